What follows belongs to an exercise in optimizing a design on an open flow for small area, a short achievable clock period and few clock cycles; a production flow would make more cautious choices.
Function was checked by simulation only, so behaviour that the tests miss may differ from the original.
Order is by start time. A run may have started before the one above it ended, and the first run may already hold edits.
The series may have gaps, and a smaller design here may also do less where the tests do not look.
Power is estimated from default activity; no workload was simulated.

==> design.v <==
module CHIP #(                                                                                  
    parameter BIT_W = 32                                                                        
)(                                                                                              
        input               i_clk,                                                              
        input               i_rst_n,                                                            
        input  [BIT_W-1:0]  i_IMEM_data,                                                        
        output [BIT_W-1:0]  o_IMEM_addr,                                                        
        output              o_IMEM_cen,                                                         
        input               i_DMEM_stall,                                                       
        input  [BIT_W-1:0]  i_DMEM_rdata,                                                       
        output              o_DMEM_cen,                                                         
        output              o_DMEM_wen,                                                         
        output [BIT_W-1:0]  o_DMEM_addr,                                                        
        output [BIT_W-1:0]  o_DMEM_wdata,                                                       
        output              o_finish,                                                           
        input               i_cache_finish,                                                     
        output              o_proc_finish                                                       
);                                                                                              
    parameter           S_TYPE = 7'b0100011;
    parameter           B_TYPE = 7'b1100011;
    parameter           J_TYPE = 7'b1101111;
    parameter           R_TYPE = 7'b0110011;
    parameter           I_TYPE = 7'b0010011;
    parameter           I_TYPE_LOAD = 7'b0000011;
    parameter           I_TYPE_JALR = 7'b1100111;
    parameter           U_TYPE_AUIPC = 7'b0010111;
    parameter           ECALL = 7'b1110011;
        reg [BIT_W-1:0] PC, next_PC;
        wire mem_cen, mem_wen;
        wire [BIT_W-1:0] mem_addr, o_mem_wdata, mem_rdata;
        wire mem_stall;
        wire    [BIT_W-1:0]  instr;
        wire    [6:0]       opcode;
        wire    [BIT_W-1:0]  imm;
        reg     [BIT_W-1:0]  imm_gen_output;
        wire                ctrl_jalr, ctrl_jal, ctrl_branch, ctrl_mem_to_reg, ctrl_mem_write, ctrl_alu_src, ctrl_reg_write, ctrl_shamt;
        wire                ctrl_auipc,ctrl_mem_read, ctrl_ecall;
        wire    [BIT_W-1:0]  write_data, rs1_data, rs2_data;
        wire    [BIT_W-1:0]  alu_in_1, alu_in_2, alu_result;
        wire                br_comp; 
        wire                br_equal, br_less;
        reg     [3:0]       ctrl_alu;
        wire    [BIT_W-1:0]  read_or_alu_result; 
        wire    [BIT_W-1:0]  pc_plus_4, pc_plus_imm;
        wire    [BIT_W-1:0]  jal_addr, jalr_addr;
        wire    [6:0]       funct7;
        wire    [2:0]       funct3;
        wire                alu_ready;
    assign instr = i_IMEM_data;
    assign opcode = instr[6:0];
    assign funct3 = instr[14:12];
    assign funct7 = instr[31:25];
    assign o_IMEM_addr = PC;
    assign imm = imm_gen_output;
    assign ctrl_jalr = (opcode == I_TYPE_JALR) ? 1'b1 : 1'b0;
    assign ctrl_jal = (opcode == J_TYPE) ? 1'b1 : 1'b0;
    assign ctrl_shamt = ((opcode == I_TYPE) && ((funct3 == 3'b001) || (funct3 == 3'b101))) ? 1'b1 : 1'b0;
    assign ctrl_alu_src = ( (opcode == I_TYPE_LOAD)||(opcode == I_TYPE)||(opcode == S_TYPE)||(opcode == U_TYPE_AUIPC) ) ? 1'b1 : 1'b0;
    assign ctrl_auipc = (opcode == U_TYPE_AUIPC) ? 1'b1 : 1'b0;
    assign ctrl_mem_to_reg = ( opcode == I_TYPE_LOAD ) ? 1'b1 : 1'b0;
    assign ctrl_reg_write = (( (opcode == S_TYPE) || (opcode == B_TYPE) ) || i_DMEM_stall) ? 1'b0 : 1'b1;
    assign ctrl_mem_write = ( opcode == S_TYPE) ? 1'b1 : 1'b0;
    assign ctrl_mem_read = ( opcode == I_TYPE_LOAD) ? 1'b1 : 1'b0;
    assign ctrl_branch = ( opcode == B_TYPE) ? 1'b1 : 1'b0;
    assign alu_in_1 = rs1_data;
    assign alu_in_2 = (ctrl_shamt) ? {27'b0, instr[24:20]}
                    :(ctrl_alu_src) ? imm : rs2_data;
    assign read_or_alu_result = (ctrl_mem_to_reg) ? i_DMEM_rdata: alu_result;
    assign write_data = (ctrl_auipc) ? pc_plus_imm
                        : (ctrl_jal ||ctrl_jalr) ? pc_plus_4 : read_or_alu_result;
    assign o_DMEM_cen = (ctrl_mem_write || ctrl_mem_read) ; 
    assign o_DMEM_wen = ctrl_mem_write;
    assign o_DMEM_addr = alu_result;
    assign o_DMEM_wdata = rs2_data;
    assign pc_plus_4 = PC +4;
    assign pc_plus_imm = PC + imm;
    assign br_comp = ( 
        (funct3 == 3'b000 && br_equal) || 
        (funct3 == 3'b001 && ~br_equal) || 
        (funct3 == 3'b100 && br_less) || 
        (funct3 == 3'b101 && ~br_less) 
    );
    assign jal_addr = (ctrl_jal||(ctrl_branch && br_comp)) ? pc_plus_imm : pc_plus_4;
    assign jalr_addr = rs1_data + imm;
    always @(*) begin
        next_PC = (i_DMEM_stall || !alu_ready) ? PC 
                : (ctrl_jalr) ? jalr_addr : jal_addr;
    end
    assign o_IMEM_cen = 1'b1;
    assign ctrl_ecall = ({funct3, opcode}== {3'b000, ECALL}) ? 1'b1 : 1'b0;
    assign o_proc_finish = ctrl_ecall;
    assign o_finish = (ctrl_ecall && i_cache_finish) ? 1'b1 : 1'b0;
    Reg_file reg0(               
        .i_clk  (i_clk),             
        .i_rst_n(i_rst_n),         
        .wen    (ctrl_reg_write),          
        .rs1    (instr[19:15]),                
        .rs2    (instr[24:20]),                
        .rd     (instr[11:7]),                 
        .wdata  (write_data),             
        .rdata1 (rs1_data),           
        .rdata2 (rs2_data)
    );
    alu #(.BIT_W(BIT_W)) alu_U0(
        .ctrl(ctrl_alu),
        .x(alu_in_1),
        .y(alu_in_2),
        .i_clk(i_clk),
        .br_equal(br_equal),
        .br_less(br_less),
        .out(alu_result),
        .o_ready(alu_ready)
    );
    always @(*) begin
        case(opcode)
            I_TYPE, I_TYPE_JALR, I_TYPE_LOAD : begin
                imm_gen_output = {{21{instr[31]}}, instr[30:25], instr[24:21], instr[20]};
            end
            S_TYPE : begin
                imm_gen_output = {{21{instr[31]}}, instr[30:25], instr[11:8], instr[7]};
            end
            B_TYPE : begin
                imm_gen_output = {{20{instr[31]}}, instr[7], instr[30:25], instr[11:8], 1'b0};
            end
            J_TYPE : begin
                imm_gen_output = {{12{instr[31]}}, instr[19:12], instr[20],instr[30:25], instr[24:21], 1'b0};
            end
            U_TYPE_AUIPC : begin
                imm_gen_output = {instr[31:12], 12'b0};
            end
            default : imm_gen_output = 0;  
        endcase
    end
    always @(*) begin
        case(opcode)
            R_TYPE : begin
                case ({funct7, funct3})
                    {7'b0000000, 3'b111} : ctrl_alu = 4'b0000; 
                    {7'b0000000, 3'b110} : ctrl_alu = 4'b0001; 
                    {7'b0000000, 3'b000} : ctrl_alu = 4'b0010; 
                    {7'b0100000, 3'b000} : ctrl_alu = 4'b0110; 
                    {7'b0000000, 3'b100} : ctrl_alu = 4'b0100; 
                    {7'b0000001, 3'b000} : ctrl_alu = 4'b0111; 
                    default : ctrl_alu = 4'b0010; 
                endcase
            end
            B_TYPE : ctrl_alu = 4'b0110; 
            I_TYPE : begin
                case (funct3)
                    {3'b000} : ctrl_alu = 4'b0010; 
                    {3'b001} : ctrl_alu = 4'b0101; 
                    {3'b101} : ctrl_alu = 4'b0011; 
                    {3'b010} : ctrl_alu = 4'b1000; 
                    default : ctrl_alu = 4'b0010; 
                endcase
            end
            S_TYPE, I_TYPE_LOAD : ctrl_alu = 4'b0010; 
            default : ctrl_alu = 4'b0010; 
        endcase
    end
    always @(posedge i_clk or negedge i_rst_n) begin
        if (!i_rst_n) begin
            PC <= 32'h00010000;  
        end
        else begin
            PC <= next_PC;
        end
    end
endmodule
module Reg_file(i_clk, i_rst_n, wen, rs1, rs2, rd, wdata, rdata1, rdata2);
    parameter BITS = 32;
    parameter word_depth = 32;
    parameter addr_width = 5;  
    input i_clk, i_rst_n, wen;  
    input [BITS-1:0] wdata;
    input [addr_width-1:0] rs1, rs2, rd;
    output [BITS-1:0] rdata1, rdata2;
    reg [BITS-1:0] mem [0:word_depth-1];
    reg [BITS-1:0] mem_nxt [0:word_depth-1];
    integer i;
    assign rdata1 = mem[rs1];
    assign rdata2 = mem[rs2];
    always @(*) begin
        for (i=0; i<word_depth; i=i+1)
            mem_nxt[i] = (wen && (rd == i)) ? wdata : mem[i];
    end
    always @(posedge i_clk or negedge i_rst_n) begin
        if (!i_rst_n) begin
            mem[0] <= 0;
            for (i=1; i<word_depth; i=i+1) begin
                case(i)
                    32'd2: mem[i] <= 32'hbffffff0;
                    32'd3: mem[i] <= 32'h10008000;
                    default: mem[i] <= 32'h0;
                endcase
            end
        end
        else begin
            mem[0] <= 0;
            for (i=1; i<word_depth; i=i+1)
                mem[i] <= mem_nxt[i];
        end       
    end
endmodule
module Cache#(
        parameter BIT_W = 32,
        parameter ADDR_W = 32
    )(
        input i_clk,
        input i_rst_n,
            input i_proc_cen,
            input i_proc_wen,
            input [ADDR_W-1:0] i_proc_addr,
            input [BIT_W-1:0]  i_proc_wdata,
            output reg [BIT_W-1:0] o_proc_rdata,
            output reg o_proc_stall,
            input i_proc_finish,
            output reg o_cache_finish,
            output o_mem_cen,
            output o_mem_wen,
            output [ADDR_W-1:0] o_mem_addr,
            output reg [BIT_W*4-1:0]  o_mem_wdata,
            input [BIT_W*4-1:0] i_mem_rdata,
            input i_mem_stall,
            output o_cache_available,
        input  [ADDR_W-1: 0] i_offset
    );
    assign o_cache_available = 1;  
        reg  [  2:0] state_r, state_w;
        reg  [ 31:0] cache_data [0:31], cache_data_w [0:31];
        reg  [ 25:0] cache_tags [0:7 ], cache_tags_w [0:7 ];
        reg          cache_valid[0:7 ], cache_valid_w[0:7 ];
        reg          cache_dirty[0:7 ], cache_dirty_w[0:7 ];
        reg          cache_lru  [0:3 ], cache_lru_w  [0:3 ];
        wire         miss;
        wire [ 25:0] tag;
        wire [  1:0] set_i;
        wire [  1:0] offset;
        wire [  3:0] word_i;
        wire [29:0] proc_addr;
        wire         ele_i, lru_i;
        reg  [ 27:0] mem_addr;
        wire mem_ready;
        assign mem_ready = ~i_mem_stall;
        wire   proc_read, proc_write;
        assign proc_read = (i_proc_cen && (!i_proc_wen));
        assign proc_write = (i_proc_cen && i_proc_wen);
        reg mem_read, mem_write;
        assign o_mem_cen = (mem_read || mem_write);
        assign o_mem_wen = mem_write;
        integer i;
        localparam S_IDLE    = 3'd0;
        localparam S_READ    = 3'd1;
        localparam S_WRITE   = 3'd2;
        localparam S_FLUSH   = 3'd3;
        localparam S_FINISH  = 3'd4;
        wire [31:0] correct_address;
        assign correct_address = i_proc_addr - i_offset;
        assign proc_addr = correct_address[31:2];
        assign {tag, word_i}   = proc_addr;
        assign {set_i, offset} = word_i;
        assign miss            = (!cache_valid[{1'b0, set_i}] || (cache_tags[{1'b0, set_i}] != tag))
                            && (!cache_valid[{1'b1, set_i}] || (cache_tags[{1'b1, set_i}] != tag));
        assign ele_i           = (cache_valid[{1'b1, set_i}] && cache_tags[{1'b1, set_i}] == tag);
        assign lru_i           = cache_lru[{set_i}];
        reg [2:0] flush_index;
        wire flush_done;
        assign flush_done = (flush_index == 3'd7) && mem_ready;
        always @(*) begin
            case (state_r)
                S_IDLE : state_w = (i_proc_cen && miss) ? (cache_dirty[{lru_i, set_i}] ? S_WRITE : S_READ) :
                                   (i_proc_finish ? S_FLUSH : S_IDLE);
                S_READ : state_w = mem_ready ? S_IDLE : S_READ;
                S_WRITE: state_w = mem_ready ? S_READ : S_WRITE;
                S_FLUSH: state_w = (mem_ready && flush_done) ? S_FINISH : (mem_ready ? S_FLUSH : S_FLUSH);
                S_FINISH: state_w = S_IDLE;
                default: state_w = S_IDLE;
            endcase
        end
        always @(*) begin
            for (i = 0; i < 32; i = i + 1)
                cache_data_w[i] = cache_data[i];
            if (state_r == S_IDLE && proc_write && !miss)
                cache_data_w[{ele_i, word_i}] = i_proc_wdata;
            if (state_r == S_READ) begin
                {cache_data_w[{lru_i, set_i, 2'b11}], cache_data_w[{lru_i, set_i, 2'b10}],
                cache_data_w[{lru_i, set_i, 2'b01}], cache_data_w[{lru_i, set_i, 2'b00}]} = i_mem_rdata;
                if (proc_write) cache_data_w[{lru_i, word_i}] = i_proc_wdata;
            end
        end
        always @(*) begin
            for (i = 0; i < 8; i = i + 1) begin
                cache_dirty_w[i] = cache_dirty[i];
                cache_tags_w [i] = cache_tags [i];
            end
            if (state_r == S_IDLE && proc_write) begin
                if (miss) cache_dirty_w[{lru_i, set_i}] = 1'b1;
                else      cache_dirty_w[{ele_i, set_i}] = 1'b1;
            end
            if (state_r == S_READ) begin
                cache_dirty_w[{lru_i, set_i}] = proc_write;
                cache_tags_w [{lru_i, set_i}] = tag;
            end
        end
        always @(*) begin
            for (i = 0; i < 8; i = i + 1)
                cache_valid_w[i] = cache_valid[i] || (state_r == S_READ && i == {lru_i, set_i});
        end
        always @(*) begin
            for (i = 0; i < 4; i = i + 1)
                cache_lru_w[i] = cache_lru[i];
            if (state_r == S_IDLE && i_proc_cen && !miss)
                cache_lru_w[set_i] = !ele_i;
            if (state_r == S_READ && mem_ready)
                cache_lru_w[set_i] = !lru_i;
        end
        always @(*) begin
            case (state_r)
                S_IDLE : o_proc_stall = i_proc_cen && miss;
                S_READ : o_proc_stall = i_mem_stall;
                S_WRITE: o_proc_stall = 1'b1;
                S_FLUSH: o_proc_stall = 1'b1;
                S_FINISH: o_proc_stall = 1'b0;
                default: o_proc_stall = 1'b0;
            endcase
        end
        always @(*) begin
            case (state_r)
                S_IDLE: o_proc_rdata = cache_data[{ele_i, set_i, offset}];
                S_READ: o_proc_rdata = i_mem_rdata[32 * offset +: 32];
                default: o_proc_rdata = cache_data[{ele_i, set_i, offset}];
            endcase
        end
        always @(*) begin
            case (state_r)
                S_IDLE: begin
                    mem_read  = proc_read  && miss;
                    mem_write = proc_write && miss && cache_dirty[{lru_i, set_i}];
                end
                S_READ: begin
                    mem_read  = 1'b1;
                    mem_write = 1'b0;
                end
                S_WRITE: begin
                    mem_read  = 1'b0;
                    mem_write = 1'b1;
                end
                S_FLUSH: begin
                    mem_read  = 1'b0;
                    mem_write = cache_dirty[flush_index];
                end
                S_FINISH: begin
                    mem_read  = 1'b0;
                    mem_write = 1'b0;
                end
                default: begin
                    mem_read  = 1'b0;
                    mem_write = 1'b0;
                end
            endcase
        end
        always @(*) begin
            case (state_r)
                S_IDLE : mem_addr = cache_dirty[{lru_i, set_i}] ? {cache_tags[{lru_i, set_i}], set_i} : {tag, set_i};
                S_READ : mem_addr = {tag, set_i};
                S_WRITE: mem_addr = {cache_tags[{lru_i, set_i}], set_i};
                S_FLUSH: mem_addr = {cache_tags[flush_index], flush_index[1:0]};
                default: mem_addr = {tag, set_i};
            endcase
        end
        assign o_mem_addr = {mem_addr, 4'b0}+ i_offset;
        always @(*) begin
            o_mem_wdata = {cache_data[{lru_i, set_i, 2'b11}], cache_data[{lru_i, set_i, 2'b10}],
                        cache_data[{lru_i, set_i, 2'b01}], cache_data[{lru_i, set_i, 2'b00}]};
            if (state_r == S_FLUSH)
                o_mem_wdata = {cache_data[{flush_index, 2'b11}], cache_data[{flush_index, 2'b10}],
                             cache_data[{flush_index, 2'b01}], cache_data[{flush_index, 2'b00}]};
        end
    always@( posedge i_clk ) begin
        if( !i_rst_n ) begin
            for (i = 0; i < 32; i = i + 1) begin
                cache_data [i] <= 32'b0;
            end
            for (i = 0; i < 8; i = i + 1) begin
                cache_tags [i] <= 26'b0;
                cache_valid[i] <= 1'b0;
                cache_dirty[i] <= 1'b0;
            end
            for (i = 0; i < 4; i = i + 1) begin
                cache_lru  [i] <= 1'b0;
            end
            state_r <= S_IDLE;
            flush_index <= 3'd0;
            o_cache_finish <= 1'b0;
        end
        else begin
            for (i = 0; i < 32; i = i + 1) begin
                cache_data [i] <= cache_data_w [i];
            end
            for (i = 0; i < 8; i = i + 1) begin
                cache_tags [i] <= cache_tags_w [i];
                cache_valid[i] <= cache_valid_w[i];
                cache_dirty[i] <= cache_dirty_w[i];
            end
            for (i = 0; i < 4; i = i + 1) begin
                cache_lru  [i] <= cache_lru_w  [i];
            end
            state_r <= state_w;
            if (state_r == S_FLUSH && mem_ready) begin
                    flush_index <= flush_index + 1;
                end
            if (state_r == S_FINISH) begin
                o_cache_finish <= 1'b1;
            end else if (i_proc_finish) begin
                o_cache_finish <= 1'b0;
            end
        end
    end
endmodule
module alu #(
    parameter BIT_W = 32
)(
    ctrl,
    x,
    y,
    i_clk,
    br_equal,
    br_less,
    out,
    o_ready
);
    input  [3:0] ctrl;
    input  i_clk;
    input  [BIT_W-1:0] x; 
    input  [BIT_W-1:0] y; 
    output reg      br_equal, br_less;
    output [BIT_W-1:0] out;
    output o_ready;
    parameter   BITWISE_AND = 4'b0000, BITWISE_OR = 4'b0001, ADD = 4'b0010, SUB = 4'b0110, SLT = 4'b1000,
                SRA = 4'b0011, XOR = 4'b0100, SLL = 4'b0101, MUL = 4'b0111; 
    reg            carry;
    reg [BIT_W-1:0] out;
    reg start_calc;
    wire o_ready;
    wire [63:0] out_64;
    MUL_unit muldiv_unit(
        .A(x),
        .B(y),
        .i_clk(i_clk),
        .i_start_calc(start_calc),
        .Y(out_64),
        .o_ready(o_ready)
    );
    always@(*)begin
        start_calc = 0;
        case(ctrl)
            ADD: begin
                {carry, out} = {x[BIT_W-1], x} + {y[BIT_W-1],y};
                br_equal = 1'b0;
                br_less = 1'b0;
            end
            SUB: begin
                {carry, out} = {x[BIT_W-1], x} - {y[BIT_W-1],y};
                br_equal = ~(|out); 
                br_less = carry; 
            end
            BITWISE_AND:  begin
                {carry, out} = {1'b0, x & y};
                br_equal = 1'b0;
                br_less = 1'b0;
            end  
            BITWISE_OR:begin
                {carry, out} = {1'b0,  x | y};
                br_equal = 1'b0;
                br_less = 1'b0;
            end     
            SLT:  begin
                carry = 1'b0;
                out = ($signed(x) < $signed(y)) ? {31'b0, 1'b1} : {31'b0, 1'b0};
                br_equal = 1'b0;
                br_less = 1'b0;
            end 
            SRA:  begin
                carry = 1'b0;
                out = $signed(x) >>> y[4:0];
                br_equal = 1'b0;
                br_less = 1'b0;
            end 
            SLL:  begin
                carry = 1'b0;
                out = x << y[4:0];
                br_equal = 1'b0;
                br_less = 1'b0;
            end 
            XOR:  begin
                {carry, out} = {1'b0, x ^ y};
                br_equal = 1'b0;
                br_less = 1'b0;
            end 
            MUL : begin
                {carry, out} = {1'b0, out_64[31:0]};
                br_equal = 1'b0;
                br_less = 1'b0;
                start_calc = 1;
            end
            default:    {start_calc, br_equal, br_less, carry, out} = {1'b0, 1'b0, 1'b0, 1'b0, 32'b0};
        endcase
    end   
endmodule
module MUL_unit(
    input [31:0] A, 
    input [31:0] B, 
    input i_clk,
    input i_start_calc,  
    output o_ready,
    output [63:0] Y
);
    reg  [32:0] adder_out;
    reg  [4: 0] counter, counter_nxt;
    reg  [64:0] shreg, shreg_nxt;
    reg state, state_nxt;
    reg [31:0] a, b, a_nxt, b_nxt;
    reg finished, finished_nxt;
    assign Y = shreg;
    assign o_ready = state_nxt;
    localparam S_IDLE = 1'b1, S_CALC = 1'b0;
    always @(*) begin
        case (state)
            S_IDLE: state_nxt = i_start_calc ? S_CALC : S_IDLE;
            S_CALC: state_nxt = (counter == 5'b11111) ? S_IDLE : S_CALC;
            default: state_nxt = S_IDLE;
        endcase
    end
    always @(*) begin
        case (state)
            S_IDLE: begin
                a_nxt = A;
                b_nxt = B;
            end
            default : begin
                a_nxt = a;
                b_nxt = b;
            end
        endcase
    end
    always @(*) begin
        case (state)
            S_IDLE: counter_nxt = 5'b0;
            S_CALC: counter_nxt = (counter == 5'b11111) ? 5'b0 : counter + 5'b1;
        endcase
    end 
    always @(*) begin
        case (counter)
            5'b11111: finished_nxt = 1'b1;
            default: finished_nxt = 1'b0;
        endcase
    end
    always @(*) begin
        adder_out = shreg[63:32] + b;
    end
    always @(*) begin
        case (state)
            S_IDLE: 
                case (state_nxt)
                    S_IDLE: shreg_nxt = 0;
                    S_CALC: 
                        if (A[0]) shreg_nxt = {B, A[31:1]};
                        else shreg_nxt = {33'b0, A[31:1]};
                endcase
            S_CALC:    
                if (shreg[0]) shreg_nxt = {adder_out, shreg[31:1]};
                else shreg_nxt = {1'b0, shreg[64:1]};
        endcase
    end
    always @(posedge i_clk) begin
        begin
            state <= state_nxt;
            counter <= counter_nxt;
            shreg <= shreg_nxt;
            a <= a_nxt;
            b <= b_nxt;
            finished <= finished_nxt;
        end
    end
endmodule
module riscv_sys (
    input          i_clk,
    input          i_rst_n,
    input  [31:0]  i_IMEM_data,
    output [31:0]  o_IMEM_addr,
    output         o_mem_cen,
    output         o_mem_wen,
    output [31:0]  o_mem_addr,
    output [127:0] o_mem_wdata,
    input  [127:0] i_mem_rdata,
    input          i_mem_stall,
    output         o_finish
);
    wire        imem_cen;
    wire        dmem_cen, dmem_wen, dmem_stall;
    wire [31:0] dmem_addr, dmem_wdata, dmem_rdata;
    wire        proc_finish, cache_finish, cache_available;
    CHIP #(.BIT_W(32)) u_chip (
        .i_clk          (i_clk),
        .i_rst_n        (i_rst_n),
        .i_IMEM_data    (i_IMEM_data),
        .o_IMEM_addr    (o_IMEM_addr),
        .o_IMEM_cen     (imem_cen),
        .i_DMEM_stall   (dmem_stall),
        .i_DMEM_rdata   (dmem_rdata),
        .o_DMEM_cen     (dmem_cen),
        .o_DMEM_wen     (dmem_wen),
        .o_DMEM_addr    (dmem_addr),
        .o_DMEM_wdata   (dmem_wdata),
        .o_finish       (o_finish),
        .i_cache_finish (cache_finish),
        .o_proc_finish  (proc_finish)
    );
    Cache #(.BIT_W(32), .ADDR_W(32)) u_cache (
        .i_clk            (i_clk),
        .i_rst_n          (i_rst_n),
        .i_proc_cen       (dmem_cen),
        .i_proc_wen       (dmem_wen),
        .i_proc_addr      (dmem_addr),
        .i_proc_wdata     (dmem_wdata),
        .o_proc_rdata     (dmem_rdata),
        .o_proc_stall     (dmem_stall),
        .i_proc_finish    (proc_finish),
        .o_cache_finish   (cache_finish),
        .o_mem_cen        (o_mem_cen),
        .o_mem_wen        (o_mem_wen),
        .o_mem_addr       (o_mem_addr),
        .o_mem_wdata      (o_mem_wdata),
        .i_mem_rdata      (i_mem_rdata),
        .i_mem_stall      (i_mem_stall),
        .o_cache_available(cache_available),
        .i_offset         (32'd0)
    );
endmodule
==> run.sh <==
#!/bin/bash
# synth_recipe.tcl (not shown) runs the flow's synth.tcl, then flattens the netlist and writes it again
# the make line also repeats each setting of config.mk as NAME=value (left out here)
make -C /OpenROAD-flow-scripts/flow DESIGN_CONFIG=/design/flow/config.mk WORK_HOME=/design/flow/orfs CLKGATE_MAP_FILE= SYNTH_SCRIPT=/design/flow/synth_recipe.tcl finish
==> config.mk <==
export PLATFORM = sky130hd
export DESIGN_NAME = riscv_sys
export DESIGN_NICKNAME = riscv_sys
export VERILOG_FILES = /design/flow/design.v
export SDC_FILE = /design/flow/constraint.sdc
export NUM_CORES = 8
export LEC_CHECK = 0
export CAP_MARGIN = 20
export CORE_MARGIN = 2
export CORE_UTILIZATION = 28
export PLACE_DENSITY = 0.34
export SLEW_MARGIN = 20
==> constraint.sdc <==
create_clock -name core_clock -period 25.0 [get_ports {i_clk}]
set_input_delay 5.0000 -clock core_clock [delete_from_list [all_inputs] [get_ports {i_clk}]]
set_output_delay 5.0000 -clock core_clock [all_outputs]
set_load 0.01 [all_outputs]
==> out/metrics.csv, run 1 <==
metric,value,unit
Power Density,142,nW/um^2
Simple-Gate Fraction of Synth Area,18.2,%
CTS hold repair buffers,0,
clock buffer depth,4,
Finished Layout Cells,26900,
FMAX,45.2,MHz
Yosys cell types,115,
period utilization,88.5,%
initial antenna violation count,214,
"Worst Setup Slack, final",2870,ps
hold depth,1,
Synth Area in Compound Gates,26.4,%
Async SR Flop Fraction,42.9,%
pre-CTS WS,3020,ps
GP Congestion,0.976,
largest net degree at the start of global routing,125,
first-pass GRT wire length,1740000,um
status,no timing/DRC/antenna violations,
RSZ-0062 raised after global routing,no,
CTS H-tree lvls,5,
post-synthesis mux area share,13.6,%
Worst Path Required,20000,ps
Final #Nets,19300,
CTS sink cnt,2385,
Most Frequent Cell on Critical Path,buf_4,
Clock Latency Late Sink,1080,ps
final core utilization,32.5,%
CP Class,primary input to output pin,
TritonCTS clock tree,built,
worst reg-to-reg path cell count,34,
DRT iter0 DRCs,33300,
crit path capture type,output pin,
Residual DRC,0,
GR Overflow Total,0,
VDD IR-drop max,0.207,mV
area delta synth->final,15.5,%
die area,578000,um^2
hold_ws,461,ps
Seq cells post-synth,2385,
slew margin rel.,5.17,%
slowest CP cell,nor4_2,
Die Ht,760,um
port bufs,353,
Final Max Tran Viols,0,
Post-synth EDFFs,32,
minimum clock period,22130,ps
I/O pin count,358,
flop2flop setup slack,10860,ps
routed vias/inst,7.00,
Root Driver,clkbuf_16,
synthesized cell area,160000,um^2
yosys warns,17,
Mapped Cells,19600,
Post-synth top cells,"nor2_1, nand2_1, clkbuf_1, dfxtp_1, mux2_2",
post-detail-place hpwl,863000,um
GRT Resource Usage Total,44.0,%
post-synthesis sequential area ratio,33.2,%
"area leader, netlist",dfxtp_1,
Leakage,70.0,nW
setup bufs post-CTS,0,
core area,569000,um^2
CP arrival,17130,ps
Starting Density,28.1,%
layout cells sized above 1,16.1,%
max incr delay on CP,860,ps
"top cells by area, synth","dfxtp_1, dfrtp_1, mux2_2, a22oi_1, nor2_1",
Worst Skew,99.8,ps
Die W,760,um
Inst Count DP,26200,
Synth Area in Adders,1.53,%
Final Hold Fails,0,
Yosys top cell area share,16.6,%
startpoint types,primary input,
CP max FO,40,
Post-CTS Resized,0,
Final setup viols,0,
xor and xnor fraction of the mapped netlist area,1.01,%
Mean Syn Cell Area,8.16,um^2
post-route ant nets,0,
max-cap violation count,0,
Num CTS Buffers,327,
drt total wl,1340000,um
Worst Tran Pin Value,1420,ps
row count,277,
cell with the most instances after synthesis,nor2_1,
"Clk pin slew, worst setup/hold paths",60,ps
via count,188000,
wire per inst,49.8,um
dominant synthesized flop cell,dfxtp_1,
number of global-route vias before repair,170000,
Hold Path Class,flip-flop to flip-flop,
largest family of logic cells by synthesized area,compound AO/OA/AOI/OAI gates,
Sum Neg Setup Slack,0,ps
TritonRoute pass-1 iters,11,
[sequential cells by signal, indices dropped and copies added (netlist names)]
register / count
u_cache.cache_data: 1024
u_cache.cache_dirty: 8
u_cache.cache_lru: 4
u_cache.cache_tags: 208
u_cache.cache_valid: 8
u_cache.flush_index: 3
u_cache.o_cache_finish: 1
u_cache.state_r: 3
u_chip.PC: 32
u_chip.alu_U0.muldiv_unit.b: 32
u_chip.alu_U0.muldiv_unit.counter: 5
u_chip.alu_U0.muldiv_unit.shreg: 64
u_chip.alu_U0.muldiv_unit.state: 1
u_chip.reg0.mem: 992
[cells in the final DEF (no fill, tap or decap), types with 56 or more instances in the layout]
cell and instances:
nor2_1 1691, nand2_1 1690, dfxtp_1 1323, mux2_2 1150, nand3_1 1087, a22oi_1 1083
o21ai_0 1053, a21oi_1 1012, dfrtp_1 994, buf_4 840, mux2i_1 681, o22ai_1 577
and3_1 527, a211oi_1 417, clkdlybuf4s50_1 342, a31oi_1 341, clkbuf_16 336, a222oi_1 227
a221oi_1 220, nand4_1 217, nor3_1 205, a2111oi_0 191, inv_1 189, ha_1 184
a22o_1 177, o211ai_1 169, diode_2 138, mux2_1 123, xnor2_1 122, nor2_4 109
nor2b_1 92, clkbuf_1 85, o221ai_1 83, a2bb2oi_1 78, nand2b_1 68, a21o_1 64
clkbuf_8 62, xor2_1 60, nand2_4 56
[power by group]
group	internal, mW	total [mW]	switching [mW]
clock network	2.94	5.12	2.18
logic	3.98	15.4	11.4
registers	4.68	5.75	1.06
[metal layers]
metal	up-vias	wire length, um	share of wire [%]	GRT usage (%)
met3	3942	157000	12	13.7
met4	61	106000	7.9	29.9
met2	15600	536000	40	61.3
met1	96100	540000	40	57.6
met5	-	459	0.034	0
li1	72700	-	-	-
[final timing paths]
path,from,end
worst max-delay path,i_IMEM_data[22],o_mem_cen
worst min-delay path,u_chip.alu_U0.muldiv_unit.counter[0],u_chip.alu_U0.muldiv_unit.counter[0]
worst max register to register,u_chip.reg0.mem[24][0],u_chip.reg0.mem[6][28]
worst min register to register,u_chip.alu_U0.muldiv_unit.counter[0],u_chip.alu_U0.muldiv_unit.counter[0]
max in group asynchronous,i_rst_n,u_chip.PC[13]
min in group asynchronous,i_rst_n,u_chip.reg0.mem[25][24]
[cell type report]
| cell class | count | area [um^2] |
|---|---|---|
| Sequential cell | 2385 | 53200 |
| Clock buffer | 483 | 9580 |
| Multi-Input combinational cell | 14800 | 99800 |
| Tap cell | 7533 | 9430 |
| Inverter | 199 | 757 |
| Clock inverter | 107 | 1510 |
| Timing Repair Buffer | 1219 | 10400 |
| Antenna cell | 138 | 345 |
| Fill cell | 60400 | 384000 |
[critical path, delay by kind of cell]
kind	cells	cell delay, ps
AOI/OAI and AO/OA	12	3320
xor gates and xnor gates	1	180
adders and majority gates	1	280
buffers and inverters	9	3260
muxes	2	610
and+or+nand+nor	10	4290
[cells by family after synthesis]
kind of cell | Yosys count
and+or+nand+nor | 6279
AOI/OAI and AO/OA | 6197
buffers and inverters | 2405
DFF | 2385
muxes | 1989
adders and majority gates | 193
xor gates and xnor gates | 184
other | 1
[stage by stage]
step / power (mW) / instance area, um^2
global placement: 20.4 / 173000
detailed placement: 20.3 / 174000
CTS: 25.4 / 185000
global route: 26.4 / 185000
finish: 26.3 / 185000
floorplan: 11.9 / 160000
Testbench counts, summed over its fixed seeds: cycles 165,265.
==> run 2, diff against run 1 <==
==> design.v (replaced) <==
module CHIP (
    input          i_clk,
    input          i_rst_n,
    input  [31:0]  i_IMEM_data,
    output [31:0]  o_IMEM_addr,
    output         o_mem_cen,
    output         o_mem_wen,
    output [31:0]  o_mem_addr,
    output [127:0] o_mem_wdata,
    input  [127:0] i_mem_rdata,
    input          i_mem_stall,
    output         o_finish
);
    reg  [31:2] fpc;             
    reg  [31:0] ir;              
    reg  [31:2] xpc;             
    reg         xv;              
    reg         mph;             
    reg  [31:0] ms, mc;          
    reg  [27:0] ltag;            
    reg         lval, ldirty;
    reg  [127:0] line;
    reg         mcen, mwen;      
    reg         fin;
    assign o_IMEM_addr = {fpc, 2'b00};
    assign o_mem_cen   = mcen;
    assign o_mem_wen   = mwen;
    assign o_mem_addr  = {ltag, 4'b0000};
    assign o_mem_wdata = line;
    assign o_finish    = fin;
    wire [2:0] f3  = ir[14:12];
    wire [4:0] rs1 = ir[19:15];
    wire [4:0] rs2 = ir[24:20];
    wire [4:0] rd  = ir[11:7];
    wire op_jmp  =  ir[6] &  ir[2];                        
    wire op_jal  =  ir[6] &  ir[3];
    wire op_jalr =  ir[6] & ~ir[3] & ir[2];
    wire op_br   =  ir[6] & ~ir[4] & ~ir[2];
    wire op_sys  =  ir[6] &  ir[4];
    wire op_ld   = ~ir[6] & ~ir[5] & ~ir[4];
    wire op_st   = ~ir[6] &  ir[5] & ~ir[4];
    wire op_mem  = ~ir[6] & ~ir[4];
    wire op_r    = ~ir[6] &  ir[5] &  ir[4];
    wire op_i    = ~ir[6] & ~ir[5] &  ir[4] & ~ir[2];
    wire op_aui  = ~ir[6] &  ir[4] &  ir[2];
    wire op_mul  =  op_r & ir[25];
    wire op_wr   = ~(op_st | op_br | op_sys);
    wire [31:0] rfq [0:31];
    reg  [31:1] rfv;             
    wire [31:0] rfv0 = {rfv, 1'b0};
    wire        rf_we;
    reg  [31:0] wd;
    assign rfq[0] = 32'd0;
    genvar g;
    generate for (g = 1; g < 32; g = g + 1) begin : g_rf
        reg [31:0] r;
        always @(posedge i_clk)
            if (rf_we && rd == g) r <= wd;
        assign rfq[g] = r;
    end endgenerate
    always @(posedge i_clk or negedge i_rst_n)
        if (!i_rst_n) rfv <= 31'd0;
        else if (rf_we) rfv[rd] <= 1'b1;    
    function [31:0] rf_init(input [4:0] r);
        rf_init = (r == 5'd2) ? 32'hbffffff0 : (r == 5'd3) ? 32'h10008000 : 32'd0;
    endfunction
    wire [31:0] r1 = rfv0[rs1] ? rfq[rs1] : rf_init(rs1);
    wire [31:0] r2 = rfv0[rs2] ? rfq[rs2] : rf_init(rs2);
    wire [31:0] imm_i = {{20{ir[31]}}, ir[31:20]};
    wire [31:0] imm_s = {{20{ir[31]}}, ir[31:25], ir[11:7]};
    wire        b_reg = ir[5] & (ir[4] | (ir[6] & ~ir[2]));   
    wire [31:0] bv    = b_reg ? r2 : (op_st ? imm_s : imm_i);
    wire        sub   = (op_r & ir[30]) | op_br | (op_i & f3 == 3'b010);
    wire [32:0] sum_c = {r1, 1'b1} + {bv ^ {32{sub}}, sub};
    wire [31:0] sum   = sum_c[32:1];
    wire        lt    = (r1[31] ^ bv[31]) ? r1[31] : sum[31];
    wire        eq    = ~|sum;
    wire [31:0] sh_in, sh_out;
    wire [31:0] sh_r = $signed({f3[2] & r1[31], sh_in}) >>> rs2;
    generate for (g = 0; g < 32; g = g + 1) begin : g_rev
        assign sh_in[g]  = f3[2] ? r1[g] : r1[31-g];
        assign sh_out[g] = f3[2] ? sh_r[g] : sh_r[31-g];
    end endgenerate
    reg [31:0] alu;
    always @(*)
        case (f3)
            3'b000:         alu = sum;
            3'b001, 3'b101: alu = sh_out;
            3'b010:         alu = {31'd0, lt};
            3'b100:         alu = r1 ^ bv;
            3'b110:         alu = r1 | bv;
            default:        alu = r1 & bv;
        endcase
    wire [31:0] ts, tc;
    mul_csa u_mul (.a(r1), .b(r2), .ts(ts), .tc(tc));
    always @(posedge i_clk) begin
        ms <= ts;
        mc <= tc;
    end
    wire [31:0] mul_res = ms + mc;
    wire [31:2] imm_t = op_br  ? {{19{ir[31]}}, ir[31], ir[7], ir[30:25], ir[11:9]} :
                        op_jal ? {{11{ir[31]}}, ir[31], ir[19:12], ir[20], ir[30:22]} :
                                 {ir[31:12], 10'd0};
    wire [31:2] tgt   = xpc + imm_t;
    wire        taken = op_br & (f3[2] ? (lt ^ f3[0]) : (eq ^ f3[0]));
    wire        hit     = lval & (ltag == sum[31:4]);
    wire        mem_done = mcen & ~i_mem_stall;
    wire        rd_act  = mcen & ~mwen;
    wire        rd_done = mem_done & ~mwen;
    wire        wb_done = mem_done & mwen;
    wire        mem_ok  = hit | rd_done;
    wire        need    = xv & op_mem & ~hit;
    wire        st_go   = xv & op_st & mem_ok;
    wire        start_rd = need & ((~mcen & ~ldirty) | wb_done);
    wire        dirty_n = st_go | (ldirty & ~mem_done);
    reg  [31:0] ld_line, ld_mem;
    always @(*) begin
        case (sum[3:2])
            2'd0: begin ld_line = line[31:0];   ld_mem = i_mem_rdata[31:0];   end
            2'd1: begin ld_line = line[63:32];  ld_mem = i_mem_rdata[63:32];  end
            2'd2: begin ld_line = line[95:64];  ld_mem = i_mem_rdata[95:64];  end
            default: begin ld_line = line[127:96]; ld_mem = i_mem_rdata[127:96]; end
        endcase
    end
    wire [31:0] ld_data = rd_act ? ld_mem : ld_line;
    generate for (g = 0; g < 4; g = g + 1) begin : g_line
        wire st_here = st_go && sum[3:2] == g;
        always @(posedge i_clk)
            if (st_here) line[32*g +: 32] <= r2;
            else if (rd_done) line[32*g +: 32] <= i_mem_rdata[32*g +: 32];
    end endgenerate
    always @(posedge i_clk)
        if (start_rd) ltag <= sum[31:4];
    always @(posedge i_clk or negedge i_rst_n)
        if (!i_rst_n) begin
            lval   <= 1'b0;
            ldirty <= 1'b0;
            mcen   <= 1'b0;
            mwen   <= 1'b0;
            fin    <= 1'b0;
        end else begin
            if (start_rd) lval <= 1'b0;
            else if (rd_done) lval <= 1'b1;
            ldirty <= dirty_n;
            if (~mcen | mem_done) begin
                if (start_rd) begin
                    mcen <= 1'b1;
                    mwen <= 1'b0;
                end else begin
                    mcen <= dirty_n;
                    mwen <= 1'b1;
                end
            end
            fin <= xv & op_sys & ((~mcen & ~ldirty) | wb_done);
        end
    wire stall    = xv & ((op_mul & ~mph) | (op_mem & ~mem_ok) | op_sys);
    wire redirect = xv & (taken | op_jmp);
    assign rf_we  = xv & ~stall & op_wr & (rd != 5'd0);
    always @(*) begin
        if (op_mul)       wd = mul_res;
        else if (op_ld)   wd = ld_data;
        else if (op_jmp)  wd = {fpc, 2'b00};
        else if (op_aui)  wd = {tgt, 2'b00};
        else              wd = alu;
    end
    always @(posedge i_clk or negedge i_rst_n)
        if (!i_rst_n) begin
            fpc <= 30'h00004000;
            xv  <= 1'b0;
            mph <= 1'b0;
        end else begin
            mph <= xv & op_mul & ~mph;
            if (!stall) begin
                if (redirect) begin
                    fpc <= op_jalr ? sum[31:2] : tgt;
                    xv  <= 1'b0;
                end else begin
                    fpc <= fpc + 30'd1;
                    xv  <= 1'b1;
                end
            end
        end
    always @(posedge i_clk)
        if (!stall) begin
            ir  <= i_IMEM_data;
            xpc <= fpc;
        end
endmodule
module mul_csa (
    input  [31:0] a,
    input  [31:0] b,
    output [31:0] ts,
    output [31:0] tc
);
    wire [31:0] pp [0:31];
    genvar gi;
    generate for (gi = 0; gi < 32; gi = gi + 1) begin : g_pp
        assign pp[gi] = b[gi] ? a : 32'd0;
    end endgenerate
    wire t1 = pp[0][28] ^ pp[1][27];
    wire t2 = pp[0][28] & pp[1][27];
    wire t3 = pp[0][29] ^ pp[1][28] ^ pp[2][27];
    wire t4 = (pp[0][29] & pp[1][28]) | (pp[0][29] & pp[2][27]) | (pp[1][28] & pp[2][27]);
    wire t5 = pp[3][26] ^ pp[4][25];
    wire t6 = pp[3][26] & pp[4][25];
    wire t7 = pp[0][30] ^ pp[1][29] ^ pp[2][28];
    wire t8 = (pp[0][30] & pp[1][29]) | (pp[0][30] & pp[2][28]) | (pp[1][29] & pp[2][28]);
    wire t9 = pp[3][27] ^ pp[4][26] ^ pp[5][25];
    wire t10 = (pp[3][27] & pp[4][26]) | (pp[3][27] & pp[5][25]) | (pp[4][26] & pp[5][25]);
    wire t11 = pp[6][24] ^ pp[7][23];
    wire t12 = pp[6][24] & pp[7][23];
    wire t13 = pp[0][31] ^ pp[1][30] ^ pp[2][29];
    wire t15 = pp[3][28] ^ pp[4][27] ^ pp[5][26];
    wire t17 = pp[6][25] ^ pp[7][24] ^ pp[8][23];
    wire t19 = pp[9][22] ^ pp[10][21];
    wire t21 = pp[0][19] ^ pp[1][18];
    wire t22 = pp[0][19] & pp[1][18];
    wire t23 = pp[0][20] ^ pp[1][19] ^ pp[2][18];
    wire t24 = (pp[0][20] & pp[1][19]) | (pp[0][20] & pp[2][18]) | (pp[1][19] & pp[2][18]);
    wire t25 = pp[3][17] ^ pp[4][16];
    wire t26 = pp[3][17] & pp[4][16];
    wire t27 = pp[0][21] ^ pp[1][20] ^ pp[2][19];
    wire t28 = (pp[0][21] & pp[1][20]) | (pp[0][21] & pp[2][19]) | (pp[1][20] & pp[2][19]);
    wire t29 = pp[3][18] ^ pp[4][17] ^ pp[5][16];
    wire t30 = (pp[3][18] & pp[4][17]) | (pp[3][18] & pp[5][16]) | (pp[4][17] & pp[5][16]);
    wire t31 = pp[6][15] ^ pp[7][14];
    wire t32 = pp[6][15] & pp[7][14];
    wire t33 = pp[0][22] ^ pp[1][21] ^ pp[2][20];
    wire t34 = (pp[0][22] & pp[1][21]) | (pp[0][22] & pp[2][20]) | (pp[1][21] & pp[2][20]);
    wire t35 = pp[3][19] ^ pp[4][18] ^ pp[5][17];
    wire t36 = (pp[3][19] & pp[4][18]) | (pp[3][19] & pp[5][17]) | (pp[4][18] & pp[5][17]);
    wire t37 = pp[6][16] ^ pp[7][15] ^ pp[8][14];
    wire t38 = (pp[6][16] & pp[7][15]) | (pp[6][16] & pp[8][14]) | (pp[7][15] & pp[8][14]);
    wire t39 = pp[9][13] ^ pp[10][12];
    wire t40 = pp[9][13] & pp[10][12];
    wire t41 = pp[0][23] ^ pp[1][22] ^ pp[2][21];
    wire t42 = (pp[0][23] & pp[1][22]) | (pp[0][23] & pp[2][21]) | (pp[1][22] & pp[2][21]);
    wire t43 = pp[3][20] ^ pp[4][19] ^ pp[5][18];
    wire t44 = (pp[3][20] & pp[4][19]) | (pp[3][20] & pp[5][18]) | (pp[4][19] & pp[5][18]);
    wire t45 = pp[6][17] ^ pp[7][16] ^ pp[8][15];
    wire t46 = (pp[6][17] & pp[7][16]) | (pp[6][17] & pp[8][15]) | (pp[7][16] & pp[8][15]);
    wire t47 = pp[9][14] ^ pp[10][13] ^ pp[11][12];
    wire t48 = (pp[9][14] & pp[10][13]) | (pp[9][14] & pp[11][12]) | (pp[10][13] & pp[11][12]);
    wire t49 = pp[12][11] ^ pp[13][10];
    wire t50 = pp[12][11] & pp[13][10];
    wire t51 = pp[0][24] ^ pp[1][23] ^ pp[2][22];
    wire t52 = (pp[0][24] & pp[1][23]) | (pp[0][24] & pp[2][22]) | (pp[1][23] & pp[2][22]);
    wire t53 = pp[3][21] ^ pp[4][20] ^ pp[5][19];
    wire t54 = (pp[3][21] & pp[4][20]) | (pp[3][21] & pp[5][19]) | (pp[4][20] & pp[5][19]);
    wire t55 = pp[6][18] ^ pp[7][17] ^ pp[8][16];
    wire t56 = (pp[6][18] & pp[7][17]) | (pp[6][18] & pp[8][16]) | (pp[7][17] & pp[8][16]);
    wire t57 = pp[9][15] ^ pp[10][14] ^ pp[11][13];
    wire t58 = (pp[9][15] & pp[10][14]) | (pp[9][15] & pp[11][13]) | (pp[10][14] & pp[11][13]);
    wire t59 = pp[12][12] ^ pp[13][11] ^ pp[14][10];
    wire t60 = (pp[12][12] & pp[13][11]) | (pp[12][12] & pp[14][10]) | (pp[13][11] & pp[14][10]);
    wire t61 = pp[15][9] ^ pp[16][8];
    wire t62 = pp[15][9] & pp[16][8];
    wire t63 = pp[0][25] ^ pp[1][24] ^ pp[2][23];
    wire t64 = (pp[0][25] & pp[1][24]) | (pp[0][25] & pp[2][23]) | (pp[1][24] & pp[2][23]);
    wire t65 = pp[3][22] ^ pp[4][21] ^ pp[5][20];
    wire t66 = (pp[3][22] & pp[4][21]) | (pp[3][22] & pp[5][20]) | (pp[4][21] & pp[5][20]);
    wire t67 = pp[6][19] ^ pp[7][18] ^ pp[8][17];
    wire t68 = (pp[6][19] & pp[7][18]) | (pp[6][19] & pp[8][17]) | (pp[7][18] & pp[8][17]);
    wire t69 = pp[9][16] ^ pp[10][15] ^ pp[11][14];
    wire t70 = (pp[9][16] & pp[10][15]) | (pp[9][16] & pp[11][14]) | (pp[10][15] & pp[11][14]);
    wire t71 = pp[12][13] ^ pp[13][12] ^ pp[14][11];
    wire t72 = (pp[12][13] & pp[13][12]) | (pp[12][13] & pp[14][11]) | (pp[13][12] & pp[14][11]);
    wire t73 = pp[15][10] ^ pp[16][9] ^ pp[17][8];
    wire t74 = (pp[15][10] & pp[16][9]) | (pp[15][10] & pp[17][8]) | (pp[16][9] & pp[17][8]);
    wire t75 = pp[18][7] ^ pp[19][6];
    wire t76 = pp[18][7] & pp[19][6];
    wire t77 = pp[0][26] ^ pp[1][25] ^ pp[2][24];
    wire t78 = (pp[0][26] & pp[1][25]) | (pp[0][26] & pp[2][24]) | (pp[1][25] & pp[2][24]);
    wire t79 = pp[3][23] ^ pp[4][22] ^ pp[5][21];
    wire t80 = (pp[3][23] & pp[4][22]) | (pp[3][23] & pp[5][21]) | (pp[4][22] & pp[5][21]);
    wire t81 = pp[6][20] ^ pp[7][19] ^ pp[8][18];
    wire t82 = (pp[6][20] & pp[7][19]) | (pp[6][20] & pp[8][18]) | (pp[7][19] & pp[8][18]);
    wire t83 = pp[9][17] ^ pp[10][16] ^ pp[11][15];
    wire t84 = (pp[9][17] & pp[10][16]) | (pp[9][17] & pp[11][15]) | (pp[10][16] & pp[11][15]);
    wire t85 = pp[12][14] ^ pp[13][13] ^ pp[14][12];
    wire t86 = (pp[12][14] & pp[13][13]) | (pp[12][14] & pp[14][12]) | (pp[13][13] & pp[14][12]);
    wire t87 = pp[15][11] ^ pp[16][10] ^ pp[17][9];
    wire t88 = (pp[15][11] & pp[16][10]) | (pp[15][11] & pp[17][9]) | (pp[16][10] & pp[17][9]);
    wire t89 = pp[18][8] ^ pp[19][7] ^ pp[20][6];
    wire t90 = (pp[18][8] & pp[19][7]) | (pp[18][8] & pp[20][6]) | (pp[19][7] & pp[20][6]);
    wire t91 = pp[21][5] ^ pp[22][4];
    wire t92 = pp[21][5] & pp[22][4];
    wire t93 = pp[0][27] ^ pp[1][26] ^ pp[2][25];
    wire t94 = (pp[0][27] & pp[1][26]) | (pp[0][27] & pp[2][25]) | (pp[1][26] & pp[2][25]);
    wire t95 = pp[3][24] ^ pp[4][23] ^ pp[5][22];
    wire t96 = (pp[3][24] & pp[4][23]) | (pp[3][24] & pp[5][22]) | (pp[4][23] & pp[5][22]);
    wire t97 = pp[6][21] ^ pp[7][20] ^ pp[8][19];
    wire t98 = (pp[6][21] & pp[7][20]) | (pp[6][21] & pp[8][19]) | (pp[7][20] & pp[8][19]);
    wire t99 = pp[9][18] ^ pp[10][17] ^ pp[11][16];
    wire t100 = (pp[9][18] & pp[10][17]) | (pp[9][18] & pp[11][16]) | (pp[10][17] & pp[11][16]);
    wire t101 = pp[12][15] ^ pp[13][14] ^ pp[14][13];
    wire t102 = (pp[12][15] & pp[13][14]) | (pp[12][15] & pp[14][13]) | (pp[13][14] & pp[14][13]);
    wire t103 = pp[15][12] ^ pp[16][11] ^ pp[17][10];
    wire t104 = (pp[15][12] & pp[16][11]) | (pp[15][12] & pp[17][10]) | (pp[16][11] & pp[17][10]);
    wire t105 = pp[18][9] ^ pp[19][8] ^ pp[20][7];
    wire t106 = (pp[18][9] & pp[19][8]) | (pp[18][9] & pp[20][7]) | (pp[19][8] & pp[20][7]);
    wire t107 = pp[21][6] ^ pp[22][5] ^ pp[23][4];
    wire t108 = (pp[21][6] & pp[22][5]) | (pp[21][6] & pp[23][4]) | (pp[22][5] & pp[23][4]);
    wire t109 = pp[24][3] ^ pp[25][2];
    wire t110 = pp[24][3] & pp[25][2];
    wire t111 = t1 ^ pp[2][26] ^ pp[3][25];
    wire t112 = (t1 & pp[2][26]) | (t1 & pp[3][25]) | (pp[2][26] & pp[3][25]);
    wire t113 = pp[4][24] ^ pp[5][23] ^ pp[6][22];
    wire t114 = (pp[4][24] & pp[5][23]) | (pp[4][24] & pp[6][22]) | (pp[5][23] & pp[6][22]);
    wire t115 = pp[7][21] ^ pp[8][20] ^ pp[9][19];
    wire t116 = (pp[7][21] & pp[8][20]) | (pp[7][21] & pp[9][19]) | (pp[8][20] & pp[9][19]);
    wire t117 = pp[10][18] ^ pp[11][17] ^ pp[12][16];
    wire t118 = (pp[10][18] & pp[11][17]) | (pp[10][18] & pp[12][16]) | (pp[11][17] & pp[12][16]);
    wire t119 = pp[13][15] ^ pp[14][14] ^ pp[15][13];
    wire t120 = (pp[13][15] & pp[14][14]) | (pp[13][15] & pp[15][13]) | (pp[14][14] & pp[15][13]);
    wire t121 = pp[16][12] ^ pp[17][11] ^ pp[18][10];
    wire t122 = (pp[16][12] & pp[17][11]) | (pp[16][12] & pp[18][10]) | (pp[17][11] & pp[18][10]);
    wire t123 = pp[19][9] ^ pp[20][8] ^ pp[21][7];
    wire t124 = (pp[19][9] & pp[20][8]) | (pp[19][9] & pp[21][7]) | (pp[20][8] & pp[21][7]);
    wire t125 = pp[22][6] ^ pp[23][5] ^ pp[24][4];
    wire t126 = (pp[22][6] & pp[23][5]) | (pp[22][6] & pp[24][4]) | (pp[23][5] & pp[24][4]);
    wire t127 = pp[25][3] ^ pp[26][2] ^ pp[27][1];
    wire t128 = (pp[25][3] & pp[26][2]) | (pp[25][3] & pp[27][1]) | (pp[26][2] & pp[27][1]);
    wire t129 = t2 ^ t3 ^ t5;
    wire t130 = (t2 & t3) | (t2 & t5) | (t3 & t5);
    wire t131 = pp[5][24] ^ pp[6][23] ^ pp[7][22];
    wire t132 = (pp[5][24] & pp[6][23]) | (pp[5][24] & pp[7][22]) | (pp[6][23] & pp[7][22]);
    wire t133 = pp[8][21] ^ pp[9][20] ^ pp[10][19];
    wire t134 = (pp[8][21] & pp[9][20]) | (pp[8][21] & pp[10][19]) | (pp[9][20] & pp[10][19]);
    wire t135 = pp[11][18] ^ pp[12][17] ^ pp[13][16];
    wire t136 = (pp[11][18] & pp[12][17]) | (pp[11][18] & pp[13][16]) | (pp[12][17] & pp[13][16]);
    wire t137 = pp[14][15] ^ pp[15][14] ^ pp[16][13];
    wire t138 = (pp[14][15] & pp[15][14]) | (pp[14][15] & pp[16][13]) | (pp[15][14] & pp[16][13]);
    wire t139 = pp[17][12] ^ pp[18][11] ^ pp[19][10];
    wire t140 = (pp[17][12] & pp[18][11]) | (pp[17][12] & pp[19][10]) | (pp[18][11] & pp[19][10]);
    wire t141 = pp[20][9] ^ pp[21][8] ^ pp[22][7];
    wire t142 = (pp[20][9] & pp[21][8]) | (pp[20][9] & pp[22][7]) | (pp[21][8] & pp[22][7]);
    wire t143 = pp[23][6] ^ pp[24][5] ^ pp[25][4];
    wire t144 = (pp[23][6] & pp[24][5]) | (pp[23][6] & pp[25][4]) | (pp[24][5] & pp[25][4]);
    wire t145 = pp[26][3] ^ pp[27][2] ^ pp[28][1];
    wire t146 = (pp[26][3] & pp[27][2]) | (pp[26][3] & pp[28][1]) | (pp[27][2] & pp[28][1]);
    wire t147 = t4 ^ t6 ^ t7;
    wire t148 = (t4 & t6) | (t4 & t7) | (t6 & t7);
    wire t149 = t9 ^ t11 ^ pp[8][22];
    wire t150 = (t9 & t11) | (t9 & pp[8][22]) | (t11 & pp[8][22]);
    wire t151 = pp[9][21] ^ pp[10][20] ^ pp[11][19];
    wire t152 = (pp[9][21] & pp[10][20]) | (pp[9][21] & pp[11][19]) | (pp[10][20] & pp[11][19]);
    wire t153 = pp[12][18] ^ pp[13][17] ^ pp[14][16];
    wire t154 = (pp[12][18] & pp[13][17]) | (pp[12][18] & pp[14][16]) | (pp[13][17] & pp[14][16]);
    wire t155 = pp[15][15] ^ pp[16][14] ^ pp[17][13];
    wire t156 = (pp[15][15] & pp[16][14]) | (pp[15][15] & pp[17][13]) | (pp[16][14] & pp[17][13]);
    wire t157 = pp[18][12] ^ pp[19][11] ^ pp[20][10];
    wire t158 = (pp[18][12] & pp[19][11]) | (pp[18][12] & pp[20][10]) | (pp[19][11] & pp[20][10]);
    wire t159 = pp[21][9] ^ pp[22][8] ^ pp[23][7];
    wire t160 = (pp[21][9] & pp[22][8]) | (pp[21][9] & pp[23][7]) | (pp[22][8] & pp[23][7]);
    wire t161 = pp[24][6] ^ pp[25][5] ^ pp[26][4];
    wire t162 = (pp[24][6] & pp[25][5]) | (pp[24][6] & pp[26][4]) | (pp[25][5] & pp[26][4]);
    wire t163 = pp[27][3] ^ pp[28][2] ^ pp[29][1];
    wire t164 = (pp[27][3] & pp[28][2]) | (pp[27][3] & pp[29][1]) | (pp[28][2] & pp[29][1]);
    wire t165 = t8 ^ t10 ^ t12;
    wire t167 = t13 ^ t15 ^ t17;
    wire t169 = t19 ^ pp[11][20] ^ pp[12][19];
    wire t171 = pp[13][18] ^ pp[14][17] ^ pp[15][16];
    wire t173 = pp[16][15] ^ pp[17][14] ^ pp[18][13];
    wire t175 = pp[19][12] ^ pp[20][11] ^ pp[21][10];
    wire t177 = pp[22][9] ^ pp[23][8] ^ pp[24][7];
    wire t179 = pp[25][6] ^ pp[26][5] ^ pp[27][4];
    wire t181 = pp[28][3] ^ pp[29][2] ^ pp[30][1];
    wire t183 = pp[0][13] ^ pp[1][12];
    wire t184 = pp[0][13] & pp[1][12];
    wire t185 = pp[0][14] ^ pp[1][13] ^ pp[2][12];
    wire t186 = (pp[0][14] & pp[1][13]) | (pp[0][14] & pp[2][12]) | (pp[1][13] & pp[2][12]);
    wire t187 = pp[3][11] ^ pp[4][10];
    wire t188 = pp[3][11] & pp[4][10];
    wire t189 = pp[0][15] ^ pp[1][14] ^ pp[2][13];
    wire t190 = (pp[0][15] & pp[1][14]) | (pp[0][15] & pp[2][13]) | (pp[1][14] & pp[2][13]);
    wire t191 = pp[3][12] ^ pp[4][11] ^ pp[5][10];
    wire t192 = (pp[3][12] & pp[4][11]) | (pp[3][12] & pp[5][10]) | (pp[4][11] & pp[5][10]);
    wire t193 = pp[6][9] ^ pp[7][8];
    wire t194 = pp[6][9] & pp[7][8];
    wire t195 = pp[0][16] ^ pp[1][15] ^ pp[2][14];
    wire t196 = (pp[0][16] & pp[1][15]) | (pp[0][16] & pp[2][14]) | (pp[1][15] & pp[2][14]);
    wire t197 = pp[3][13] ^ pp[4][12] ^ pp[5][11];
    wire t198 = (pp[3][13] & pp[4][12]) | (pp[3][13] & pp[5][11]) | (pp[4][12] & pp[5][11]);
    wire t199 = pp[6][10] ^ pp[7][9] ^ pp[8][8];
    wire t200 = (pp[6][10] & pp[7][9]) | (pp[6][10] & pp[8][8]) | (pp[7][9] & pp[8][8]);
    wire t201 = pp[9][7] ^ pp[10][6];
    wire t202 = pp[9][7] & pp[10][6];
    wire t203 = pp[0][17] ^ pp[1][16] ^ pp[2][15];
    wire t204 = (pp[0][17] & pp[1][16]) | (pp[0][17] & pp[2][15]) | (pp[1][16] & pp[2][15]);
    wire t205 = pp[3][14] ^ pp[4][13] ^ pp[5][12];
    wire t206 = (pp[3][14] & pp[4][13]) | (pp[3][14] & pp[5][12]) | (pp[4][13] & pp[5][12]);
    wire t207 = pp[6][11] ^ pp[7][10] ^ pp[8][9];
    wire t208 = (pp[6][11] & pp[7][10]) | (pp[6][11] & pp[8][9]) | (pp[7][10] & pp[8][9]);
    wire t209 = pp[9][8] ^ pp[10][7] ^ pp[11][6];
    wire t210 = (pp[9][8] & pp[10][7]) | (pp[9][8] & pp[11][6]) | (pp[10][7] & pp[11][6]);
    wire t211 = pp[12][5] ^ pp[13][4];
    wire t212 = pp[12][5] & pp[13][4];
    wire t213 = pp[0][18] ^ pp[1][17] ^ pp[2][16];
    wire t214 = (pp[0][18] & pp[1][17]) | (pp[0][18] & pp[2][16]) | (pp[1][17] & pp[2][16]);
    wire t215 = pp[3][15] ^ pp[4][14] ^ pp[5][13];
    wire t216 = (pp[3][15] & pp[4][14]) | (pp[3][15] & pp[5][13]) | (pp[4][14] & pp[5][13]);
    wire t217 = pp[6][12] ^ pp[7][11] ^ pp[8][10];
    wire t218 = (pp[6][12] & pp[7][11]) | (pp[6][12] & pp[8][10]) | (pp[7][11] & pp[8][10]);
    wire t219 = pp[9][9] ^ pp[10][8] ^ pp[11][7];
    wire t220 = (pp[9][9] & pp[10][8]) | (pp[9][9] & pp[11][7]) | (pp[10][8] & pp[11][7]);
    wire t221 = pp[12][6] ^ pp[13][5] ^ pp[14][4];
    wire t222 = (pp[12][6] & pp[13][5]) | (pp[12][6] & pp[14][4]) | (pp[13][5] & pp[14][4]);
    wire t223 = pp[15][3] ^ pp[16][2];
    wire t224 = pp[15][3] & pp[16][2];
    wire t225 = t21 ^ pp[2][17] ^ pp[3][16];
    wire t226 = (t21 & pp[2][17]) | (t21 & pp[3][16]) | (pp[2][17] & pp[3][16]);
    wire t227 = pp[4][15] ^ pp[5][14] ^ pp[6][13];
    wire t228 = (pp[4][15] & pp[5][14]) | (pp[4][15] & pp[6][13]) | (pp[5][14] & pp[6][13]);
    wire t229 = pp[7][12] ^ pp[8][11] ^ pp[9][10];
    wire t230 = (pp[7][12] & pp[8][11]) | (pp[7][12] & pp[9][10]) | (pp[8][11] & pp[9][10]);
    wire t231 = pp[10][9] ^ pp[11][8] ^ pp[12][7];
    wire t232 = (pp[10][9] & pp[11][8]) | (pp[10][9] & pp[12][7]) | (pp[11][8] & pp[12][7]);
    wire t233 = pp[13][6] ^ pp[14][5] ^ pp[15][4];
    wire t234 = (pp[13][6] & pp[14][5]) | (pp[13][6] & pp[15][4]) | (pp[14][5] & pp[15][4]);
    wire t235 = pp[16][3] ^ pp[17][2] ^ pp[18][1];
    wire t236 = (pp[16][3] & pp[17][2]) | (pp[16][3] & pp[18][1]) | (pp[17][2] & pp[18][1]);
    wire t237 = t22 ^ t23 ^ t25;
    wire t238 = (t22 & t23) | (t22 & t25) | (t23 & t25);
    wire t239 = pp[5][15] ^ pp[6][14] ^ pp[7][13];
    wire t240 = (pp[5][15] & pp[6][14]) | (pp[5][15] & pp[7][13]) | (pp[6][14] & pp[7][13]);
    wire t241 = pp[8][12] ^ pp[9][11] ^ pp[10][10];
    wire t242 = (pp[8][12] & pp[9][11]) | (pp[8][12] & pp[10][10]) | (pp[9][11] & pp[10][10]);
    wire t243 = pp[11][9] ^ pp[12][8] ^ pp[13][7];
    wire t244 = (pp[11][9] & pp[12][8]) | (pp[11][9] & pp[13][7]) | (pp[12][8] & pp[13][7]);
    wire t245 = pp[14][6] ^ pp[15][5] ^ pp[16][4];
    wire t246 = (pp[14][6] & pp[15][5]) | (pp[14][6] & pp[16][4]) | (pp[15][5] & pp[16][4]);
    wire t247 = pp[17][3] ^ pp[18][2] ^ pp[19][1];
    wire t248 = (pp[17][3] & pp[18][2]) | (pp[17][3] & pp[19][1]) | (pp[18][2] & pp[19][1]);
    wire t249 = t24 ^ t26 ^ t27;
    wire t250 = (t24 & t26) | (t24 & t27) | (t26 & t27);
    wire t251 = t29 ^ t31 ^ pp[8][13];
    wire t252 = (t29 & t31) | (t29 & pp[8][13]) | (t31 & pp[8][13]);
    wire t253 = pp[9][12] ^ pp[10][11] ^ pp[11][10];
    wire t254 = (pp[9][12] & pp[10][11]) | (pp[9][12] & pp[11][10]) | (pp[10][11] & pp[11][10]);
    wire t255 = pp[12][9] ^ pp[13][8] ^ pp[14][7];
    wire t256 = (pp[12][9] & pp[13][8]) | (pp[12][9] & pp[14][7]) | (pp[13][8] & pp[14][7]);
    wire t257 = pp[15][6] ^ pp[16][5] ^ pp[17][4];
    wire t258 = (pp[15][6] & pp[16][5]) | (pp[15][6] & pp[17][4]) | (pp[16][5] & pp[17][4]);
    wire t259 = pp[18][3] ^ pp[19][2] ^ pp[20][1];
    wire t260 = (pp[18][3] & pp[19][2]) | (pp[18][3] & pp[20][1]) | (pp[19][2] & pp[20][1]);
    wire t261 = t28 ^ t30 ^ t32;
    wire t262 = (t28 & t30) | (t28 & t32) | (t30 & t32);
    wire t263 = t33 ^ t35 ^ t37;
    wire t264 = (t33 & t35) | (t33 & t37) | (t35 & t37);
    wire t265 = t39 ^ pp[11][11] ^ pp[12][10];
    wire t266 = (t39 & pp[11][11]) | (t39 & pp[12][10]) | (pp[11][11] & pp[12][10]);
    wire t267 = pp[13][9] ^ pp[14][8] ^ pp[15][7];
    wire t268 = (pp[13][9] & pp[14][8]) | (pp[13][9] & pp[15][7]) | (pp[14][8] & pp[15][7]);
    wire t269 = pp[16][6] ^ pp[17][5] ^ pp[18][4];
    wire t270 = (pp[16][6] & pp[17][5]) | (pp[16][6] & pp[18][4]) | (pp[17][5] & pp[18][4]);
    wire t271 = pp[19][3] ^ pp[20][2] ^ pp[21][1];
    wire t272 = (pp[19][3] & pp[20][2]) | (pp[19][3] & pp[21][1]) | (pp[20][2] & pp[21][1]);
    wire t273 = t34 ^ t36 ^ t38;
    wire t274 = (t34 & t36) | (t34 & t38) | (t36 & t38);
    wire t275 = t40 ^ t41 ^ t43;
    wire t276 = (t40 & t41) | (t40 & t43) | (t41 & t43);
    wire t277 = t45 ^ t47 ^ t49;
    wire t278 = (t45 & t47) | (t45 & t49) | (t47 & t49);
    wire t279 = pp[14][9] ^ pp[15][8] ^ pp[16][7];
    wire t280 = (pp[14][9] & pp[15][8]) | (pp[14][9] & pp[16][7]) | (pp[15][8] & pp[16][7]);
    wire t281 = pp[17][6] ^ pp[18][5] ^ pp[19][4];
    wire t282 = (pp[17][6] & pp[18][5]) | (pp[17][6] & pp[19][4]) | (pp[18][5] & pp[19][4]);
    wire t283 = pp[20][3] ^ pp[21][2] ^ pp[22][1];
    wire t284 = (pp[20][3] & pp[21][2]) | (pp[20][3] & pp[22][1]) | (pp[21][2] & pp[22][1]);
    wire t285 = t42 ^ t44 ^ t46;
    wire t286 = (t42 & t44) | (t42 & t46) | (t44 & t46);
    wire t287 = t48 ^ t50 ^ t51;
    wire t288 = (t48 & t50) | (t48 & t51) | (t50 & t51);
    wire t289 = t53 ^ t55 ^ t57;
    wire t290 = (t53 & t55) | (t53 & t57) | (t55 & t57);
    wire t291 = t59 ^ t61 ^ pp[17][7];
    wire t292 = (t59 & t61) | (t59 & pp[17][7]) | (t61 & pp[17][7]);
    wire t293 = pp[18][6] ^ pp[19][5] ^ pp[20][4];
    wire t294 = (pp[18][6] & pp[19][5]) | (pp[18][6] & pp[20][4]) | (pp[19][5] & pp[20][4]);
    wire t295 = pp[21][3] ^ pp[22][2] ^ pp[23][1];
    wire t296 = (pp[21][3] & pp[22][2]) | (pp[21][3] & pp[23][1]) | (pp[22][2] & pp[23][1]);
    wire t297 = t52 ^ t54 ^ t56;
    wire t298 = (t52 & t54) | (t52 & t56) | (t54 & t56);
    wire t299 = t58 ^ t60 ^ t62;
    wire t300 = (t58 & t60) | (t58 & t62) | (t60 & t62);
    wire t301 = t63 ^ t65 ^ t67;
    wire t302 = (t63 & t65) | (t63 & t67) | (t65 & t67);
    wire t303 = t69 ^ t71 ^ t73;
    wire t304 = (t69 & t71) | (t69 & t73) | (t71 & t73);
    wire t305 = t75 ^ pp[20][5] ^ pp[21][4];
    wire t306 = (t75 & pp[20][5]) | (t75 & pp[21][4]) | (pp[20][5] & pp[21][4]);
    wire t307 = pp[22][3] ^ pp[23][2] ^ pp[24][1];
    wire t308 = (pp[22][3] & pp[23][2]) | (pp[22][3] & pp[24][1]) | (pp[23][2] & pp[24][1]);
    wire t309 = t64 ^ t66 ^ t68;
    wire t310 = (t64 & t66) | (t64 & t68) | (t66 & t68);
    wire t311 = t70 ^ t72 ^ t74;
    wire t312 = (t70 & t72) | (t70 & t74) | (t72 & t74);
    wire t313 = t76 ^ t77 ^ t79;
    wire t314 = (t76 & t77) | (t76 & t79) | (t77 & t79);
    wire t315 = t81 ^ t83 ^ t85;
    wire t316 = (t81 & t83) | (t81 & t85) | (t83 & t85);
    wire t317 = t87 ^ t89 ^ t91;
    wire t318 = (t87 & t89) | (t87 & t91) | (t89 & t91);
    wire t319 = pp[23][3] ^ pp[24][2] ^ pp[25][1];
    wire t320 = (pp[23][3] & pp[24][2]) | (pp[23][3] & pp[25][1]) | (pp[24][2] & pp[25][1]);
    wire t321 = t78 ^ t80 ^ t82;
    wire t322 = (t78 & t80) | (t78 & t82) | (t80 & t82);
    wire t323 = t84 ^ t86 ^ t88;
    wire t324 = (t84 & t86) | (t84 & t88) | (t86 & t88);
    wire t325 = t90 ^ t92 ^ t93;
    wire t326 = (t90 & t92) | (t90 & t93) | (t92 & t93);
    wire t327 = t95 ^ t97 ^ t99;
    wire t328 = (t95 & t97) | (t95 & t99) | (t97 & t99);
    wire t329 = t101 ^ t103 ^ t105;
    wire t330 = (t101 & t103) | (t101 & t105) | (t103 & t105);
    wire t331 = t107 ^ t109 ^ pp[26][1];
    wire t332 = (t107 & t109) | (t107 & pp[26][1]) | (t109 & pp[26][1]);
    wire t333 = t94 ^ t96 ^ t98;
    wire t334 = (t94 & t96) | (t94 & t98) | (t96 & t98);
    wire t335 = t100 ^ t102 ^ t104;
    wire t336 = (t100 & t102) | (t100 & t104) | (t102 & t104);
    wire t337 = t106 ^ t108 ^ t110;
    wire t338 = (t106 & t108) | (t106 & t110) | (t108 & t110);
    wire t339 = t111 ^ t113 ^ t115;
    wire t340 = (t111 & t113) | (t111 & t115) | (t113 & t115);
    wire t341 = t117 ^ t119 ^ t121;
    wire t342 = (t117 & t119) | (t117 & t121) | (t119 & t121);
    wire t343 = t123 ^ t125 ^ t127;
    wire t344 = (t123 & t125) | (t123 & t127) | (t125 & t127);
    wire t345 = t112 ^ t114 ^ t116;
    wire t346 = (t112 & t114) | (t112 & t116) | (t114 & t116);
    wire t347 = t118 ^ t120 ^ t122;
    wire t348 = (t118 & t120) | (t118 & t122) | (t120 & t122);
    wire t349 = t124 ^ t126 ^ t128;
    wire t350 = (t124 & t126) | (t124 & t128) | (t126 & t128);
    wire t351 = t129 ^ t131 ^ t133;
    wire t352 = (t129 & t131) | (t129 & t133) | (t131 & t133);
    wire t353 = t135 ^ t137 ^ t139;
    wire t354 = (t135 & t137) | (t135 & t139) | (t137 & t139);
    wire t355 = t141 ^ t143 ^ t145;
    wire t356 = (t141 & t143) | (t141 & t145) | (t143 & t145);
    wire t357 = t130 ^ t132 ^ t134;
    wire t358 = (t130 & t132) | (t130 & t134) | (t132 & t134);
    wire t359 = t136 ^ t138 ^ t140;
    wire t360 = (t136 & t138) | (t136 & t140) | (t138 & t140);
    wire t361 = t142 ^ t144 ^ t146;
    wire t362 = (t142 & t144) | (t142 & t146) | (t144 & t146);
    wire t363 = t147 ^ t149 ^ t151;
    wire t364 = (t147 & t149) | (t147 & t151) | (t149 & t151);
    wire t365 = t153 ^ t155 ^ t157;
    wire t366 = (t153 & t155) | (t153 & t157) | (t155 & t157);
    wire t367 = t159 ^ t161 ^ t163;
    wire t368 = (t159 & t161) | (t159 & t163) | (t161 & t163);
    wire t369 = t148 ^ t150 ^ t152;
    wire t371 = t154 ^ t156 ^ t158;
    wire t373 = t160 ^ t162 ^ t164;
    wire t375 = t165 ^ t167 ^ t169;
    wire t377 = t171 ^ t173 ^ t175;
    wire t379 = t177 ^ t179 ^ t181;
    wire t381 = pp[0][9] ^ pp[1][8];
    wire t382 = pp[0][9] & pp[1][8];
    wire t383 = pp[0][10] ^ pp[1][9] ^ pp[2][8];
    wire t384 = (pp[0][10] & pp[1][9]) | (pp[0][10] & pp[2][8]) | (pp[1][9] & pp[2][8]);
    wire t385 = pp[3][7] ^ pp[4][6];
    wire t386 = pp[3][7] & pp[4][6];
    wire t387 = pp[0][11] ^ pp[1][10] ^ pp[2][9];
    wire t388 = (pp[0][11] & pp[1][10]) | (pp[0][11] & pp[2][9]) | (pp[1][10] & pp[2][9]);
    wire t389 = pp[3][8] ^ pp[4][7] ^ pp[5][6];
    wire t390 = (pp[3][8] & pp[4][7]) | (pp[3][8] & pp[5][6]) | (pp[4][7] & pp[5][6]);
    wire t391 = pp[6][5] ^ pp[7][4];
    wire t392 = pp[6][5] & pp[7][4];
    wire t393 = pp[0][12] ^ pp[1][11] ^ pp[2][10];
    wire t394 = (pp[0][12] & pp[1][11]) | (pp[0][12] & pp[2][10]) | (pp[1][11] & pp[2][10]);
    wire t395 = pp[3][9] ^ pp[4][8] ^ pp[5][7];
    wire t396 = (pp[3][9] & pp[4][8]) | (pp[3][9] & pp[5][7]) | (pp[4][8] & pp[5][7]);
    wire t397 = pp[6][6] ^ pp[7][5] ^ pp[8][4];
    wire t398 = (pp[6][6] & pp[7][5]) | (pp[6][6] & pp[8][4]) | (pp[7][5] & pp[8][4]);
    wire t399 = pp[9][3] ^ pp[10][2];
    wire t400 = pp[9][3] & pp[10][2];
    wire t401 = t183 ^ pp[2][11] ^ pp[3][10];
    wire t402 = (t183 & pp[2][11]) | (t183 & pp[3][10]) | (pp[2][11] & pp[3][10]);
    wire t403 = pp[4][9] ^ pp[5][8] ^ pp[6][7];
    wire t404 = (pp[4][9] & pp[5][8]) | (pp[4][9] & pp[6][7]) | (pp[5][8] & pp[6][7]);
    wire t405 = pp[7][6] ^ pp[8][5] ^ pp[9][4];
    wire t406 = (pp[7][6] & pp[8][5]) | (pp[7][6] & pp[9][4]) | (pp[8][5] & pp[9][4]);
    wire t407 = pp[10][3] ^ pp[11][2] ^ pp[12][1];
    wire t408 = (pp[10][3] & pp[11][2]) | (pp[10][3] & pp[12][1]) | (pp[11][2] & pp[12][1]);
    wire t409 = t184 ^ t185 ^ t187;
    wire t410 = (t184 & t185) | (t184 & t187) | (t185 & t187);
    wire t411 = pp[5][9] ^ pp[6][8] ^ pp[7][7];
    wire t412 = (pp[5][9] & pp[6][8]) | (pp[5][9] & pp[7][7]) | (pp[6][8] & pp[7][7]);
    wire t413 = pp[8][6] ^ pp[9][5] ^ pp[10][4];
    wire t414 = (pp[8][6] & pp[9][5]) | (pp[8][6] & pp[10][4]) | (pp[9][5] & pp[10][4]);
    wire t415 = pp[11][3] ^ pp[12][2] ^ pp[13][1];
    wire t416 = (pp[11][3] & pp[12][2]) | (pp[11][3] & pp[13][1]) | (pp[12][2] & pp[13][1]);
    wire t417 = t186 ^ t188 ^ t189;
    wire t418 = (t186 & t188) | (t186 & t189) | (t188 & t189);
    wire t419 = t191 ^ t193 ^ pp[8][7];
    wire t420 = (t191 & t193) | (t191 & pp[8][7]) | (t193 & pp[8][7]);
    wire t421 = pp[9][6] ^ pp[10][5] ^ pp[11][4];
    wire t422 = (pp[9][6] & pp[10][5]) | (pp[9][6] & pp[11][4]) | (pp[10][5] & pp[11][4]);
    wire t423 = pp[12][3] ^ pp[13][2] ^ pp[14][1];
    wire t424 = (pp[12][3] & pp[13][2]) | (pp[12][3] & pp[14][1]) | (pp[13][2] & pp[14][1]);
    wire t425 = t190 ^ t192 ^ t194;
    wire t426 = (t190 & t192) | (t190 & t194) | (t192 & t194);
    wire t427 = t195 ^ t197 ^ t199;
    wire t428 = (t195 & t197) | (t195 & t199) | (t197 & t199);
    wire t429 = t201 ^ pp[11][5] ^ pp[12][4];
    wire t430 = (t201 & pp[11][5]) | (t201 & pp[12][4]) | (pp[11][5] & pp[12][4]);
    wire t431 = pp[13][3] ^ pp[14][2] ^ pp[15][1];
    wire t432 = (pp[13][3] & pp[14][2]) | (pp[13][3] & pp[15][1]) | (pp[14][2] & pp[15][1]);
    wire t433 = t196 ^ t198 ^ t200;
    wire t434 = (t196 & t198) | (t196 & t200) | (t198 & t200);
    wire t435 = t202 ^ t203 ^ t205;
    wire t436 = (t202 & t203) | (t202 & t205) | (t203 & t205);
    wire t437 = t207 ^ t209 ^ t211;
    wire t438 = (t207 & t209) | (t207 & t211) | (t209 & t211);
    wire t439 = pp[14][3] ^ pp[15][2] ^ pp[16][1];
    wire t440 = (pp[14][3] & pp[15][2]) | (pp[14][3] & pp[16][1]) | (pp[15][2] & pp[16][1]);
    wire t441 = t204 ^ t206 ^ t208;
    wire t442 = (t204 & t206) | (t204 & t208) | (t206 & t208);
    wire t443 = t210 ^ t212 ^ t213;
    wire t444 = (t210 & t212) | (t210 & t213) | (t212 & t213);
    wire t445 = t215 ^ t217 ^ t219;
    wire t446 = (t215 & t217) | (t215 & t219) | (t217 & t219);
    wire t447 = t221 ^ t223 ^ pp[17][1];
    wire t448 = (t221 & t223) | (t221 & pp[17][1]) | (t223 & pp[17][1]);
    wire t449 = t214 ^ t216 ^ t218;
    wire t450 = (t214 & t216) | (t214 & t218) | (t216 & t218);
    wire t451 = t220 ^ t222 ^ t224;
    wire t452 = (t220 & t222) | (t220 & t224) | (t222 & t224);
    wire t453 = t225 ^ t227 ^ t229;
    wire t454 = (t225 & t227) | (t225 & t229) | (t227 & t229);
    wire t455 = t231 ^ t233 ^ t235;
    wire t456 = (t231 & t233) | (t231 & t235) | (t233 & t235);
    wire t457 = t226 ^ t228 ^ t230;
    wire t458 = (t226 & t228) | (t226 & t230) | (t228 & t230);
    wire t459 = t232 ^ t234 ^ t236;
    wire t460 = (t232 & t234) | (t232 & t236) | (t234 & t236);
    wire t461 = t237 ^ t239 ^ t241;
    wire t462 = (t237 & t239) | (t237 & t241) | (t239 & t241);
    wire t463 = t243 ^ t245 ^ t247;
    wire t464 = (t243 & t245) | (t243 & t247) | (t245 & t247);
    wire t465 = t238 ^ t240 ^ t242;
    wire t466 = (t238 & t240) | (t238 & t242) | (t240 & t242);
    wire t467 = t244 ^ t246 ^ t248;
    wire t468 = (t244 & t246) | (t244 & t248) | (t246 & t248);
    wire t469 = t249 ^ t251 ^ t253;
    wire t470 = (t249 & t251) | (t249 & t253) | (t251 & t253);
    wire t471 = t255 ^ t257 ^ t259;
    wire t472 = (t255 & t257) | (t255 & t259) | (t257 & t259);
    wire t473 = t250 ^ t252 ^ t254;
    wire t474 = (t250 & t252) | (t250 & t254) | (t252 & t254);
    wire t475 = t256 ^ t258 ^ t260;
    wire t476 = (t256 & t258) | (t256 & t260) | (t258 & t260);
    wire t477 = t261 ^ t263 ^ t265;
    wire t478 = (t261 & t263) | (t261 & t265) | (t263 & t265);
    wire t479 = t267 ^ t269 ^ t271;
    wire t480 = (t267 & t269) | (t267 & t271) | (t269 & t271);
    wire t481 = t262 ^ t264 ^ t266;
    wire t482 = (t262 & t264) | (t262 & t266) | (t264 & t266);
    wire t483 = t268 ^ t270 ^ t272;
    wire t484 = (t268 & t270) | (t268 & t272) | (t270 & t272);
    wire t485 = t273 ^ t275 ^ t277;
    wire t486 = (t273 & t275) | (t273 & t277) | (t275 & t277);
    wire t487 = t279 ^ t281 ^ t283;
    wire t488 = (t279 & t281) | (t279 & t283) | (t281 & t283);
    wire t489 = t274 ^ t276 ^ t278;
    wire t490 = (t274 & t276) | (t274 & t278) | (t276 & t278);
    wire t491 = t280 ^ t282 ^ t284;
    wire t492 = (t280 & t282) | (t280 & t284) | (t282 & t284);
    wire t493 = t285 ^ t287 ^ t289;
    wire t494 = (t285 & t287) | (t285 & t289) | (t287 & t289);
    wire t495 = t291 ^ t293 ^ t295;
    wire t496 = (t291 & t293) | (t291 & t295) | (t293 & t295);
    wire t497 = t286 ^ t288 ^ t290;
    wire t498 = (t286 & t288) | (t286 & t290) | (t288 & t290);
    wire t499 = t292 ^ t294 ^ t296;
    wire t500 = (t292 & t294) | (t292 & t296) | (t294 & t296);
    wire t501 = t297 ^ t299 ^ t301;
    wire t502 = (t297 & t299) | (t297 & t301) | (t299 & t301);
    wire t503 = t303 ^ t305 ^ t307;
    wire t504 = (t303 & t305) | (t303 & t307) | (t305 & t307);
    wire t505 = t298 ^ t300 ^ t302;
    wire t506 = (t298 & t300) | (t298 & t302) | (t300 & t302);
    wire t507 = t304 ^ t306 ^ t308;
    wire t508 = (t304 & t306) | (t304 & t308) | (t306 & t308);
    wire t509 = t309 ^ t311 ^ t313;
    wire t510 = (t309 & t311) | (t309 & t313) | (t311 & t313);
    wire t511 = t315 ^ t317 ^ t319;
    wire t512 = (t315 & t317) | (t315 & t319) | (t317 & t319);
    wire t513 = t310 ^ t312 ^ t314;
    wire t514 = (t310 & t312) | (t310 & t314) | (t312 & t314);
    wire t515 = t316 ^ t318 ^ t320;
    wire t516 = (t316 & t318) | (t316 & t320) | (t318 & t320);
    wire t517 = t321 ^ t323 ^ t325;
    wire t518 = (t321 & t323) | (t321 & t325) | (t323 & t325);
    wire t519 = t327 ^ t329 ^ t331;
    wire t520 = (t327 & t329) | (t327 & t331) | (t329 & t331);
    wire t521 = t322 ^ t324 ^ t326;
    wire t522 = (t322 & t324) | (t322 & t326) | (t324 & t326);
    wire t523 = t328 ^ t330 ^ t332;
    wire t524 = (t328 & t330) | (t328 & t332) | (t330 & t332);
    wire t525 = t333 ^ t335 ^ t337;
    wire t526 = (t333 & t335) | (t333 & t337) | (t335 & t337);
    wire t527 = t339 ^ t341 ^ t343;
    wire t528 = (t339 & t341) | (t339 & t343) | (t341 & t343);
    wire t529 = t334 ^ t336 ^ t338;
    wire t530 = (t334 & t336) | (t334 & t338) | (t336 & t338);
    wire t531 = t340 ^ t342 ^ t344;
    wire t532 = (t340 & t342) | (t340 & t344) | (t342 & t344);
    wire t533 = t345 ^ t347 ^ t349;
    wire t534 = (t345 & t347) | (t345 & t349) | (t347 & t349);
    wire t535 = t351 ^ t353 ^ t355;
    wire t536 = (t351 & t353) | (t351 & t355) | (t353 & t355);
    wire t537 = t346 ^ t348 ^ t350;
    wire t538 = (t346 & t348) | (t346 & t350) | (t348 & t350);
    wire t539 = t352 ^ t354 ^ t356;
    wire t540 = (t352 & t354) | (t352 & t356) | (t354 & t356);
    wire t541 = t357 ^ t359 ^ t361;
    wire t542 = (t357 & t359) | (t357 & t361) | (t359 & t361);
    wire t543 = t363 ^ t365 ^ t367;
    wire t544 = (t363 & t365) | (t363 & t367) | (t365 & t367);
    wire t545 = t358 ^ t360 ^ t362;
    wire t547 = t364 ^ t366 ^ t368;
    wire t549 = t369 ^ t371 ^ t373;
    wire t551 = t375 ^ t377 ^ t379;
    wire t553 = pp[0][6] ^ pp[1][5];
    wire t554 = pp[0][6] & pp[1][5];
    wire t555 = pp[0][7] ^ pp[1][6] ^ pp[2][5];
    wire t556 = (pp[0][7] & pp[1][6]) | (pp[0][7] & pp[2][5]) | (pp[1][6] & pp[2][5]);
    wire t557 = pp[3][4] ^ pp[4][3];
    wire t558 = pp[3][4] & pp[4][3];
    wire t559 = pp[0][8] ^ pp[1][7] ^ pp[2][6];
    wire t560 = (pp[0][8] & pp[1][7]) | (pp[0][8] & pp[2][6]) | (pp[1][7] & pp[2][6]);
    wire t561 = pp[3][5] ^ pp[4][4] ^ pp[5][3];
    wire t562 = (pp[3][5] & pp[4][4]) | (pp[3][5] & pp[5][3]) | (pp[4][4] & pp[5][3]);
    wire t563 = pp[6][2] ^ pp[7][1];
    wire t564 = pp[6][2] & pp[7][1];
    wire t565 = t381 ^ pp[2][7] ^ pp[3][6];
    wire t566 = (t381 & pp[2][7]) | (t381 & pp[3][6]) | (pp[2][7] & pp[3][6]);
    wire t567 = pp[4][5] ^ pp[5][4] ^ pp[6][3];
    wire t568 = (pp[4][5] & pp[5][4]) | (pp[4][5] & pp[6][3]) | (pp[5][4] & pp[6][3]);
    wire t569 = pp[7][2] ^ pp[8][1] ^ pp[9][0];
    wire t570 = (pp[7][2] & pp[8][1]) | (pp[7][2] & pp[9][0]) | (pp[8][1] & pp[9][0]);
    wire t571 = t382 ^ t383 ^ t385;
    wire t572 = (t382 & t383) | (t382 & t385) | (t383 & t385);
    wire t573 = pp[5][5] ^ pp[6][4] ^ pp[7][3];
    wire t574 = (pp[5][5] & pp[6][4]) | (pp[5][5] & pp[7][3]) | (pp[6][4] & pp[7][3]);
    wire t575 = pp[8][2] ^ pp[9][1] ^ pp[10][0];
    wire t576 = (pp[8][2] & pp[9][1]) | (pp[8][2] & pp[10][0]) | (pp[9][1] & pp[10][0]);
    wire t577 = t384 ^ t386 ^ t387;
    wire t578 = (t384 & t386) | (t384 & t387) | (t386 & t387);
    wire t579 = t389 ^ t391 ^ pp[8][3];
    wire t580 = (t389 & t391) | (t389 & pp[8][3]) | (t391 & pp[8][3]);
    wire t581 = pp[9][2] ^ pp[10][1] ^ pp[11][0];
    wire t582 = (pp[9][2] & pp[10][1]) | (pp[9][2] & pp[11][0]) | (pp[10][1] & pp[11][0]);
    wire t583 = t388 ^ t390 ^ t392;
    wire t584 = (t388 & t390) | (t388 & t392) | (t390 & t392);
    wire t585 = t393 ^ t395 ^ t397;
    wire t586 = (t393 & t395) | (t393 & t397) | (t395 & t397);
    wire t587 = t399 ^ pp[11][1] ^ pp[12][0];
    wire t588 = (t399 & pp[11][1]) | (t399 & pp[12][0]) | (pp[11][1] & pp[12][0]);
    wire t589 = t394 ^ t396 ^ t398;
    wire t590 = (t394 & t396) | (t394 & t398) | (t396 & t398);
    wire t591 = t400 ^ t401 ^ t403;
    wire t592 = (t400 & t401) | (t400 & t403) | (t401 & t403);
    wire t593 = t405 ^ t407 ^ pp[13][0];
    wire t594 = (t405 & t407) | (t405 & pp[13][0]) | (t407 & pp[13][0]);
    wire t595 = t402 ^ t404 ^ t406;
    wire t596 = (t402 & t404) | (t402 & t406) | (t404 & t406);
    wire t597 = t408 ^ t409 ^ t411;
    wire t598 = (t408 & t409) | (t408 & t411) | (t409 & t411);
    wire t599 = t413 ^ t415 ^ pp[14][0];
    wire t600 = (t413 & t415) | (t413 & pp[14][0]) | (t415 & pp[14][0]);
    wire t601 = t410 ^ t412 ^ t414;
    wire t602 = (t410 & t412) | (t410 & t414) | (t412 & t414);
    wire t603 = t416 ^ t417 ^ t419;
    wire t604 = (t416 & t417) | (t416 & t419) | (t417 & t419);
    wire t605 = t421 ^ t423 ^ pp[15][0];
    wire t606 = (t421 & t423) | (t421 & pp[15][0]) | (t423 & pp[15][0]);
    wire t607 = t418 ^ t420 ^ t422;
    wire t608 = (t418 & t420) | (t418 & t422) | (t420 & t422);
    wire t609 = t424 ^ t425 ^ t427;
    wire t610 = (t424 & t425) | (t424 & t427) | (t425 & t427);
    wire t611 = t429 ^ t431 ^ pp[16][0];
    wire t612 = (t429 & t431) | (t429 & pp[16][0]) | (t431 & pp[16][0]);
    wire t613 = t426 ^ t428 ^ t430;
    wire t614 = (t426 & t428) | (t426 & t430) | (t428 & t430);
    wire t615 = t432 ^ t433 ^ t435;
    wire t616 = (t432 & t433) | (t432 & t435) | (t433 & t435);
    wire t617 = t437 ^ t439 ^ pp[17][0];
    wire t618 = (t437 & t439) | (t437 & pp[17][0]) | (t439 & pp[17][0]);
    wire t619 = t434 ^ t436 ^ t438;
    wire t620 = (t434 & t436) | (t434 & t438) | (t436 & t438);
    wire t621 = t440 ^ t441 ^ t443;
    wire t622 = (t440 & t441) | (t440 & t443) | (t441 & t443);
    wire t623 = t445 ^ t447 ^ pp[18][0];
    wire t624 = (t445 & t447) | (t445 & pp[18][0]) | (t447 & pp[18][0]);
    wire t625 = t442 ^ t444 ^ t446;
    wire t626 = (t442 & t444) | (t442 & t446) | (t444 & t446);
    wire t627 = t448 ^ t449 ^ t451;
    wire t628 = (t448 & t449) | (t448 & t451) | (t449 & t451);
    wire t629 = t453 ^ t455 ^ pp[19][0];
    wire t630 = (t453 & t455) | (t453 & pp[19][0]) | (t455 & pp[19][0]);
    wire t631 = t450 ^ t452 ^ t454;
    wire t632 = (t450 & t452) | (t450 & t454) | (t452 & t454);
    wire t633 = t456 ^ t457 ^ t459;
    wire t634 = (t456 & t457) | (t456 & t459) | (t457 & t459);
    wire t635 = t461 ^ t463 ^ pp[20][0];
    wire t636 = (t461 & t463) | (t461 & pp[20][0]) | (t463 & pp[20][0]);
    wire t637 = t458 ^ t460 ^ t462;
    wire t638 = (t458 & t460) | (t458 & t462) | (t460 & t462);
    wire t639 = t464 ^ t465 ^ t467;
    wire t640 = (t464 & t465) | (t464 & t467) | (t465 & t467);
    wire t641 = t469 ^ t471 ^ pp[21][0];
    wire t642 = (t469 & t471) | (t469 & pp[21][0]) | (t471 & pp[21][0]);
    wire t643 = t466 ^ t468 ^ t470;
    wire t644 = (t466 & t468) | (t466 & t470) | (t468 & t470);
    wire t645 = t472 ^ t473 ^ t475;
    wire t646 = (t472 & t473) | (t472 & t475) | (t473 & t475);
    wire t647 = t477 ^ t479 ^ pp[22][0];
    wire t648 = (t477 & t479) | (t477 & pp[22][0]) | (t479 & pp[22][0]);
    wire t649 = t474 ^ t476 ^ t478;
    wire t650 = (t474 & t476) | (t474 & t478) | (t476 & t478);
    wire t651 = t480 ^ t481 ^ t483;
    wire t652 = (t480 & t481) | (t480 & t483) | (t481 & t483);
    wire t653 = t485 ^ t487 ^ pp[23][0];
    wire t654 = (t485 & t487) | (t485 & pp[23][0]) | (t487 & pp[23][0]);
    wire t655 = t482 ^ t484 ^ t486;
    wire t656 = (t482 & t484) | (t482 & t486) | (t484 & t486);
    wire t657 = t488 ^ t489 ^ t491;
    wire t658 = (t488 & t489) | (t488 & t491) | (t489 & t491);
    wire t659 = t493 ^ t495 ^ pp[24][0];
    wire t660 = (t493 & t495) | (t493 & pp[24][0]) | (t495 & pp[24][0]);
    wire t661 = t490 ^ t492 ^ t494;
    wire t662 = (t490 & t492) | (t490 & t494) | (t492 & t494);
    wire t663 = t496 ^ t497 ^ t499;
    wire t664 = (t496 & t497) | (t496 & t499) | (t497 & t499);
    wire t665 = t501 ^ t503 ^ pp[25][0];
    wire t666 = (t501 & t503) | (t501 & pp[25][0]) | (t503 & pp[25][0]);
    wire t667 = t498 ^ t500 ^ t502;
    wire t668 = (t498 & t500) | (t498 & t502) | (t500 & t502);
    wire t669 = t504 ^ t505 ^ t507;
    wire t670 = (t504 & t505) | (t504 & t507) | (t505 & t507);
    wire t671 = t509 ^ t511 ^ pp[26][0];
    wire t672 = (t509 & t511) | (t509 & pp[26][0]) | (t511 & pp[26][0]);
    wire t673 = t506 ^ t508 ^ t510;
    wire t674 = (t506 & t508) | (t506 & t510) | (t508 & t510);
    wire t675 = t512 ^ t513 ^ t515;
    wire t676 = (t512 & t513) | (t512 & t515) | (t513 & t515);
    wire t677 = t517 ^ t519 ^ pp[27][0];
    wire t678 = (t517 & t519) | (t517 & pp[27][0]) | (t519 & pp[27][0]);
    wire t679 = t514 ^ t516 ^ t518;
    wire t680 = (t514 & t516) | (t514 & t518) | (t516 & t518);
    wire t681 = t520 ^ t521 ^ t523;
    wire t682 = (t520 & t521) | (t520 & t523) | (t521 & t523);
    wire t683 = t525 ^ t527 ^ pp[28][0];
    wire t684 = (t525 & t527) | (t525 & pp[28][0]) | (t527 & pp[28][0]);
    wire t685 = t522 ^ t524 ^ t526;
    wire t686 = (t522 & t524) | (t522 & t526) | (t524 & t526);
    wire t687 = t528 ^ t529 ^ t531;
    wire t688 = (t528 & t529) | (t528 & t531) | (t529 & t531);
    wire t689 = t533 ^ t535 ^ pp[29][0];
    wire t690 = (t533 & t535) | (t533 & pp[29][0]) | (t535 & pp[29][0]);
    wire t691 = t530 ^ t532 ^ t534;
    wire t692 = (t530 & t532) | (t530 & t534) | (t532 & t534);
    wire t693 = t536 ^ t537 ^ t539;
    wire t694 = (t536 & t537) | (t536 & t539) | (t537 & t539);
    wire t695 = t541 ^ t543 ^ pp[30][0];
    wire t696 = (t541 & t543) | (t541 & pp[30][0]) | (t543 & pp[30][0]);
    wire t697 = t538 ^ t540 ^ t542;
    wire t699 = t544 ^ t545 ^ t547;
    wire t701 = t549 ^ t551 ^ pp[31][0];
    wire t703 = pp[0][4] ^ pp[1][3];
    wire t704 = pp[0][4] & pp[1][3];
    wire t705 = pp[0][5] ^ pp[1][4] ^ pp[2][3];
    wire t706 = (pp[0][5] & pp[1][4]) | (pp[0][5] & pp[2][3]) | (pp[1][4] & pp[2][3]);
    wire t707 = pp[3][2] ^ pp[4][1];
    wire t708 = pp[3][2] & pp[4][1];
    wire t709 = t553 ^ pp[2][4] ^ pp[3][3];
    wire t710 = (t553 & pp[2][4]) | (t553 & pp[3][3]) | (pp[2][4] & pp[3][3]);
    wire t711 = pp[4][2] ^ pp[5][1] ^ pp[6][0];
    wire t712 = (pp[4][2] & pp[5][1]) | (pp[4][2] & pp[6][0]) | (pp[5][1] & pp[6][0]);
    wire t713 = t554 ^ t555 ^ t557;
    wire t714 = (t554 & t555) | (t554 & t557) | (t555 & t557);
    wire t715 = pp[5][2] ^ pp[6][1] ^ pp[7][0];
    wire t716 = (pp[5][2] & pp[6][1]) | (pp[5][2] & pp[7][0]) | (pp[6][1] & pp[7][0]);
    wire t717 = t556 ^ t558 ^ t559;
    wire t718 = (t556 & t558) | (t556 & t559) | (t558 & t559);
    wire t719 = t561 ^ t563 ^ pp[8][0];
    wire t720 = (t561 & t563) | (t561 & pp[8][0]) | (t563 & pp[8][0]);
    wire t721 = t560 ^ t562 ^ t564;
    wire t722 = (t560 & t562) | (t560 & t564) | (t562 & t564);
    wire t723 = t565 ^ t567 ^ t569;
    wire t724 = (t565 & t567) | (t565 & t569) | (t567 & t569);
    wire t725 = t566 ^ t568 ^ t570;
    wire t726 = (t566 & t568) | (t566 & t570) | (t568 & t570);
    wire t727 = t571 ^ t573 ^ t575;
    wire t728 = (t571 & t573) | (t571 & t575) | (t573 & t575);
    wire t729 = t572 ^ t574 ^ t576;
    wire t730 = (t572 & t574) | (t572 & t576) | (t574 & t576);
    wire t731 = t577 ^ t579 ^ t581;
    wire t732 = (t577 & t579) | (t577 & t581) | (t579 & t581);
    wire t733 = t578 ^ t580 ^ t582;
    wire t734 = (t578 & t580) | (t578 & t582) | (t580 & t582);
    wire t735 = t583 ^ t585 ^ t587;
    wire t736 = (t583 & t585) | (t583 & t587) | (t585 & t587);
    wire t737 = t584 ^ t586 ^ t588;
    wire t738 = (t584 & t586) | (t584 & t588) | (t586 & t588);
    wire t739 = t589 ^ t591 ^ t593;
    wire t740 = (t589 & t591) | (t589 & t593) | (t591 & t593);
    wire t741 = t590 ^ t592 ^ t594;
    wire t742 = (t590 & t592) | (t590 & t594) | (t592 & t594);
    wire t743 = t595 ^ t597 ^ t599;
    wire t744 = (t595 & t597) | (t595 & t599) | (t597 & t599);
    wire t745 = t596 ^ t598 ^ t600;
    wire t746 = (t596 & t598) | (t596 & t600) | (t598 & t600);
    wire t747 = t601 ^ t603 ^ t605;
    wire t748 = (t601 & t603) | (t601 & t605) | (t603 & t605);
    wire t749 = t602 ^ t604 ^ t606;
    wire t750 = (t602 & t604) | (t602 & t606) | (t604 & t606);
    wire t751 = t607 ^ t609 ^ t611;
    wire t752 = (t607 & t609) | (t607 & t611) | (t609 & t611);
    wire t753 = t608 ^ t610 ^ t612;
    wire t754 = (t608 & t610) | (t608 & t612) | (t610 & t612);
    wire t755 = t613 ^ t615 ^ t617;
    wire t756 = (t613 & t615) | (t613 & t617) | (t615 & t617);
    wire t757 = t614 ^ t616 ^ t618;
    wire t758 = (t614 & t616) | (t614 & t618) | (t616 & t618);
    wire t759 = t619 ^ t621 ^ t623;
    wire t760 = (t619 & t621) | (t619 & t623) | (t621 & t623);
    wire t761 = t620 ^ t622 ^ t624;
    wire t762 = (t620 & t622) | (t620 & t624) | (t622 & t624);
    wire t763 = t625 ^ t627 ^ t629;
    wire t764 = (t625 & t627) | (t625 & t629) | (t627 & t629);
    wire t765 = t626 ^ t628 ^ t630;
    wire t766 = (t626 & t628) | (t626 & t630) | (t628 & t630);
    wire t767 = t631 ^ t633 ^ t635;
    wire t768 = (t631 & t633) | (t631 & t635) | (t633 & t635);
    wire t769 = t632 ^ t634 ^ t636;
    wire t770 = (t632 & t634) | (t632 & t636) | (t634 & t636);
    wire t771 = t637 ^ t639 ^ t641;
    wire t772 = (t637 & t639) | (t637 & t641) | (t639 & t641);
    wire t773 = t638 ^ t640 ^ t642;
    wire t774 = (t638 & t640) | (t638 & t642) | (t640 & t642);
    wire t775 = t643 ^ t645 ^ t647;
    wire t776 = (t643 & t645) | (t643 & t647) | (t645 & t647);
    wire t777 = t644 ^ t646 ^ t648;
    wire t778 = (t644 & t646) | (t644 & t648) | (t646 & t648);
    wire t779 = t649 ^ t651 ^ t653;
    wire t780 = (t649 & t651) | (t649 & t653) | (t651 & t653);
    wire t781 = t650 ^ t652 ^ t654;
    wire t782 = (t650 & t652) | (t650 & t654) | (t652 & t654);
    wire t783 = t655 ^ t657 ^ t659;
    wire t784 = (t655 & t657) | (t655 & t659) | (t657 & t659);
    wire t785 = t656 ^ t658 ^ t660;
    wire t786 = (t656 & t658) | (t656 & t660) | (t658 & t660);
    wire t787 = t661 ^ t663 ^ t665;
    wire t788 = (t661 & t663) | (t661 & t665) | (t663 & t665);
    wire t789 = t662 ^ t664 ^ t666;
    wire t790 = (t662 & t664) | (t662 & t666) | (t664 & t666);
    wire t791 = t667 ^ t669 ^ t671;
    wire t792 = (t667 & t669) | (t667 & t671) | (t669 & t671);
    wire t793 = t668 ^ t670 ^ t672;
    wire t794 = (t668 & t670) | (t668 & t672) | (t670 & t672);
    wire t795 = t673 ^ t675 ^ t677;
    wire t796 = (t673 & t675) | (t673 & t677) | (t675 & t677);
    wire t797 = t674 ^ t676 ^ t678;
    wire t798 = (t674 & t676) | (t674 & t678) | (t676 & t678);
    wire t799 = t679 ^ t681 ^ t683;
    wire t800 = (t679 & t681) | (t679 & t683) | (t681 & t683);
    wire t801 = t680 ^ t682 ^ t684;
    wire t802 = (t680 & t682) | (t680 & t684) | (t682 & t684);
    wire t803 = t685 ^ t687 ^ t689;
    wire t804 = (t685 & t687) | (t685 & t689) | (t687 & t689);
    wire t805 = t686 ^ t688 ^ t690;
    wire t806 = (t686 & t688) | (t686 & t690) | (t688 & t690);
    wire t807 = t691 ^ t693 ^ t695;
    wire t808 = (t691 & t693) | (t691 & t695) | (t693 & t695);
    wire t809 = t692 ^ t694 ^ t696;
    wire t811 = t697 ^ t699 ^ t701;
    wire t813 = pp[0][3] ^ pp[1][2];
    wire t814 = pp[0][3] & pp[1][2];
    wire t815 = t703 ^ pp[2][2] ^ pp[3][1];
    wire t816 = (t703 & pp[2][2]) | (t703 & pp[3][1]) | (pp[2][2] & pp[3][1]);
    wire t817 = t704 ^ t705 ^ t707;
    wire t818 = (t704 & t705) | (t704 & t707) | (t705 & t707);
    wire t819 = t706 ^ t708 ^ t709;
    wire t820 = (t706 & t708) | (t706 & t709) | (t708 & t709);
    wire t821 = t710 ^ t712 ^ t713;
    wire t822 = (t710 & t712) | (t710 & t713) | (t712 & t713);
    wire t823 = t714 ^ t716 ^ t717;
    wire t824 = (t714 & t716) | (t714 & t717) | (t716 & t717);
    wire t825 = t718 ^ t720 ^ t721;
    wire t826 = (t718 & t720) | (t718 & t721) | (t720 & t721);
    wire t827 = t722 ^ t724 ^ t725;
    wire t828 = (t722 & t724) | (t722 & t725) | (t724 & t725);
    wire t829 = t726 ^ t728 ^ t729;
    wire t830 = (t726 & t728) | (t726 & t729) | (t728 & t729);
    wire t831 = t730 ^ t732 ^ t733;
    wire t832 = (t730 & t732) | (t730 & t733) | (t732 & t733);
    wire t833 = t734 ^ t736 ^ t737;
    wire t834 = (t734 & t736) | (t734 & t737) | (t736 & t737);
    wire t835 = t738 ^ t740 ^ t741;
    wire t836 = (t738 & t740) | (t738 & t741) | (t740 & t741);
    wire t837 = t742 ^ t744 ^ t745;
    wire t838 = (t742 & t744) | (t742 & t745) | (t744 & t745);
    wire t839 = t746 ^ t748 ^ t749;
    wire t840 = (t746 & t748) | (t746 & t749) | (t748 & t749);
    wire t841 = t750 ^ t752 ^ t753;
    wire t842 = (t750 & t752) | (t750 & t753) | (t752 & t753);
    wire t843 = t754 ^ t756 ^ t757;
    wire t844 = (t754 & t756) | (t754 & t757) | (t756 & t757);
    wire t845 = t758 ^ t760 ^ t761;
    wire t846 = (t758 & t760) | (t758 & t761) | (t760 & t761);
    wire t847 = t762 ^ t764 ^ t765;
    wire t848 = (t762 & t764) | (t762 & t765) | (t764 & t765);
    wire t849 = t766 ^ t768 ^ t769;
    wire t850 = (t766 & t768) | (t766 & t769) | (t768 & t769);
    wire t851 = t770 ^ t772 ^ t773;
    wire t852 = (t770 & t772) | (t770 & t773) | (t772 & t773);
    wire t853 = t774 ^ t776 ^ t777;
    wire t854 = (t774 & t776) | (t774 & t777) | (t776 & t777);
    wire t855 = t778 ^ t780 ^ t781;
    wire t856 = (t778 & t780) | (t778 & t781) | (t780 & t781);
    wire t857 = t782 ^ t784 ^ t785;
    wire t858 = (t782 & t784) | (t782 & t785) | (t784 & t785);
    wire t859 = t786 ^ t788 ^ t789;
    wire t860 = (t786 & t788) | (t786 & t789) | (t788 & t789);
    wire t861 = t790 ^ t792 ^ t793;
    wire t862 = (t790 & t792) | (t790 & t793) | (t792 & t793);
    wire t863 = t794 ^ t796 ^ t797;
    wire t864 = (t794 & t796) | (t794 & t797) | (t796 & t797);
    wire t865 = t798 ^ t800 ^ t801;
    wire t866 = (t798 & t800) | (t798 & t801) | (t800 & t801);
    wire t867 = t802 ^ t804 ^ t805;
    wire t868 = (t802 & t804) | (t802 & t805) | (t804 & t805);
    wire t869 = t806 ^ t808 ^ t809;
    wire t871 = pp[0][2] ^ pp[1][1];
    wire t872 = pp[0][2] & pp[1][1];
    wire t873 = t813 ^ pp[2][1] ^ pp[3][0];
    wire t874 = (t813 & pp[2][1]) | (t813 & pp[3][0]) | (pp[2][1] & pp[3][0]);
    wire t875 = t814 ^ t815 ^ pp[4][0];
    wire t876 = (t814 & t815) | (t814 & pp[4][0]) | (t815 & pp[4][0]);
    wire t877 = t816 ^ t817 ^ pp[5][0];
    wire t878 = (t816 & t817) | (t816 & pp[5][0]) | (t817 & pp[5][0]);
    wire t879 = t818 ^ t819 ^ t711;
    wire t880 = (t818 & t819) | (t818 & t711) | (t819 & t711);
    wire t881 = t820 ^ t821 ^ t715;
    wire t882 = (t820 & t821) | (t820 & t715) | (t821 & t715);
    wire t883 = t822 ^ t823 ^ t719;
    wire t884 = (t822 & t823) | (t822 & t719) | (t823 & t719);
    wire t885 = t824 ^ t825 ^ t723;
    wire t886 = (t824 & t825) | (t824 & t723) | (t825 & t723);
    wire t887 = t826 ^ t827 ^ t727;
    wire t888 = (t826 & t827) | (t826 & t727) | (t827 & t727);
    wire t889 = t828 ^ t829 ^ t731;
    wire t890 = (t828 & t829) | (t828 & t731) | (t829 & t731);
    wire t891 = t830 ^ t831 ^ t735;
    wire t892 = (t830 & t831) | (t830 & t735) | (t831 & t735);
    wire t893 = t832 ^ t833 ^ t739;
    wire t894 = (t832 & t833) | (t832 & t739) | (t833 & t739);
    wire t895 = t834 ^ t835 ^ t743;
    wire t896 = (t834 & t835) | (t834 & t743) | (t835 & t743);
    wire t897 = t836 ^ t837 ^ t747;
    wire t898 = (t836 & t837) | (t836 & t747) | (t837 & t747);
    wire t899 = t838 ^ t839 ^ t751;
    wire t900 = (t838 & t839) | (t838 & t751) | (t839 & t751);
    wire t901 = t840 ^ t841 ^ t755;
    wire t902 = (t840 & t841) | (t840 & t755) | (t841 & t755);
    wire t903 = t842 ^ t843 ^ t759;
    wire t904 = (t842 & t843) | (t842 & t759) | (t843 & t759);
    wire t905 = t844 ^ t845 ^ t763;
    wire t906 = (t844 & t845) | (t844 & t763) | (t845 & t763);
    wire t907 = t846 ^ t847 ^ t767;
    wire t908 = (t846 & t847) | (t846 & t767) | (t847 & t767);
    wire t909 = t848 ^ t849 ^ t771;
    wire t910 = (t848 & t849) | (t848 & t771) | (t849 & t771);
    wire t911 = t850 ^ t851 ^ t775;
    wire t912 = (t850 & t851) | (t850 & t775) | (t851 & t775);
    wire t913 = t852 ^ t853 ^ t779;
    wire t914 = (t852 & t853) | (t852 & t779) | (t853 & t779);
    wire t915 = t854 ^ t855 ^ t783;
    wire t916 = (t854 & t855) | (t854 & t783) | (t855 & t783);
    wire t917 = t856 ^ t857 ^ t787;
    wire t918 = (t856 & t857) | (t856 & t787) | (t857 & t787);
    wire t919 = t858 ^ t859 ^ t791;
    wire t920 = (t858 & t859) | (t858 & t791) | (t859 & t791);
    wire t921 = t860 ^ t861 ^ t795;
    wire t922 = (t860 & t861) | (t860 & t795) | (t861 & t795);
    wire t923 = t862 ^ t863 ^ t799;
    wire t924 = (t862 & t863) | (t862 & t799) | (t863 & t799);
    wire t925 = t864 ^ t865 ^ t803;
    wire t926 = (t864 & t865) | (t864 & t803) | (t865 & t803);
    wire t927 = t866 ^ t867 ^ t807;
    wire t928 = (t866 & t867) | (t866 & t807) | (t867 & t807);
    wire t929 = t868 ^ t869 ^ t811;
    assign ts[0] = pp[0][0];
    assign tc[0] = 1'b0;
    assign ts[1] = pp[0][1];
    assign tc[1] = pp[1][0];
    assign ts[2] = t871;
    assign tc[2] = pp[2][0];
    assign ts[3] = t872;
    assign tc[3] = t873;
    assign ts[4] = t874;
    assign tc[4] = t875;
    assign ts[5] = t876;
    assign tc[5] = t877;
    assign ts[6] = t878;
    assign tc[6] = t879;
    assign ts[7] = t880;
    assign tc[7] = t881;
    assign ts[8] = t882;
    assign tc[8] = t883;
    assign ts[9] = t884;
    assign tc[9] = t885;
    assign ts[10] = t886;
    assign tc[10] = t887;
    assign ts[11] = t888;
    assign tc[11] = t889;
    assign ts[12] = t890;
    assign tc[12] = t891;
    assign ts[13] = t892;
    assign tc[13] = t893;
    assign ts[14] = t894;
    assign tc[14] = t895;
    assign ts[15] = t896;
    assign tc[15] = t897;
    assign ts[16] = t898;
    assign tc[16] = t899;
    assign ts[17] = t900;
    assign tc[17] = t901;
    assign ts[18] = t902;
    assign tc[18] = t903;
    assign ts[19] = t904;
    assign tc[19] = t905;
    assign ts[20] = t906;
    assign tc[20] = t907;
    assign ts[21] = t908;
    assign tc[21] = t909;
    assign ts[22] = t910;
    assign tc[22] = t911;
    assign ts[23] = t912;
    assign tc[23] = t913;
    assign ts[24] = t914;
    assign tc[24] = t915;
    assign ts[25] = t916;
    assign tc[25] = t917;
    assign ts[26] = t918;
    assign tc[26] = t919;
    assign ts[27] = t920;
    assign tc[27] = t921;
    assign ts[28] = t922;
    assign tc[28] = t923;
    assign ts[29] = t924;
    assign tc[29] = t925;
    assign ts[30] = t926;
    assign tc[30] = t927;
    assign ts[31] = t928;
    assign tc[31] = t929;
endmodule
module riscv_sys (
    input          i_clk,
    input          i_rst_n,
    input  [31:0]  i_IMEM_data,
    output [31:0]  o_IMEM_addr,
    output         o_mem_cen,
    output         o_mem_wen,
    output [31:0]  o_mem_addr,
    output [127:0] o_mem_wdata,
    input  [127:0] i_mem_rdata,
    input          i_mem_stall,
    output         o_finish
);
    CHIP u_chip (
        .i_clk       (i_clk),
        .i_rst_n     (i_rst_n),
        .i_IMEM_data (i_IMEM_data),
        .o_IMEM_addr (o_IMEM_addr),
        .o_mem_cen   (o_mem_cen),
        .o_mem_wen   (o_mem_wen),
        .o_mem_addr  (o_mem_addr),
        .o_mem_wdata (o_mem_wdata),
        .i_mem_rdata (i_mem_rdata),
        .i_mem_stall (i_mem_stall),
        .o_finish    (o_finish)
    );
endmodule
==> run 2 against run 1 <==
  * Non-clock buffer count shrank 473
  * Utilization grew 1.1 points
  * Via count shrank 60%
  * Synthesized area shrank 47%
  * Clock-buffer cell count shrank 275
  * Critical path depth shrank 1
  * Wire length shrank 60%
  * Clock skew shrank 13 ps
  * Design area shrank 45%
  * Flip-flop and latch count shrank 1046
  * Critical path type is now flip-flop to flip-flop
==> out/metrics.csv, run 2 <==
metric,value,unit,change
status,no timing/DRC/antenna violations,,unchanged
hold_ws,431,ps,was 461 ps
max incr delay on CP,1060,ps,was 860 ps
die area,309000,um^2,was 578000 um^2
Yosys top cell area share,42.6,%,was 16.6%
routed vias/inst,6.10,,was 7.00
TritonCTS clock tree,built,,unchanged
period utilization,56.9,%,was 88.5%
minimum clock period,14220,ps,was 22130 ps
area delta synth->final,19.5,%,was 15.5%
number of global-route vias before repair,74100,,was 170k
Worst Path Required,25490,ps,was 20000 ps
Clock Latency Late Sink,920,ps,was 1080 ps
Post-synth EDFFs,1208,,was 32
"top cells by area, synth","edfxtp_1, fa_1, a22oi_1, nand3_1, inv_1",,"was dfxtp_1, dfrtp_1, mux2_2, a22oi_1, nor2_1"
wire per inst,42.9,um,was 49.8 um
cell with the most instances after synthesis,edfxtp_1,,was nor2_1
I/O pin count,358,,unchanged
post-synthesis sequential area ratio,46.1,%,was 33.2%
synthesized cell area,85200,um^2,was 160000 um^2
FMAX,70.3,MHz,was 45.2 MHz
via count,75300,,was 188k
Final #Nets,8975,,was 19.3k
post-detail-place hpwl,351000,um,was 863000 um
Residual DRC,0,,unchanged
Worst Skew,86.9,ps,was 99.8 ps
first-pass GRT wire length,700000,um,was 1740000 um
dominant synthesized flop cell,edfxtp_1,,was dfxtp_1
crit path capture type,flip-flop,,was output pin
CTS hold repair buffers,0,,unchanged
Final Hold Fails,0,,unchanged
slew margin rel.,10.1,%,was 5.17%
Biggest register,u_chip.g_rf.r,,was u_cache.cache_data
largest net degree at the start of global routing,82,,was 125
Num CTS Buffers,171,,was 327
Async SR Flop Fraction,5.08,%,was 42.9%
port bufs,349,,was 353
most frequent cells in the layout,"edfxtp_1, inv_1, nand3_1",,"was nor2_1, nand2_1, dfxtp_1"
Post-synth top cells,"edfxtp_1, inv_1, nand3_1, nor2_1, nand2_1",,"was nor2_1, nand2_1, clkbuf_1, dfxtp_1, mux2_2"
CP Class,flip-flop to flip-flop,,was primary input to output pin
TritonRoute pass-1 iters,7,,was 11
Die Ht,556,um,was 760 um
Post-CTS Resized,0,,unchanged
row count,202,,was 277
Root Driver,clkbuf_16,,unchanged
CP max FO,50,,was 40
"commonest non-fill, non-tap cell in the layout",edfxtp_1,,was nor2_1
Sum Neg Setup Slack,0,ps,unchanged
area of the multi-input gates,42600,um^2,was 99800 um^2
post-route ant nets,0,,unchanged
"area leader, netlist",edfxtp_1,,was dfxtp_1
Seq cells post-synth,1339,,was 2385
GP Congestion,0.928,,was 0.976
DRT iter0 DRCs,10300,,was 33.3k
RSZ-0062 raised after global routing,no,,unchanged
setup bufs post-CTS,0,,unchanged
Yosys cell types,113,,was 115
drt total wl,529000,um,was 1340000 um
yosys warns,2,,was 17
Mean Syn Cell Area,10.9,um^2,was 8.16 um^2
core area,303000,um^2,was 569000 um^2
slowest CP cell,nor2_4,,was nor4_2
max-cap violation count,0,,unchanged
biggest regs,"u_chip.g_rf.r x992, u_chip.line x128, u_chip.ms x32",,"was u_cache.cache_data x1024, u_chip.reg0.mem x992, u_cache.cache_tags x208"
initial antenna violation count,44,,was 214
GRT Resource Usage Total,33.4,%,was 44.0%
clock buffer depth,4,,unchanged
Starting Density,28.1,%,about the same
Die W,556,um,was 760 um
Reg area,39200,um^2,was 53200 um^2
startpoint types,flip-flop,,was primary input
Final setup viols,0,,unchanged
layout cells sized above 1,12.8,%,was 16.1%
critical path's top delay family,simple AND/OR/NAND/NOR gates,,unchanged
filler cell count in the final layout,30500,,was 60.4k
"Clk pin slew, worst setup/hold paths",60,ps,about the same
max reg flops,992,,was 1024
CTS sink cnt,1339,,was 2385
Buf/Inv on CP,6,,was 9
CTS H-tree lvls,4,,was 5
GR Overflow Total,0,,unchanged
CP arrival,14710,ps,was 17130 ps
Worst Tran Pin Value,1350,ps,was 1420 ps
Hold Path Class,flip-flop to flip-flop,,unchanged
Final Max Tran Viols,0,,unchanged
Mapped Cells,7848,,was 19.6k
-- run 2: cell types whose count changed after synthesis, moves of 565 or more --
cell,before,now
a21oi_1,1034,223
clkbuf_1,1640,451
mux2_2,1150,69
nor2_1,1818,525
nand3_1,1096,531
dfxtp_1,1329,63
a22oi_1,1084,386
nand2_1,1755,515
dfrtp_1,994,67
o21ai_0,1085,295
edfxtp_1,32,1208
-- run 2: path summary, 6_finish.rpt --
path / from / endpoint / slack, ps / cells after the start
max in group asynchronous: i_rst_n / u_chip.rfv[13] / 19840 / 2
setup reg to reg: u_chip.ir[21] / u_chip.g_rf[7].r[29] / 10780 / 34
hold / removal: u_chip.mph / u_chip.mph / 430 / 1
min in group asynchronous: i_rst_n / u_chip.fpc[10] / 4020 / 1
setup / recovery: u_chip.ir[21] / u_chip.g_rf[7].r[29] / 10780 / 34
hold reg to reg: u_chip.mph / u_chip.mph / 430 / 1
-- run 2: cell type report --
cell class / count / area share, %
timing repair buffer: 746 / 6.48
antenna: 23 / 0.0565
clock buffer: 208 / 4.43
tap: 3978 / 4.89
inverter: 692 / 2.55
clock inverter: 101 / 1.22
multi-input combinational: 5257 / 41.8
sequential: 1339 / 38.5
-- run 2: logic make-up after synthesis --
| group | count (synthesis) | synth area share, % |
|---|---|---|
| compound gates | 1770 | 15.1 |
| xor+xnor | 198 | 2.17 |
| fa+ha+maj | 605 | 12.5 |
| buf+inv | 1257 | 5.71 |
| flops | 1339 | 46.1 |
| mux | 311 | 4.72 |
| other cells | 1 | 0.00440 |
| simple gates | 2367 | 13.8 |
-- run 2: metal layers --
metal	track usage (%)	wire length [um]
met5	0	149
met3	6.24	44100
met1	42.9	212000
met4	17.8	33700
met2	53.3	239000
-- run 2: worst register-to-register path, delay by kind of cell, from the launching register on --
family | cells | cell delay, ps
and+or+nand+nor | 21 | 7820
buffers and inverters | 6 | 3420
AOI/OAI and AO/OA | 5 | 1590
adders and majority gates | 1 | 460
DFF | 1 | 320
xor gates and xnor gates | 1 | 260
-- run 2: through the flow --
| step | setup WS, ps | util [%] | instances | area (um^2) |
|---|---|---|---|---|
| floorplan | 15140 | - | 7853 | 85200 |
| global placement | 10970 | 31.7 | 12000 | 96000 |
| detailed placement | 11020 | 31.7 | 12000 | 96000 |
| CTS | 11010 | 33.6 | 12300 | 102000 |
| global route | 10550 | 33.6 | 12300 | 102000 |
| finish | 10780 | 33.6 | 12300 | 102000 |
Testbench counts for the RTL of run 2, summed over its fixed seeds: cycles 108,154.
Power of run 2 is left out: the tool's default activity adds up to more than one toggle a clock period on the data nets, which glitch-free logic cannot reach.
==> run 3, diff against run 2 <==
--- a/design.v
+++ b/design.v
@@ -16,5 +16,5 @@
     reg  [31:2] xpc;             
     reg         xv;              
-    reg         mph;             
+    reg  [1:0]  mph;             
     reg  [31:0] ms, mc;          
     reg  [27:0] ltag;            
@@ -50,4 +50,6 @@
     wire [31:0] rfv0 = {rfv, 1'b0};
     wire        rf_we;
+    wire [4:0]  rf_wa;
+    wire [31:0] rf_wd;
     reg  [31:0] wd;
     assign rfq[0] = 32'd0;
@@ -56,10 +58,10 @@
         reg [31:0] r;
         always @(posedge i_clk)
-            if (rf_we && rd == g) r <= wd;
+            if (rf_we && rf_wa == g) r <= rf_wd;
         assign rfq[g] = r;
     end endgenerate
     always @(posedge i_clk or negedge i_rst_n)
         if (!i_rst_n) rfv <= 31'd0;
-        else if (rf_we) rfv[rd] <= 1'b1;    
+        else if (rf_we) rfv[rf_wa] <= 1'b1;    
     function [31:0] rf_init(input [4:0] r);
         rf_init = (r == 5'd2) ? 32'hbffffff0 : (r == 5'd3) ? 32'h10008000 : 32'd0;
@@ -75,5 +77,5 @@
     wire [31:0] sum   = sum_c[32:1];
     wire        lt    = (r1[31] ^ bv[31]) ? r1[31] : sum[31];
-    wire        eq    = ~|sum;
+    wire        eq    = r1 == r2;
     wire [31:0] sh_in, sh_out;
     wire [31:0] sh_r = $signed({f3[2] & r1[31], sh_in}) >>> rs2;
@@ -92,7 +94,10 @@
             default:        alu = r1 & bv;
         endcase
+    reg  [31:0] ma, mb;
     wire [31:0] ts, tc;
-    mul_csa u_mul (.a(r1), .b(r2), .ts(ts), .tc(tc));
+    mul_csa u_mul (.a(ma), .b(mb), .ts(ts), .tc(tc));
     always @(posedge i_clk) begin
+        ma <= r1;
+        mb <= r2;
         ms <= ts;
         mc <= tc;
@@ -104,32 +109,54 @@
     wire [31:2] tgt   = xpc + imm_t;
     wire        taken = op_br & (f3[2] ? (lt ^ f3[0]) : (eq ^ f3[0]));
-    wire        hit     = lval & (ltag == sum[31:4]);
+    reg         pl, ps;          
+    reg  [4:0]  prd;             
+    reg  [1:0]  pwi;             
+    wire [31:0] kt = {ltag, 4'd0};
+    wire [4:0]  lo4 = {1'b0, r1[3:0]} + {1'b0, bv[3:0]};
+    wire [31:4] ec;              
+    assign ec[4] = lo4[4];
+    generate for (g = 5; g < 32; g = g + 1) begin : g_ec
+        assign ec[g] = (r1[g-1] & bv[g-1]) | ((r1[g-1] | bv[g-1]) & ~kt[g-1]);
+    end endgenerate
+    wire        hit      = lval & ((r1[31:4] ^ bv[31:4] ^ kt[31:4]) == ec[31:4]);
     wire        mem_done = mcen & ~i_mem_stall;
-    wire        rd_act  = mcen & ~mwen;
-    wire        rd_done = mem_done & ~mwen;
-    wire        wb_done = mem_done & mwen;
-    wire        mem_ok  = hit | rd_done;
-    wire        need    = xv & op_mem & ~hit;
-    wire        st_go   = xv & op_st & mem_ok;
-    wire        start_rd = need & ((~mcen & ~ldirty) | wb_done);
-    wire        dirty_n = st_go | (ldirty & ~mem_done);
-    reg  [31:0] ld_line, ld_mem;
+    wire        rd_act   = mcen & ~mwen;
+    wire        rd_done  = mem_done & ~mwen;
+    wire        wb_done  = mem_done & mwen;
+    wire        xw_raw   = xv & op_wr & ~op_mem & ~(op_mul & (mph != 2'd2)) & ~pl_hz & (rd != 5'd0);
+    wire        lwb      = pl & lval & ~xw_raw;
+    wire        can_rd   = (~mcen & ~ldirty) | wb_done;
+    wire        mem_go   = xv & op_mem & ~pl_hz & ~(pl & lval & op_ld) & (hit | can_rd);
+    wire        start_rd = mem_go & ~hit;
+    wire        st_go    = mem_go & op_st;
+    wire        dirty_n  = (st_go & hit) | (ldirty & ~wb_done) | (rd_done & ps);
+    reg  [31:0] ld_line, lwb_data;
     always @(*) begin
         case (sum[3:2])
-            2'd0: begin ld_line = line[31:0];   ld_mem = i_mem_rdata[31:0];   end
-            2'd1: begin ld_line = line[63:32];  ld_mem = i_mem_rdata[63:32];  end
-            2'd2: begin ld_line = line[95:64];  ld_mem = i_mem_rdata[95:64];  end
-            default: begin ld_line = line[127:96]; ld_mem = i_mem_rdata[127:96]; end
+            2'd0: ld_line = line[31:0];
+            2'd1: ld_line = line[63:32];
+            2'd2: ld_line = line[95:64];
+            default: ld_line = line[127:96];
+        endcase
+        case (pwi)
+            2'd0: lwb_data = line[31:0];
+            2'd1: lwb_data = line[63:32];
+            2'd2: lwb_data = line[95:64];
+            default: lwb_data = line[127:96];
         endcase
     end
-    wire [31:0] ld_data = rd_act ? ld_mem : ld_line;
     generate for (g = 0; g < 4; g = g + 1) begin : g_line
         wire st_here = st_go && sum[3:2] == g;
+        wire keep    = ps && pwi == g;
         always @(posedge i_clk)
             if (st_here) line[32*g +: 32] <= r2;
-            else if (rd_done) line[32*g +: 32] <= i_mem_rdata[32*g +: 32];
+            else if (rd_done && !keep) line[32*g +: 32] <= i_mem_rdata[32*g +: 32];
     end endgenerate
     always @(posedge i_clk)
-        if (start_rd) ltag <= sum[31:4];
+        if (start_rd) begin
+            ltag <= sum[31:4];
+            pwi  <= sum[3:2];
+            prd  <= rd;
+        end
     always @(posedge i_clk or negedge i_rst_n)
         if (!i_rst_n) begin
@@ -138,4 +165,6 @@
             mcen   <= 1'b0;
             mwen   <= 1'b0;
+            pl     <= 1'b0;
+            ps     <= 1'b0;
             fin    <= 1'b0;
         end else begin
@@ -143,4 +172,8 @@
             else if (rd_done) lval <= 1'b1;
             ldirty <= dirty_n;
+            if (start_rd) ps <= op_st;
+            else if (rd_done) ps <= 1'b0;
+            if (start_rd) pl <= op_ld & (rd != 5'd0);
+            else if (lwb) pl <= 1'b0;
             if (~mcen | mem_done) begin
                 if (start_rd) begin
@@ -152,12 +185,20 @@
                 end
             end
-            fin <= xv & op_sys & ((~mcen & ~ldirty) | wb_done);
+            fin <= xv & op_sys & ~pl & ((~mcen & ~ldirty) | wb_done);
         end
-    wire stall    = xv & ((op_mul & ~mph) | (op_mem & ~mem_ok) | op_sys);
+    wire use1  = ~(op_jal | op_aui | op_sys);
+    wire use2  = b_reg | op_st;
+    wire pl_hz = pl & ((use1 & rs1 == prd) | (use2 & rs2 == prd) | (op_wr & rd == prd));
+    wire hz    = pl_hz | (lwb & op_ld);
+    wire stall = xv & ((op_mul & (mph != 2'd2)) | (op_mem & ~mem_go) | op_sys | hz);
     wire redirect = xv & (taken | op_jmp);
-    assign rf_we  = xv & ~stall & op_wr & (rd != 5'd0);
+    wire x_we  = xv & op_wr & (rd != 5'd0) & ~(op_mul & (mph != 2'd2)) & ~hz &
+                 (op_ld ? hit & ~(pl & lval) & ~pl_hz : ~op_mem);
+    assign rf_we  = x_we | lwb;
+    assign rf_wa  = lwb ? prd : rd;
+    assign rf_wd  = lwb ? lwb_data : wd;
     always @(*) begin
         if (op_mul)       wd = mul_res;
-        else if (op_ld)   wd = ld_data;
+        else if (op_ld)   wd = ld_line;
         else if (op_jmp)  wd = {fpc, 2'b00};
         else if (op_aui)  wd = {tgt, 2'b00};
@@ -168,7 +209,12 @@
             fpc <= 30'h00004000;
             xv  <= 1'b0;
-            mph <= 1'b0;
+            mph <= 2'd0;
         end else begin
-            mph <= xv & op_mul & ~mph;
+            if (!(xv & op_mul) | (mph == 2'd0 & hz))
+                mph <= 2'd0;
+            else if (mph != 2'd2)
+                mph <= mph + 2'd1;
+            else if (!hz)
+                mph <= 2'd0;
             if (!stall) begin
                 if (redirect) begin
==> flow/run.sh (new file) <==
#!/bin/bash
# The standard ORFS layout (standard.sh, unchanged synthesis), with timing
# repair asked to leave 18 ns of setup slack at the 25 ns clock, so that the
# layout is made for the shortest period it can reach. Each step's full
# output goes to make_finish.log here; ORFS's own logs stay under orfs/logs.
set -uo pipefail
bash standard.sh SETUP_SLACK_MARGIN=18 finish > make_finish.log 2>&1
status=$?
tail -n 20 make_finish.log
exit $status
==> standard.sh (new file) <==
#!/bin/bash
# synth_recipe.tcl (not shown) runs the flow's synth.tcl, then flattens the netlist and writes it again
# the make line also repeats each setting of config.mk as NAME=value (left out here)
make -C /OpenROAD-flow-scripts/flow DESIGN_CONFIG=/design/flow/config.mk WORK_HOME=/design/flow/orfs CLKGATE_MAP_FILE= SYNTH_SCRIPT=/design/flow/synth_recipe.tcl "${@:-finish}"
--- a/config.mk
+++ b/config.mk
@@ -8,5 +8,5 @@
 export CAP_MARGIN = 20
 export CORE_MARGIN = 2
-export CORE_UTILIZATION = 28
-export PLACE_DENSITY = 0.34
+export CORE_UTILIZATION = 40
+export PLACE_DENSITY = 0.5
 export SLEW_MARGIN = 20
removed: run.sh
==> run 3 against run 2 <==
  * The layout now fails its checks (max-capacitance violations, max-slew violations)
  * Sequential share of layout area fell by 2.8 points
  * Flip-flop and latch count up 74
  * Worst setup slack better by 6800 ps
  * Die area fell by 26%
  * Maximum frequency is 93% higher
  * Critical path type unchanged
  * Highest routed layer unchanged
==> out/metrics.csv, run 3 <==
metric,value,unit,change
clock buffer depth,3,,was 4
max-cap violation count,1,,was 0
Yosys cell types,116,,was 113
Final Hold Fails,0,,unchanged
Hold Path Class,flip-flop to flip-flop,,unchanged
"commonest non-fill, non-tap cell in the layout",edfxtp_1,,unchanged
startpoint types,flip-flop,,unchanged
slowest CP cell,fa_1,,was nor2_4
FMAX,136,MHz,was 70.3 MHz
RR Startpoint,u_chip.ir[19],,was u_chip.ir[21]
Worst Path Required,25500,ps,was 25490 ps
flop2flop setup slack,17620,ps,was 10780 ps
period utilization,29.5,%,was 56.9%
Biggest register,u_chip.g_rf.r,,unchanged
hold depth,1,,unchanged
post-route ant nets,0,,unchanged
routed vias/inst,7.18,,was 6.10
Yosys top cell area share,40.7,%,was 42.6%
worst hold start,u_chip.mph[0],,was u_chip.mph
RSZ-0062 raised after global routing,yes,,was no
Sum Neg Setup Slack,0,ps,unchanged
post-synthesis sequential area ratio,45.5,%,was 46.1%
CP max FO,32,,was 50
status,finished with violations,,was no timing/DRC/antenna violations
largest net degree at the start of global routing,89,,was 82
minimum clock period,7380,ps,was 14220 ps
Num CTS Buffers,165,,was 171
post-detail-place hpwl,329000,um,was 351000 um
Final Max Tran Viols,12,,was 0
die area,228000,um^2,was 309000 um^2
Worst Hold End,u_chip.mph[0],,was u_chip.mph
biggest regs,"u_chip.g_rf.r x992, u_chip.line x128",,"was u_chip.g_rf.r x992, u_chip.line x128, u_chip.ms x32"
Starting Density,40.3,%,was 28.1%
crit path capture type,flip-flop,,unchanged
Seq cells post-synth,1413,,was 1339
I/O pin count,358,,unchanged
Die W,478,um,was 556 um
first-pass GRT wire length,705000,um,was 700000 um
cell with the most instances after synthesis,edfxtp_1,,unchanged
Post-synth top cells,"edfxtp_1, inv_1, and3_1, nand2_1, fa_1",,"was edfxtp_1, inv_1, nand3_1, nor2_1, nand2_1"
Most Frequent Cell on Critical Path,buf_4,,
GR Overflow Total,0,,unchanged
Async SR Flop Fraction,5.02,%,was 5.08%
max incr delay on CP,560,ps,was 1060 ps
area delta synth->final,27.4,%,was 19.5%
synthesized cell area,89700,um^2,was 85200 um^2
row count,173,,was 202
max reg flops,992,,unchanged
number of global-route vias before repair,78900,,was 74.1k
Root Driver,clkbuf_16,,unchanged
GRT Resource Usage Total,45.4,%,was 33.4%
Residual DRC,0,,unchanged
Mapped Cells,8101,,was 7848
core area,223000,um^2,was 303000 um^2
"top cells by area, synth","edfxtp_1, fa_1, and3_1, a22oi_1, and2_1",,"was edfxtp_1, fa_1, a22oi_1, nand3_1, inv_1"
"Clk pin slew, worst setup/hold paths",60,ps,about the same
initial antenna violation count,81,,was 44
yosys warns,2,,unchanged
filler cell count in the final layout,19800,,was 30.5k
Mean Syn Cell Area,11.1,um^2,was 10.9 um^2
TritonCTS clock tree,built,,unchanged
"area leader, netlist",edfxtp_1,,unchanged
wire per inst,45.8,um,was 42.9 um
Final #Nets,9689,,was 8975
layout cells sized above 1,20.6,%,was 12.8%
drt total wl,553000,um,was 529000 um
CTS H-tree lvls,4,,unchanged
CTS sink cnt,1413,,was 1339
CP Class,flip-flop to flip-flop,,unchanged
Final setup viols,0,,unchanged
port bufs,349,,unchanged
Worst Skew,65.1,ps,was 86.9 ps
TritonRoute pass-1 iters,11,,was 7
most frequent cells in the layout,"edfxtp_1, inv_1, and3_1",,"was edfxtp_1, inv_1, nand3_1"
DRT iter0 DRCs,16500,,was 10.3k
GP Congestion,1.04,,was 0.928
Clock Latency Late Sink,890,ps,was 920 ps
dominant synthesized flop cell,edfxtp_1,,unchanged
Post-synth EDFFs,1215,,was 1208
CP arrival,7880,ps,was 14710 ps
slew margin rel.,-2.85,%,was 10.1%
Die Ht,478,um,was 556 um
R2R Path End,u_chip.g_rf[4].r[13],,was u_chip.g_rf[7].r[29]
worst reg-to-reg path cell count,25,,was 34
Violated Checks,"max-capacitance violations, max-slew violations",,
via count,86800,,was 75.3k
Worst Tran Pin Value,1540,ps,was 1350 ps
==> run 3: cell types whose count changed in the layout (fill, tap and decap cells not counted), moves of 89 or more <==
cell      before  now
a221oi_1     163   58
and2_1        87  408
and3_1       105  487
buf_12        10  137
buf_4        388  484
mux2i_1      175   86
nand3_1      530  343
nor2_1       441  212
o21ai_0      288  193
==> run 3: through the flow <==
step	instance area, um^2	hold slack, ps	setup WS (ps)	cells	util (%)
after detailed placement	98400	454	14180	11200	44.2
after global placement	98400	439	14260	11200	44.2
after global routing	114000	496	17780	12000	51.3
final	114000	463	17620	12100	51.3
after CTS	110000	461	17950	11800	49.5
after floorplan	89800	424	17550	8106	-
==> run 3: routing by layer <==
layer / routed length [um] / part of all wire [%] / track usage [%]
met1: 186000 / 34 / 54.5
met2: 220000 / 40 / 63.9
met3: 86700 / 16 / 19.5
met4: 60000 / 11 / 35.2
met5: 515 / 0.093 / 0.0210
==> run 3: what timing repair did <==
action	in CTS	in global routing
hold buffers	0	0
setup buffers	224	161
gates resized for setup	707	347
hold endpoints to repair	0	0
pin swaps	115	122
cloned	41	46
endpoints found under the setup margin	2480	2080
==> run 3: layout make-up <==
| cell class | count | area [um^2] | area share [%] |
|---|---|---|---|
| inverter | 624 | 2380 | 2.08 |
| timing repair buffer | 1174 | 13900 | 12.1 |
| tap | 2975 | 3720 | 3.26 |
| sequential | 1413 | 40800 | 35.7 |
| clock buffer | 194 | 4340 | 3.80 |
| clock inverter | 117 | 1310 | 1.15 |
| antenna | 75 | 188 | 0.164 |
| multi-input combinational | 5517 | 47600 | 41.7 |
==> run 3: cell families (layout without fill, tap and decap cells) <==
family	count (synthesis)	in the layout	share of synthesized area [%]
XOR/XNOR	246	246	2.40
AO/OA/AOI/OAI	1709	1711	13.9
AND/OR/NAND/NOR	2635	2643	16.0
other	1	81	0.00418
flip-flops	1413	1413	45.5
adder cells (fa/ha/maj)	632	632	12.5
multiplexers	279	279	4.47
buffers and inverters	1186	2109	5.24
==> run 3: worst max-delay path: cells and delay by family, from the launching register on <==
kind / cells / cell delay, ps
buffers and inverters: 8 / 2010
DFF: 1 / 420
adders and majority gates: 1 / 560
xor gates and xnor gates: 1 / 190
AOI/OAI and AO/OA: 5 / 900
and+or+nand+nor: 10 / 2560
==> run 3: worst max path at each step <==
| stage | from | to | slack, ps | cells after the start |
|---|---|---|---|---|
| floorplan | i_mem_stall | u_chip.pl | 17550 | 6 |
| global placement | u_chip.ir[23] | u_chip.g_rf[17].r[22] | 14260 | 26 |
| detailed placement | u_chip.ir[23] | u_chip.g_rf[17].r[22] | 14180 | 26 |
| CTS | u_chip.ir[21] | u_chip.g_rf[6].r[27] | 17950 | 32 |
| global route | u_chip.ir[20] | u_chip.g_rf[24].r[27] | 17780 | 28 |
| finish | u_chip.ir[19] | u_chip.g_rf[4].r[13] | 17620 | 25 |
Testbench counts for the RTL of run 3, summed over its fixed seeds: cycles 94,812.
Power of run 3 is not shown: the default activity estimate is doubtful for this run.
==> run 4, diff against run 3 <==
--- a/design.v
+++ b/design.v
@@ -48,5 +48,4 @@
     wire [31:0] rfq [0:31];
     reg  [31:1] rfv;             
-    wire [31:0] rfv0 = {rfv, 1'b0};
     wire        rf_we;
     wire [4:0]  rf_wa;
@@ -64,9 +63,15 @@
         if (!i_rst_n) rfv <= 31'd0;
         else if (rf_we) rfv[rf_wa] <= 1'b1;    
-    function [31:0] rf_init(input [4:0] r);
-        rf_init = (r == 5'd2) ? 32'hbffffff0 : (r == 5'd3) ? 32'h10008000 : 32'd0;
-    endfunction
-    wire [31:0] r1 = rfv0[rs1] ? rfq[rs1] : rf_init(rs1);
-    wire [31:0] r2 = rfv0[rs2] ? rfq[rs2] : rf_init(rs2);
+    reg  [31:1] oh1, oh2;
+    reg  [31:0] r1, r2;
+    integer k;
+    always @(*) begin
+        r1 = ({32{oh1[2] & ~rfv[2]}} & 32'hbffffff0) | ({32{oh1[3] & ~rfv[3]}} & 32'h10008000);
+        r2 = ({32{oh2[2] & ~rfv[2]}} & 32'hbffffff0) | ({32{oh2[3] & ~rfv[3]}} & 32'h10008000);
+        for (k = 1; k < 32; k = k + 1) begin
+            r1 = r1 | ({32{oh1[k] & rfv[k]}} & rfq[k]);
+            r2 = r2 | ({32{oh2[k] & rfv[k]}} & rfq[k]);
+        end
+    end
     wire [31:0] imm_i = {{20{ir[31]}}, ir[31:20]};
     wire [31:0] imm_s = {{20{ir[31]}}, ir[31:25], ir[11:7]};
@@ -151,5 +156,5 @@
         always @(posedge i_clk)
             if (st_here) line[32*g +: 32] <= r2;
-            else if (rd_done && !keep) line[32*g +: 32] <= i_mem_rdata[32*g +: 32];
+            else if (rd_act && !keep) line[32*g +: 32] <= i_mem_rdata[32*g +: 32];
     end endgenerate
     always @(posedge i_clk)
@@ -201,5 +206,5 @@
         if (op_mul)       wd = mul_res;
         else if (op_ld)   wd = ld_line;
-        else if (op_jmp)  wd = {fpc, 2'b00};
+        else if (op_jmp)  wd = {fpc, 2'b00};      
         else if (op_aui)  wd = {tgt, 2'b00};
         else              wd = alu;
@@ -229,6 +234,8 @@
     always @(posedge i_clk)
         if (!stall) begin
-            ir  <= i_IMEM_data;
-            xpc <= fpc;
+            ir    <= i_IMEM_data;
+            oh1   <= 31'h7fffffff & (32'd1 << i_IMEM_data[19:15]) >> 1;
+            oh2   <= 31'h7fffffff & (32'd1 << i_IMEM_data[24:20]) >> 1;
+            xpc   <= fpc;
         end
 endmodule
--- a/config.mk
+++ b/config.mk
@@ -6,7 +6,7 @@
 export NUM_CORES = 8
 export LEC_CHECK = 0
-export CAP_MARGIN = 20
+export CAP_MARGIN = 40
 export CORE_MARGIN = 2
 export CORE_UTILIZATION = 40
 export PLACE_DENSITY = 0.5
-export SLEW_MARGIN = 20
+export SLEW_MARGIN = 40
==> run 4 against run 3 <==
  * Now clean on timing, DRC and antenna
  * Non-clock buffer count decreased by 330
  * Clock skew increased by 31 ps
  * Flip-flop and latch count is 62 higher
  * Clock-buffer cell count up 2
  * Wire length fell by 6.4%
  * Synthesized cell count decreased by 2.7%
  * Largest cell class unchanged
==> out/metrics.csv, run 4 <==
metric,value,unit,change
largest net degree at the start of global routing,67,,was 89
startpoint types,flip-flop,,unchanged
routed vias/inst,7.18,,about the same
"Clk pin slew, worst setup/hold paths",60,ps,about the same
most frequent cells in the layout,"edfxtp_1, inv_1, nand3_1",,"was edfxtp_1, inv_1, and3_1"
CP max FO,32,,unchanged
pre-CTS WS,16130,ps,was 14180 ps
slowest CP cell,buf_6,,was fa_1
CTS H-tree lvls,4,,unchanged
Die W,478,um,about the same
Mapped Cells,7879,,was 8101
Buf/Inv on CP,5,,was 8
"area leader, netlist",edfxtp_1,,unchanged
"top cells by area, synth","edfxtp_1, fa_1, nand3_1, and2_1, a22oi_1",,"was edfxtp_1, fa_1, and3_1, a22oi_1, and2_1"
max incr delay on CP,590,ps,was 560 ps
GP Congestion,1.01,,was 1.04
initial antenna violation count,83,,was 81
Biggest register,u_chip.g_rf.r,,unchanged
Post-synth top cells,"edfxtp_1, inv_1, nand3_1, clkbuf_1, and2_1",,"was edfxtp_1, inv_1, and3_1, nand2_1, fa_1"
layout cells sized above 1,15.6,%,was 20.6%
Critical Path Start,u_chip.rfv[22],,was u_chip.ir[19]
Die Ht,478,um,about the same
CP arrival,7760,ps,was 7880 ps
Yosys cell types,94,,was 116
post-detail-place hpwl,327000,um,was 329000 um
slew margin rel.,35.4,%,was -2.85%
CTS sink cnt,1475,,was 1413
max reg flops,992,,unchanged
Root Driver,clkbuf_16,,unchanged
TritonCTS clock tree,built,,unchanged
Starting Density,40.3,%,about the same
Final #Nets,9102,,was 9689
worst-path cell chain,buf_4 -> buf_6 -> and2_2 -> buf_4 -> a22oi_1 -> nand3_1 -> or4_1 -> buf_4 -> fa_1 -> xor2_2 -> nand4_1 -> nor4_2 -> nand4_1 -> nor2_4 -> nor2_1 -> o22ai_1 -> a21boi_2 -> nor2_4 -> nand2_2 -> nor2_4 -> buf_6,,
worst hold start,u_chip.mph[1],,was u_chip.mph[0]
TritonRoute pass-1 iters,13,,was 11
Hold Path Class,flip-flop to flip-flop,,unchanged
biggest regs,"u_chip.g_rf.r x992, u_chip.line x128",,unchanged
Final Max Tran Viols,0,,was 12
GR Overflow Total,0,,unchanged
CTS hold repair buffers,0,,unchanged
post-synthesis sequential area ratio,47.5,%,was 45.5%
Worst Tran Pin Value,962,ps,was 1540 ps
Mean Syn Cell Area,11.4,um^2,was 11.1 um^2
CP Class,flip-flop to flip-flop,,unchanged
die area,228000,um^2,about the same
clock buffer depth,3,,unchanged
core area,223000,um^2,about the same
synthesized cell area,89800,um^2,was 89700 um^2
Num CTS Buffers,167,,was 165
crit path capture type,flip-flop,,unchanged
yosys warns,2,,unchanged
via count,83100,,was 86.8k
wire per inst,44.7,um,was 45.8 um
port bufs,349,,unchanged
"commonest non-fill, non-tap cell in the layout",edfxtp_1,,unchanged
Worst Path Required,25440,ps,was 25500 ps
post-route ant nets,0,,unchanged
Final Hold Fails,0,,unchanged
drt total wl,518000,um,was 553000 um
row count,173,,unchanged
Worst Skew,96.0,ps,was 65.1 ps
minimum clock period,7320,ps,was 7380 ps
RSZ-0062 raised after global routing,no,,was yes
first-pass GRT wire length,683000,um,was 705000 um
Yosys top cell area share,42.7,%,was 40.7%
dominant synthesized flop cell,edfxtp_1,,unchanged
Async SR Flop Fraction,4.81,%,was 5.02%
FMAX,137,MHz,was 136 MHz
I/O pin count,358,,unchanged
period utilization,29.3,%,was 29.5%
critical path's top delay family,buffers and inverters,,was simple AND/OR/NAND/NOR gates
number of global-route vias before repair,76400,,was 78.9k
cell with the most instances after synthesis,edfxtp_1,,unchanged
max-cap violation count,0,,was 1
Residual DRC,0,,unchanged
Seq cells post-synth,1475,,was 1413
GRT Resource Usage Total,44.0,%,was 45.4%
status,no timing/DRC/antenna violations,,was finished with violations
Post-synth EDFFs,1277,,was 1215
RR Startpoint,u_chip.rfv[22],,was u_chip.ir[19]
Final setup viols,0,,unchanged
"Worst Setup Slack, final",17680,ps,was 17620 ps
Clock Latency Late Sink,910,ps,was 890 ps
DRT iter0 DRCs,16700,,was 16.5k
Sum Neg Setup Slack,0,ps,unchanged
area delta synth->final,19.3,%,was 27.4%
[run 4: area by class of cell]
cell class                 count  area, um^2
antenna                      152         380
clock buffer                 196        4390
clock inverter               114        1430
fill                       20000      116000
inverter                     618        2350
multi-input combinational   5201       43900
sequential                  1475       42700
tap                         2975        3720
timing repair buffer         844        8240
timing repair inverter         1        16.3
[run 4: what timing repair did]
action,CTS,global route
pin swaps,20,24
setup buffers,43,19
gates resized for setup,220,189
gates cloned,3,4
endpoints found under the setup margin,2420,1981
[run 4: path summary, 6_finish.rpt]
| check | end | slack (ps) | cells past startpoint |
|---|---|---|---|
| min reg2reg | u_chip.mph[0] | 460 | 1 |
| max in group asynchronous | u_chip.rfv[11] | 19770 | 2 |
| max | u_chip.g_rf[30].r[30] | 17680 | 21 |
| min in group asynchronous | u_chip.fin | 4130 | 1 |
| max reg2reg | u_chip.g_rf[30].r[30] | 17680 | 21 |
| min | u_chip.mph[0] | 460 | 1 |
[run 4: worst register-to-register path, stage by stage, from the launching register on]
cell	delay (ps)
dfrtp_2	340
buf_4	480
buf_6	650
and2_2	470
buf_4	480
a22oi_1	200
nand3_1	100
or4_1	190
buf_4	340
fa_1	570
xor2_2	280
nand4_1	260
nor4_2	360
nand4_1	200
nor2_4	250
nor2_1	70
o22ai_1	200
a21boi_2	200
nor2_4	210
nand2_2	180
nor2_4	120
buf_6	590
[run 4: logic make-up (layout without fill, tap and decap cells)]
| family | after synthesis | count (layout) | share of synthesized area, % |
|---|---|---|---|
| mux | 316 | 316 | 5.26 |
| fa+ha+maj | 631 | 631 | 12.4 |
| simple gates | 2584 | 2585 | 15.4 |
| compound gates | 1401 | 1401 | 11.6 |
| flops | 1475 | 1475 | 47.5 |
| buf+inv | 1209 | 1773 | 5.28 |
| xor+xnor | 262 | 262 | 2.56 |
| other cells | 1 | 158 | 0.00418 |
[run 4: through the flow]
stage          util, %  std cells  cell area (um^2)  hold WS, ps
2_1_floorplan        -       7884             89900          424
3_3_place_gp      44.1      11000             98300          438
3_5_place_dp      44.3      11000             98800          454
4_1_cts           47.5      11400            106000          462
5_1_grt           48.0      11500            107000          491
6_report          48.1      11600            107000          461
[run 4: per-layer routing]
| metal | vias to the layer above | global-route usage, % | wire (um) |
|---|---|---|---|
| li1 | 30200 | - | - |
| met1 | 41100 | 53.2 | 179000 |
| met2 | 8925 | 61.8 | 210000 |
| met3 | 2826 | 18.8 | 76800 |
| met4 | 37 | 33.6 | 51700 |
| met5 | - | 1.05 | 603 |
Testbench counts for the RTL of run 4, summed over its fixed seeds: cycles 94,812.
Power of run 4 is left out: the tool's default activity adds up to more than one toggle a clock period on the data nets, which glitch-free logic cannot reach.
==> run 5, diff against run 4 <==
--- a/design.v
+++ b/design.v
@@ -15,6 +15,6 @@
     reg  [31:0] ir;              
     reg  [31:2] xpc;             
+    reg         xpred;           
     reg         xv;              
-    reg  [1:0]  mph;             
     reg  [31:0] ms, mc;          
     reg  [27:0] ltag;            
@@ -47,9 +47,18 @@
     wire op_wr   = ~(op_st | op_br | op_sys);
     wire [31:0] rfq [0:31];
-    reg  [31:1] rfv;             
     wire        rf_we;
     wire [4:0]  rf_wa;
     wire [31:0] rf_wd;
     reg  [31:0] wd;
+    reg         rst_q;           
+    reg  [4:0]  ini;             
+    always @(posedge i_clk) begin
+        rst_q <= i_rst_n;
+        ini   <= ini + 5'd1;
+    end
+    wire        we_all = rf_we | ~rst_q;
+    wire [4:0]  wa_all = rst_q ? rf_wa : ini;
+    wire [31:0] wd_all = rst_q ? rf_wd :
+                         (ini == 5'd2) ? 32'hbffffff0 : (ini == 5'd3) ? 32'h10008000 : 32'd0;
     assign rfq[0] = 32'd0;
     genvar g;
@@ -57,19 +66,16 @@
         reg [31:0] r;
         always @(posedge i_clk)
-            if (rf_we && rf_wa == g) r <= rf_wd;
+            if (we_all && wa_all == g) r <= wd_all;
         assign rfq[g] = r;
     end endgenerate
-    always @(posedge i_clk or negedge i_rst_n)
-        if (!i_rst_n) rfv <= 31'd0;
-        else if (rf_we) rfv[rf_wa] <= 1'b1;    
     reg  [31:1] oh1, oh2;
     reg  [31:0] r1, r2;
     integer k;
     always @(*) begin
-        r1 = ({32{oh1[2] & ~rfv[2]}} & 32'hbffffff0) | ({32{oh1[3] & ~rfv[3]}} & 32'h10008000);
-        r2 = ({32{oh2[2] & ~rfv[2]}} & 32'hbffffff0) | ({32{oh2[3] & ~rfv[3]}} & 32'h10008000);
+        r1 = 32'd0;
+        r2 = 32'd0;
         for (k = 1; k < 32; k = k + 1) begin
-            r1 = r1 | ({32{oh1[k] & rfv[k]}} & rfq[k]);
-            r2 = r2 | ({32{oh2[k] & rfv[k]}} & rfq[k]);
+            r1 = r1 | ({32{oh1[k]}} & rfq[k]);
+            r2 = r2 | ({32{oh2[k]}} & rfq[k]);
         end
     end
@@ -100,9 +106,15 @@
         endcase
     reg  [31:0] ma, mb;
+    reg         pm, pm1;         
+    reg  [4:0]  pmrd;            
     wire [31:0] ts, tc;
+    wire        mul_go;
     mul_csa u_mul (.a(ma), .b(mb), .ts(ts), .tc(tc));
     always @(posedge i_clk) begin
-        ma <= r1;
-        mb <= r2;
+        if (mul_go) begin
+            ma   <= r1;
+            mb   <= r2;
+            pmrd <= rd;
+        end
         ms <= ts;
         mc <= tc;
@@ -113,4 +125,5 @@
                                  {ir[31:12], 10'd0};
     wire [31:2] tgt   = xpc + imm_t;
+    wire [31:2] xpc1  = xpc + 30'd1;
     wire        taken = op_br & (f3[2] ? (lt ^ f3[0]) : (eq ^ f3[0]));
     reg         pl, ps;          
@@ -129,8 +142,9 @@
     wire        rd_done  = mem_done & ~mwen;
     wire        wb_done  = mem_done & mwen;
-    wire        xw_raw   = xv & op_wr & ~op_mem & ~(op_mul & (mph != 2'd2)) & ~pl_hz & (rd != 5'd0);
+    wire        xw_raw   = xv & op_wr & ~op_mem & ~op_mul & ~dep_hz & (rd != 5'd0);
     wire        lwb      = pl & lval & ~xw_raw;
+    wire        mwb      = pm & pm1 & ~xw_raw & ~lwb;
     wire        can_rd   = (~mcen & ~ldirty) | wb_done;
-    wire        mem_go   = xv & op_mem & ~pl_hz & ~(pl & lval & op_ld) & (hit | can_rd);
+    wire        mem_go   = xv & op_mem & ~dep_hz & ~(op_ld & (bwb_want)) & (hit | can_rd);
     wire        start_rd = mem_go & ~hit;
     wire        st_go    = mem_go & op_st;
@@ -190,21 +204,34 @@
                 end
             end
-            fin <= xv & op_sys & ~pl & ((~mcen & ~ldirty) | wb_done);
+            fin <= xv & op_sys & ~pl & ~pm & ((~mcen & ~ldirty) | wb_done);
         end
+    wire [31:0] fi      = i_IMEM_data;
+    wire [31:2] fpc_inc = fpc + 30'd1;
+    wire        f_jal   = fi[6] & fi[3];
+    wire        f_br    = fi[6] & ~fi[4] & ~fi[2];
+    wire [8:0]  f_js    = {1'b0, fpc[9:2]} + {1'b0, fi[29], fi[28:22]};
+    wire [8:0]  f_bs    = {1'b0, fpc[9:2]} + {2'b01, fi[28:25], fi[11:9]};
+    wire        f_jok   = f_jal & (fi[19:12] == {8{fi[29]}}) & (fi[31] == fi[29]) &
+                          (fi[20] == fi[29]) & (fi[30] == fi[29]) & (f_js[8] == fi[29]);
+    wire        f_bok   = f_br & fi[31] & fi[7] & fi[30] & fi[29] & f_bs[8];
+    wire        f_pred  = (f_jok | f_bok) & ~(&fpc[9:2]);
+    wire [9:2]  f_lo    = f_jal ? f_js[7:0] : f_bs[7:0];
     wire use1  = ~(op_jal | op_aui | op_sys);
     wire use2  = b_reg | op_st;
     wire pl_hz = pl & ((use1 & rs1 == prd) | (use2 & rs2 == prd) | (op_wr & rd == prd));
-    wire hz    = pl_hz | (lwb & op_ld);
-    wire stall = xv & ((op_mul & (mph != 2'd2)) | (op_mem & ~mem_go) | op_sys | hz);
-    wire redirect = xv & (taken | op_jmp);
-    wire x_we  = xv & op_wr & (rd != 5'd0) & ~(op_mul & (mph != 2'd2)) & ~hz &
-                 (op_ld ? hit & ~(pl & lval) & ~pl_hz : ~op_mem);
-    assign rf_we  = x_we | lwb;
-    assign rf_wa  = lwb ? prd : rd;
-    assign rf_wd  = lwb ? lwb_data : wd;
+    wire pm_hz = pm & ((use1 & rs1 == pmrd) | (use2 & rs2 == pmrd) | (op_wr & rd == pmrd));
+    wire dep_hz = pl_hz | pm_hz;
+    wire bwb_want = (pl & lval) | (pm & pm1);    
+    wire hz    = dep_hz | (op_ld & bwb_want) | (op_mul & pm);
+    assign mul_go = xv & op_mul & ~hz & (rd != 5'd0);
+    wire stall = xv & ((op_mem & ~mem_go) | op_sys | hz);
+    wire redirect = xv & (op_jalr | (op_jal & ~xpred) | (op_br & (taken ^ xpred)));
+    wire x_we  = xv & op_wr & (rd != 5'd0) & ~op_mul & ~hz & (~op_mem | hit);
+    assign rf_we  = x_we | lwb | mwb;
+    assign rf_wa  = lwb ? prd : mwb ? pmrd : rd;
+    assign rf_wd  = lwb ? lwb_data : mwb ? mul_res : wd;
     always @(*) begin
-        if (op_mul)       wd = mul_res;
-        else if (op_ld)   wd = ld_line;
-        else if (op_jmp)  wd = {fpc, 2'b00};      
+        if (op_ld)        wd = ld_line;
+        else if (op_jmp)  wd = {xpc1, 2'b00};
         else if (op_aui)  wd = {tgt, 2'b00};
         else              wd = alu;
@@ -214,18 +241,16 @@
             fpc <= 30'h00004000;
             xv  <= 1'b0;
-            mph <= 2'd0;
+            pm  <= 1'b0;
+            pm1 <= 1'b0;
         end else begin
-            if (!(xv & op_mul) | (mph == 2'd0 & hz))
-                mph <= 2'd0;
-            else if (mph != 2'd2)
-                mph <= mph + 2'd1;
-            else if (!hz)
-                mph <= 2'd0;
+            if (mul_go) pm <= 1'b1;
+            else if (mwb) pm <= 1'b0;
+            pm1 <= pm & ~mul_go & ~mwb;
             if (!stall) begin
                 if (redirect) begin
-                    fpc <= op_jalr ? sum[31:2] : tgt;
+                    fpc <= op_jalr ? sum[31:2] : (op_br & xpred) ? xpc1 : tgt;
                     xv  <= 1'b0;
                 end else begin
-                    fpc <= fpc + 30'd1;
+                    fpc <= {fpc_inc[31:10], f_pred ? f_lo : fpc_inc[9:2]};
                     xv  <= 1'b1;
                 end
@@ -238,4 +263,5 @@
             oh2   <= 31'h7fffffff & (32'd1 << i_IMEM_data[24:20]) >> 1;
             xpc   <= fpc;
+            xpred <= f_pred;
         end
 endmodule
==> run 5 against run 4 <==
  * Utilization decreased by 0.74 points
  * Global-route usage down 4.4 points
  * Clock-buffer cell count increased by 23
  * Hold slack got worse by 2.6 ps
  * Still clean
  * Clock skew decreased by 33 ps
  * Critical path type unchanged
  * Worst setup slack better by 310 ps
  * Synthesized cell count decreased by 4.1%
  * Wire length shrank 12%
==> out/metrics.csv, run 5 <==
metric,value,unit,change
Hold Path Class,flip-flop to flip-flop,,unchanged
wire per inst,41.1,um,was 44.7 um
row count,172,,was 173
Biggest register,u_chip.g_rf.r,,unchanged
I/O pin count,358,,unchanged
via count,75400,,was 83.1k
Yosys cell types,86,,was 94
synthesized cell area,87900,um^2,was 89800 um^2
core area,219000,um^2,was 223000 um^2
Clock Latency Late Sink,890,ps,was 910 ps
slowest CP cell,edfxtp_1,,was buf_6
Async SR Flop Fraction,2.75,%,was 4.81%
drt total wl,453000,um,was 518000 um
"Clk pin slew, worst setup/hold paths",60,ps,about the same
largest net degree at the start of global routing,64,,was 67
CP arrival,7520,ps,was 7760 ps
"top cells by area, synth","edfxtp_1, fa_1, a22oi_1, and2_1, mux4_2",,"was edfxtp_1, fa_1, nand3_1, and2_1, a22oi_1"
Seq cells post-synth,1456,,was 1475
RSZ-0062 raised after global routing,no,,unchanged
period utilization,28.1,%,was 29.3%
Post-synth EDFFs,1347,,was 1277
port bufs,349,,unchanged
routed vias/inst,6.84,,was 7.18
CP max FO,32,,unchanged
max reg flops,992,,unchanged
dominant synthesized flop cell,edfxtp_1,,unchanged
post-detail-place hpwl,285000,um,was 327000 um
Num CTS Buffers,166,,was 167
TritonRoute pass-1 iters,13,,unchanged
max-cap violation count,0,,unchanged
filler cell count in the final layout,19800,,was 20.0k
Final Hold Fails,0,,unchanged
minimum clock period,7010,ps,was 7320 ps
startpoint types,flip-flop,,unchanged
area of the multi-input gates,41900,um^2,was 43900 um^2
crit path capture type,flip-flop,,unchanged
Starting Density,40.1,%,was 40.3%
Sum Neg Setup Slack,0,ps,unchanged
CTS sink cnt,1456,,was 1475
pre-CTS WS,16150,ps,was 16130 ps
max incr delay on CP,740,ps,was 590 ps
Worst Path Required,25500,ps,was 25440 ps
FMAX,143,MHz,was 137 MHz
GP Congestion,0.990,,was 1.01
cell with the most instances after synthesis,edfxtp_1,,unchanged
Residual DRC,0,,unchanged
Final Max Tran Viols,0,,unchanged
yosys warns,2,,unchanged
die area,224000,um^2,was 228000 um^2
Final setup viols,0,,unchanged
Post-synth top cells,"edfxtp_1, a22oi_1, inv_1, nand2_1, fa_1",,"was edfxtp_1, inv_1, nand3_1, clkbuf_1, and2_1"
CP Class,flip-flop to flip-flop,,unchanged
Root Driver,clkbuf_16,,unchanged
worst-path cell chain,buf_4 -> a22o_1 -> a221oi_1 -> nand3_1 -> or4_1 -> buf_4 -> fa_1 -> xor2_1 -> nand4_1 -> nor4_1 -> nand3_2 -> o21ai_0 -> a21oi_1 -> o31ai_4 -> nor2b_1 -> nand2_1 -> nor2_4 -> buf_6,,was buf_4 -> buf_6 -> and2_2 -> buf_4 -> a22oi_1 -> nand3_1 -> or4_1 -> buf_4 -> fa_1 -> xor2_2 -> nand4_1 -> nor4_2 -> nand4_1 -> nor2_4 -> nor2_1 -> o22ai_1 -> a21boi_2 -> nor2_4 -> nand2_2 -> nor2_4 -> buf_6
Die Ht,473,um,was 478 um
layout cells sized above 1,12.7,%,was 15.6%
area delta synth->final,18.0,%,was 19.3%
post-synthesis sequential area ratio,48.7,%,was 47.5%
"Worst Setup Slack, final",17990,ps,was 17680 ps
initial antenna violation count,29,,was 83
DRT iter0 DRCs,13400,,was 16.7k
CTS H-tree lvls,4,,unchanged
GR Overflow Total,0,,unchanged
Worst Tran Pin Value,1050,ps,was 962 ps
clock buffer depth,3,,unchanged
Yosys top cell area share,46.0,%,was 42.7%
Mean Syn Cell Area,11.6,um^2,was 11.4 um^2
Final #Nets,8794,,was 9102
GRT Resource Usage Total,39.6,%,was 44.0%
slew margin rel.,30.0,%,was 35.4%
TritonCTS clock tree,built,,unchanged
most frequent cells in the layout,"edfxtp_1, a22oi_1, inv_1",,"was edfxtp_1, inv_1, nand3_1"
"area leader, netlist",edfxtp_1,,unchanged
Die W,473,um,was 478 um
Most Frequent Cell on Critical Path,buf_4,,
Mapped Cells,7555,,was 7879
Worst Skew,63.3,ps,was 96.0 ps
"commonest non-fill, non-tap cell in the layout",edfxtp_1,,unchanged
status,no timing/DRC/antenna violations,,unchanged
number of global-route vias before repair,72100,,was 76.4k
biggest regs,"u_chip.g_rf.r x992, u_chip.line x128",,unchanged
post-route ant nets,0,,unchanged
first-pass GRT wire length,610000,um,was 683000 um
Reg area,42800,um^2,was 42700 um^2
==> run 5: critical path, delay by kind of cell (launching register included) <==
family | cells | cell delay (ps)
buffers and inverters | 3 | 1380
AOI/OAI and AO/OA | 5 | 1340
xor gates and xnor gates | 1 | 180
adders and majority gates | 1 | 550
and+or+nand+nor | 8 | 2290
DFF | 1 | 740
==> run 5: kinds of logic (layout without fill, tap and decap cells) <==
group                    after synthesis  in the layout  share of synthesized area (%)
buffers and inverters               1156           1732                           5.11
other                                  1             19                        0.00427
XOR/XNOR                             312            312                           3.11
AO/OA/AOI/OAI                       1924           1924                           15.7
multiplexers                         193            193                           3.83
AND/OR/NAND/NOR                     1878           1880                           10.8
flip-flops                          1456           1456                           48.7
adder cells (fa/ha/maj)              635            635                           12.8
==> run 5: final timing paths <==
kind | endpoint | from | cells past startpoint | slack, ps
worst max-delay path | u_chip.g_rf[16].r[11] | u_chip.oh1[8] | 18 | 17990
min in group asynchronous | u_chip.fpc[18] | i_rst_n | 2 | 4190
max in group asynchronous | u_chip.fpc[3] | i_rst_n | 2 | 20330
worst min-delay path | u_chip.ini[0] | u_chip.ini[0] | 1 | 460
worst min register to register | u_chip.ini[0] | u_chip.ini[0] | 1 | 460
worst max register to register | u_chip.g_rf[16].r[11] | u_chip.oh1[8] | 18 | 17990
==> run 5: per-layer routing <==
layer	share of wire, %	up-vias	GRT usage, %	routed length (um)
li1	-	29100	-	-
met1	36	38000	49.6	162000
met2	42	6452	58.3	192000
met3	13	1844	12.0	58200
met4	9.0	22	28.7	40600
met5	0.040	-	0	182
==> run 5: cell type report <==
class,count,share of cell area [%]
clock buffer,219,4.41
antenna,13,0.0314
sequential,1456,41.3
inverter,664,2.43
clock inverter,91,0.968
tap,2871,3.46
multi-input combinational,4950,40.4
timing repair buffer,757,7.00
timing repair inverter,1,0.00844
==> run 5: per-stage QoR <==
stage	hold WS (ps)	instances	util [%]	cell area (um^2)
final	458	11000	47.4	104000
after CTS	461	11000	47.1	103000
after global routing	487	11000	47.3	104000
after floorplan	405	7560	-	88100
after global placement	431	10600	43.9	96200
after detailed placement	449	10600	44.2	96800
==> run 5: repair_timing <==
action                                  4_1_cts  5_1_grt
hold buffers                                  0        0
gates resized for setup                     121       88
hold endpoints to repair                      0        0
endpoints found under the setup margin     2035     1869
buffers inserted                             36       22
pin swaps                                    16       15
cloned                                        3        1
Testbench counts for the RTL of run 5, summed over its fixed seeds: cycles 89,293.
Power of run 5 is not shown: the default activity estimate is doubtful for this run.
==> run 6, diff against run 5 <==
--- a/design.v
+++ b/design.v
@@ -148,14 +148,9 @@
     wire        mem_go   = xv & op_mem & ~dep_hz & ~(op_ld & (bwb_want)) & (hit | can_rd);
     wire        start_rd = mem_go & ~hit;
+    wire        ld_go    = mem_go & op_ld;
     wire        st_go    = mem_go & op_st;
     wire        dirty_n  = (st_go & hit) | (ldirty & ~wb_done) | (rd_done & ps);
-    reg  [31:0] ld_line, lwb_data;
+    reg  [31:0] lwb_data;
     always @(*) begin
-        case (sum[3:2])
-            2'd0: ld_line = line[31:0];
-            2'd1: ld_line = line[63:32];
-            2'd2: ld_line = line[95:64];
-            default: ld_line = line[127:96];
-        endcase
         case (pwi)
             2'd0: lwb_data = line[31:0];
@@ -172,10 +167,11 @@
             else if (rd_act && !keep) line[32*g +: 32] <= i_mem_rdata[32*g +: 32];
     end endgenerate
-    always @(posedge i_clk)
-        if (start_rd) begin
-            ltag <= sum[31:4];
+    always @(posedge i_clk) begin
+        if (start_rd) ltag <= sum[31:4];
+        if (start_rd | ld_go) begin
             pwi  <= sum[3:2];
             prd  <= rd;
         end
+    end
     always @(posedge i_clk or negedge i_rst_n)
         if (!i_rst_n) begin
@@ -193,5 +189,5 @@
             if (start_rd) ps <= op_st;
             else if (rd_done) ps <= 1'b0;
-            if (start_rd) pl <= op_ld & (rd != 5'd0);
+            if (start_rd | ld_go) pl <= op_ld & (rd != 5'd0);
             else if (lwb) pl <= 1'b0;
             if (~mcen | mem_done) begin
@@ -208,13 +204,8 @@
     wire [31:0] fi      = i_IMEM_data;
     wire [31:2] fpc_inc = fpc + 30'd1;
-    wire        f_jal   = fi[6] & fi[3];
-    wire        f_br    = fi[6] & ~fi[4] & ~fi[2];
-    wire [8:0]  f_js    = {1'b0, fpc[9:2]} + {1'b0, fi[29], fi[28:22]};
     wire [8:0]  f_bs    = {1'b0, fpc[9:2]} + {2'b01, fi[28:25], fi[11:9]};
-    wire        f_jok   = f_jal & (fi[19:12] == {8{fi[29]}}) & (fi[31] == fi[29]) &
-                          (fi[20] == fi[29]) & (fi[30] == fi[29]) & (f_js[8] == fi[29]);
-    wire        f_bok   = f_br & fi[31] & fi[7] & fi[30] & fi[29] & f_bs[8];
-    wire        f_pred  = (f_jok | f_bok) & ~(&fpc[9:2]);
-    wire [9:2]  f_lo    = f_jal ? f_js[7:0] : f_bs[7:0];
+    wire        f_pred  = fi[6] & ~fi[4] & ~fi[2] & fi[31] & fi[7] & fi[30] & fi[29] &
+                          f_bs[8] & ~(&fpc[9:2]);
+    wire [9:2]  f_lo    = f_bs[7:0];
     wire use1  = ~(op_jal | op_aui | op_sys);
     wire use2  = b_reg | op_st;
@@ -226,12 +217,11 @@
     assign mul_go = xv & op_mul & ~hz & (rd != 5'd0);
     wire stall = xv & ((op_mem & ~mem_go) | op_sys | hz);
-    wire redirect = xv & (op_jalr | (op_jal & ~xpred) | (op_br & (taken ^ xpred)));
-    wire x_we  = xv & op_wr & (rd != 5'd0) & ~op_mul & ~hz & (~op_mem | hit);
+    wire redirect = xv & (op_jmp | (op_br & (taken ^ xpred)));
+    wire x_we  = xv & op_wr & (rd != 5'd0) & ~op_mul & ~hz & ~op_mem;
     assign rf_we  = x_we | lwb | mwb;
     assign rf_wa  = lwb ? prd : mwb ? pmrd : rd;
     assign rf_wd  = lwb ? lwb_data : mwb ? mul_res : wd;
     always @(*) begin
-        if (op_ld)        wd = ld_line;
-        else if (op_jmp)  wd = {xpc1, 2'b00};
+        if (op_jmp)  wd = {xpc1, 2'b00};
         else if (op_aui)  wd = {tgt, 2'b00};
         else              wd = alu;
==> flow/run.sh (replaced) <==
#!/bin/bash
# The standard ORFS layout (standard.sh, unchanged synthesis) with two
# changes to how it is made: the port buffers buffer_ports inserts are
# buf_2 cells (every port still gets its buffer), and timing repair is asked
# to leave 18.5 ns of setup slack at the 25 ns clock, so that the layout is
# made for the shortest period it can reach. The full output of the make
# run goes to make_finish.log here; ORFS's own logs stay under orfs/logs.
set -uo pipefail
export BUFFER_PORTS_ARGS="-buffer_cell sky130_fd_sc_hd__buf_2"
bash standard.sh SETUP_SLACK_MARGIN=18.5 finish > make_finish.log 2>&1
status=$?
tail -n 20 make_finish.log
exit $status
==> run 6 against run 5 <==
  * Final cell count down 3.0%
  * Wire length down 6.6%
  * Global-route usage shrank 2.4 points
  * Via count shrank 4.2%
  * Worst setup slack better by 420 ps
  * First-iteration DRC count fell by 5.8%
  * Synthesized cell count fell by 4.0%
  * Critical path depth down 17
  * Die area down 1.1%
  * Hold slack got worse by 2.7 ps
  * Utilization shrank 0.64 points
  * Critical path type is now flip-flop to output pin
  * Highest routed layer unchanged
==> out/metrics.csv, run 6 <==
metric,value,unit,change
Final setup viols,0,,unchanged
"top cells by area, synth","edfxtp_1, fa_1, a22oi_1, and2_1, ha_1",,"was edfxtp_1, fa_1, a22oi_1, and2_1, mux4_2"
GRT Resource Usage Total,37.2,%,was 39.6%
pre-CTS WS,16650,ps,was 16150 ps
CP arrival,1590,ps,was 7520 ps
slowest CP cell,edfxtp_1,,unchanged
TritonRoute pass-1 iters,10,,was 13
Root Driver,clkbuf_16,,unchanged
"Worst Setup Slack, final",18410,ps,was 17990 ps
Worst Path Required,20000,ps,was 25500 ps
filler cell count in the final layout,19800,,about the same
Yosys cell types,92,,was 86
max reg flops,992,,unchanged
Final #Nets,8475,,was 8794
largest net degree at the start of global routing,71,,was 64
Post-synth EDFFs,1347,,unchanged
layout cells sized above 1,18.9,%,was 12.7%
period utilization,26.4,%,was 28.1%
via count,72200,,was 75.4k
Sum Neg Setup Slack,0,ps,unchanged
cell with the most instances after synthesis,edfxtp_1,,unchanged
Hold Path Class,flip-flop to flip-flop,,unchanged
Async SR Flop Fraction,2.75,%,unchanged
Mapped Cells,7254,,was 7555
max incr delay on CP,540,ps,was 740 ps
synthesized cell area,86900,um^2,was 87900 um^2
die area,221000,um^2,was 224000 um^2
area delta synth->final,16.4,%,was 18.0%
Die W,470,um,was 473 um
Biggest register,u_chip.g_rf.r,,unchanged
biggest regs,"u_chip.g_rf.r x992, u_chip.line x128",,unchanged
most frequent cells in the layout,"edfxtp_1, a22oi_1, inv_1",,unchanged
Buf/Inv on CP,1,,was 3
Post-synth top cells,"edfxtp_1, a22oi_1, inv_1, fa_1, and2_1",,"was edfxtp_1, a22oi_1, inv_1, nand2_1, fa_1"
clock buffer depth,3,,unchanged
Reg area,42900,um^2,was 42800 um^2
Worst Skew,61.3,ps,was 63.3 ps
DRT iter0 DRCs,12600,,was 13.4k
Starting Density,40.1,%,about the same
post-route ant nets,0,,unchanged
Residual DRC,0,,unchanged
GP Congestion,1.02,,was 0.990
wire per inst,39.6,um,was 41.1 um
final core utilization,46.7,%,was 47.4%
port bufs,349,,unchanged
post-detail-place hpwl,260000,um,was 285000 um
worst-path cell chain,buf_2,,was buf_4 -> a22o_1 -> a221oi_1 -> nand3_1 -> or4_1 -> buf_4 -> fa_1 -> xor2_1 -> nand4_1 -> nor4_1 -> nand3_2 -> o21ai_0 -> a21oi_1 -> o31ai_4 -> nor2b_1 -> nand2_1 -> nor2_4 -> buf_6
critical path's top delay family,flip-flops,,was simple AND/OR/NAND/NOR gates
Yosys top cell area share,46.5,%,was 46.0%
core area,217000,um^2,was 219000 um^2
"commonest non-fill, non-tap cell in the layout",edfxtp_1,,unchanged
Seq cells post-synth,1456,,unchanged
Clock Latency Late Sink,860,ps,was 890 ps
"Clk pin slew, worst setup/hold paths",60,ps,about the same
CP Class,flip-flop to output pin,,was flip-flop to flip-flop
routed vias/inst,6.75,,was 6.84
Final Max Tran Viols,0,,unchanged
dominant synthesized flop cell,edfxtp_1,,unchanged
Num CTS Buffers,163,,was 166
"area leader, netlist",edfxtp_1,,unchanged
max-cap violation count,0,,unchanged
Final Hold Fails,0,,unchanged
initial antenna violation count,36,,was 29
first-pass GRT wire length,573000,um,was 610000 um
Die Ht,470,um,was 473 um
post-synthesis sequential area ratio,49.3,%,was 48.7%
Worst Tran Pin Value,1060,ps,was 1050 ps
number of global-route vias before repair,69200,,was 72.1k
row count,171,,was 172
status,no timing/DRC/antenna violations,,unchanged
CP max FO,2,,was 32
TritonCTS clock tree,built,,unchanged
I/O pin count,358,,unchanged
RSZ-0062 raised after global routing,yes,,was no
minimum clock period,6590,ps,was 7010 ps
slew margin rel.,29.2,%,was 30.0%
crit path capture type,output pin,,was flip-flop
CTS H-tree lvls,4,,unchanged
yosys warns,2,,unchanged
GR Overflow Total,0,,unchanged
CTS sink cnt,1456,,unchanged
startpoint types,flip-flop,,unchanged
Mean Syn Cell Area,12.0,um^2,was 11.6 um^2
area of the multi-input gates,41100,um^2,was 41900 um^2
drt total wl,423000,um,was 453000 um
FMAX,152,MHz,was 143 MHz
-- run 6: what timing repair did --
| item | in CTS | in global routing |
|---|---|---|
| gates resized for setup | 131 | 106 |
| setup buffers | 53 | 27 |
| pin swaps | 20 | 34 |
| hold buffers | 0 | 0 |
| endpoints found under the setup margin | 1079 | 883 |
| gates cloned | 9 | 2 |
| hold endpoints to repair | 0 | 0 |
-- run 6: cell families (layout without fill, tap and decap cells) --
kind of cell | after synthesis | after routing | synth area share (%)
mux | 283 | 283 | 4.69
buf+inv | 1122 | 1684 | 5.15
simple gates | 1723 | 1724 | 10.3
flops | 1456 | 1456 | 49.3
compound gates | 1739 | 1739 | 14.7
xor+xnor | 300 | 300 | 3.02
other cells | 1 | 21 | 0.00431
fa+ha+maj | 630 | 630 | 12.8
-- run 6: layer usage --
layer | part of all wire, % | GRT usage [%]
met4 | 7.9 | 23.3
met2 | 43 | 55.9
met3 | 13 | 12.2
met1 | 36 | 46.4
met5 | 0.068 | 0
-- run 6: layout make-up --
cell class              count  area share (%)
multi-input cells        4682            40.6
well taps                2854            3.53
repair inverters            2          0.0173
clock buffers             204            4.27
clock inverters           101            1.09
diodes                     15          0.0371
repair buffers            755            5.71
inverters                 622            2.33
flip-flops and latches   1456            42.4
-- run 6: path summary, 6_finish.rpt --
check | slack (ps) | from | depth (start not counted) | endpoint
worst max-delay path | 18410 | u_chip.ltag[4] | 1 | o_mem_addr[8]
worst min-delay path | 460 | u_chip.ini[0] | 1 | u_chip.ini[0]
worst max register to register | 18490 | u_chip.oh2[20] | 25 | u_chip.g_rf[31].r[27]
worst min register to register | 460 | u_chip.ini[0] | 1 | u_chip.ini[0]
max in group asynchronous | 20290 | i_rst_n | 1 | u_chip.fpc[5]
min in group asynchronous | 4210 | i_rst_n | 1 | u_chip.fpc[23]
-- run 6: metrics by stage --
step | hold slack, ps | cells | instance area (um^2)
after floorplan | 405 | 7259 | 87600
after global placement | 437 | 10300 | 93200
after detailed placement | 449 | 10300 | 93700
after CTS | 462 | 10600 | 100000
after global routing | 478 | 10700 | 101000
final | 455 | 10700 | 101000
Testbench counts for the RTL of run 6, summed over its fixed seeds: cycles 89,926.
Power of run 6 is not shown: the default activity estimate is doubtful for this run.
==> run 7, diff against run 6 <==
--- a/design.v
+++ b/design.v
@@ -121,9 +121,8 @@
     end
     wire [31:0] mul_res = ms + mc;
-    wire [31:2] imm_t = op_br  ? {{19{ir[31]}}, ir[31], ir[7], ir[30:25], ir[11:9]} :
+    wire [31:2] imm_t = op_br  ? (xpred ? 30'd1 : {{19{ir[31]}}, ir[31], ir[7], ir[30:25], ir[11:9]}) :
                         op_jal ? {{11{ir[31]}}, ir[31], ir[19:12], ir[20], ir[30:22]} :
                                  {ir[31:12], 10'd0};
     wire [31:2] tgt   = xpc + imm_t;
-    wire [31:2] xpc1  = xpc + 30'd1;
     wire        taken = op_br & (f3[2] ? (lt ^ f3[0]) : (eq ^ f3[0]));
     reg         pl, ps;          
@@ -146,5 +145,5 @@
     wire        mwb      = pm & pm1 & ~xw_raw & ~lwb;
     wire        can_rd   = (~mcen & ~ldirty) | wb_done;
-    wire        mem_go   = xv & op_mem & ~dep_hz & ~(op_ld & (bwb_want)) & (hit | can_rd);
+    wire        mem_go   = xv & op_mem & ~dep_hz & (hit | can_rd);
     wire        start_rd = mem_go & ~hit;
     wire        ld_go    = mem_go & op_ld;
@@ -213,6 +212,5 @@
     wire pm_hz = pm & ((use1 & rs1 == pmrd) | (use2 & rs2 == pmrd) | (op_wr & rd == pmrd));
     wire dep_hz = pl_hz | pm_hz;
-    wire bwb_want = (pl & lval) | (pm & pm1);    
-    wire hz    = dep_hz | (op_ld & bwb_want) | (op_mul & pm);
+    wire hz    = dep_hz | (op_mul & pm);
     assign mul_go = xv & op_mul & ~hz & (rd != 5'd0);
     wire stall = xv & ((op_mem & ~mem_go) | op_sys | hz);
@@ -223,5 +221,5 @@
     assign rf_wd  = lwb ? lwb_data : mwb ? mul_res : wd;
     always @(*) begin
-        if (op_jmp)  wd = {xpc1, 2'b00};
+        if (op_jmp)       wd = {fpc, 2'b00};      
         else if (op_aui)  wd = {tgt, 2'b00};
         else              wd = alu;
@@ -239,5 +237,5 @@
             if (!stall) begin
                 if (redirect) begin
-                    fpc <= op_jalr ? sum[31:2] : (op_br & xpred) ? xpc1 : tgt;
+                    fpc <= op_jalr ? sum[31:2] : tgt;
                     xv  <= 1'b0;
                 end else begin
--- a/config.mk
+++ b/config.mk
@@ -9,4 +9,6 @@
 export CORE_MARGIN = 2
 export CORE_UTILIZATION = 40
-export PLACE_DENSITY = 0.5
+export CTS_CLUSTER_DIAMETER = 80
+export CTS_CLUSTER_SIZE = 24
+export PLACE_DENSITY = 0.6
 export SLEW_MARGIN = 40
==> run 7 against run 6 <==
  * Still clean on timing, DRC and antenna
  * Hold slack better by 8.0 ps
  * Clock-buffer cell count shrank 110
  * Global-route usage is 0.55 points lower
  * Synthesized area down 0.80%
  * Critical path depth did not move
  * Register-to-register slack improved by 20 ps
  * Flip-flop and latch count did not move
  * First-iteration DRC count up 9.7%
  * Wire length decreased by 2.3%
  * Synthesized cell count fell by 1.4%
  * Highest routed layer unchanged
==> out/metrics.csv, run 7 <==
metric,value,unit,change
wire per inst,39.7,um,was 39.6 um
clock buffer depth,3,,unchanged
period utilization,26.3,%,was 26.4%
Final Hold Fails,0,,unchanged
crit path capture type,output pin,,unchanged
CP Class,flip-flop to output pin,,unchanged
Async SR Flop Fraction,2.75,%,unchanged
biggest regs,"u_chip.g_rf.r x992, u_chip.line x128",,unchanged
Worst Path Required,20000,ps,about the same
yosys warns,2,,unchanged
"Clk pin slew, worst setup/hold paths",90,ps,was 60 ps
Final setup viols,0,,unchanged
flop2flop setup slack,18510,ps,was 18490 ps
max reg flops,992,,unchanged
minimum clock period,6580,ps,was 6590 ps
GR Overflow Total,0,,unchanged
Worst Skew,84.8,ps,was 61.3 ps
DRT iter0 DRCs,13900,,was 12.6k
Mapped Cells,7149,,was 7254
port bufs,349,,unchanged
CTS sink cnt,1456,,unchanged
post-route ant nets,0,,unchanged
critical path's top delay family,flip-flops,,unchanged
Seq cells post-synth,1456,,unchanged
Root Driver,clkbuf_16,,unchanged
slowest CP cell,edfxtp_1,,unchanged
"Worst Setup Slack, final",18420,ps,was 18410 ps
Post-synth top cells,"edfxtp_1, a22oi_1, inv_1, fa_1, and2_1",,unchanged
GP Congestion,0.986,,was 1.02
worst-path cell chain,buf_6,,was buf_2
drt total wl,413000,um,was 423000 um
via count,72100,,was 72.2k
area delta synth->final,12.9,%,was 16.4%
CP max FO,2,,unchanged
Residual DRC,0,,unchanged
I/O pin count,358,,unchanged
Biggest register,u_chip.g_rf.r,,unchanged
"area leader, netlist",edfxtp_1,,unchanged
layout cells sized above 1,18.0,%,was 18.9%
routed vias/inst,6.92,,was 6.75
synthesized cell area,86200,um^2,was 86900 um^2
hold_ws,463,ps,was 455 ps
slew margin rel.,29.3,%,was 29.2%
startpoint types,flip-flop,,unchanged
Buf/Inv on CP,1,,unchanged
initial antenna violation count,39,,was 36
filler cell count in the final layout,19500,,was 19.8k
post-synthesis sequential area ratio,49.7,%,was 49.3%
Yosys top cell area share,46.9,%,was 46.5%
Sum Neg Setup Slack,0,ps,unchanged
Clock Latency Late Sink,820,ps,was 860 ps
FMAX,152,MHz,about the same
Die W,468,um,was 470 um
largest net degree at the start of global routing,84,,was 71
Final Max Tran Viols,0,,unchanged
Yosys cell types,90,,was 92
TritonCTS clock tree,built,,unchanged
Final #Nets,8294,,was 8475
Num CTS Buffers,90,,was 163
core area,214000,um^2,was 217000 um^2
dominant synthesized flop cell,edfxtp_1,,unchanged
number of global-route vias before repair,68400,,was 69.2k
die area,219000,um^2,was 221000 um^2
Mean Syn Cell Area,12.1,um^2,was 12.0 um^2
Post-synth EDFFs,1347,,unchanged
most frequent cells in the layout,"edfxtp_1, a22oi_1, inv_1",,unchanged
pre-CTS WS,17180,ps,was 16650 ps
GRT Resource Usage Total,36.7,%,was 37.2%
Starting Density,40.2,%,was 40.1%
post-detail-place hpwl,254000,um,was 260000 um
Die Ht,468,um,was 470 um
first-pass GRT wire length,558000,um,was 573000 um
TritonRoute pass-1 iters,7,,was 10
CTS H-tree lvls,3,,was 4
Hold Path Class,flip-flop to flip-flop,,unchanged
CTS hold repair buffers,0,,unchanged
CP arrival,1580,ps,was 1590 ps
max-cap violation count,0,,unchanged
RSZ-0062 raised after global routing,yes,,unchanged
status,no timing/DRC/antenna violations,,unchanged
max incr delay on CP,590,ps,was 540 ps
row count,170,,was 171
cell with the most instances after synthesis,edfxtp_1,,unchanged
Worst Tran Pin Value,1060,ps,about the same
"top cells by area, synth","edfxtp_1, fa_1, a22oi_1, and2_1, ha_1",,unchanged
"commonest non-fill, non-tap cell in the layout",edfxtp_1,,unchanged
run 7: cell count changes in the layout (fill, tap and decap cells not counted), sizes merged, moves of 11 or more:
cell / previous run / this run
clkbuf: 208 / 96
xor2: 143 / 118
a21oi: 172 / 185
nand4: 161 / 144
inv: 630 / 647
clkinv: 68 / 13
o21a: 42 / 14
o211ai: 36 / 25
o22ai: 11 / 23
nor3: 48 / 37
xnor2: 157 / 175
a22o: 76 / 96
diode: 15 / 27
a22oi: 768 / 738
run 7: what timing repair did:
action                     in CTS  in global routing
buffers inserted               66                 22
setup endpoints to repair    1348               1025
gates cloned                    2                  3
gates resized for setup       124                 82
pin swaps                      20                 28
run 7: metal layers:
layer	up-vias	wire length, um	GRT usage (%)
met2	7009	169000	52.5
met5	-	96	0
met4	12	36900	25.3
li1	27300	-	-
met3	1976	64700	14.6
met1	35800	142000	45.2
run 7: stage by stage:
step | area, um^2 | std cells | utilization (%)
floorplan | 86600 | 7154 | -
CTS | 96600 | 10400 | 45.0
global route | 97300 | 10400 | 45.4
detailed placement | 92500 | 10100 | 43.1
global placement | 92100 | 10100 | 42.9
finish | 97300 | 10400 | 45.4
run 7: final cells by class:
cell class / instances / area [um^2] / share of cell area (%)
flip-flops and latches: 1456 / 42900 / 44.0
multi-input cells: 4590 / 40000 / 41.1
repair buffers: 747 / 5440 / 5.59
well taps: 2838 / 3550 / 3.65
inverters: 617 / 2330 / 2.40
clock buffers: 94 / 2290 / 2.35
clock inverters: 53 / 803 / 0.825
diodes: 27 / 67.6 / 0.0694
run 7: worst paths after layout:
check                            startpoint                   end  depth (start not counted)
min                           u_chip.ini[0]         u_chip.ini[0]                          1
max                        u_chip.line[110]      o_mem_wdata[110]                          1
min in group asynchronous           i_rst_n        u_chip.fpc[24]                          2
max in group asynchronous           i_rst_n        u_chip.fpc[12]                          2
max reg2reg                  u_chip.oh2[12]  u_chip.g_rf[3].r[30]                         23
min reg2reg                   u_chip.ini[0]         u_chip.ini[0]                          1
run 7: cells by family (layout without fill, tap and decap cells):
logic type	after synthesis	count (layout)	synth area share [%]
flops	1456	1456	49.7
other cells	1	33	0.00435
xor+xnor	293	293	2.98
fa+ha+maj	629	629	12.9
buf+inv	1111	1511	5.23
compound gates	1676	1679	14.2
simple gates	1689	1689	10.1
mux	294	294	4.82
Testbench counts for the RTL of run 7, summed over its fixed seeds: cycles 88,284.
Power of run 7 is not shown: the default activity estimate is doubtful for this run.
==> run 8, diff against run 7 <==
--- a/design.v
+++ b/design.v
@@ -52,19 +52,15 @@
     reg  [31:0] wd;
     reg         rst_q;           
-    reg  [4:0]  ini;             
-    always @(posedge i_clk) begin
+    always @(posedge i_clk)
         rst_q <= i_rst_n;
-        ini   <= ini + 5'd1;
-    end
-    wire        we_all = rf_we | ~rst_q;
-    wire [4:0]  wa_all = rst_q ? rf_wa : ini;
-    wire [31:0] wd_all = rst_q ? rf_wd :
-                         (ini == 5'd2) ? 32'hbffffff0 : (ini == 5'd3) ? 32'h10008000 : 32'd0;
+    wire [31:0] wd_all = rf_wd & {32{rst_q}};
     assign rfq[0] = 32'd0;
     genvar g;
     generate for (g = 1; g < 32; g = g + 1) begin : g_rf
         reg [31:0] r;
+        wire [31:0] d = (g == 2) ? (rst_q ? rf_wd : 32'hbffffff0) :
+                        (g == 3) ? (rst_q ? rf_wd : 32'h10008000) : wd_all;
         always @(posedge i_clk)
-            if (we_all && wa_all == g) r <= wd_all;
+            if ((rf_we && rf_wa == g) || !rst_q) r <= d;
         assign rfq[g] = r;
     end endgenerate
==> run 8 against run 7 <==
  * Critical path depth increased by 19
  * Worst setup slack worse by 50 ps
  * Wire length increased by 2.8%
  * Synthesized cell count up 0.48%
  * Utilization up 0.48 points
==> out/metrics.csv, run 8 <==
metric,value,unit,change
post-synthesis sequential area ratio,49.6,%,was 49.7%
initial antenna violation count,37,,was 39
Biggest register,u_chip.g_rf.r,,unchanged
Final #Nets,8350,,was 8294
startpoint types,flip-flop,,unchanged
dominant synthesized flop cell,edfxtp_1,,unchanged
CTS sink cnt,1451,,was 1456
area delta synth->final,14.1,%,was 12.9%
core area,214000,um^2,unchanged
layout cells sized above 1,18.4,%,was 18.0%
max reg flops,992,,unchanged
CP Class,flip-flop to flip-flop,,was flip-flop to output pin
filler cell count in the final layout,19400,,was 19.5k
Worst Path Required,25540,ps,was 20000 ps
Yosys cell types,90,,unchanged
RR Startpoint,u_chip.oh1[24],,was u_chip.oh2[12]
most frequent cells in the layout,"edfxtp_1, a22oi_1, inv_1",,unchanged
TritonCTS clock tree,built,,unchanged
hold_ws,560,ps,was 463 ps
slew margin rel.,28.5,%,was 29.3%
"top cells by area, synth","edfxtp_1, fa_1, a22oi_1, and2_1, ha_1",,unchanged
worst hold start,u_chip.fpc[13],,was u_chip.ini[0]
hold depth,0,,was 1
I/O pin count,358,,unchanged
post-route ant nets,0,,unchanged
Simple-Gate Fraction of Synth Area,10.2,%,was 10.1%
CP arrival,7180,ps,was 1580 ps
post-synthesis mux area share,4.64,%,was 4.82%
row count,170,,unchanged
minimum clock period,6630,ps,was 6580 ps
"Clk pin slew, worst setup/hold paths",90,ps,about the same
RSZ-0062 raised after global routing,yes,,unchanged
Final setup viols,0,,unchanged
Worst Tran Pin Value,1070,ps,was 1060 ps
FMAX,151,MHz,was 152 MHz
CTS H-tree lvls,3,,unchanged
period utilization,26.5,%,was 26.3%
xor and xnor fraction of the mapped netlist area,2.81,%,was 2.98%
Die Ht,468,um,about the same
Yosys top cell area share,46.9,%,about the same
clock buffer depth,3,,unchanged
drt total wl,425000,um,was 413000 um
DRT iter0 DRCs,14600,,was 13.9k
Die W,468,um,about the same
cell with the most instances after synthesis,edfxtp_1,,unchanged
GR Overflow Total,0,,unchanged
Clock Latency Late Sink,830,ps,was 820 ps
Seq cells post-synth,1451,,was 1456
Worst Skew,69.2,ps,was 84.8 ps
Mean Syn Cell Area,12.0,um^2,was 12.1 um^2
Root Driver,clkbuf_16,,unchanged
CTS hold repair buffers,0,,unchanged
Synth Area in Adders,12.9,%,about the same
"commonest non-fill, non-tap cell in the layout",edfxtp_1,,unchanged
flop2flop setup slack,18370,ps,was 18510 ps
crit path capture type,flip-flop,,was output pin
port bufs,349,,unchanged
number of global-route vias before repair,68700,,was 68.4k
via count,73100,,was 72.1k
GRT Resource Usage Total,37.5,%,was 36.7%
Residual DRC,0,,unchanged
"area leader, netlist",edfxtp_1,,unchanged
routed vias/inst,6.97,,was 6.92
wire per inst,40.5,um,was 39.7 um
worst reg-to-reg path cell count,20,,was 23
max-cap violation count,0,,unchanged
Hold Path Class,flip-flop to flip-flop,,unchanged
Post-synth top cells,"edfxtp_1, a22oi_1, inv_1, fa_1, and2_1",,unchanged
GP Congestion,1.02,,was 0.986
status,no timing/DRC/antenna violations,,unchanged
post-detail-place hpwl,267000,um,was 254000 um
R2R Path End,u_chip.g_rf[19].r[28],,was u_chip.g_rf[3].r[30]
TritonRoute pass-1 iters,12,,was 7
yosys warns,2,,unchanged
first-pass GRT wire length,566000,um,was 558000 um
Num CTS Buffers,91,,was 90
biggest regs,"u_chip.g_rf.r x992, u_chip.line x128",,unchanged
Final Max Tran Viols,0,,unchanged
largest net degree at the start of global routing,73,,was 84
CP max FO,29,,was 2
Mapped Cells,7183,,was 7149
die area,219000,um^2,about the same
Worst Hold End,u_chip.xpc[13],,was u_chip.ini[0]
Final Hold Fails,0,,unchanged
synthesized cell area,86200,um^2,about the same
Sum Neg Setup Slack,0,ps,unchanged
Post-synth EDFFs,1347,,unchanged
Starting Density,40.2,%,about the same
largest family of logic cells by synthesized area,compound AO/OA/AOI/OAI gates,,unchanged
Synth Area in Compound Gates,14.7,%,was 14.2%
Async SR Flop Fraction,2.76,%,was 2.75%
## run 8: cell types whose count changed in the layout (fill, tap and decap cells not counted), sizes merged, moves of 22 or more
cell / change
a21oi: -22
a221oi: +46
a22o: +32
a22oi: -72
nand2: +26
o21ai: +36
## run 8: worst max-delay path, cell delays in order, from the launching register on
cell and delay (ps):
edfxtp_1 820, buf_4 530, a22o_1 300, a221oi_1 220, nand4_1 150, or3_1 410, buf_4 250, ha_2 460
and3_1 220, nand4_1 180, or2_2 380, a311oi_4 250, buf_4 210, o21ai_2 100, a21oi_2 310, o41ai_4 130
xnor2_2 250, a221oi_4 420, o221a_4 410, nor2_1 70, buf_4 250
## run 8: kinds of logic (layout without fill, tap and decap cells)
family,count (synthesis),in the layout
buffers and inverters,1127,1555
flip-flops,1451,1451
AND/OR/NAND/NOR,1714,1719
XOR/XNOR,275,275
adder cells (fa/ha/maj),627,627
multiplexers,274,274
other,1,38
AO/OA/AOI/OAI,1714,1716
## run 8: area by class of cell
cell class	count	area, um^2	share of cell area, %
clock buffer	101	2390	2.43
timing repair buffer	774	5830	5.93
sequential	1451	42800	43.5
tap	2838	3550	3.61
multi-input combinational	4617	40700	41.3
inverter	623	2370	2.41
timing repair inverter	2	22.5	0.0229
antenna	32	80.1	0.0814
clock inverter	55	692	0.703
## run 8: how the worst max path moves through the flow
stage / start / endpoint / slack [ps] / depth (start not counted)
finish: u_chip.oh1[24] / u_chip.g_rf[19].r[28] / 18370 / 20
global route: i_IMEM_data[9] / u_chip.fpc[2] / 18440 / 16
CTS: i_mem_stall / u_chip.fpc[13] / 18440 / 14
detailed placement: i_mem_stall / u_chip.fpc[13] / 16380 / 13
global placement: u_chip.oh2[25] / u_chip.g_rf[23].r[30] / 15770 / 22
floorplan: i_IMEM_data[9] / u_chip.fpc[9] / 17970 / 15
## run 8: per-layer routing
metal	track usage, %	share of wire (%)
met1	45.0	33
met2	52.8	41
met3	17.1	16
met4	27.1	9.7
met5	0	0.064
## run 8: timing repair
action                                 4_1_cts  5_1_grt
endpoints found under the hold margin        0        0
gates cloned                                 8        8
setup endpoints to repair                 1311     1094
pin swaps                                   28       31
resized for setup                          170      121
setup buffers                               52       33
## run 8: stage by stage
stage | utilization [%] | cells | setup slack, ps | cell area [um^2]
6_report | 45.9 | 10500 | 18370 | 98400
3_3_place_gp | 43.2 | 10200 | 15770 | 92600
2_1_floorplan | - | 7188 | 17970 | 86800
5_1_grt | 45.8 | 10500 | 18440 | 98300
4_1_cts | 45.4 | 10400 | 18440 | 97300
3_5_place_dp | 43.3 | 10200 | 16380 | 92900
Testbench counts for the RTL of run 8, summed over its fixed seeds: cycles 88,284.
Power of run 8 is left out: the tool's default activity adds up to more than one toggle a clock period on the data nets, which glitch-free logic cannot reach.
==> run 9, diff against run 8 <==
==> design.v (replaced) <==
module CHIP (
    input          i_clk,
    input          i_rst_n,
    input  [31:0]  i_IMEM_data,
    output [31:0]  o_IMEM_addr,
    output         o_mem_cen,
    output         o_mem_wen,
    output [31:0]  o_mem_addr,
    output [127:0] o_mem_wdata,
    input  [127:0] i_mem_rdata,
    input          i_mem_stall,
    output         o_finish
);
    reg  [31:2] fpc;             
    reg  [31:0] ir;              
    reg  [31:2] xpc;             
    reg         xpred;           
    reg         xv;              
    reg  [31:0] ms, mc;          
    reg  [27:0] ltag;            
    reg         lval, ldirty;
    reg  [127:0] line;
    reg         mcen, mwen;      
    reg         fin;
    assign o_IMEM_addr = {fpc, 2'b00};
    assign o_mem_cen   = mcen;
    assign o_mem_wen   = mwen;
    assign o_mem_addr  = {ltag, 4'b0000};
    assign o_mem_wdata = line;
    assign o_finish    = fin;
    wire [2:0] f3  = ir[14:12];
    wire [4:0] rs1 = ir[19:15];
    wire [4:0] rs2 = ir[24:20];
    wire [4:0] rd  = ir[11:7];
    wire op_jmp  =  ir[6] &  ir[2];                        
    wire op_jal  =  ir[6] &  ir[3];
    wire op_jalr =  ir[6] & ~ir[3] & ir[2];
    wire op_br   =  ir[6] & ~ir[4] & ~ir[2];
    wire op_sys  =  ir[6] &  ir[4];
    wire op_ld   = ~ir[6] & ~ir[5] & ~ir[4];
    wire op_st   = ~ir[6] &  ir[5] & ~ir[4];
    wire op_mem  = ~ir[6] & ~ir[4];
    wire op_r    = ~ir[6] &  ir[5] &  ir[4];
    wire op_i    = ~ir[6] & ~ir[5] &  ir[4] & ~ir[2];
    wire op_aui  = ~ir[6] &  ir[4] &  ir[2];
    wire op_mul  =  op_r & ir[25];
    wire op_wr   = ~(op_st | op_br | op_sys);
    wire [31:0] rfq [0:31];
    wire        rf_we;
    wire [4:0]  rf_wa;
    wire [31:0] rf_wd;
    reg  [31:0] wd;
    reg         rst_q;           
    always @(posedge i_clk)
        rst_q <= i_rst_n;
    wire [31:0] wd_all = rf_wd & {32{rst_q}};
    assign rfq[0] = 32'd0;
    genvar g;
    generate for (g = 1; g < 32; g = g + 1) begin : g_rf
        reg [31:0] r;
        wire [31:0] d = (g == 2) ? (rst_q ? rf_wd : 32'hbffffff0) :
                        (g == 3) ? (rst_q ? rf_wd : 32'h10008000) : wd_all;
        always @(posedge i_clk)
            if ((rf_we && rf_wa == g) || !rst_q) r <= d;
        assign rfq[g] = r;
    end endgenerate
    reg  [31:1] oh1, oh2;
    reg  [31:0] r1, r2;
    integer k;
    always @(*) begin
        r1 = 32'd0;
        r2 = 32'd0;
        for (k = 1; k < 32; k = k + 1) begin
            r1 = r1 | ({32{oh1[k]}} & rfq[k]);
            r2 = r2 | ({32{oh2[k]}} & rfq[k]);
        end
    end
    wire [31:0] imm_i = {{20{ir[31]}}, ir[31:20]};
    wire [31:0] imm_s = {{20{ir[31]}}, ir[31:25], ir[11:7]};
    wire        b_reg = ir[5] & (ir[4] | (ir[6] & ~ir[2]));   
    wire [31:0] bv    = b_reg ? r2 : (op_st ? imm_s : imm_i);
    wire        sub   = (op_r & ir[30]) | op_br | (op_i & f3 == 3'b010);
    wire [32:0] sum_c = {r1, 1'b1} + {bv ^ {32{sub}}, sub};
    wire [31:0] sum   = sum_c[32:1];
    wire        lt    = (r1[31] ^ bv[31]) ? r1[31] : sum[31];
    wire        eq    = r1 == r2;
    wire [31:0] sh_in, sh_out;
    wire [31:0] sh_r = $signed({f3[2] & r1[31], sh_in}) >>> rs2;
    generate for (g = 0; g < 32; g = g + 1) begin : g_rev
        assign sh_in[g]  = f3[2] ? r1[g] : r1[31-g];
        assign sh_out[g] = f3[2] ? sh_r[g] : sh_r[31-g];
    end endgenerate
    reg [31:0] alu;
    always @(*)
        case (f3)
            3'b000:         alu = sum;
            3'b001, 3'b101: alu = sh_out;
            3'b010:         alu = {31'd0, lt};
            3'b100:         alu = r1 ^ bv;
            3'b110:         alu = r1 | bv;
            default:        alu = r1 & bv;
        endcase
    localparam MK = 8;
    reg  [31:0] ma, mb;
    reg         pm;              
    reg  [3:0]  mcnt;            
    reg  [4:0]  pmrd;            
    wire [31:0] ts, tc;
    wire        mul_go;
    wire        pm1 = pm & (mcnt == 4'd0);     
    mul_step u_mul (.a(ma), .b(mb[MK-1:0]), .s(ms), .c(mc), .ts(ts), .tc(tc));
    always @(posedge i_clk) begin
        if (mul_go) begin
            ma   <= r1;
            mb   <= r2;
            ms   <= 32'd0;
            mc   <= 32'd0;
            pmrd <= rd;
        end else if (mcnt != 4'd0) begin
            ma   <= ma << MK;
            mb   <= mb >> MK;
            ms   <= ts;
            mc   <= tc;
        end
    end
    wire [31:0] mul_res = ms + mc;
    wire [31:2] imm_t = op_br  ? (xpred ? 30'd1 : {{19{ir[31]}}, ir[31], ir[7], ir[30:25], ir[11:9]}) :
                        op_jal ? {{11{ir[31]}}, ir[31], ir[19:12], ir[20], ir[30:22]} :
                                 {ir[31:12], 10'd0};
    wire [31:2] tgt   = xpc + imm_t;
    wire        taken = op_br & (f3[2] ? (lt ^ f3[0]) : (eq ^ f3[0]));
    reg         pl, ps;          
    reg  [4:0]  prd;             
    reg  [1:0]  pwi;             
    wire [31:0] kt = {ltag, 4'd0};
    wire [4:0]  lo4 = {1'b0, r1[3:0]} + {1'b0, bv[3:0]};
    wire [31:4] ec;              
    assign ec[4] = lo4[4];
    generate for (g = 5; g < 32; g = g + 1) begin : g_ec
        assign ec[g] = (r1[g-1] & bv[g-1]) | ((r1[g-1] | bv[g-1]) & ~kt[g-1]);
    end endgenerate
    wire        hit      = lval & ((r1[31:4] ^ bv[31:4] ^ kt[31:4]) == ec[31:4]);
    wire        mem_done = mcen & ~i_mem_stall;
    wire        rd_act   = mcen & ~mwen;
    wire        rd_done  = mem_done & ~mwen;
    wire        wb_done  = mem_done & mwen;
    wire        xw_raw   = xv & op_wr & ~op_mem & ~op_mul & ~dep_hz & (rd != 5'd0);
    wire        lwb      = pl & lval & ~xw_raw;
    wire        mwb      = pm & pm1 & ~xw_raw & ~lwb;
    wire        can_rd   = (~mcen & ~ldirty) | wb_done;
    wire        mem_go   = xv & op_mem & ~dep_hz & (hit | can_rd);
    wire        start_rd = mem_go & ~hit;
    wire        ld_go    = mem_go & op_ld;
    wire        st_go    = mem_go & op_st;
    wire        dirty_n  = (st_go & hit) | (ldirty & ~wb_done) | (rd_done & ps);
    reg  [31:0] lwb_data;
    always @(*) begin
        case (pwi)
            2'd0: lwb_data = line[31:0];
            2'd1: lwb_data = line[63:32];
            2'd2: lwb_data = line[95:64];
            default: lwb_data = line[127:96];
        endcase
    end
    generate for (g = 0; g < 4; g = g + 1) begin : g_line
        wire st_here = st_go && sum[3:2] == g;
        wire keep    = ps && pwi == g;
        always @(posedge i_clk)
            if (st_here) line[32*g +: 32] <= r2;
            else if (rd_act && !keep) line[32*g +: 32] <= i_mem_rdata[32*g +: 32];
    end endgenerate
    always @(posedge i_clk) begin
        if (start_rd) ltag <= sum[31:4];
        if (start_rd | ld_go) begin
            pwi  <= sum[3:2];
            prd  <= rd;
        end
    end
    always @(posedge i_clk or negedge i_rst_n)
        if (!i_rst_n) begin
            lval   <= 1'b0;
            ldirty <= 1'b0;
            mcen   <= 1'b0;
            mwen   <= 1'b0;
            pl     <= 1'b0;
            ps     <= 1'b0;
            fin    <= 1'b0;
        end else begin
            if (start_rd) lval <= 1'b0;
            else if (rd_done) lval <= 1'b1;
            ldirty <= dirty_n;
            if (start_rd) ps <= op_st;
            else if (rd_done) ps <= 1'b0;
            if (start_rd | ld_go) pl <= op_ld & (rd != 5'd0);
            else if (lwb) pl <= 1'b0;
            if (~mcen | mem_done) begin
                if (start_rd) begin
                    mcen <= 1'b1;
                    mwen <= 1'b0;
                end else begin
                    mcen <= dirty_n;
                    mwen <= 1'b1;
                end
            end
            fin <= xv & op_sys & ~pl & ~pm & ((~mcen & ~ldirty) | wb_done);
        end
    wire [31:0] fi      = i_IMEM_data;
    wire [31:2] fpc_inc = fpc + 30'd1;
    wire [8:0]  f_bs    = {1'b0, fpc[9:2]} + {2'b01, fi[28:25], fi[11:9]};
    wire        f_pred  = fi[6] & ~fi[4] & ~fi[2] & fi[31] & fi[7] & fi[30] & fi[29] &
                          f_bs[8] & ~(&fpc[9:2]);
    wire [9:2]  f_lo    = f_bs[7:0];
    wire use1  = ~(op_jal | op_aui | op_sys);
    wire use2  = b_reg | op_st;
    wire pl_hz = pl & ((use1 & rs1 == prd) | (use2 & rs2 == prd) | (op_wr & rd == prd));
    wire pm_hz = pm & ((use1 & rs1 == pmrd) | (use2 & rs2 == pmrd) | (op_wr & rd == pmrd));
    wire dep_hz = pl_hz | pm_hz;
    wire hz    = dep_hz | (op_mul & pm);
    assign mul_go = xv & op_mul & ~hz & (rd != 5'd0);
    wire stall = xv & ((op_mem & ~mem_go) | op_sys | hz);
    wire redirect = xv & (op_jmp | (op_br & (taken ^ xpred)));
    wire x_we  = xv & op_wr & (rd != 5'd0) & ~op_mul & ~hz & ~op_mem;
    assign rf_we  = x_we | lwb | mwb;
    assign rf_wa  = lwb ? prd : mwb ? pmrd : rd;
    assign rf_wd  = lwb ? lwb_data : mwb ? mul_res : wd;
    always @(*) begin
        if (op_jmp)       wd = {fpc, 2'b00};      
        else if (op_aui)  wd = {tgt, 2'b00};
        else              wd = alu;
    end
    always @(posedge i_clk or negedge i_rst_n)
        if (!i_rst_n) begin
            fpc <= 30'h00004000;
            xv  <= 1'b0;
            pm   <= 1'b0;
            mcnt <= 4'd0;
        end else begin
            if (mul_go) pm <= 1'b1;
            else if (mwb) pm <= 1'b0;
            if (mul_go) mcnt <= 32 / MK;
            else if (mcnt != 4'd0) mcnt <= mcnt - 4'd1;
            if (!stall) begin
                if (redirect) begin
                    fpc <= op_jalr ? sum[31:2] : tgt;
                    xv  <= 1'b0;
                end else begin
                    fpc <= {fpc_inc[31:10], f_pred ? f_lo : fpc_inc[9:2]};
                    xv  <= 1'b1;
                end
            end
        end
    always @(posedge i_clk)
        if (!stall) begin
            ir    <= i_IMEM_data;
            oh1   <= 31'h7fffffff & (32'd1 << i_IMEM_data[19:15]) >> 1;
            oh2   <= 31'h7fffffff & (32'd1 << i_IMEM_data[24:20]) >> 1;
            xpc   <= fpc;
            xpred <= f_pred;
        end
endmodule
module mul_step (
    input  [31:0] a,
    input  [7:0]  b,
    input  [31:0] s,
    input  [31:0] c,
    output [31:0] ts,
    output [31:0] tc
);
    wire [31:0] pp0 = b[0] ? a[31:0] : 32'd0;
    wire [30:0] pp1 = b[1] ? a[30:0] : 31'd0;
    wire [29:0] pp2 = b[2] ? a[29:0] : 30'd0;
    wire [28:0] pp3 = b[3] ? a[28:0] : 29'd0;
    wire [27:0] pp4 = b[4] ? a[27:0] : 28'd0;
    wire [26:0] pp5 = b[5] ? a[26:0] : 27'd0;
    wire [25:0] pp6 = b[6] ? a[25:0] : 26'd0;
    wire [24:0] pp7 = b[7] ? a[24:0] : 25'd0;
    wire t1 = s[7] ^ c[7];
    wire t2 = s[7] & c[7];
    wire t3 = s[8] ^ c[8] ^ pp0[8];
    wire t4 = (s[8] & c[8]) | (s[8] & pp0[8]) | (c[8] & pp0[8]);
    wire t5 = s[9] ^ c[9] ^ pp0[9];
    wire t6 = (s[9] & c[9]) | (s[9] & pp0[9]) | (c[9] & pp0[9]);
    wire t7 = s[10] ^ c[10] ^ pp0[10];
    wire t8 = (s[10] & c[10]) | (s[10] & pp0[10]) | (c[10] & pp0[10]);
    wire t9 = s[11] ^ c[11] ^ pp0[11];
    wire t10 = (s[11] & c[11]) | (s[11] & pp0[11]) | (c[11] & pp0[11]);
    wire t11 = s[12] ^ c[12] ^ pp0[12];
    wire t12 = (s[12] & c[12]) | (s[12] & pp0[12]) | (c[12] & pp0[12]);
    wire t13 = s[13] ^ c[13] ^ pp0[13];
    wire t14 = (s[13] & c[13]) | (s[13] & pp0[13]) | (c[13] & pp0[13]);
    wire t15 = s[14] ^ c[14] ^ pp0[14];
    wire t16 = (s[14] & c[14]) | (s[14] & pp0[14]) | (c[14] & pp0[14]);
    wire t17 = s[15] ^ c[15] ^ pp0[15];
    wire t18 = (s[15] & c[15]) | (s[15] & pp0[15]) | (c[15] & pp0[15]);
    wire t19 = s[16] ^ c[16] ^ pp0[16];
    wire t20 = (s[16] & c[16]) | (s[16] & pp0[16]) | (c[16] & pp0[16]);
    wire t21 = s[17] ^ c[17] ^ pp0[17];
    wire t22 = (s[17] & c[17]) | (s[17] & pp0[17]) | (c[17] & pp0[17]);
    wire t23 = s[18] ^ c[18] ^ pp0[18];
    wire t24 = (s[18] & c[18]) | (s[18] & pp0[18]) | (c[18] & pp0[18]);
    wire t25 = s[19] ^ c[19] ^ pp0[19];
    wire t26 = (s[19] & c[19]) | (s[19] & pp0[19]) | (c[19] & pp0[19]);
    wire t27 = s[20] ^ c[20] ^ pp0[20];
    wire t28 = (s[20] & c[20]) | (s[20] & pp0[20]) | (c[20] & pp0[20]);
    wire t29 = s[21] ^ c[21] ^ pp0[21];
    wire t30 = (s[21] & c[21]) | (s[21] & pp0[21]) | (c[21] & pp0[21]);
    wire t31 = s[22] ^ c[22] ^ pp0[22];
    wire t32 = (s[22] & c[22]) | (s[22] & pp0[22]) | (c[22] & pp0[22]);
    wire t33 = s[23] ^ c[23] ^ pp0[23];
    wire t34 = (s[23] & c[23]) | (s[23] & pp0[23]) | (c[23] & pp0[23]);
    wire t35 = s[24] ^ c[24] ^ pp0[24];
    wire t36 = (s[24] & c[24]) | (s[24] & pp0[24]) | (c[24] & pp0[24]);
    wire t37 = s[25] ^ c[25] ^ pp0[25];
    wire t38 = (s[25] & c[25]) | (s[25] & pp0[25]) | (c[25] & pp0[25]);
    wire t39 = s[26] ^ c[26] ^ pp0[26];
    wire t40 = (s[26] & c[26]) | (s[26] & pp0[26]) | (c[26] & pp0[26]);
    wire t41 = s[27] ^ c[27] ^ pp0[27];
    wire t42 = (s[27] & c[27]) | (s[27] & pp0[27]) | (c[27] & pp0[27]);
    wire t43 = s[28] ^ c[28] ^ pp0[28];
    wire t44 = (s[28] & c[28]) | (s[28] & pp0[28]) | (c[28] & pp0[28]);
    wire t45 = s[29] ^ c[29] ^ pp0[29];
    wire t46 = (s[29] & c[29]) | (s[29] & pp0[29]) | (c[29] & pp0[29]);
    wire t47 = s[30] ^ c[30] ^ pp0[30];
    wire t48 = (s[30] & c[30]) | (s[30] & pp0[30]) | (c[30] & pp0[30]);
    wire t49 = s[31] ^ c[31] ^ pp0[31];
    wire t51 = s[4] ^ c[4];
    wire t52 = s[4] & c[4];
    wire t53 = s[5] ^ c[5] ^ pp0[5];
    wire t54 = (s[5] & c[5]) | (s[5] & pp0[5]) | (c[5] & pp0[5]);
    wire t55 = pp1[4] ^ pp2[3];
    wire t56 = pp1[4] & pp2[3];
    wire t57 = s[6] ^ c[6] ^ pp0[6];
    wire t58 = (s[6] & c[6]) | (s[6] & pp0[6]) | (c[6] & pp0[6]);
    wire t59 = pp1[5] ^ pp2[4] ^ pp3[3];
    wire t60 = (pp1[5] & pp2[4]) | (pp1[5] & pp3[3]) | (pp2[4] & pp3[3]);
    wire t61 = pp4[2] ^ pp5[1];
    wire t62 = pp4[2] & pp5[1];
    wire t63 = t1 ^ pp0[7] ^ pp1[6];
    wire t64 = (t1 & pp0[7]) | (t1 & pp1[6]) | (pp0[7] & pp1[6]);
    wire t65 = pp2[5] ^ pp3[4] ^ pp4[3];
    wire t66 = (pp2[5] & pp3[4]) | (pp2[5] & pp4[3]) | (pp3[4] & pp4[3]);
    wire t67 = pp5[2] ^ pp6[1] ^ pp7[0];
    wire t68 = (pp5[2] & pp6[1]) | (pp5[2] & pp7[0]) | (pp6[1] & pp7[0]);
    wire t69 = t2 ^ t3 ^ pp1[7];
    wire t70 = (t2 & t3) | (t2 & pp1[7]) | (t3 & pp1[7]);
    wire t71 = pp2[6] ^ pp3[5] ^ pp4[4];
    wire t72 = (pp2[6] & pp3[5]) | (pp2[6] & pp4[4]) | (pp3[5] & pp4[4]);
    wire t73 = pp5[3] ^ pp6[2] ^ pp7[1];
    wire t74 = (pp5[3] & pp6[2]) | (pp5[3] & pp7[1]) | (pp6[2] & pp7[1]);
    wire t75 = t4 ^ t5 ^ pp1[8];
    wire t76 = (t4 & t5) | (t4 & pp1[8]) | (t5 & pp1[8]);
    wire t77 = pp2[7] ^ pp3[6] ^ pp4[5];
    wire t78 = (pp2[7] & pp3[6]) | (pp2[7] & pp4[5]) | (pp3[6] & pp4[5]);
    wire t79 = pp5[4] ^ pp6[3] ^ pp7[2];
    wire t80 = (pp5[4] & pp6[3]) | (pp5[4] & pp7[2]) | (pp6[3] & pp7[2]);
    wire t81 = t6 ^ t7 ^ pp1[9];
    wire t82 = (t6 & t7) | (t6 & pp1[9]) | (t7 & pp1[9]);
    wire t83 = pp2[8] ^ pp3[7] ^ pp4[6];
    wire t84 = (pp2[8] & pp3[7]) | (pp2[8] & pp4[6]) | (pp3[7] & pp4[6]);
    wire t85 = pp5[5] ^ pp6[4] ^ pp7[3];
    wire t86 = (pp5[5] & pp6[4]) | (pp5[5] & pp7[3]) | (pp6[4] & pp7[3]);
    wire t87 = t8 ^ t9 ^ pp1[10];
    wire t88 = (t8 & t9) | (t8 & pp1[10]) | (t9 & pp1[10]);
    wire t89 = pp2[9] ^ pp3[8] ^ pp4[7];
    wire t90 = (pp2[9] & pp3[8]) | (pp2[9] & pp4[7]) | (pp3[8] & pp4[7]);
    wire t91 = pp5[6] ^ pp6[5] ^ pp7[4];
    wire t92 = (pp5[6] & pp6[5]) | (pp5[6] & pp7[4]) | (pp6[5] & pp7[4]);
    wire t93 = t10 ^ t11 ^ pp1[11];
    wire t94 = (t10 & t11) | (t10 & pp1[11]) | (t11 & pp1[11]);
    wire t95 = pp2[10] ^ pp3[9] ^ pp4[8];
    wire t96 = (pp2[10] & pp3[9]) | (pp2[10] & pp4[8]) | (pp3[9] & pp4[8]);
    wire t97 = pp5[7] ^ pp6[6] ^ pp7[5];
    wire t98 = (pp5[7] & pp6[6]) | (pp5[7] & pp7[5]) | (pp6[6] & pp7[5]);
    wire t99 = t12 ^ t13 ^ pp1[12];
    wire t100 = (t12 & t13) | (t12 & pp1[12]) | (t13 & pp1[12]);
    wire t101 = pp2[11] ^ pp3[10] ^ pp4[9];
    wire t102 = (pp2[11] & pp3[10]) | (pp2[11] & pp4[9]) | (pp3[10] & pp4[9]);
    wire t103 = pp5[8] ^ pp6[7] ^ pp7[6];
    wire t104 = (pp5[8] & pp6[7]) | (pp5[8] & pp7[6]) | (pp6[7] & pp7[6]);
    wire t105 = t14 ^ t15 ^ pp1[13];
    wire t106 = (t14 & t15) | (t14 & pp1[13]) | (t15 & pp1[13]);
    wire t107 = pp2[12] ^ pp3[11] ^ pp4[10];
    wire t108 = (pp2[12] & pp3[11]) | (pp2[12] & pp4[10]) | (pp3[11] & pp4[10]);
    wire t109 = pp5[9] ^ pp6[8] ^ pp7[7];
    wire t110 = (pp5[9] & pp6[8]) | (pp5[9] & pp7[7]) | (pp6[8] & pp7[7]);
    wire t111 = t16 ^ t17 ^ pp1[14];
    wire t112 = (t16 & t17) | (t16 & pp1[14]) | (t17 & pp1[14]);
    wire t113 = pp2[13] ^ pp3[12] ^ pp4[11];
    wire t114 = (pp2[13] & pp3[12]) | (pp2[13] & pp4[11]) | (pp3[12] & pp4[11]);
    wire t115 = pp5[10] ^ pp6[9] ^ pp7[8];
    wire t116 = (pp5[10] & pp6[9]) | (pp5[10] & pp7[8]) | (pp6[9] & pp7[8]);
    wire t117 = t18 ^ t19 ^ pp1[15];
    wire t118 = (t18 & t19) | (t18 & pp1[15]) | (t19 & pp1[15]);
    wire t119 = pp2[14] ^ pp3[13] ^ pp4[12];
    wire t120 = (pp2[14] & pp3[13]) | (pp2[14] & pp4[12]) | (pp3[13] & pp4[12]);
    wire t121 = pp5[11] ^ pp6[10] ^ pp7[9];
    wire t122 = (pp5[11] & pp6[10]) | (pp5[11] & pp7[9]) | (pp6[10] & pp7[9]);
    wire t123 = t20 ^ t21 ^ pp1[16];
    wire t124 = (t20 & t21) | (t20 & pp1[16]) | (t21 & pp1[16]);
    wire t125 = pp2[15] ^ pp3[14] ^ pp4[13];
    wire t126 = (pp2[15] & pp3[14]) | (pp2[15] & pp4[13]) | (pp3[14] & pp4[13]);
    wire t127 = pp5[12] ^ pp6[11] ^ pp7[10];
    wire t128 = (pp5[12] & pp6[11]) | (pp5[12] & pp7[10]) | (pp6[11] & pp7[10]);
    wire t129 = t22 ^ t23 ^ pp1[17];
    wire t130 = (t22 & t23) | (t22 & pp1[17]) | (t23 & pp1[17]);
    wire t131 = pp2[16] ^ pp3[15] ^ pp4[14];
    wire t132 = (pp2[16] & pp3[15]) | (pp2[16] & pp4[14]) | (pp3[15] & pp4[14]);
    wire t133 = pp5[13] ^ pp6[12] ^ pp7[11];
    wire t134 = (pp5[13] & pp6[12]) | (pp5[13] & pp7[11]) | (pp6[12] & pp7[11]);
    wire t135 = t24 ^ t25 ^ pp1[18];
    wire t136 = (t24 & t25) | (t24 & pp1[18]) | (t25 & pp1[18]);
    wire t137 = pp2[17] ^ pp3[16] ^ pp4[15];
    wire t138 = (pp2[17] & pp3[16]) | (pp2[17] & pp4[15]) | (pp3[16] & pp4[15]);
    wire t139 = pp5[14] ^ pp6[13] ^ pp7[12];
    wire t140 = (pp5[14] & pp6[13]) | (pp5[14] & pp7[12]) | (pp6[13] & pp7[12]);
    wire t141 = t26 ^ t27 ^ pp1[19];
    wire t142 = (t26 & t27) | (t26 & pp1[19]) | (t27 & pp1[19]);
    wire t143 = pp2[18] ^ pp3[17] ^ pp4[16];
    wire t144 = (pp2[18] & pp3[17]) | (pp2[18] & pp4[16]) | (pp3[17] & pp4[16]);
    wire t145 = pp5[15] ^ pp6[14] ^ pp7[13];
    wire t146 = (pp5[15] & pp6[14]) | (pp5[15] & pp7[13]) | (pp6[14] & pp7[13]);
    wire t147 = t28 ^ t29 ^ pp1[20];
    wire t148 = (t28 & t29) | (t28 & pp1[20]) | (t29 & pp1[20]);
    wire t149 = pp2[19] ^ pp3[18] ^ pp4[17];
    wire t150 = (pp2[19] & pp3[18]) | (pp2[19] & pp4[17]) | (pp3[18] & pp4[17]);
    wire t151 = pp5[16] ^ pp6[15] ^ pp7[14];
    wire t152 = (pp5[16] & pp6[15]) | (pp5[16] & pp7[14]) | (pp6[15] & pp7[14]);
    wire t153 = t30 ^ t31 ^ pp1[21];
    wire t154 = (t30 & t31) | (t30 & pp1[21]) | (t31 & pp1[21]);
    wire t155 = pp2[20] ^ pp3[19] ^ pp4[18];
    wire t156 = (pp2[20] & pp3[19]) | (pp2[20] & pp4[18]) | (pp3[19] & pp4[18]);
    wire t157 = pp5[17] ^ pp6[16] ^ pp7[15];
    wire t158 = (pp5[17] & pp6[16]) | (pp5[17] & pp7[15]) | (pp6[16] & pp7[15]);
    wire t159 = t32 ^ t33 ^ pp1[22];
    wire t160 = (t32 & t33) | (t32 & pp1[22]) | (t33 & pp1[22]);
    wire t161 = pp2[21] ^ pp3[20] ^ pp4[19];
    wire t162 = (pp2[21] & pp3[20]) | (pp2[21] & pp4[19]) | (pp3[20] & pp4[19]);
    wire t163 = pp5[18] ^ pp6[17] ^ pp7[16];
    wire t164 = (pp5[18] & pp6[17]) | (pp5[18] & pp7[16]) | (pp6[17] & pp7[16]);
    wire t165 = t34 ^ t35 ^ pp1[23];
    wire t166 = (t34 & t35) | (t34 & pp1[23]) | (t35 & pp1[23]);
    wire t167 = pp2[22] ^ pp3[21] ^ pp4[20];
    wire t168 = (pp2[22] & pp3[21]) | (pp2[22] & pp4[20]) | (pp3[21] & pp4[20]);
    wire t169 = pp5[19] ^ pp6[18] ^ pp7[17];
    wire t170 = (pp5[19] & pp6[18]) | (pp5[19] & pp7[17]) | (pp6[18] & pp7[17]);
    wire t171 = t36 ^ t37 ^ pp1[24];
    wire t172 = (t36 & t37) | (t36 & pp1[24]) | (t37 & pp1[24]);
    wire t173 = pp2[23] ^ pp3[22] ^ pp4[21];
    wire t174 = (pp2[23] & pp3[22]) | (pp2[23] & pp4[21]) | (pp3[22] & pp4[21]);
    wire t175 = pp5[20] ^ pp6[19] ^ pp7[18];
    wire t176 = (pp5[20] & pp6[19]) | (pp5[20] & pp7[18]) | (pp6[19] & pp7[18]);
    wire t177 = t38 ^ t39 ^ pp1[25];
    wire t178 = (t38 & t39) | (t38 & pp1[25]) | (t39 & pp1[25]);
    wire t179 = pp2[24] ^ pp3[23] ^ pp4[22];
    wire t180 = (pp2[24] & pp3[23]) | (pp2[24] & pp4[22]) | (pp3[23] & pp4[22]);
    wire t181 = pp5[21] ^ pp6[20] ^ pp7[19];
    wire t182 = (pp5[21] & pp6[20]) | (pp5[21] & pp7[19]) | (pp6[20] & pp7[19]);
    wire t183 = t40 ^ t41 ^ pp1[26];
    wire t184 = (t40 & t41) | (t40 & pp1[26]) | (t41 & pp1[26]);
    wire t185 = pp2[25] ^ pp3[24] ^ pp4[23];
    wire t186 = (pp2[25] & pp3[24]) | (pp2[25] & pp4[23]) | (pp3[24] & pp4[23]);
    wire t187 = pp5[22] ^ pp6[21] ^ pp7[20];
    wire t188 = (pp5[22] & pp6[21]) | (pp5[22] & pp7[20]) | (pp6[21] & pp7[20]);
    wire t189 = t42 ^ t43 ^ pp1[27];
    wire t190 = (t42 & t43) | (t42 & pp1[27]) | (t43 & pp1[27]);
    wire t191 = pp2[26] ^ pp3[25] ^ pp4[24];
    wire t192 = (pp2[26] & pp3[25]) | (pp2[26] & pp4[24]) | (pp3[25] & pp4[24]);
    wire t193 = pp5[23] ^ pp6[22] ^ pp7[21];
    wire t194 = (pp5[23] & pp6[22]) | (pp5[23] & pp7[21]) | (pp6[22] & pp7[21]);
    wire t195 = t44 ^ t45 ^ pp1[28];
    wire t196 = (t44 & t45) | (t44 & pp1[28]) | (t45 & pp1[28]);
    wire t197 = pp2[27] ^ pp3[26] ^ pp4[25];
    wire t198 = (pp2[27] & pp3[26]) | (pp2[27] & pp4[25]) | (pp3[26] & pp4[25]);
    wire t199 = pp5[24] ^ pp6[23] ^ pp7[22];
    wire t200 = (pp5[24] & pp6[23]) | (pp5[24] & pp7[22]) | (pp6[23] & pp7[22]);
    wire t201 = t46 ^ t47 ^ pp1[29];
    wire t202 = (t46 & t47) | (t46 & pp1[29]) | (t47 & pp1[29]);
    wire t203 = pp2[28] ^ pp3[27] ^ pp4[26];
    wire t204 = (pp2[28] & pp3[27]) | (pp2[28] & pp4[26]) | (pp3[27] & pp4[26]);
    wire t205 = pp5[25] ^ pp6[24] ^ pp7[23];
    wire t206 = (pp5[25] & pp6[24]) | (pp5[25] & pp7[23]) | (pp6[24] & pp7[23]);
    wire t207 = t48 ^ t49 ^ pp1[30];
    wire t209 = pp2[29] ^ pp3[28] ^ pp4[27];
    wire t211 = pp5[26] ^ pp6[25] ^ pp7[24];
    wire t213 = s[2] ^ c[2];
    wire t214 = s[2] & c[2];
    wire t215 = s[3] ^ c[3] ^ pp0[3];
    wire t216 = (s[3] & c[3]) | (s[3] & pp0[3]) | (c[3] & pp0[3]);
    wire t217 = pp1[2] ^ pp2[1];
    wire t218 = pp1[2] & pp2[1];
    wire t219 = t51 ^ pp0[4] ^ pp1[3];
    wire t220 = (t51 & pp0[4]) | (t51 & pp1[3]) | (pp0[4] & pp1[3]);
    wire t221 = pp2[2] ^ pp3[1] ^ pp4[0];
    wire t222 = (pp2[2] & pp3[1]) | (pp2[2] & pp4[0]) | (pp3[1] & pp4[0]);
    wire t223 = t52 ^ t53 ^ t55;
    wire t224 = (t52 & t53) | (t52 & t55) | (t53 & t55);
    wire t225 = pp3[2] ^ pp4[1] ^ pp5[0];
    wire t226 = (pp3[2] & pp4[1]) | (pp3[2] & pp5[0]) | (pp4[1] & pp5[0]);
    wire t227 = t54 ^ t56 ^ t57;
    wire t228 = (t54 & t56) | (t54 & t57) | (t56 & t57);
    wire t229 = t59 ^ t61 ^ pp6[0];
    wire t230 = (t59 & t61) | (t59 & pp6[0]) | (t61 & pp6[0]);
    wire t231 = t58 ^ t60 ^ t62;
    wire t232 = (t58 & t60) | (t58 & t62) | (t60 & t62);
    wire t233 = t63 ^ t65 ^ t67;
    wire t234 = (t63 & t65) | (t63 & t67) | (t65 & t67);
    wire t235 = t64 ^ t66 ^ t68;
    wire t236 = (t64 & t66) | (t64 & t68) | (t66 & t68);
    wire t237 = t69 ^ t71 ^ t73;
    wire t238 = (t69 & t71) | (t69 & t73) | (t71 & t73);
    wire t239 = t70 ^ t72 ^ t74;
    wire t240 = (t70 & t72) | (t70 & t74) | (t72 & t74);
    wire t241 = t75 ^ t77 ^ t79;
    wire t242 = (t75 & t77) | (t75 & t79) | (t77 & t79);
    wire t243 = t76 ^ t78 ^ t80;
    wire t244 = (t76 & t78) | (t76 & t80) | (t78 & t80);
    wire t245 = t81 ^ t83 ^ t85;
    wire t246 = (t81 & t83) | (t81 & t85) | (t83 & t85);
    wire t247 = t82 ^ t84 ^ t86;
    wire t248 = (t82 & t84) | (t82 & t86) | (t84 & t86);
    wire t249 = t87 ^ t89 ^ t91;
    wire t250 = (t87 & t89) | (t87 & t91) | (t89 & t91);
    wire t251 = t88 ^ t90 ^ t92;
    wire t252 = (t88 & t90) | (t88 & t92) | (t90 & t92);
    wire t253 = t93 ^ t95 ^ t97;
    wire t254 = (t93 & t95) | (t93 & t97) | (t95 & t97);
    wire t255 = t94 ^ t96 ^ t98;
    wire t256 = (t94 & t96) | (t94 & t98) | (t96 & t98);
    wire t257 = t99 ^ t101 ^ t103;
    wire t258 = (t99 & t101) | (t99 & t103) | (t101 & t103);
    wire t259 = t100 ^ t102 ^ t104;
    wire t260 = (t100 & t102) | (t100 & t104) | (t102 & t104);
    wire t261 = t105 ^ t107 ^ t109;
    wire t262 = (t105 & t107) | (t105 & t109) | (t107 & t109);
    wire t263 = t106 ^ t108 ^ t110;
    wire t264 = (t106 & t108) | (t106 & t110) | (t108 & t110);
    wire t265 = t111 ^ t113 ^ t115;
    wire t266 = (t111 & t113) | (t111 & t115) | (t113 & t115);
    wire t267 = t112 ^ t114 ^ t116;
    wire t268 = (t112 & t114) | (t112 & t116) | (t114 & t116);
    wire t269 = t117 ^ t119 ^ t121;
    wire t270 = (t117 & t119) | (t117 & t121) | (t119 & t121);
    wire t271 = t118 ^ t120 ^ t122;
    wire t272 = (t118 & t120) | (t118 & t122) | (t120 & t122);
    wire t273 = t123 ^ t125 ^ t127;
    wire t274 = (t123 & t125) | (t123 & t127) | (t125 & t127);
    wire t275 = t124 ^ t126 ^ t128;
    wire t276 = (t124 & t126) | (t124 & t128) | (t126 & t128);
    wire t277 = t129 ^ t131 ^ t133;
    wire t278 = (t129 & t131) | (t129 & t133) | (t131 & t133);
    wire t279 = t130 ^ t132 ^ t134;
    wire t280 = (t130 & t132) | (t130 & t134) | (t132 & t134);
    wire t281 = t135 ^ t137 ^ t139;
    wire t282 = (t135 & t137) | (t135 & t139) | (t137 & t139);
    wire t283 = t136 ^ t138 ^ t140;
    wire t284 = (t136 & t138) | (t136 & t140) | (t138 & t140);
    wire t285 = t141 ^ t143 ^ t145;
    wire t286 = (t141 & t143) | (t141 & t145) | (t143 & t145);
    wire t287 = t142 ^ t144 ^ t146;
    wire t288 = (t142 & t144) | (t142 & t146) | (t144 & t146);
    wire t289 = t147 ^ t149 ^ t151;
    wire t290 = (t147 & t149) | (t147 & t151) | (t149 & t151);
    wire t291 = t148 ^ t150 ^ t152;
    wire t292 = (t148 & t150) | (t148 & t152) | (t150 & t152);
    wire t293 = t153 ^ t155 ^ t157;
    wire t294 = (t153 & t155) | (t153 & t157) | (t155 & t157);
    wire t295 = t154 ^ t156 ^ t158;
    wire t296 = (t154 & t156) | (t154 & t158) | (t156 & t158);
    wire t297 = t159 ^ t161 ^ t163;
    wire t298 = (t159 & t161) | (t159 & t163) | (t161 & t163);
    wire t299 = t160 ^ t162 ^ t164;
    wire t300 = (t160 & t162) | (t160 & t164) | (t162 & t164);
    wire t301 = t165 ^ t167 ^ t169;
    wire t302 = (t165 & t167) | (t165 & t169) | (t167 & t169);
    wire t303 = t166 ^ t168 ^ t170;
    wire t304 = (t166 & t168) | (t166 & t170) | (t168 & t170);
    wire t305 = t171 ^ t173 ^ t175;
    wire t306 = (t171 & t173) | (t171 & t175) | (t173 & t175);
    wire t307 = t172 ^ t174 ^ t176;
    wire t308 = (t172 & t174) | (t172 & t176) | (t174 & t176);
    wire t309 = t177 ^ t179 ^ t181;
    wire t310 = (t177 & t179) | (t177 & t181) | (t179 & t181);
    wire t311 = t178 ^ t180 ^ t182;
    wire t312 = (t178 & t180) | (t178 & t182) | (t180 & t182);
    wire t313 = t183 ^ t185 ^ t187;
    wire t314 = (t183 & t185) | (t183 & t187) | (t185 & t187);
    wire t315 = t184 ^ t186 ^ t188;
    wire t316 = (t184 & t186) | (t184 & t188) | (t186 & t188);
    wire t317 = t189 ^ t191 ^ t193;
    wire t318 = (t189 & t191) | (t189 & t193) | (t191 & t193);
    wire t319 = t190 ^ t192 ^ t194;
    wire t320 = (t190 & t192) | (t190 & t194) | (t192 & t194);
    wire t321 = t195 ^ t197 ^ t199;
    wire t322 = (t195 & t197) | (t195 & t199) | (t197 & t199);
    wire t323 = t196 ^ t198 ^ t200;
    wire t324 = (t196 & t198) | (t196 & t200) | (t198 & t200);
    wire t325 = t201 ^ t203 ^ t205;
    wire t326 = (t201 & t203) | (t201 & t205) | (t203 & t205);
    wire t327 = t202 ^ t204 ^ t206;
    wire t329 = t207 ^ t209 ^ t211;
    wire t331 = s[1] ^ c[1];
    wire t332 = s[1] & c[1];
    wire t333 = t213 ^ pp0[2] ^ pp1[1];
    wire t334 = (t213 & pp0[2]) | (t213 & pp1[1]) | (pp0[2] & pp1[1]);
    wire t335 = t214 ^ t215 ^ t217;
    wire t336 = (t214 & t215) | (t214 & t217) | (t215 & t217);
    wire t337 = t216 ^ t218 ^ t219;
    wire t338 = (t216 & t218) | (t216 & t219) | (t218 & t219);
    wire t339 = t220 ^ t222 ^ t223;
    wire t340 = (t220 & t222) | (t220 & t223) | (t222 & t223);
    wire t341 = t224 ^ t226 ^ t227;
    wire t342 = (t224 & t226) | (t224 & t227) | (t226 & t227);
    wire t343 = t228 ^ t230 ^ t231;
    wire t344 = (t228 & t230) | (t228 & t231) | (t230 & t231);
    wire t345 = t232 ^ t234 ^ t235;
    wire t346 = (t232 & t234) | (t232 & t235) | (t234 & t235);
    wire t347 = t236 ^ t238 ^ t239;
    wire t348 = (t236 & t238) | (t236 & t239) | (t238 & t239);
    wire t349 = t240 ^ t242 ^ t243;
    wire t350 = (t240 & t242) | (t240 & t243) | (t242 & t243);
    wire t351 = t244 ^ t246 ^ t247;
    wire t352 = (t244 & t246) | (t244 & t247) | (t246 & t247);
    wire t353 = t248 ^ t250 ^ t251;
    wire t354 = (t248 & t250) | (t248 & t251) | (t250 & t251);
    wire t355 = t252 ^ t254 ^ t255;
    wire t356 = (t252 & t254) | (t252 & t255) | (t254 & t255);
    wire t357 = t256 ^ t258 ^ t259;
    wire t358 = (t256 & t258) | (t256 & t259) | (t258 & t259);
    wire t359 = t260 ^ t262 ^ t263;
    wire t360 = (t260 & t262) | (t260 & t263) | (t262 & t263);
    wire t361 = t264 ^ t266 ^ t267;
    wire t362 = (t264 & t266) | (t264 & t267) | (t266 & t267);
    wire t363 = t268 ^ t270 ^ t271;
    wire t364 = (t268 & t270) | (t268 & t271) | (t270 & t271);
    wire t365 = t272 ^ t274 ^ t275;
    wire t366 = (t272 & t274) | (t272 & t275) | (t274 & t275);
    wire t367 = t276 ^ t278 ^ t279;
    wire t368 = (t276 & t278) | (t276 & t279) | (t278 & t279);
    wire t369 = t280 ^ t282 ^ t283;
    wire t370 = (t280 & t282) | (t280 & t283) | (t282 & t283);
    wire t371 = t284 ^ t286 ^ t287;
    wire t372 = (t284 & t286) | (t284 & t287) | (t286 & t287);
    wire t373 = t288 ^ t290 ^ t291;
    wire t374 = (t288 & t290) | (t288 & t291) | (t290 & t291);
    wire t375 = t292 ^ t294 ^ t295;
    wire t376 = (t292 & t294) | (t292 & t295) | (t294 & t295);
    wire t377 = t296 ^ t298 ^ t299;
    wire t378 = (t296 & t298) | (t296 & t299) | (t298 & t299);
    wire t379 = t300 ^ t302 ^ t303;
    wire t380 = (t300 & t302) | (t300 & t303) | (t302 & t303);
    wire t381 = t304 ^ t306 ^ t307;
    wire t382 = (t304 & t306) | (t304 & t307) | (t306 & t307);
    wire t383 = t308 ^ t310 ^ t311;
    wire t384 = (t308 & t310) | (t308 & t311) | (t310 & t311);
    wire t385 = t312 ^ t314 ^ t315;
    wire t386 = (t312 & t314) | (t312 & t315) | (t314 & t315);
    wire t387 = t316 ^ t318 ^ t319;
    wire t388 = (t316 & t318) | (t316 & t319) | (t318 & t319);
    wire t389 = t320 ^ t322 ^ t323;
    wire t390 = (t320 & t322) | (t320 & t323) | (t322 & t323);
    wire t391 = t324 ^ t326 ^ t327;
    wire t393 = s[0] ^ c[0];
    wire t394 = s[0] & c[0];
    wire t395 = t331 ^ pp0[1] ^ pp1[0];
    wire t396 = (t331 & pp0[1]) | (t331 & pp1[0]) | (pp0[1] & pp1[0]);
    wire t397 = t332 ^ t333 ^ pp2[0];
    wire t398 = (t332 & t333) | (t332 & pp2[0]) | (t333 & pp2[0]);
    wire t399 = t334 ^ t335 ^ pp3[0];
    wire t400 = (t334 & t335) | (t334 & pp3[0]) | (t335 & pp3[0]);
    wire t401 = t336 ^ t337 ^ t221;
    wire t402 = (t336 & t337) | (t336 & t221) | (t337 & t221);
    wire t403 = t338 ^ t339 ^ t225;
    wire t404 = (t338 & t339) | (t338 & t225) | (t339 & t225);
    wire t405 = t340 ^ t341 ^ t229;
    wire t406 = (t340 & t341) | (t340 & t229) | (t341 & t229);
    wire t407 = t342 ^ t343 ^ t233;
    wire t408 = (t342 & t343) | (t342 & t233) | (t343 & t233);
    wire t409 = t344 ^ t345 ^ t237;
    wire t410 = (t344 & t345) | (t344 & t237) | (t345 & t237);
    wire t411 = t346 ^ t347 ^ t241;
    wire t412 = (t346 & t347) | (t346 & t241) | (t347 & t241);
    wire t413 = t348 ^ t349 ^ t245;
    wire t414 = (t348 & t349) | (t348 & t245) | (t349 & t245);
    wire t415 = t350 ^ t351 ^ t249;
    wire t416 = (t350 & t351) | (t350 & t249) | (t351 & t249);
    wire t417 = t352 ^ t353 ^ t253;
    wire t418 = (t352 & t353) | (t352 & t253) | (t353 & t253);
    wire t419 = t354 ^ t355 ^ t257;
    wire t420 = (t354 & t355) | (t354 & t257) | (t355 & t257);
    wire t421 = t356 ^ t357 ^ t261;
    wire t422 = (t356 & t357) | (t356 & t261) | (t357 & t261);
    wire t423 = t358 ^ t359 ^ t265;
    wire t424 = (t358 & t359) | (t358 & t265) | (t359 & t265);
    wire t425 = t360 ^ t361 ^ t269;
    wire t426 = (t360 & t361) | (t360 & t269) | (t361 & t269);
    wire t427 = t362 ^ t363 ^ t273;
    wire t428 = (t362 & t363) | (t362 & t273) | (t363 & t273);
    wire t429 = t364 ^ t365 ^ t277;
    wire t430 = (t364 & t365) | (t364 & t277) | (t365 & t277);
    wire t431 = t366 ^ t367 ^ t281;
    wire t432 = (t366 & t367) | (t366 & t281) | (t367 & t281);
    wire t433 = t368 ^ t369 ^ t285;
    wire t434 = (t368 & t369) | (t368 & t285) | (t369 & t285);
    wire t435 = t370 ^ t371 ^ t289;
    wire t436 = (t370 & t371) | (t370 & t289) | (t371 & t289);
    wire t437 = t372 ^ t373 ^ t293;
    wire t438 = (t372 & t373) | (t372 & t293) | (t373 & t293);
    wire t439 = t374 ^ t375 ^ t297;
    wire t440 = (t374 & t375) | (t374 & t297) | (t375 & t297);
    wire t441 = t376 ^ t377 ^ t301;
    wire t442 = (t376 & t377) | (t376 & t301) | (t377 & t301);
    wire t443 = t378 ^ t379 ^ t305;
    wire t444 = (t378 & t379) | (t378 & t305) | (t379 & t305);
    wire t445 = t380 ^ t381 ^ t309;
    wire t446 = (t380 & t381) | (t380 & t309) | (t381 & t309);
    wire t447 = t382 ^ t383 ^ t313;
    wire t448 = (t382 & t383) | (t382 & t313) | (t383 & t313);
    wire t449 = t384 ^ t385 ^ t317;
    wire t450 = (t384 & t385) | (t384 & t317) | (t385 & t317);
    wire t451 = t386 ^ t387 ^ t321;
    wire t452 = (t386 & t387) | (t386 & t321) | (t387 & t321);
    wire t453 = t388 ^ t389 ^ t325;
    wire t454 = (t388 & t389) | (t388 & t325) | (t389 & t325);
    wire t455 = t390 ^ t391 ^ t329;
    assign ts[0] = t393;
    assign tc[0] = pp0[0];
    assign ts[1] = t394;
    assign tc[1] = t395;
    assign ts[2] = t396;
    assign tc[2] = t397;
    assign ts[3] = t398;
    assign tc[3] = t399;
    assign ts[4] = t400;
    assign tc[4] = t401;
    assign ts[5] = t402;
    assign tc[5] = t403;
    assign ts[6] = t404;
    assign tc[6] = t405;
    assign ts[7] = t406;
    assign tc[7] = t407;
    assign ts[8] = t408;
    assign tc[8] = t409;
    assign ts[9] = t410;
    assign tc[9] = t411;
    assign ts[10] = t412;
    assign tc[10] = t413;
    assign ts[11] = t414;
    assign tc[11] = t415;
    assign ts[12] = t416;
    assign tc[12] = t417;
    assign ts[13] = t418;
    assign tc[13] = t419;
    assign ts[14] = t420;
    assign tc[14] = t421;
    assign ts[15] = t422;
    assign tc[15] = t423;
    assign ts[16] = t424;
    assign tc[16] = t425;
    assign ts[17] = t426;
    assign tc[17] = t427;
    assign ts[18] = t428;
    assign tc[18] = t429;
    assign ts[19] = t430;
    assign tc[19] = t431;
    assign ts[20] = t432;
    assign tc[20] = t433;
    assign ts[21] = t434;
    assign tc[21] = t435;
    assign ts[22] = t436;
    assign tc[22] = t437;
    assign ts[23] = t438;
    assign tc[23] = t439;
    assign ts[24] = t440;
    assign tc[24] = t441;
    assign ts[25] = t442;
    assign tc[25] = t443;
    assign ts[26] = t444;
    assign tc[26] = t445;
    assign ts[27] = t446;
    assign tc[27] = t447;
    assign ts[28] = t448;
    assign tc[28] = t449;
    assign ts[29] = t450;
    assign tc[29] = t451;
    assign ts[30] = t452;
    assign tc[30] = t453;
    assign ts[31] = t454;
    assign tc[31] = t455;
endmodule
module riscv_sys (
    input          i_clk,
    input          i_rst_n,
    input  [31:0]  i_IMEM_data,
    output [31:0]  o_IMEM_addr,
    output         o_mem_cen,
    output         o_mem_wen,
    output [31:0]  o_mem_addr,
    output [127:0] o_mem_wdata,
    input  [127:0] i_mem_rdata,
    input          i_mem_stall,
    output         o_finish
);
    CHIP u_chip (
        .i_clk       (i_clk),
        .i_rst_n     (i_rst_n),
        .i_IMEM_data (i_IMEM_data),
        .o_IMEM_addr (o_IMEM_addr),
        .o_mem_cen   (o_mem_cen),
        .o_mem_wen   (o_mem_wen),
        .o_mem_addr  (o_mem_addr),
        .o_mem_wdata (o_mem_wdata),
        .i_mem_rdata (i_mem_rdata),
        .i_mem_stall (i_mem_stall),
        .o_finish    (o_finish)
    );
endmodule
--- a/config.mk
+++ b/config.mk
@@ -11,4 +11,4 @@
 export CTS_CLUSTER_DIAMETER = 80
 export CTS_CLUSTER_SIZE = 24
-export PLACE_DENSITY = 0.6
+export PLACE_DENSITY = 0.5
 export SLEW_MARGIN = 40
==> run 9 against run 8 <==
  * Still clean
  * Non-clock buffer count shrank 34
  * Design area fell by 5.4%
  * Wire length fell by 0.42%
  * Utilization grew 0.65 points
  * Critical path depth shrank 8
  * Final cell count decreased by 6.2%
  * Clock skew increased by 6.1 ps
  * Hold slack lost 100 ps
  * Worst setup slack worse by 74 ps
  * Register-to-register slack worse by 70 ps
  * Critical path type unchanged
==> out/metrics.csv, run 9 <==
metric,value,unit,change
most frequent cells in the layout,"edfxtp_1, a22oi_1, nand2_1",,"was edfxtp_1, a22oi_1, inv_1"
Post-synth EDFFs,1347,,unchanged
Sum Neg Setup Slack,0,ps,unchanged
port bufs,349,,unchanged
worst-path cell chain,or3b_2 -> o21ai_0 -> nor4_1 -> o31ai_1 -> nand3_1 -> nand3_2 -> buf_4 -> nor2_1 -> a31oi_1 -> nand3_1 -> o21ai_4 -> buf_4,,was buf_4 -> a22o_1 -> a221oi_1 -> nand4_1 -> or3_1 -> buf_4 -> ha_2 -> and3_1 -> nand4_1 -> or2_2 -> a311oi_4 -> buf_4 -> o21ai_2 -> a21oi_2 -> o41ai_4 -> xnor2_2 -> a221oi_4 -> o221a_4 -> nor2_1 -> buf_4
CTS sink cnt,1455,,was 1451
DRT iter0 DRCs,13700,,was 14.6k
Num CTS Buffers,100,,was 91
die area,205000,um^2,was 219000 um^2
synthesized cell area,80700,um^2,was 86200 um^2
"Clk pin slew, worst setup/hold paths",80,ps,was 90 ps
Worst Skew,75.4,ps,was 69.2 ps
max incr delay on CP,860,ps,was 820 ps
layout cells sized above 1,20.3,%,was 18.4%
flop2flop setup slack,18290,ps,was 18370 ps
Yosys top cell area share,50.1,%,was 46.9%
Starting Density,40.3,%,was 40.2%
Die W,453,um,was 468 um
Residual DRC,0,,unchanged
TritonCTS clock tree,built,,unchanged
largest net degree at the start of global routing,157,,was 73
I/O pin count,358,,unchanged
Yosys cell types,94,,was 90
critical path's top delay family,simple AND/OR/NAND/NOR gates,,was compound AO/OA/AOI/OAI gates
Final Max Tran Viols,0,,unchanged
CP arrival,7140,ps,was 7180 ps
post-route ant nets,0,,unchanged
GRT Resource Usage Total,40.1,%,was 37.5%
"commonest non-fill, non-tap cell in the layout",edfxtp_1,,unchanged
biggest regs,"u_chip.g_rf.r x992, u_chip.line x128",,unchanged
post-synthesis sequential area ratio,53.1,%,was 49.6%
Mapped Cells,6717,,was 7183
routed vias/inst,6.97,,about the same
CTS H-tree lvls,3,,unchanged
Final setup viols,0,,unchanged
dominant synthesized flop cell,edfxtp_1,,unchanged
Hold Path Class,flip-flop to flip-flop,,unchanged
area delta synth->final,15.4,%,was 14.1%
startpoint types,flip-flop,,unchanged
Buf/Inv on CP,2,,was 4
filler cell count in the final layout,18300,,was 19.4k
Async SR Flop Fraction,2.96,%,was 2.76%
via count,68600,,was 73.1k
RSZ-0062 raised after global routing,yes,,unchanged
crit path capture type,flip-flop,,unchanged
status,no timing/DRC/antenna violations,,unchanged
CP Class,flip-flop to flip-flop,,unchanged
Worst Tran Pin Value,1090,ps,was 1070 ps
Root Driver,clkbuf_16,,unchanged
"top cells by area, synth","edfxtp_1, a22oi_1, fa_1, ha_1, mux4_2",,"was edfxtp_1, fa_1, a22oi_1, and2_1, ha_1"
Post-synth top cells,"edfxtp_1, a22oi_1, nand2_1, inv_1, clkbuf_1",,"was edfxtp_1, a22oi_1, inv_1, fa_1, and2_1"
period utilization,26.8,%,was 26.5%
slowest CP cell,o21ai_4,,was edfxtp_1
Die Ht,453,um,was 468 um
CP max FO,25,,was 29
max reg flops,992,,unchanged
Final #Nets,7677,,was 8350
Seq cells post-synth,1455,,was 1451
yosys warns,1,,was 2
post-detail-place hpwl,262000,um,was 267000 um
first-pass GRT wire length,562000,um,was 566000 um
slew margin rel.,27.4,%,was 28.5%
drt total wl,423000,um,was 425000 um
"area leader, netlist",edfxtp_1,,unchanged
wire per inst,43.0,um,was 40.5 um
row count,164,,was 170
max-cap violation count,0,,unchanged
Biggest register,u_chip.g_rf.r,,unchanged
TritonRoute pass-1 iters,8,,was 12
Worst Path Required,25440,ps,was 25540 ps
GR Overflow Total,0,,unchanged
Clock Latency Late Sink,830,ps,about the same
GP Congestion,1.04,,was 1.02
number of global-route vias before repair,64600,,was 68.7k
cell with the most instances after synthesis,edfxtp_1,,unchanged
initial antenna violation count,25,,was 37
FMAX,149,MHz,was 151 MHz
Final Hold Fails,0,,unchanged
core area,200000,um^2,was 214000 um^2
clock buffer depth,3,,unchanged
minimum clock period,6710,ps,was 6630 ps
Mean Syn Cell Area,12.0,um^2,about the same
==> run 9: cell types whose count changed after synthesis, moves of 23 or more <==
cell | before | now
a21oi_1 | 160 | 262
ha_1 | 191 | 168
a221oi_1 | 148 | 89
and2_1 | 419 | 221
nor2_1 | 294 | 331
mux2_2 | 134 | 161
xnor2_1 | 167 | 135
nand2_1 | 408 | 456
inv_1 | 622 | 420
fa_1 | 436 | 242
a22o_1 | 128 | 78
a22oi_1 | 665 | 769
buf_2 | 60 | 31
==> run 9: tightest hold or removal path, cell delays in order, from the launching register on <==
cell and delay [ps]:
dfxtp_1 320, nand2_1 50, a21oi_1 50
==> run 9: worst paths after layout <==
| path | from | endpoint | cells after the start |
|---|---|---|---|
| worst max-delay path | u_chip.ir[5] | u_chip.g_rf[27].r[21] | 12 |
| worst min-delay path | u_chip.mc[4] | u_chip.mc[4] | 2 |
| worst max register to register | u_chip.ir[5] | u_chip.g_rf[27].r[21] | 12 |
| worst min register to register | u_chip.mc[4] | u_chip.mc[4] | 2 |
| max in group asynchronous | i_rst_n | u_chip.fpc[3] | 2 |
| min in group asynchronous | i_rst_n | u_chip.fpc[31] | 2 |
==> run 9: cell families (layout without fill, tap and decap cells) <==
| logic type | count (synthesis) | after routing | share of synthesized area, % |
|---|---|---|---|
| compound gates | 1825 | 1828 | 16.3 |
| simple gates | 1609 | 1610 | 9.87 |
| flops | 1455 | 1455 | 53.1 |
| buf+inv | 891 | 1339 | 4.28 |
| fa+ha+maj | 410 | 410 | 8.61 |
| mux | 294 | 294 | 5.35 |
| xor+xnor | 232 | 232 | 2.53 |
| other cells | 1 | 19 | 0.00465 |
==> run 9: area by class of cell <==
| class | count | area [um^2] | area share (%) |
|---|---|---|---|
| flip-flops and latches | 1455 | 42900 | 46.0 |
| multi-input cells | 4380 | 36300 | 39.0 |
| repair buffers | 740 | 5570 | 5.99 |
| well taps | 2656 | 3320 | 3.57 |
| clock buffers | 103 | 2560 | 2.75 |
| inverters | 426 | 1620 | 1.74 |
| clock inverters | 69 | 845 | 0.907 |
| diodes | 13 | 32.5 | 0.0349 |
| repair inverters | 1 | 8.76 | 0.00941 |
==> run 9: repair_timing <==
| action | 4_1_cts | 5_1_grt |
|---|---|---|
| gates cloned | 8 | 2 |
| hold buffers | 0 | 0 |
| buffers inserted | 59 | 26 |
| pin swaps | 20 | 38 |
| endpoints found under the setup margin | 1376 | 919 |
| gates resized for setup | 189 | 93 |
==> run 9: stage by stage <==
stage	cells	worst slack, ps	utilization, %	hold WS, ps	area (um^2)
floorplan	6722	17760	-	436	81500
global placement	9538	16390	43.5	443	87000
detailed placement	9558	16460	43.8	449	87600
CTS	9797	18330	46.1	460	92300
global route	9834	18240	46.5	481	93100
finish	9843	18290	46.5	461	93100
==> run 9: layer usage <==
metal  vias to the layer above  global-route usage (%)  part of all wire, %
met5                         -                       0                0.073
met4                        18                    27.2                  8.5
met3                      1620                    13.7                   14
met2                      6096                    58.5                   42
met1                     34400                    50.3                   35
li1                      26400                       -                    -
Testbench counts for the RTL of run 9, summed over its fixed seeds: cycles 90,648.
Power of run 9 is not shown: the default activity estimate is doubtful for this run.
==> run 10, diff against run 9 <==
--- a/design.v
+++ b/design.v
@@ -33,20 +33,49 @@
     wire [4:0] rs2 = ir[24:20];
     wire [4:0] rd  = ir[11:7];
-    wire op_jmp  =  ir[6] &  ir[2];                        
-    wire op_jal  =  ir[6] &  ir[3];
-    wire op_jalr =  ir[6] & ~ir[3] & ir[2];
-    wire op_br   =  ir[6] & ~ir[4] & ~ir[2];
-    wire op_sys  =  ir[6] &  ir[4];
-    wire op_ld   = ~ir[6] & ~ir[5] & ~ir[4];
-    wire op_st   = ~ir[6] &  ir[5] & ~ir[4];
-    wire op_mem  = ~ir[6] & ~ir[4];
-    wire op_r    = ~ir[6] &  ir[5] &  ir[4];
-    wire op_i    = ~ir[6] & ~ir[5] &  ir[4] & ~ir[2];
-    wire op_aui  = ~ir[6] &  ir[4] &  ir[2];
-    wire op_mul  =  op_r & ir[25];
-    wire op_wr   = ~(op_st | op_br | op_sys);
+    function [15:0] decode(input [31:0] w);
+        reg jmp, jal, jalr, br, sys, ld, st, mem, r, i, aui, mul, wr;
+        begin
+            jmp  =  w[6] &  w[2];                          
+            jal  =  w[6] &  w[3];
+            jalr =  w[6] & ~w[3] & w[2];
+            br   =  w[6] & ~w[4] & ~w[2];
+            sys  =  w[6] &  w[4];
+            ld   = ~w[6] & ~w[5] & ~w[4];
+            st   = ~w[6] &  w[5] & ~w[4];
+            mem  = ~w[6] & ~w[4];
+            r    = ~w[6] &  w[5] &  w[4];
+            i    = ~w[6] & ~w[5] &  w[4] & ~w[2];
+            aui  = ~w[6] &  w[4] &  w[2];
+            mul  =  r & w[25];
+            wr   = ~(st | br | sys);
+            decode = {
+                wr & (w[11:7] != 5'd0),                      
+                (r & w[30]) | br | (i & w[14:12] == 3'b010),   
+                w[5] & (w[4] | (w[6] & ~w[2])),              
+                ~(jal | aui | sys),                          
+                (w[5] & (w[4] | (w[6] & ~w[2]))) | st,       
+                wr, mul, aui, mem, st, ld, sys, br, jalr, jal, jmp};
+        end
+    endfunction
+    reg  [15:0] xc;
+    wire op_jmp  = xc[0];
+    wire op_jal  = xc[1];
+    wire op_jalr = xc[2];
+    wire op_br   = xc[3];
+    wire op_sys  = xc[4];
+    wire op_ld   = xc[5];
+    wire op_st   = xc[6];
+    wire op_mem  = xc[7];
+    wire op_aui  = xc[8];
+    wire op_mul  = xc[9];
+    wire op_wr   = xc[10];
+    wire use2    = xc[11];
+    wire use1    = xc[12];
+    wire b_reg   = xc[13];
+    wire sub     = xc[14];
+    wire op_wrz  = xc[15];
     wire [31:0] rfq [0:31];
-    wire        rf_we;
-    wire [4:0]  rf_wa;
+    wire        x_we, lwb, mwb;  
+    wire [4:0]  prd, pmrd;       
     wire [31:0] rf_wd;
     reg  [31:0] wd;
@@ -61,6 +90,7 @@
         wire [31:0] d = (g == 2) ? (rst_q ? rf_wd : 32'hbffffff0) :
                         (g == 3) ? (rst_q ? rf_wd : 32'h10008000) : wd_all;
+        wire we = (x_we & (rd == g)) | (lwb & (prd == g)) | (mwb & (pmrd == g)) | !rst_q;
         always @(posedge i_clk)
-            if ((rf_we && rf_wa == g) || !rst_q) r <= d;
+            if (we) r <= d;
         assign rfq[g] = r;
     end endgenerate
@@ -78,7 +108,5 @@
     wire [31:0] imm_i = {{20{ir[31]}}, ir[31:20]};
     wire [31:0] imm_s = {{20{ir[31]}}, ir[31:25], ir[11:7]};
-    wire        b_reg = ir[5] & (ir[4] | (ir[6] & ~ir[2]));   
     wire [31:0] bv    = b_reg ? r2 : (op_st ? imm_s : imm_i);
-    wire        sub   = (op_r & ir[30]) | op_br | (op_i & f3 == 3'b010);
     wire [32:0] sum_c = {r1, 1'b1} + {bv ^ {32{sub}}, sub};
     wire [31:0] sum   = sum_c[32:1];
@@ -105,5 +133,6 @@
     reg         pm;              
     reg  [3:0]  mcnt;            
-    reg  [4:0]  pmrd;            
+    reg  [4:0]  pmrd_r;          
+    assign pmrd = pmrd_r;
     wire [31:0] ts, tc;
     wire        mul_go;
@@ -116,5 +145,5 @@
             ms   <= 32'd0;
             mc   <= 32'd0;
-            pmrd <= rd;
+            pmrd_r <= rd;
         end else if (mcnt != 4'd0) begin
             ma   <= ma << MK;
@@ -131,5 +160,6 @@
     wire        taken = op_br & (f3[2] ? (lt ^ f3[0]) : (eq ^ f3[0]));
     reg         pl, ps;          
-    reg  [4:0]  prd;             
+    reg  [4:0]  prd_r;           
+    assign prd = prd_r;
     reg  [1:0]  pwi;             
     wire [31:0] kt = {ltag, 4'd0};
@@ -145,7 +175,7 @@
     wire        rd_done  = mem_done & ~mwen;
     wire        wb_done  = mem_done & mwen;
-    wire        xw_raw   = xv & op_wr & ~op_mem & ~op_mul & ~dep_hz & (rd != 5'd0);
-    wire        lwb      = pl & lval & ~xw_raw;
-    wire        mwb      = pm & pm1 & ~xw_raw & ~lwb;
+    wire        xw_raw   = xv & op_wrz & ~op_mem & ~op_mul & ~dep_hz;
+    assign      lwb      = pl & lval & ~xw_raw;
+    assign      mwb      = pm & pm1 & ~xw_raw & ~lwb;
     wire        can_rd   = (~mcen & ~ldirty) | wb_done;
     wire        mem_go   = xv & op_mem & ~dep_hz & (hit | can_rd);
@@ -174,5 +204,5 @@
         if (start_rd | ld_go) begin
             pwi  <= sum[3:2];
-            prd  <= rd;
+            prd_r <= rd;
         end
     end
@@ -192,5 +222,5 @@
             if (start_rd) ps <= op_st;
             else if (rd_done) ps <= 1'b0;
-            if (start_rd | ld_go) pl <= op_ld & (rd != 5'd0);
+            if (start_rd | ld_go) pl <= op_ld & op_wrz;
             else if (lwb) pl <= 1'b0;
             if (~mcen | mem_done) begin
@@ -211,16 +241,12 @@
                           f_bs[8] & ~(&fpc[9:2]);
     wire [9:2]  f_lo    = f_bs[7:0];
-    wire use1  = ~(op_jal | op_aui | op_sys);
-    wire use2  = b_reg | op_st;
     wire pl_hz = pl & ((use1 & rs1 == prd) | (use2 & rs2 == prd) | (op_wr & rd == prd));
     wire pm_hz = pm & ((use1 & rs1 == pmrd) | (use2 & rs2 == pmrd) | (op_wr & rd == pmrd));
     wire dep_hz = pl_hz | pm_hz;
     wire hz    = dep_hz | (op_mul & pm);
-    assign mul_go = xv & op_mul & ~hz & (rd != 5'd0);
+    assign mul_go = xv & op_mul & ~hz & op_wrz;
     wire stall = xv & ((op_mem & ~mem_go) | op_sys | hz);
     wire redirect = xv & (op_jmp | (op_br & (taken ^ xpred)));
-    wire x_we  = xv & op_wr & (rd != 5'd0) & ~op_mul & ~hz & ~op_mem;
-    assign rf_we  = x_we | lwb | mwb;
-    assign rf_wa  = lwb ? prd : mwb ? pmrd : rd;
+    assign x_we   = xv & op_wrz & ~op_mul & ~hz & ~op_mem;
     assign rf_wd  = lwb ? lwb_data : mwb ? mul_res : wd;
     always @(*) begin
@@ -250,9 +276,14 @@
             end
         end
+    wire [4:0]  n_rs1 = stall ? ir[19:15] : i_IMEM_data[19:15];
+    wire [4:0]  n_rs2 = stall ? ir[24:20] : i_IMEM_data[24:20];
+    always @(posedge i_clk) begin
+        oh1 <= 31'h7fffffff & (32'd1 << n_rs1) >> 1;
+        oh2 <= 31'h7fffffff & (32'd1 << n_rs2) >> 1;
+        xc  <= decode(stall ? ir : i_IMEM_data);
+    end
     always @(posedge i_clk)
         if (!stall) begin
             ir    <= i_IMEM_data;
-            oh1   <= 31'h7fffffff & (32'd1 << i_IMEM_data[19:15]) >> 1;
-            oh2   <= 31'h7fffffff & (32'd1 << i_IMEM_data[24:20]) >> 1;
             xpc   <= fpc;
             xpred <= f_pred;
==> run 10 against run 9 <==
  * Clock-buffer cell count grew 4
  * Worst setup slack is essentially flat
  * Design area grew 0.56%
  * Synthesized cell count grew 2.7%
  * Flip-flop and latch count grew 16
  * Utilization grew 0.21 points
  * Clock skew grew 14 ps
  * Register-to-register slack is essentially flat
  * Critical path depth grew 10
  * Critical endpoint is now u_chip.fpc[7]
  * Highest routed layer unchanged
==> out/metrics.csv, run 10 <==
metric,value,unit,change
FMAX,149,MHz,about the same
I/O pin count,358,,unchanged
first-pass GRT wire length,567000,um,was 562000 um
Hold Path Class,flip-flop to flip-flop,,unchanged
Mean Syn Cell Area,11.7,um^2,was 12.0 um^2
Residual DRC,0,,unchanged
Final #Nets,7878,,was 7677
layout cells sized above 1,20.6,%,was 20.3%
area delta synth->final,15.9,%,was 15.4%
post-route cell area,93600,um^2,was 93100 um^2
post-detail-place hpwl,271000,um,was 262000 um
pre-CTS WS,16130,ps,was 16460 ps
status,no timing/DRC/antenna violations,,unchanged
Clock Latency Late Sink,850,ps,was 830 ps
Most Frequent Cell on Critical Path,a21oi_1,,
routed vias/inst,6.99,,was 6.97
placed cell area,87200,um^2,was 87600 um^2
largest net degree at the start of global routing,82,,was 157
Mapped Cells,6897,,was 6717
"area leader, netlist",edfxtp_1,,unchanged
Post-synth EDFFs,1270,,was 1347
Starting Density,40.3,%,about the same
max incr delay on CP,910,ps,was 860 ps
GP Congestion,1.05,,was 1.04
post-route ant nets,0,,unchanged
Worst Path Required,25720,ps,was 25440 ps
Worst Skew,89.6,ps,was 75.4 ps
via count,70300,,was 68.6k
most frequent cells in the layout,"edfxtp_1, a22oi_1, nand2_1",,unchanged
"Worst Setup Slack, final",18290,ps,about the same
Sum Neg Setup Slack,0,ps,unchanged
initial antenna violation count,23,,was 25
Num CTS Buffers,100,,unchanged
period utilization,26.8,%,about the same
cell with the most instances after synthesis,edfxtp_1,,unchanged
Yosys cell types,88,,was 94
"commonest non-fill, non-tap cell in the layout",edfxtp_1,,unchanged
CTS H-tree lvls,3,,unchanged
flop2flop setup slack,18290,ps,about the same
drt total wl,430000,um,was 423000 um
slowest CP cell,dfxtp_2,,was o21ai_4
Die W,453,um,about the same
Final Hold Fails,0,,unchanged
Async SR Flop Fraction,2.92,%,was 2.96%
number of global-route vias before repair,65900,,was 64.6k
core area,200000,um^2,about the same
CP Class,flip-flop to flip-flop,,unchanged
synthesized cell area,80800,um^2,was 80700 um^2
row count,164,,unchanged
startpoint types,flip-flop,,unchanged
DRT iter0 DRCs,13400,,was 13.7k
Seq cells post-synth,1471,,was 1455
wire per inst,42.8,um,was 43.0 um
Biggest register,u_chip.g_rf.r,,unchanged
CTS hold repair buffers,0,,unchanged
minimum clock period,6710,ps,about the same
Root Driver,clkbuf_16,,unchanged
CTS sink cnt,1471,,was 1455
worst-path cell chain,buf_4 -> a22oi_1 -> nand4_1 -> nor4_4 -> buf_12 -> a21oi_1 -> buf_4 -> xnor2_1 -> ha_1 -> a21o_1 -> a21o_1 -> a21oi_1 -> o21ai_0 -> o21bai_2 -> o211ai_2 -> nor4b_4 -> nor4b_1 -> or4b_4 -> a31oi_1 -> buf_6 -> mux2_4 -> a21oi_1,,was or3b_2 -> o21ai_0 -> nor4_1 -> o31ai_1 -> nand3_1 -> nand3_2 -> buf_4 -> nor2_1 -> a31oi_1 -> nand3_1 -> o21ai_4 -> buf_4
max reg flops,992,,unchanged
slew margin rel.,29.2,%,was 27.4%
TritonRoute pass-1 iters,10,,was 8
Worst Tran Pin Value,1060,ps,was 1090 ps
Die Ht,453,um,about the same
crit path capture type,flip-flop,,unchanged
die area,206000,um^2,was 205000 um^2
post-synthesis sequential area ratio,52.4,%,was 53.1%
Post-synth top cells,"edfxtp_1, a22oi_1, nand2_1, inv_1, nor2_1",,"was edfxtp_1, a22oi_1, nand2_1, inv_1, clkbuf_1"
RSZ-0062 raised after global routing,yes,,unchanged
port bufs,349,,unchanged
Final setup viols,0,,unchanged
CP arrival,7430,ps,was 7140 ps
TritonCTS clock tree,built,,unchanged
dominant synthesized flop cell,edfxtp_1,,unchanged
final core utilization,46.7,%,was 46.5%
GR Overflow Total,0,,unchanged
GRT Resource Usage Total,40.2,%,was 40.1%
"Clk pin slew, worst setup/hold paths",100,ps,was 80 ps
yosys warns,1,,unchanged
Yosys top cell area share,47.2,%,was 50.1%
biggest regs,"u_chip.g_rf.r x992, u_chip.line x128",,unchanged
"top cells by area, synth","edfxtp_1, a22oi_1, fa_1, dfxtp_1, ha_1",,"was edfxtp_1, a22oi_1, fa_1, ha_1, mux4_2"
clock buffer depth,3,,unchanged
Final Max Tran Viols,0,,unchanged
CP max FO,19,,was 25
max-cap violation count,0,,unchanged
==> run 10: cell types whose count changed after synthesis, sizes merged, moves of 31 or more <==
cell	delta
a31oi	+47
buf	+42
clkbuf	-35
dfxtp	+93
edfxtp	-77
mux2	-52
nand2	+45
nand3	-33
nor2	+34
nor3	+32
o21ai	+31
==> run 10: cell families after synthesis <==
logic type,count (synthesis),synth area share (%)
compound gates,1946,17.2
simple gates,1672,10.1
xor+xnor,237,2.57
mux,254,4.72
flops,1471,52.4
buf+inv,906,4.35
fa+ha+maj,410,8.60
other cells,1,0.00464
==> run 10: worst paths after layout <==
| check | from | end | cells after the start |
|---|---|---|---|
| worst min register to register | u_chip.ms[0] | u_chip.ms[0] | 2 |
| worst max-delay path | u_chip.oh2[1] | u_chip.fpc[7] | 22 |
| max in group asynchronous | i_rst_n | u_chip.fpc[23] | 2 |
| min in group asynchronous | i_rst_n | u_chip.fpc[6] | 2 |
| worst max register to register | u_chip.oh2[1] | u_chip.fpc[7] | 22 |
| worst min-delay path | u_chip.ms[0] | u_chip.ms[0] | 2 |
==> run 10: repair_timing <==
item,CTS,global route
endpoints found under the setup margin,1297,906
hold endpoints to repair,0,0
setup buffers,90,29
pin swaps,36,26
gates cloned,7,17
resized for setup,196,115
==> run 10: layout make-up <==
cell class / count / area (um^2)
Timing Repair Buffer: 767 / 5900
Fill cell: 18300 / 107000
Clock buffer: 107 / 2540
Sequential cell: 1471 / 42500
Tap cell: 2656 / 3320
Inverter: 434 / 1650
Timing Repair inverter: 3 / 26.3
Antenna cell: 17 / 42.5
Clock inverter: 78 / 1030
Multi-Input combinational cell: 4528 / 36600
==> run 10: layer usage <==
layer / track usage, % / wire length, um
met5: 0 / 44
met4: 26.0 / 36700
met3: 12.8 / 58300
met2: 59.5 / 182000
met1: 50.7 / 153000
==> run 10: worst max-delay path: cells and delay by family (launching register included) <==
kind	cells	cell delay, ps
DFF	1	910
adders and majority gates	1	400
xor gates and xnor gates	1	80
muxes	1	310
and+or+nand+nor	5	1560
buffers and inverters	4	1170
AOI/OAI and AO/OA	10	2080
==> run 10: stage by stage <==
step | instances | hold slack, ps
3_5_place_dp | 9716 | 452
2_1_floorplan | 6902 | 424
6_report | 10100 | 464
5_1_grt | 10000 | 481
3_3_place_gp | 9711 | 442
4_1_cts | 9998 | 465
Testbench counts for the RTL of run 10, summed over its fixed seeds: cycles 90,648.
Power of run 10 is not shown: the default activity estimate is doubtful for this run.
==> run 11, diff against run 10 <==
--- a/config.mk
+++ b/config.mk
@@ -13,2 +13,3 @@
 export PLACE_DENSITY = 0.5
 export SLEW_MARGIN = 40
+export TNS_END_PERCENT = 20
==> run 11 against run 10 <==
  * Sequential share of layout area up 0.72 points
  * Critical path depth decreased by 14
  * Still clean on timing, DRC and antenna
  * Synthesized area unchanged
  * Wire length is 2.0% lower
  * Register-to-register slack barely moved
  * Hold slack lost 1.2 ps
  * Utilization is 0.75 points lower
  * Die area unchanged
  * Clock-buffer cell count increased by 7
==> out/metrics.csv, run 11 <==
metric,value,unit,change
Worst Path Required,25550,ps,was 25720 ps
layout cells sized above 1,18.7,%,was 20.6%
"top cells by area, synth","edfxtp_1, a22oi_1, fa_1, dfxtp_1, ha_1",,unchanged
TritonCTS clock tree,built,,unchanged
Yosys top cell area share,47.2,%,unchanged
GP Congestion,1.00,,was 1.05
Synth Area in Adders,8.60,%,unchanged
max-cap violation count,0,,unchanged
Critical Path Start,i_mem_stall,,was u_chip.oh2[1]
cell with the most instances after synthesis,edfxtp_1,,unchanged
die area,206000,um^2,unchanged
area delta synth->final,14.0,%,was 15.9%
Seq cells post-synth,1471,,unchanged
FMAX,149,MHz,about the same
max reg flops,992,,unchanged
largest family of logic cells by synthesized area,compound AO/OA/AOI/OAI gates,,unchanged
Root Driver,clkbuf_16,,unchanged
TritonRoute pass-1 iters,13,,was 10
Synth Area in Compound Gates,17.2,%,unchanged
initial antenna violation count,20,,was 23
startpoint types,primary input,,was flip-flop
RR Startpoint,u_chip.oh2[2],,was u_chip.oh2[1]
I/O pin count,358,,unchanged
Worst Skew,70.2,ps,was 89.6 ps
CP arrival,7260,ps,was 7430 ps
CTS sink cnt,1471,,unchanged
DRT iter0 DRCs,12600,,was 13.4k
Final setup viols,0,,unchanged
"commonest non-fill, non-tap cell in the layout",edfxtp_1,,unchanged
status,no timing/DRC/antenna violations,,unchanged
RSZ-0062 raised after global routing,yes,,unchanged
CP Class,primary input to flip-flop,,was flip-flop to flip-flop
number of global-route vias before repair,65300,,was 65.9k
CTS H-tree lvls,3,,unchanged
Hold Path Class,flip-flop to flip-flop,,unchanged
Post-synth EDFFs,1270,,unchanged
largest net degree at the start of global routing,91,,was 82
minimum clock period,6710,ps,about the same
synthesized cell area,80800,um^2,unchanged
most frequent cells in the layout,"edfxtp_1, a22oi_1, nand2_1",,unchanged
first-pass GRT wire length,563000,um,was 567000 um
Simple-Gate Fraction of Synth Area,10.1,%,unchanged
Starting Density,40.3,%,unchanged
routed vias/inst,6.97,,was 6.99
via count,69700,,was 70.3k
Final #Nets,7817,,was 7878
Sum Neg Setup Slack,0,ps,unchanged
Residual DRC,0,,unchanged
Async SR Flop Fraction,2.92,%,unchanged
Final Max Tran Viols,0,,unchanged
Inst Count DP,9720,,was 9716
CP max FO,11,,was 19
Biggest register,u_chip.g_rf.r,,unchanged
xor and xnor fraction of the mapped netlist area,2.57,%,unchanged
Mapped Cells,6897,,unchanged
worst hold start,u_chip.mc[7],,was u_chip.ms[0]
Finished Layout Cells,9994,,was 10.1k
Post-synth top cells,"edfxtp_1, a22oi_1, nand2_1, inv_1, nor2_1",,unchanged
Final Hold Fails,0,,unchanged
placed cell area,87100,um^2,was 87200 um^2
clock buffer depth,3,,unchanged
Mean Syn Cell Area,11.7,um^2,unchanged
post-synthesis mux area share,4.72,%,unchanged
post-synthesis sequential area ratio,52.4,%,unchanged
row count,164,,unchanged
crit path capture type,flip-flop,,unchanged
period utilization,26.8,%,about the same
"Worst Setup Slack, final",18290,ps,about the same
Clock Latency Late Sink,830,ps,was 850 ps
yosys warns,1,,unchanged
core area,200000,um^2,unchanged
Num CTS Buffers,101,,was 100
slowest CP cell,or3_2,,was dfxtp_2
Yosys cell types,88,,unchanged
worst-path cell chain,buf_12 -> nor2b_4 -> a21oi_4 -> a2111oi_4 -> buf_4 -> nand2_2 -> or3_2 -> mux2_2,,was buf_4 -> a22oi_1 -> nand4_1 -> nor4_4 -> buf_12 -> a21oi_1 -> buf_4 -> xnor2_1 -> ha_1 -> a21o_1 -> a21o_1 -> a21oi_1 -> o21ai_0 -> o21bai_2 -> o211ai_2 -> nor4b_4 -> nor4b_1 -> or4b_4 -> a31oi_1 -> buf_6 -> mux2_4 -> a21oi_1
post-detail-place hpwl,265000,um,was 271000 um
post-route cell area,92100,um^2,was 93600 um^2
post-route ant nets,0,,unchanged
dominant synthesized flop cell,edfxtp_1,,unchanged
biggest regs,"u_chip.g_rf.r x992, u_chip.line x128",,unchanged
port bufs,349,,unchanged
slew margin rel.,30.2,%,was 29.2%
Die Ht,453,um,unchanged
wire per inst,42.2,um,was 42.8 um
GR Overflow Total,0,,unchanged
"Clk pin slew, worst setup/hold paths",90,ps,was 100 ps
pre-CTS WS,16370,ps,was 16130 ps
max incr delay on CP,820,ps,was 910 ps
drt total wl,422000,um,was 430000 um
GRT Resource Usage Total,39.9,%,was 40.2%
Worst Tran Pin Value,1050,ps,was 1060 ps
Die W,453,um,unchanged
"area leader, netlist",edfxtp_1,,unchanged
[run 11: cell types whose count changed in the layout (fill, tap and decap cells not counted), sizes merged, moves of 3 or more]
cell,delta
and2,+3
clkinvlp,+4
clkinv,-16
buf,-55
or3,+4
clkbuf,-4
inv,-4
bufinv,+5
[run 11: layout make-up]
class                      count  area [um^2]
sequential                  1471        42500
timing repair inverter         3         28.8
fill                       18500       108000
inverter                     434         1650
timing repair buffer         700         4920
clock inverter                67          832
multi-input combinational   4533        36200
tap                         2656         3320
antenna                       16         40.0
clock buffer                 114         2650
[run 11: repair_timing]
action | 4_1_cts | 5_1_grt
buffers inserted | 48 | 12
hold buffers | 0 | 0
pin swaps | 34 | 15
resized for setup | 103 | 67
setup endpoints to repair | 1348 | 1064
cloned | 9 | 4
[run 11: through the flow]
step / utilization [%] / hold slack, ps
after floorplan: - / 424
after global placement: 43.3 / 442
after detailed placement: 43.5 / 453
after CTS: 45.7 / 464
after global routing: 46.0 / 471
final: 46.0 / 463
[run 11: cell families after synthesis]
logic type	Yosys count
buf+inv	906
flops	1471
mux	254
fa+ha+maj	410
simple gates	1672
other cells	1
xor+xnor	237
compound gates	1946
[run 11: worst max-delay path: cells and delay by family]
kind,cells,cell delay (ps)
buffers and inverters,2,310
AO/OA/AOI/OAI,2,370
AND/OR/NAND/NOR,3,1210
multiplexers,1,350
[run 11: final timing paths]
check                                  end  slack [ps]  cells after the start
setup / recovery           u_chip.line[22]       18290                      8
hold / removal                u_chip.mc[7]         460                      2
setup reg to reg           u_chip.line[22]       18300                     17
hold reg to reg               u_chip.mc[7]         460                      2
max in group asynchronous        u_chip.pl       20130                      2
min in group asynchronous   u_chip.mcnt[3]        4350                      2
[run 11: per-layer routing]
layer	vias up	wire length [um]	global-route usage (%)
met2	5903	179000	59.1
met4	27	32700	23.3
li1	27000	-	-
met1	35200	153000	51.1
met5	-	284	0.350
met3	1573	56400	13.0
Power of run 11 is not shown: the default activity estimate is doubtful for this run.
==> run 12, diff against run 11 <==
--- a/design.v
+++ b/design.v
@@ -244,5 +244,5 @@
     wire pm_hz = pm & ((use1 & rs1 == pmrd) | (use2 & rs2 == pmrd) | (op_wr & rd == pmrd));
     wire dep_hz = pl_hz | pm_hz;
-    wire hz    = dep_hz | (op_mul & pm);
+    wire hz    = dep_hz | (op_mul & pm & ~mwb);
     assign mul_go = xv & op_mul & ~hz & op_wrz;
     wire stall = xv & ((op_mem & ~mem_go) | op_sys | hz);
--- a/config.mk
+++ b/config.mk
@@ -8,8 +8,8 @@
 export CAP_MARGIN = 40
 export CORE_MARGIN = 2
-export CORE_UTILIZATION = 40
+export CORE_UTILIZATION = 45
 export CTS_CLUSTER_DIAMETER = 80
 export CTS_CLUSTER_SIZE = 24
-export PLACE_DENSITY = 0.5
+export PLACE_DENSITY = 0.6
 export SLEW_MARGIN = 40
 export TNS_END_PERCENT = 20
==> run 12 against run 11 <==
  * Synthesized area shrank 0.14%
  * Critical path depth is 9 higher
  * Design area is 0.35% lower
  * Register-to-register slack worse by 80 ps
  * Highest routed layer unchanged
  * Worst setup slack worse by 77 ps
  * Utilization up 5.5 points
==> out/metrics.csv, run 12 <==
metric,value,unit,change
status,no timing/DRC/antenna violations,,unchanged
crit path capture type,flip-flop,,unchanged
Starting Density,45.3,%,was 40.3%
Final setup viols,0,,unchanged
Final #Nets,7845,,was 7817
pre-CTS WS,16400,ps,was 16370 ps
CTS hold repair buffers,0,,unchanged
"Worst Setup Slack, final",18220,ps,was 18290 ps
CP arrival,7280,ps,was 7260 ps
via count,71000,,was 69.7k
Yosys cell types,97,,was 88
first-pass GRT wire length,541000,um,was 563000 um
max-cap violation count,0,,unchanged
Mean Syn Cell Area,11.6,um^2,was 11.7 um^2
post-detail-place hpwl,251000,um,was 265000 um
CTS H-tree lvls,3,,unchanged
max reg flops,992,,unchanged
worst reg-to-reg path cell count,17,,unchanged
Yosys top cell area share,47.3,%,was 47.2%
period utilization,27.1,%,was 26.8%
largest net degree at the start of global routing,99,,was 91
TritonRoute pass-1 iters,11,,was 13
minimum clock period,6780,ps,was 6710 ps
Worst Path Required,25500,ps,was 25550 ps
initial antenna violation count,19,,was 20
"area leader, netlist",edfxtp_1,,unchanged
most frequent cells in the layout,"edfxtp_1, a22oi_1, nand2_1",,unchanged
Final Max Tran Viols,0,,unchanged
filler cell count in the final layout,15600,,was 18.5k
GRT Resource Usage Total,43.1,%,was 39.9%
area of the multi-input gates,36300,um^2,was 36200 um^2
number of global-route vias before repair,66600,,was 65.3k
Post-synth top cells,"edfxtp_1, a22oi_1, nand2_1, inv_1, nor2_1",,unchanged
drt total wl,402000,um,was 422000 um
biggest regs,"u_chip.g_rf.r x992, u_chip.line x128",,unchanged
GP Congestion,1.02,,was 1.00
TritonCTS clock tree,built,,unchanged
Num CTS Buffers,96,,was 101
GR Overflow Total,0,,unchanged
"top cells by area, synth","edfxtp_1, a22oi_1, fa_1, dfxtp_1, nand2_1",,"was edfxtp_1, a22oi_1, fa_1, dfxtp_1, ha_1"
hold_ws,466,ps,was 463 ps
Clock Latency Late Sink,820,ps,was 830 ps
cell with the most instances after synthesis,edfxtp_1,,unchanged
synthesized cell area,80700,um^2,was 80800 um^2
Post-synth EDFFs,1270,,unchanged
startpoint types,flip-flop,,was primary input
CP max FO,54,,was 11
Root Driver,clkbuf_16,,unchanged
Worst Skew,86.7,ps,was 70.2 ps
Seq cells post-synth,1471,,unchanged
post-synthesis sequential area ratio,52.5,%,was 52.4%
FMAX,147,MHz,was 149 MHz
core area,178000,um^2,was 200000 um^2
row count,155,,was 164
layout cells sized above 1,17.7,%,was 18.7%
routed vias/inst,7.30,,was 6.97
port bufs,349,,unchanged
wire per inst,41.4,um,was 42.2 um
dominant synthesized flop cell,edfxtp_1,,unchanged
Worst Tran Pin Value,1080,ps,was 1050 ps
area delta synth->final,13.8,%,was 14.0%
Mapped Cells,6928,,was 6897
Final Hold Fails,0,,unchanged
slew margin rel.,28.0,%,was 30.2%
yosys warns,1,,unchanged
"Clk pin slew, worst setup/hold paths",90,ps,about the same
CP Class,flip-flop to flip-flop,,was primary input to flip-flop
clock buffer depth,3,,unchanged
Biggest register,u_chip.g_rf.r,,unchanged
post-route ant nets,0,,unchanged
"commonest non-fill, non-tap cell in the layout",edfxtp_1,,unchanged
Reg area,42500,um^2,about the same
Die Ht,427,um,was 453 um
Async SR Flop Fraction,2.92,%,unchanged
RSZ-0062 raised after global routing,yes,,unchanged
Sum Neg Setup Slack,0,ps,unchanged
Residual DRC,0,,unchanged
hold depth,2,,unchanged
flop2flop setup slack,18220,ps,was 18300 ps
DRT iter0 DRCs,14600,,was 12.6k
die area,183000,um^2,was 206000 um^2
Hold Path Class,flip-flop to flip-flop,,unchanged
Die W,427,um,was 453 um
CTS sink cnt,1471,,unchanged
I/O pin count,358,,unchanged
==> run 12: what timing repair did <==
item / 4_1_cts / 5_1_grt
setup buffers: 37 / 25
gates resized for setup: 153 / 102
gates cloned: 9 / 0
pin swaps: 20 / 29
endpoints found under the setup margin: 1189 / 958
==> run 12: cell families (layout without fill, tap and decap cells) <==
kind of cell,after synthesis,in the layout,synth area share (%)
AOI/OAI and AO/OA,2015,2017,17.6
and+or+nand+nor,1707,1707,10.3
DFF,1471,1471,52.5
buffers and inverters,884,1288,4.25
adders and majority gates,410,410,8.61
xor gates and xnor gates,226,226,2.47
muxes,214,214,4.25
other,1,36,0.00465
==> run 12: final cells by class <==
class | instances | share of cell area (%)
well taps | 2355 | 3.21
repair buffers | 683 | 5.47
multi-input cells | 4580 | 39.5
repair inverters | 2 | 0.0191
clock buffers | 113 | 2.81
clock inverters | 52 | 0.710
flip-flops and latches | 1471 | 46.3
inverters | 438 | 1.81
diodes | 30 | 0.0818
==> run 12: per-layer routing <==
layer / vias to the layer above / global-route usage (%) / wire length (um)
met5: - / 0.0265 / 208
met4: 18 / 30.6 / 37400
met3: 2033 / 18.1 / 64300
met2: 6874 / 61.5 / 166000
met1: 34900 / 52.4 / 135000
li1: 27100 / - / -
==> run 12: final timing paths <==
kind	startpoint	end
max in group asynchronous	i_rst_n	u_chip.fpc[4]
min	u_chip.mc[7]	u_chip.mc[7]
max reg2reg	u_chip.oh1[7]	u_chip.line[14]
max	u_chip.oh1[7]	u_chip.line[14]
min in group asynchronous	i_rst_n	u_chip.fpc[12]
min reg2reg	u_chip.mc[7]	u_chip.mc[7]
==> run 12: critical path, stage by stage (launching register included) <==
cell and delay [ps]:
dfxtp_2 870, buf_4 640, a22o_1 260, a221oi_1 50, and4_1 210, nand2_1 660, fa_1 560, xor2_1 370
nand4_1 140, nor4_1 400, and3_1 510, o211a_4 300, nand2_2 150, or3_2 510, buf_8 250, o21ai_4 170
buf_12 170, buf_16 170
==> run 12: metrics by stage <==
step,util [%],area (um^2),instances
2_1_floorplan,-,80900,6933
3_3_place_gp,48.4,86300,9449
3_5_place_dp,48.6,86600,9456
4_1_cts,51.1,91000,9667
5_1_grt,51.5,91700,9699
6_report,51.5,91800,9724
Testbench counts for the RTL of run 12, summed over its fixed seeds: cycles 90,191.
Power of run 12 is not shown: the default activity estimate is doubtful for this run.

-- static timing again, ports no longer ideal --
How much do the figures lean on ideal ports? The routed layouts below were timed once more, with nothing changed but the port constraints.
Step 1, drivers: a clkbuf_16 drives i_clk and a buf_2 each remaining input, both assumed.
Step 2 times the ports against the registers' clock, not the clock port: input delays grow and output delays shrink by t, the midpoint of the rising clock arrivals with the driver on.
Slacks: ideal / step 1 / step 2; pairs: ideal / step 1.
run | t, ns | slack for setup (ns) | hold WS [ns] | latest minus earliest clock arrival (ns) | pins driven straight from the clock port
run 1 | 1.166 | 2.869 / 2.846 / 2.846 | 0.461 / 0.461 / 0.461 | 0.100 / 0.100 | 1
run 2 | 0.974 | 10.776 / 10.776 / 10.776 | 0.431 / 0.431 / 0.431 | 0.087 / 0.086 | 1
run 3 | 0.958 | 17.621 / 17.621 / 17.284 | 0.463 / 0.463 / 0.463 | 0.068 / 0.068 | 1
run 4 | 0.952 | 17.678 / 17.678 / 17.260 | 0.461 / 0.461 / 0.461 | 0.096 / 0.096 | 1
run 5 | 0.938 | 17.986 / 17.923 / 17.209 | 0.458 / 0.458 / 0.458 | 0.066 / 0.066 | 1
run 6 | 0.918 | 18.410 / 18.322 / 17.626 | 0.455 / 0.455 / 0.455 | 0.061 / 0.061 | 1
run 7 | 0.871 | 18.418 / 18.328 / 17.723 | 0.463 / 0.463 / 0.463 | 0.085 / 0.085 | 1
run 8 | 0.883 | 18.368 / 18.368 / 17.548 | 0.560 / 0.560 / 0.560 | 0.069 / 0.069 | 1
run 9 | 0.881 | 18.294 / 18.294 / 17.509 | 0.461 / 0.461 / 0.461 | 0.075 / 0.075 | 1
run 10 | 0.907 | 18.294 / 18.294 / 17.451 | 0.464 / 0.464 / 0.464 | 0.090 / 0.090 | 1
run 11 | 0.885 | 18.293 / 18.230 / 17.452 | 0.463 / 0.463 / 0.463 | 0.070 / 0.070 | 1
run 12 | 0.865 | 18.216 / 18.216 / 17.543 | 0.466 / 0.466 / 0.466 | 0.087 / 0.087 | 1
For run 10, which loses most, drivers alone change the setup slack by 0.000 ns; drivers and shift together by -0.843 ns.
